This is an optimization exercise on Yosys and OpenROAD, whose aim is small area and a short achievable clock period, not a production implementation.
Where RTL was checked, it was by simulation tests only, not by an equivalence proof against the original.
Order is by start time. A run may have started before the one above it ended, and the first run may already hold edits.
Some runs may be left out. An edit can pass the tests and still lose a function that they never use.
Only the layout flow was run in runs 5, 6, 8, 14, 20, 22, 25, 27 and 30; the RTL was not checked for function there.
The clock cells of runs 10 to 15, 18 to 26 and 28 to 30 come from the design's own scripts or RTL, not from TritonCTS.
No driver is modelled on the clock port, so clock power and skew are understated where the tree is cut down; a real chip needs a root buffer or a tree.
Power figures rest on the tool's default switching activity, not on a simulated workload.

--- flow/run.sh ---
#!/bin/bash
# synth_recipe.tcl (not shown) runs the flow's synth.tcl, then flattens the netlist and writes it again
# the make line also repeats each setting of config.mk as NAME=value (left out here)
make -C /OpenROAD-flow-scripts/flow DESIGN_CONFIG=/design/flow/config.mk WORK_HOME=/design/flow/orfs CLKGATE_MAP_FILE= SYNTH_SCRIPT=/design/flow/synth_recipe.tcl finish
--- flow/config.mk ---
export PLATFORM = sky130hd
export DESIGN_NAME = alu_top
export DESIGN_NICKNAME = alu_top
export VERILOG_FILES = /design/flow/design.v
export SDC_FILE = /design/flow/constraint.sdc
export NUM_CORES = 4
export LEC_CHECK = 0
export CAP_MARGIN = 20
export CORE_MARGIN = 2
export CORE_UTILIZATION = 40
export SLEW_MARGIN = 20
--- flow/constraint.sdc ---
create_clock -name core_clock -period 10.0 [get_ports {clk}]
set_input_delay 2.0000 -clock core_clock [delete_from_list [all_inputs] [get_ports {clk}]]
set_output_delay 2.0000 -clock core_clock [all_outputs]
set_load 0.01 [all_outputs]
--- flow/design.v ---
module alu_top (
    input             clk,
    input      [3:0]  control,
    input             CI,
    input      [31:0] DATA_A,
    input      [31:0] DATA_B,
    output reg [31:0] OUT,
    output reg        CO,
    output reg        OVF,
    output reg        N,
    output reg        Z
);
reg  [3:0]  control_q;
reg         CI_q;
reg  [31:0] A_q, B_q;
wire [31:0] out_w;
wire        co_w, ovf_w, n_w, z_w;
always @(posedge clk) begin
    control_q <= control;
    CI_q      <= CI;
    A_q       <= DATA_A;
    B_q       <= DATA_B;
end
ALU #(.WIDTH(32)) alu (
    .control(control_q), .CI(CI_q), .DATA_A(A_q), .DATA_B(B_q),
    .OUT(out_w), .CO(co_w), .OVF(ovf_w), .N(n_w), .Z(z_w)
);
always @(posedge clk) begin
    OUT <= out_w;
    CO  <= co_w;
    OVF <= ovf_w;
    N   <= n_w;
    Z   <= z_w;
end
endmodule

module ALU #(parameter WIDTH=8)
    (
	  input [3:0] control,
	  input CI,
	  input [WIDTH-1:0] DATA_A,
	  input [WIDTH-1:0] DATA_B,
      output reg [WIDTH-1:0] OUT,
	  output reg CO,
	  output reg OVF,
	  output N, Z
    );
parameter AND=4'b0000,
		  EXOR=4'b0001,
		  SubtractionAB=4'b0010,
		  SubtractionBA=4'b0011,
		  Addition=4'b0100,
		  Addition_Carry=4'b0101,
		  SubtractionAB_Carry=4'b0110,
		  SubtractionBA_Carry=4'b0111,
		  ORR=4'b1100,
		  Move=4'b1101,
		  Bit_Clear=4'b1110,
		  Move_Not=4'b1111;
assign N = OUT[WIDTH-1];
assign Z = ~(|OUT);
always@(*) begin
	case(control)
		AND:begin
			OUT = DATA_A & DATA_B;
			CO = 1'b0;
			OVF = 1'b0;
		end
		EXOR:begin
			OUT = DATA_A ^ DATA_B;
			CO = 1'b0;
			OVF = 1'b0;
		end
		SubtractionAB:begin
			OUT = DATA_A - DATA_B;
			CO = ~N;  
			OVF = (DATA_A[WIDTH-1] & ~DATA_B[WIDTH-1] & ~OUT[WIDTH-1]) | (~DATA_A[WIDTH-1] & DATA_B[WIDTH-1] & OUT[WIDTH-1]);
		end
		SubtractionBA:begin
			OUT = DATA_B - DATA_A;
			CO = ~N;  
			OVF = (DATA_B[WIDTH-1] & ~DATA_A[WIDTH-1] & ~OUT[WIDTH-1]) | (~DATA_B[WIDTH-1] & DATA_A[WIDTH-1] & OUT[WIDTH-1]);
		end
		Addition:begin
			{CO,OUT} = DATA_A + DATA_B;
			OVF = (DATA_A[WIDTH-1] & DATA_B[WIDTH-1] & ~OUT[WIDTH-1]) | (~DATA_A[WIDTH-1] & ~DATA_B[WIDTH-1] & OUT[WIDTH-1]);
		end
		Addition_Carry:begin
			{CO,OUT} = DATA_A + DATA_B + CI;
			OVF = (DATA_A[WIDTH-1] & DATA_B[WIDTH-1] & ~OUT[WIDTH-1]) | (~DATA_A[WIDTH-1] & ~DATA_B[WIDTH-1] & OUT[WIDTH-1]);
		end
		SubtractionAB_Carry:begin
			OUT = DATA_A - DATA_B + CI - 1;
			CO = ~N;  
			OVF = (DATA_A[WIDTH-1] & ~DATA_B[WIDTH-1] & ~OUT[WIDTH-1]) | (~DATA_A[WIDTH-1] & DATA_B[WIDTH-1] & OUT[WIDTH-1]);
		end
		SubtractionBA_Carry:begin
			OUT = DATA_B - DATA_A + CI - 1;
			CO = ~N;  
			OVF = (DATA_B[WIDTH-1] & ~DATA_A[WIDTH-1] & ~OUT[WIDTH-1]) | (~DATA_B[WIDTH-1] & DATA_A[WIDTH-1] & OUT[WIDTH-1]);
		end
		ORR:begin
			OUT = DATA_A | DATA_B;
			CO = 1'b0;
			OVF = 1'b0;
		end
		Move:begin
			OUT = DATA_B;
			CO = 1'b0;
			OVF = 1'b0;
		end
		Bit_Clear:begin
			OUT = DATA_A ^ ~DATA_B;
			CO = 1'b0;
			OVF = 1'b0;
		end
		Move_Not:begin
			OUT = ~DATA_B;
			CO = 1'b0;
			OVF = 1'b0;
		end
		default:begin
		OUT = {WIDTH{1'b0}};
		CO = 1'b0;
		OVF = 1'b0;
		end
	endcase
end
endmodule	 
==> flow_metrics.env, run 1 <==
export IMPL_vias=16300
export IMPL_regToRegStartpoint="B_q[10]$_DFF_P_"
export IMPL_floorplan_die_area_mm2=0.0373
export IMPL_slowest_cell_on_crit_path="sky130_fd_sc_hd__a2111oi_2"
export IMPL_yosys_most_used_dff="sky130_fd_sc_hd__dfxtp_1"
export IMPL_root_buffer="sky130_fd_sc_hd__clkbuf_16"
export IMPL_outcome="no timing/DRC/antenna violations"
export IMPL_drt_first_pass_iters=6
export IMPL_period_minus_ws_final_ps=6330
export IMPL_cts_tree="yes"
export IMPL_critical_path_top_delay_family="compound AO/OA/AOI/OAI gates"
export IMPL_cts_path_max_buffers=2
export IMPL_detail_route_wirelength_um=66900
export IMPL_post_cts_repair_setup_buffers=0
export IMPL_hpwl_um=52600
export IMPL_seq_area_frac_synth=0.146
export IMPL_drc=0
export IMPL_post_cts_hold_buffer_count=0
export IMPL_initial_utilization=0.404
export IMPL_diodes=0
export IMPL_fin_ws_ps=3670
export IMPL_hold_path_startpoint="A_q[31]$_DFF_P_"
export IMPL_synthesis_warnings=2
export IMPL_wl_per_cell_um=27.2
export IMPL_class_of_the_tightest_hold_or_removal_check="reg -> reg"
export IMPL_slowest_delay_ps=840
export IMPL_leakage_dissipation_uw=0.00619
export IMPL_core_area_mm2=0.0354
export IMPL_vdd_ir_drop_worst_mv=0.121
export IMPL_critical_path_buf_inv_count=2
export IMPL_mostFrequentLayoutCell="sky130_fd_sc_hd__a21oi_1"
export IMPL_drtIter0Drc=2302
export IMPL_clock_latency_ps=400
export IMPL_number_of_enable_flip_flop_cells_after_synthesis=0
export IMPL_post_route_cell_area_mm2=0.0160
export IMPL_final_hold_violation_count=0
export IMPL_r2r_cells=15
export IMPL_cts_resized=0
export IMPL_period_share=0.633
export IMPL_slew_violations=0
export IMPL_endpoint_type_of_the_worst_setup_path="flop"
export IMPL_fp_dieW_um=193
export IMPL_worst_clock_skew_ps=14.5
export IMPL_critical_path_class="reg -> reg"
export IMPL_critical_path_max_fanout=17
export IMPL_yosys_cell_types_count=100
export IMPL_clock_sink_count=104
export IMPL_ff2ff_setup_slack_ps=3670
export IMPL_placed_cell_area_mm2=0.0157
export IMPL_post_synth_instance_area_mm2=0.0143
export IMPL_grt_setup_unrepaired="false"
export IMPL_normalized_max_slew_margin=0.283
export IMPL_timing_final_setup_violations=0
export IMPL_antenna_violating_nets_post_route=0
export IMPL_setup_tns_final_ps=0
export IMPL_ys_seq_elements=104
export IMPL_grt_antenna_before_repair=0
export IMPL_buffer_ports_inserted=105
export IMPL_grt_max_degree=41
export IMPL_drv_cap=0
export IMPL_globalRouteTotalUtil=0.354
export IMPL_worst_hold_path_num_cells=2
export IMPL_finalNetCount=2205
export IMPL_cts_buffers=9
export IMPL_asyncSetResetFlopFracSynth=0
export IMPL_syn_inst=1951
export IMPL_vias_per_cell=6.64
export IMPL_layout_cell_share_with_drive_strength_beyond_1=0.0536
export IMPL_power_per_cell_area_mw_per_mm2=118
export IMPL_std_cell_rows=69
export IMPL_htree_levels=3
export IMPL_fp_dieH_um=193
export IMPL_synth_avg_cell_area_um2=7.33
export IMPL_wire_length_of_the_first_global_routing_pass_um=97100
export IMPL_layout_cells_most_common_list="sky130_fd_sc_hd__a21oi_1 (154), sky130_fd_sc_hd__nand2_1 (148), sky130_fd_sc_hd__ha_1 (140), sky130_fd_sc_hd__o21ai_0 (121), sky130_fd_sc_hd__nor2_1 (114)"
export IMPL_syn2layout_area_growth_pct=12.2
export IMPL_rr_endpoint="Z$_DFF_P_"
export IMPL_cp_arrival_ps=6630
export IMPL_first_global_vias=14700
export IMPL_place_gp_congestion=1.07
export IMPL_worstPathCellList="inv_1 > ha_1 > inv_2 > a21oi_1 > o31ai_1 > a2111oi_2 > xnor2_1 > a221oi_1 > o211ai_1 > a31o_2 > a211o_1 > or4_1 > nor4_1 > nand4b_1 > nor4b_2"
export IMPL_critical_path_startpoint_type="flop"
export IMPL_critPathRequiredTime_ps=10310
export IMPL_worstHoldEndpoint="OVF$_DFF_P_"
export IMPL_timing_worst_slew_pin_value_ps=1060
export IMPL_achievable_frequency_mhz=158
export IMPL_globalRouteOverflowTotal=0
export IMPL_clkSlewWorstSetupHoldPaths_ps=80
export IMPL_postSynthNetCount=2164
export IMPL_dpl_ws_ps=3890
export IMPL_design_portCount=106
[metrics by stage]
stage	power (µW)	hold WS [ps]	cells	util
final	1890	741	2458	0.453
after global routing	1980	779	2458	0.453
after CTS	1860	750	2458	0.453
after detailed placement	1490	727	2442	0.445
after global placement	1490	710	2442	0.445
after floorplan	1130	590	1951	-
[state kept, by name, summed over array words and instances (netlist names), 4 cells and up]
register and cells:
control_q 4, A_q 32, OUT 31, B_q 32
[cells by family (layout without fill, tap and decap cells)]
family,count (synthesis),after routing,share of synthesized area
AO/OA/AOI/OAI,617,617,0.290
buffers and inverters,213,259,0.0587
adder cells (fa/ha/maj),143,143,0.127
multiplexers,13,13,0.00928
flip-flops,104,104,0.146
XOR/XNOR,169,169,0.105
AND/OR/NAND/NOR,692,692,0.264
[synth_stat cells (37+ instances only)]
master,instances,share of area
sky130_fd_sc_hd__dfxtp_1,104,0.15
sky130_fd_sc_hd__xnor2_1,105,0.064
sky130_fd_sc_hd__nor2_1,116,0.030
sky130_fd_sc_hd__clkbuf_1,67,0.018
sky130_fd_sc_hd__xor2_1,62,0.038
sky130_fd_sc_hd__nand3_1,49,0.017
sky130_fd_sc_hd__ha_1,140,0.12
sky130_fd_sc_hd__nand2_1,148,0.039
sky130_fd_sc_hd__nor4_1,53,0.023
sky130_fd_sc_hd__a21oi_1,154,0.054
sky130_fd_sc_hd__nand4_1,37,0.016
sky130_fd_sc_hd__inv_1,102,0.027
sky130_fd_sc_hd__nor3_1,72,0.025
sky130_fd_sc_hd__o21ai_0,121,0.042
[report_power, final]
part	switching, µW	leakage (µW)	internal [µW]
Clock	192	0.000135	173
Combinational	670	0.00518	366
Sequential	35.1	0.000875	454
[metal layers]
| layer | GRT usage | wire length, µm | up-vias | share of wire |
|---|---|---|---|---|
| met4 | 0.130 | 2430 | 0 | 0.036 |
| met5 | 0 | 0 | - | 0 |
| met3 | 0.0979 | 7710 | 123 | 0.12 |
| li1 | - | - | 7365 | - |
| met1 | 0.502 | 29700 | 7870 | 0.44 |
| met2 | 0.508 | 27100 | 957 | 0.40 |
[worst max path at each step]
stage,slack (ps),startpoint,endpoint,cells after the start
global placement,3880,B_q[5]$_DFF_P_,Z$_DFF_P_,15
CTS,3790,B_q[5]$_DFF_P_,Z$_DFF_P_,15
floorplan,5560,B_q[12]$_DFF_P_,Z$_DFF_P_,16
finish,3670,B_q[10]$_DFF_P_,Z$_DFF_P_,15
detailed placement,3890,B_q[5]$_DFF_P_,Z$_DFF_P_,15
global route,3470,B_q[5]$_DFF_P_,Z$_DFF_P_,15
[worst register-to-register path, cell delays in order (launching register included)]
cell and delay (ps):
sky130_fd_sc_hd__dfxtp_1 460, sky130_fd_sc_hd__inv_1 120, sky130_fd_sc_hd__ha_1 700, sky130_fd_sc_hd__inv_2 190, sky130_fd_sc_hd__a21oi_1 540, sky130_fd_sc_hd__o31ai_1 290, sky130_fd_sc_hd__a2111oi_2 840, sky130_fd_sc_hd__xnor2_1 460
sky130_fd_sc_hd__a221oi_1 690, sky130_fd_sc_hd__o211ai_1 220, sky130_fd_sc_hd__a31o_2 260, sky130_fd_sc_hd__a211o_1 270, sky130_fd_sc_hd__or4_1 550, sky130_fd_sc_hd__nor4_1 260, sky130_fd_sc_hd__nand4b_1 170, sky130_fd_sc_hd__nor4b_2 220
[cell type report]
class / instances / area, µm²
fill: 3657 / 19400
multi-input combinational: 1634 / 11400
sequential: 104 / 2080
timing repair buffer: 134 / 1270
tap: 461 / 577
inverter: 109 / 409
clock buffer: 10 / 229
clock inverter: 6 / 50.0
==> inputs of run 2 (changes only) <==
==> flow/design.v (replaced) <==
module alu_top (
    input             clk,
    input      [3:0]  control,
    input             CI,
    input      [31:0] DATA_A,
    input      [31:0] DATA_B,
    output reg [31:0] OUT,
    output reg        CO,
    output reg        OVF,
    output reg        N,
    output reg        Z
);
reg  [3:0]  control_q;
reg         CI_q;
reg  [31:0] A_q, B_q;
wire [31:0] out_w;
wire        co_w, ovf_w, n_w, z_w;
always @(posedge clk) begin
    control_q <= control;
    CI_q      <= CI;
    A_q       <= DATA_A;
    B_q       <= DATA_B;
end
ALU #(.WIDTH(32)) alu (
    .control(control_q), .CI(CI_q), .DATA_A(A_q), .DATA_B(B_q),
    .OUT(out_w), .CO(co_w), .OVF(ovf_w), .N(n_w), .Z(z_w)
);
always @(posedge clk) begin
    OUT <= out_w;
    CO  <= co_w;
    OVF <= ovf_w;
    N   <= n_w;
    Z   <= z_w;
end
endmodule

module ALU #(parameter WIDTH=8)
    (
	  input [3:0] control,
	  input CI,
	  input [WIDTH-1:0] DATA_A,
	  input [WIDTH-1:0] DATA_B,
      output [WIDTH-1:0] OUT,
	  output CO,
	  output OVF,
	  output N, Z
    );
wire c3 = control[3], c2 = control[2], c1 = control[1], c0 = control[0];
wire arith = ~c3 & (c2 | c1);
wire sub   = c1;                        
wire inv   = c1 & c0;                   
wire cin   = ~c2 | ((c1 | c0) & CI);    
wire k     = cin ^ inv;                 
wire [WIDTH-1:0] X = DATA_A;
wire [WIDTH-1:0] Y = DATA_B ^ {WIDTH{sub}};
wire [WIDTH:0] sum = {1'b0, X} + {1'b0, Y} + {{WIDTH{1'b0}}, k};
wire [WIDTH-1:0] S = sum[WIDTH-1:0];
wire c_out = sum[WIDTH];
wire c_msb = S[WIDTH-1] ^ X[WIDTH-1] ^ Y[WIDTH-1];    
reg [WIDTH-1:0] L;
always @(*) begin
	case ({c3, c1, c0})
		3'b000: L = DATA_A & DATA_B;
		3'b001: L = DATA_A ^ DATA_B;
		3'b100: L = DATA_A | DATA_B;
		3'b101: L = DATA_B;
		3'b110: L = DATA_A ^ ~DATA_B;
		3'b111: L = ~DATA_B;
		default: L = {WIDTH{1'b0}};
	endcase
end
wire lvalid = (c3 & c2) | (~c3 & ~c2 & ~c1);    
wire [WIDTH-1:0] LM = L & {WIDTH{lvalid}};
assign OUT = arith ? (S ^ {WIDTH{inv}}) : LM;
assign N = OUT[WIDTH-1];
wire [WIDTH-1:0] P = X ^ Y;
wire [WIDTH-1:0] T = inv ? (X & Y) : (X | Y);
wire [WIDTH-1:0] Tprev = {T[WIDTH-2:0], k};
wire [WIDTH-1:0] zbit_a = ~(P ^ Tprev ^ {WIDTH{inv}});
assign Z = arith ? &zbit_a : ~|LM;
wire addop = ~c3 & c2 & ~c1;                    
assign CO  = arith & (sub ? ~OUT[WIDTH-1] : c_out);
assign OVF = arith & (c_msb ^ c_out);
endmodule
==> flow_metrics.env, run 2 <==
export IMPL_postSynthNetCount=1120
export IMPL_vias=6818
export IMPL_mostFrequentLayoutCell="sky130_fd_sc_hd__clkdlybuf4s50_1"
export IMPL_wl_per_cell_um=15.6
export IMPL_diodes=0
export IMPL_critPathRequiredTime_ps=10230
export IMPL_drc=0
export IMPL_clock_sink_count=104
export IMPL_period_minus_ws_final_ps=4240
export IMPL_worstHoldEndpoint="OUT[27]$_DFF_P_"
export IMPL_netlist_top_cells_area="sky130_fd_sc_hd__dfxtp_1 (26%), sky130_fd_sc_hd__ha_1 (9.9%), sky130_fd_sc_hd__xor2_1 (9.9%)"
export IMPL_period_share=0.424
export IMPL_worstPathCellList="buf_4 > mux2i_1 > a211o_1 > fa_1 > fa_1 > a21oi_1 > o211a_1 > o31ai_4 > a31o_2 > a21bo_2 > a31oi_1 > o21ai_0 > xnor2_1 > o21ai_0"
export IMPL_slowest_delay_ps=620
export IMPL_cts_path_max_buffers=2
export IMPL_design_portCount=106
export IMPL_timing_final_setup_violations=0
export IMPL_critical_path_startpoint_type="flop"
export IMPL_grt_max_degree=88
export IMPL_synthXorXnorAreaFrac=0.190
export IMPL_globalRouteTotalUtil=0.199
export IMPL_antenna_violating_nets_post_route=0
export IMPL_fin_total_pwr_uw=1410
export IMPL_layout_cell_share_with_drive_strength_beyond_1=0.0427
export IMPL_fp_dieH_um=145
export IMPL_grt_antenna_before_repair=0
export IMPL_post_synth_mux_area_share=0.0391
export IMPL_std_cell_rows=51
export IMPL_finalNetCount=1183
export IMPL_buffer_ports_inserted=105
export IMPL_most_frequently_used_cell_type_in_the_post_synthesis_netlist="sky130_fd_sc_hd__dfxtp_1"
export IMPL_ys_seq_elements=104
export IMPL_num_fill_cells=1932
export IMPL_number_of_enable_flip_flop_cells_after_synthesis=0
export IMPL_layout_top_registers="A_q x32, B_q x32, OUT x31"
export IMPL_vdd_ir_drop_worst_mv=0.103
export IMPL_endpoint_type_of_the_worst_setup_path="flop"
export IMPL_clkSlewWorstSetupHoldPaths_ps=70
export IMPL_yosys_cell_types_count=68
export IMPL_yosys_area_share_adder=0.104
export IMPL_ff2ff_setup_slack_ps=5760
export IMPL_achievable_frequency_mhz=236
export IMPL_synth_avg_cell_area_um2=8.06
export IMPL_post_synth_instance_area_mm2=0.00794
export IMPL_critical_path_max_fanout=54
export IMPL_class_of_the_tightest_hold_or_removal_check="reg -> reg"
export IMPL_critical_path_buf_inv_count=1
export IMPL_cts_buffers=9
export IMPL_synthesis_warnings=2
export IMPL_critical_path_top_delay_family="compound AO/OA/AOI/OAI gates"
export IMPL_slowest_cell_on_crit_path="sky130_fd_sc_hd__buf_4"
export IMPL_post_cts_hold_buffer_count=0
export IMPL_r2r_cells=14
export IMPL_place_gp_congestion=0.889
export IMPL_worst_clock_skew_ps=7.94
export IMPL_vias_per_cell=5.17
export IMPL_hpwl_um=15400
export IMPL_leakage_dissipation_uw=0.00412
export IMPL_drtIter0Drc=379
export IMPL_normalized_max_slew_margin=0.405
export IMPL_timing_worst_slew_pin_value_ps=889
export IMPL_largest_family_of_logic_cells_by_synthesized_area="XOR/XNOR gates"
export IMPL_rr_endpoint="OUT[18]$_DFF_P_"
export IMPL_outcome="no timing/DRC/antenna violations"
export IMPL_grt_setup_unrepaired="false"
export IMPL_setup_tns_final_ps=0
export IMPL_post_cts_repair_setup_buffers=0
export IMPL_syn_inst=985
export IMPL_final_hold_violation_count=0
export IMPL_layout_cells_most_common_list="sky130_fd_sc_hd__clkdlybuf4s50_1 (105), sky130_fd_sc_hd__dfxtp_1 (102), sky130_fd_sc_hd__a21oi_1 (94), sky130_fd_sc_hd__xor2_1 (90), sky130_fd_sc_hd__nand2_1 (82)"
export IMPL_cts_resized=0
export IMPL_syn2layout_area_growth_pct=18.7
export IMPL_globalRouteOverflowTotal=0
export IMPL_yosys_most_used_dff="sky130_fd_sc_hd__dfxtp_1"
export IMPL_post_synth_most_frequent_cells="sky130_fd_sc_hd__dfxtp_1 (104), sky130_fd_sc_hd__a21oi_1 (94), sky130_fd_sc_hd__xor2_1 (90)"
export IMPL_synth_compound_area_frac=0.189
export IMPL_hold_path_startpoint="A_q[27]$_DFF_P_"
export IMPL_fp_dieW_um=145
export IMPL_initial_utilization=0.408
export IMPL_basic_gate_share_of_the_synthesized_area_counting_and_or_nand_and_nor_cells=0.143
export IMPL_drv_cap=0
export IMPL_slew_violations=0
export IMPL_wire_length_of_the_first_global_routing_pass_um=32700
export IMPL_cp_arrival_ps=4470
export IMPL_drt_first_pass_iters=5
export IMPL_core_area_mm2=0.0195
export IMPL_yosys_area_top_type="sky130_fd_sc_hd__dfxtp_1"
export IMPL_worst_hold_path_num_cells=3
export IMPL_seq_area_frac_synth=0.262
export IMPL_placed_cells_incl_taps=1302
export IMPL_htree_levels=3
export IMPL_floorplan_die_area_mm2=0.0210
export IMPL_detail_route_wirelength_um=20600
export IMPL_critical_path_class="reg -> reg"
export IMPL_layout_core_utilization=0.484
export IMPL_clock_latency_ps=360
export IMPL_power_per_cell_area_mw_per_mm2=150
export IMPL_asyncSetResetFlopFracSynth=0
export IMPL_cts_tree="yes"
export IMPL_root_buffer="sky130_fd_sc_hd__clkbuf_16"
export IMPL_final_cells=1318
export IMPL_regToRegStartpoint="control_q[1]$_DFF_P_"
export IMPL_first_global_vias=6284
export IMPL_yosysTopAreaCellShare=0.262
[run 2: cell types whose count changed in the layout (fill, tap and decap cells not counted), sizes merged, moves of 28 or more]
cell	change
xor2	+28
nor4	-51
nand4	-28
o21ai	-73
nor3	-60
nand3	-39
a221oi	-28
ha	-77
nand2	-65
a21oi	-60
nor2	-36
inv	-35
o211ai	-30
o31ai	-30
[run 2: logic make-up (layout without fill, tap and decap cells)]
kind of cell | Yosys count | count (layout)
XOR/XNOR | 171 | 171
adder cells (fa/ha/maj) | 65 | 65
AND/OR/NAND/NOR | 244 | 244
multiplexers | 31 | 31
flip-flops | 104 | 104
AO/OA/AOI/OAI | 239 | 239
buffers and inverters | 131 | 199
[run 2: where the power goes]
group / switching (µW) / internal, µW / leakage, µW
clock: 164 / 228 / 0.000159
sequential: 31.8 / 459 / 0.000875
combinational: 276 / 251 / 0.00309
total: 472 / 938 / 0.00412
[run 2: final cells by class]
cell class,instances,area (µm²),area share
Multi-Input combinational cell,750,5300,0.563
Sequential cell,104,2080,0.221
Timing Repair Buffer,113,1110,0.118
Tap cell,265,332,0.0352
Inverter,70,263,0.0279
Clock buffer,10,239,0.0254
Clock inverter,6,90.1,0.00957
[run 2: worst min-delay path: stages, from the launching register on]
cell	delay [ps]
sky130_fd_sc_hd__dfxtp_1	350
sky130_fd_sc_hd__o32ai_1	130
sky130_fd_sc_hd__a211oi_1	80
sky130_fd_sc_hd__o21ai_1	70
[run 2: how the worst max path moves through the flow]
stage	depth (start not counted)	slack, ps	end	start
finish	14	5760	OUT[18]$_DFF_P_	control_q[1]$_DFF_P_
detailed placement	14	5770	OUT[18]$_DFF_P_	control_q[1]$_DFF_P_
global placement	14	5820	OUT[18]$_DFF_P_	control_q[1]$_DFF_P_
global route	14	5520	OUT[18]$_DFF_P_	control_q[1]$_DFF_P_
CTS	14	5760	OUT[18]$_DFF_P_	control_q[1]$_DFF_P_
floorplan	16	5800	OUT[18]$_DFF_P_	control_q[1]$_DFF_P_
[run 2: per-layer routing]
| layer | wire length [µm] | vias up | global-route usage |
|---|---|---|---|
| met3 | 1110 | 32 | 0.0359 |
| li1 | - | 3451 | - |
| met5 | 0 | - | 0 |
| met2 | 9400 | 208 | 0.322 |
| met1 | 9570 | 3127 | 0.267 |
| met4 | 486 | 0 | 0.0700 |
[run 2: metrics by stage]
| stage | hold slack, ps | cell area [µm²] | worst slack (ps) |
|---|---|---|---|
| floorplan | 571 | 7940 | 5800 |
| global placement | 656 | 9090 | 5820 |
| detailed placement | 635 | 9090 | 5770 |
| CTS | 657 | 9420 | 5760 |
| global route | 697 | 9420 | 5520 |
| finish | 658 | 9420 | 5760 |
==> inputs of run 3 (changes only) <==
--- a/flow/config.mk
+++ b/flow/config.mk
@@ -5,6 +5,7 @@
 export SDC_FILE = /design/flow/constraint.sdc
 export NUM_CORES = 4
 export LEC_CHECK = 0
+export ABC_CLOCK_PERIOD_IN_PS = 2000
 export CAP_MARGIN = 20
 export CORE_MARGIN = 2
 export CORE_UTILIZATION = 40
==> flow_metrics.env, run 3 <==
export IMPL_grt_setup_unrepaired="false"
export IMPL_worst_clock_skew_ps=7.94
export IMPL_ys_seq_elements=104
export IMPL_vias=6818
export IMPL_yosys_cell_types_count=68
export IMPL_yosys_most_used_dff="sky130_fd_sc_hd__dfxtp_1"
export IMPL_grt_antenna_before_repair=0
export IMPL_yosys_area_top_type="sky130_fd_sc_hd__dfxtp_1"
export IMPL_cp_arrival_ps=4470
export IMPL_antenna_violating_nets_post_route=0
export IMPL_fp_dieH_um=145
export IMPL_timing_final_setup_violations=0
export IMPL_critical_path_class="reg -> reg"
export IMPL_number_of_enable_flip_flop_cells_after_synthesis=0
export IMPL_synth_avg_cell_area_um2=8.06
export IMPL_leakage_dissipation_uw=0.00412
export IMPL_class_of_the_tightest_hold_or_removal_check="reg -> reg"
export IMPL_period_minus_ws_final_ps=4240
export IMPL_drc=0
export IMPL_root_buffer="sky130_fd_sc_hd__clkbuf_16"
export IMPL_seq_area_frac_synth=0.262
export IMPL_first_global_vias=6284
export IMPL_place_gp_congestion=0.889
export IMPL_achievable_frequency_mhz=236
export IMPL_slew_violations=0
export IMPL_core_area_mm2=0.0195
export IMPL_wl_per_cell_um=15.6
export IMPL_layout_cells_most_common_list="sky130_fd_sc_hd__clkdlybuf4s50_1 (105), sky130_fd_sc_hd__dfxtp_1 (102), sky130_fd_sc_hd__a21oi_1 (94), sky130_fd_sc_hd__xor2_1 (90), sky130_fd_sc_hd__nand2_1 (82)"
export IMPL_vdd_ir_drop_worst_mv=0.103
export IMPL_cts_tree="yes"
export IMPL_power_per_cell_area_mw_per_mm2=150
export IMPL_syn2layout_area_growth_pct=18.7
export IMPL_globalRouteOverflowTotal=0
export IMPL_drv_cap=0
export IMPL_diodes=0
export IMPL_design_portCount=106
export IMPL_layout_core_utilization=0.484
export IMPL_asyncSetResetFlopFracSynth=0
export IMPL_postSynthNetCount=1120
export IMPL_detail_route_wirelength_um=20600
export IMPL_critPathRequiredTime_ps=10230
export IMPL_wire_length_of_the_first_global_routing_pass_um=32700
export IMPL_drt_first_pass_iters=5
export IMPL_initial_utilization=0.408
export IMPL_timing_worst_slew_pin_value_ps=889
export IMPL_grt_max_degree=88
export IMPL_most_frequently_used_cell_type_in_the_post_synthesis_netlist="sky130_fd_sc_hd__dfxtp_1"
export IMPL_clock_latency_ps=360
export IMPL_mostFrequentLayoutCell="sky130_fd_sc_hd__clkdlybuf4s50_1"
export IMPL_cts_buffers=9
export IMPL_placed_cells_incl_taps=1302
export IMPL_final_hold_violation_count=0
export IMPL_syn_inst=985
export IMPL_synthesis_warnings=2
export IMPL_cts_resized=0
export IMPL_fin_total_pwr_uw=1410
export IMPL_endpoint_type_of_the_worst_setup_path="flop"
export IMPL_post_cts_hold_buffer_count=0
export IMPL_floorplan_die_area_mm2=0.0210
export IMPL_std_cell_rows=51
export IMPL_drtIter0Drc=379
export IMPL_period_share=0.424
export IMPL_layout_cell_share_with_drive_strength_beyond_1=0.0427
export IMPL_htree_levels=3
export IMPL_clock_sink_count=104
export IMPL_post_synth_most_frequent_cells="sky130_fd_sc_hd__dfxtp_1 (104), sky130_fd_sc_hd__a21oi_1 (94), sky130_fd_sc_hd__xor2_1 (90)"
export IMPL_globalRouteTotalUtil=0.199
export IMPL_layout_top_registers="A_q x32, B_q x32, OUT x31"
export IMPL_setup_tns_final_ps=0
export IMPL_outcome="no timing/DRC/antenna violations"
export IMPL_finalNetCount=1183
export IMPL_worstPathCellList="buf_4 > mux2i_1 > a211o_1 > fa_1 > fa_1 > a21oi_1 > o211a_1 > o31ai_4 > a31o_2 > a21bo_2 > a31oi_1 > o21ai_0 > xnor2_1 > o21ai_0"
export IMPL_yosysTopAreaCellShare=0.262
export IMPL_vias_per_cell=5.17
export IMPL_fp_dieW_um=145
export IMPL_buffer_ports_inserted=105
export IMPL_cts_path_max_buffers=2
export IMPL_critical_path_max_fanout=54
export IMPL_critical_path_startpoint_type="flop"
export IMPL_slowest_cell_on_crit_path="sky130_fd_sc_hd__buf_4"
export IMPL_normalized_max_slew_margin=0.405
export IMPL_hpwl_um=15400
export IMPL_final_cells=1318
export IMPL_post_synth_instance_area_mm2=0.00794
export IMPL_post_cts_repair_setup_buffers=0
export IMPL_slowest_delay_ps=620
export IMPL_netlist_top_cells_area="sky130_fd_sc_hd__dfxtp_1 (26%), sky130_fd_sc_hd__ha_1 (9.9%), sky130_fd_sc_hd__xor2_1 (9.9%)"
export IMPL_clkSlewWorstSetupHoldPaths_ps=70
run 3: cell counts after synthesis:
Identical to the previous run, type by type.
run 3: layout make-up:
class                      count  area (µm²)
fill                        1932       10000
multi-input combinational    750        5300
clock buffer                  10         239
clock inverter                 6        90.1
inverter                      70         263
sequential                   104        2080
timing repair buffer         113        1110
tap                          265         332
run 3: worst max-delay path, delay by kind of cell, from the launching register on:
| family | cells | cell delay (ps) |
|---|---|---|
| xor gates and xnor gates | 1 | 150 |
| muxes | 1 | 160 |
| DFF | 1 | 310 |
| AOI/OAI and AO/OA | 9 | 1920 |
| buffers and inverters | 1 | 620 |
| adders and majority gates | 2 | 890 |
run 3: path summary, 6_finish.rpt:
check | end | startpoint | slack (ps) | cells past startpoint
hold / removal | OUT[27]$_DFF_P_ | A_q[27]$_DFF_P_ | 660 | 3
hold reg to reg | OUT[27]$_DFF_P_ | A_q[27]$_DFF_P_ | 660 | 3
setup reg to reg | OUT[18]$_DFF_P_ | control_q[1]$_DFF_P_ | 5760 | 14
setup / recovery | OUT[18]$_DFF_P_ | control_q[1]$_DFF_P_ | 5760 | 14
run 3: per-layer routing:
metal	track usage	part of all wire	vias up
li1	-	-	3451
met1	0.267	0.47	3127
met2	0.322	0.46	208
met3	0.0359	0.054	32
met4	0.0700	0.024	0
met5	0	0	-
run 3: cell families after synthesis:
group                      synth area share
DFF                                   0.262
and+or+nand+nor                       0.143
muxes                                0.0391
buffers and inverters                0.0716
xor gates and xnor gates              0.190
AOI/OAI and AO/OA                     0.189
adders and majority gates             0.104
run 3: power by group:
| group | switching (µW) | internal [µW] |
|---|---|---|
| combinational | 276 | 251 |
| clock | 164 | 228 |
| sequential | 31.8 | 459 |
run 3: metrics by stage:
stage	cell area (µm²)	hold WS (ps)	setup WS, ps
2_1_floorplan	7940	571	5800
4_1_cts	9420	657	5760
6_report	9420	658	5760
3_5_place_dp	9090	635	5770
3_3_place_gp	9090	656	5820
5_1_grt	9420	697	5520
==> inputs of run 4 (changes only) <==
==> flow/design.v (replaced) <==
module alu_top (
    input             clk,
    input      [3:0]  control,
    input             CI,
    input      [31:0] DATA_A,
    input      [31:0] DATA_B,
    output reg [31:0] OUT,
    output reg        CO,
    output reg        OVF,
    output reg        N,
    output reg        Z
);
reg  [3:0]  control_q;
reg         CI_q;
reg  [31:0] A_q, B_q;
wire [31:0] out_w;
wire        co_w, ovf_w, n_w, z_w;
always @(posedge clk) begin
    control_q <= control;
    CI_q      <= CI;
    A_q       <= DATA_A;
    B_q       <= DATA_B;
end
ALU #(.WIDTH(32)) alu (
    .control(control_q), .CI(CI_q), .DATA_A(A_q), .DATA_B(B_q),
    .OUT(out_w), .CO(co_w), .OVF(ovf_w), .N(n_w), .Z(z_w)
);
always @(posedge clk) begin
    OUT <= out_w;
    CO  <= co_w;
    OVF <= ovf_w;
    N   <= n_w;
    Z   <= z_w;
end
endmodule

module ALU #(parameter WIDTH=8)
    (
	  input [3:0] control,
	  input CI,
	  input [WIDTH-1:0] DATA_A,
	  input [WIDTH-1:0] DATA_B,
      output [WIDTH-1:0] OUT,
	  output CO,
	  output OVF,
	  output N, Z
    );
generate if (WIDTH == 32) begin : g_fast
wire c3 = control[3], c2 = control[2], c1 = control[1], c0 = control[0];
wire arith = ~c3 & (c2 | c1);                
wire sub   = c1;                             
wire inv   = arith & c1 & c0;                
wire cin   = ~c2 | ((c1 | c0) & CI);
wire k     = arith & (cin ^ inv);            
wire addop = ~c3 & c2 & ~c1;                 
wire subop = arith & c1;
wire [WIDTH-1:0] a = DATA_A;
wire [WIDTH-1:0] y = DATA_B ^ {WIDTH{sub}};
wire [WIDTH-1:0] p = a ^ y;
wire [WIDTH-1:0] g = a & y & {WIDTH{arith}};
wire [WIDTH-1:0] t = a | y;
wire l_and = ~c3 & ~c2 & ~c1 & ~c0;
wire l_xor = (~c3 & ~c2 & ~c1 & c0) | (c3 & c2 & c1 & ~c0);    
wire l_orr = c3 & c2 & ~c1 & ~c0;
wire l_mov = c3 & c2 & c0;                                      
wire [WIDTH-1:0] q = ({WIDTH{arith}} & (p ^ {WIDTH{inv}}))
                   | ({WIDTH{l_and}} & (a & y))
                   | ({WIDTH{l_xor}} & p)
                   | ({WIDTH{l_orr}} & t)
                   | ({WIDTH{l_mov}} & y);
wire [31:0] G0 = {g[30:0], k};
wire [31:0] P0 = {p[30:0], 1'b0};
wire G1_1 = G0[1] | (P0[1] & G0[0]);
wire G1_3 = G0[3] | (P0[3] & G0[2]);
wire P1_3 = P0[3] & P0[2];
wire G1_5 = G0[5] | (P0[5] & G0[4]);
wire P1_5 = P0[5] & P0[4];
wire G1_7 = G0[7] | (P0[7] & G0[6]);
wire P1_7 = P0[7] & P0[6];
wire G1_9 = G0[9] | (P0[9] & G0[8]);
wire P1_9 = P0[9] & P0[8];
wire G1_11 = G0[11] | (P0[11] & G0[10]);
wire P1_11 = P0[11] & P0[10];
wire G1_13 = G0[13] | (P0[13] & G0[12]);
wire P1_13 = P0[13] & P0[12];
wire G1_15 = G0[15] | (P0[15] & G0[14]);
wire P1_15 = P0[15] & P0[14];
wire G1_17 = G0[17] | (P0[17] & G0[16]);
wire P1_17 = P0[17] & P0[16];
wire G1_19 = G0[19] | (P0[19] & G0[18]);
wire P1_19 = P0[19] & P0[18];
wire G1_21 = G0[21] | (P0[21] & G0[20]);
wire P1_21 = P0[21] & P0[20];
wire G1_23 = G0[23] | (P0[23] & G0[22]);
wire P1_23 = P0[23] & P0[22];
wire G1_25 = G0[25] | (P0[25] & G0[24]);
wire P1_25 = P0[25] & P0[24];
wire G1_27 = G0[27] | (P0[27] & G0[26]);
wire P1_27 = P0[27] & P0[26];
wire G1_29 = G0[29] | (P0[29] & G0[28]);
wire P1_29 = P0[29] & P0[28];
wire G1_31 = G0[31] | (P0[31] & G0[30]);
wire P1_31 = P0[31] & P0[30];
wire G2_3 = G1_3 | (P1_3 & G1_1);
wire G2_7 = G1_7 | (P1_7 & G1_5);
wire P2_7 = P1_7 & P1_5;
wire G2_11 = G1_11 | (P1_11 & G1_9);
wire P2_11 = P1_11 & P1_9;
wire G2_15 = G1_15 | (P1_15 & G1_13);
wire P2_15 = P1_15 & P1_13;
wire G2_19 = G1_19 | (P1_19 & G1_17);
wire P2_19 = P1_19 & P1_17;
wire G2_23 = G1_23 | (P1_23 & G1_21);
wire P2_23 = P1_23 & P1_21;
wire G2_27 = G1_27 | (P1_27 & G1_25);
wire P2_27 = P1_27 & P1_25;
wire G2_31 = G1_31 | (P1_31 & G1_29);
wire P2_31 = P1_31 & P1_29;
wire G3_7 = G2_7 | (P2_7 & G2_3);
wire G3_15 = G2_15 | (P2_15 & G2_11);
wire P3_15 = P2_15 & P2_11;
wire G3_23 = G2_23 | (P2_23 & G2_19);
wire P3_23 = P2_23 & P2_19;
wire G3_31 = G2_31 | (P2_31 & G2_27);
wire P3_31 = P2_31 & P2_27;
wire G4_15 = G3_15 | (P3_15 & G3_7);
wire G4_31 = G3_31 | (P3_31 & G3_23);
wire P4_31 = P3_31 & P3_23;
wire G5_31 = G4_31 | (P4_31 & G4_15);
wire G6_23 = G3_23 | (P3_23 & G4_15);
wire G7_11 = G2_11 | (P2_11 & G3_7);
wire G7_19 = G2_19 | (P2_19 & G4_15);
wire G7_27 = G2_27 | (P2_27 & G6_23);
wire G8_5 = G1_5 | (P1_5 & G2_3);
wire G8_9 = G1_9 | (P1_9 & G3_7);
wire G8_13 = G1_13 | (P1_13 & G7_11);
wire G8_17 = G1_17 | (P1_17 & G4_15);
wire G8_21 = G1_21 | (P1_21 & G7_19);
wire G8_25 = G1_25 | (P1_25 & G6_23);
wire G8_29 = G1_29 | (P1_29 & G7_27);
wire G9_2 = G0[2] | (P0[2] & G1_1);
wire G9_4 = G0[4] | (P0[4] & G2_3);
wire G9_6 = G0[6] | (P0[6] & G8_5);
wire G9_8 = G0[8] | (P0[8] & G3_7);
wire G9_10 = G0[10] | (P0[10] & G8_9);
wire G9_12 = G0[12] | (P0[12] & G7_11);
wire G9_14 = G0[14] | (P0[14] & G8_13);
wire G9_16 = G0[16] | (P0[16] & G4_15);
wire G9_18 = G0[18] | (P0[18] & G8_17);
wire G9_20 = G0[20] | (P0[20] & G7_19);
wire G9_22 = G0[22] | (P0[22] & G8_21);
wire G9_24 = G0[24] | (P0[24] & G6_23);
wire G9_26 = G0[26] | (P0[26] & G8_25);
wire G9_28 = G0[28] | (P0[28] & G7_27);
wire G9_30 = G0[30] | (P0[30] & G8_29);
wire [31:0] c;   
assign c[0] = G0[0];
assign c[1] = G1_1;
assign c[2] = G9_2;
assign c[3] = G2_3;
assign c[4] = G9_4;
assign c[5] = G8_5;
assign c[6] = G9_6;
assign c[7] = G3_7;
assign c[8] = G9_8;
assign c[9] = G8_9;
assign c[10] = G9_10;
assign c[11] = G7_11;
assign c[12] = G9_12;
assign c[13] = G8_13;
assign c[14] = G9_14;
assign c[15] = G4_15;
assign c[16] = G9_16;
assign c[17] = G8_17;
assign c[18] = G9_18;
assign c[19] = G7_19;
assign c[20] = G9_20;
assign c[21] = G8_21;
assign c[22] = G9_22;
assign c[23] = G6_23;
assign c[24] = G9_24;
assign c[25] = G8_25;
assign c[26] = G9_26;
assign c[27] = G7_27;
assign c[28] = G9_28;
assign c[29] = G8_29;
assign c[30] = G9_30;
assign c[31] = G5_31;
assign OUT = q ^ c;
assign N = OUT[WIDTH-1];
wire [WIDTH-1:0] tq = inv ? g : (t & {WIDTH{arith}});
wire [WIDTH-1:0] pc = {tq[WIDTH-2:0], k};
assign Z = ~|(q ^ pc);
wire c32 = g[WIDTH-1] | (p[WIDTH-1] & c[WIDTH-1]);
assign CO  = (addop & c32) | (subop & ~OUT[WIDTH-1]);
assign OVF = arith & (c[WIDTH-1] ^ c32);
end else begin : g_generic
reg [WIDTH-1:0] R; reg RC, RV;
always @(*) begin
	RC = 1'b0; RV = 1'b0;
	case (control)
		4'b0000: R = DATA_A & DATA_B;
		4'b0001: R = DATA_A ^ DATA_B;
		4'b0010: R = DATA_A - DATA_B;
		4'b0011: R = DATA_B - DATA_A;
		4'b0100: {RC, R} = DATA_A + DATA_B;
		4'b0101: {RC, R} = DATA_A + DATA_B + CI;
		4'b0110: R = DATA_A - DATA_B + CI - 1;
		4'b0111: R = DATA_B - DATA_A + CI - 1;
		4'b1100: R = DATA_A | DATA_B;
		4'b1101: R = DATA_B;
		4'b1110: R = DATA_A ^ ~DATA_B;
		4'b1111: R = ~DATA_B;
		default: R = {WIDTH{1'b0}};
	endcase
	case (control)
		4'b0010, 4'b0110: begin RC = ~R[WIDTH-1]; RV = (DATA_A[WIDTH-1] & ~DATA_B[WIDTH-1] & ~R[WIDTH-1]) | (~DATA_A[WIDTH-1] & DATA_B[WIDTH-1] & R[WIDTH-1]); end
		4'b0011, 4'b0111: begin RC = ~R[WIDTH-1]; RV = (DATA_B[WIDTH-1] & ~DATA_A[WIDTH-1] & ~R[WIDTH-1]) | (~DATA_B[WIDTH-1] & DATA_A[WIDTH-1] & R[WIDTH-1]); end
		4'b0100, 4'b0101: RV = (DATA_A[WIDTH-1] & DATA_B[WIDTH-1] & ~R[WIDTH-1]) | (~DATA_A[WIDTH-1] & ~DATA_B[WIDTH-1] & R[WIDTH-1]);
		default: ;
	endcase
end
assign OUT = R; assign CO = RC; assign OVF = RV;
assign N = R[WIDTH-1];
assign Z = ~|R;
end endgenerate
endmodule
--- a/flow/config.mk
+++ b/flow/config.mk
@@ -5,7 +5,7 @@
 export SDC_FILE = /design/flow/constraint.sdc
 export NUM_CORES = 4
 export LEC_CHECK = 0
-export ABC_CLOCK_PERIOD_IN_PS = 2000
+export ABC_AREA = 1
 export CAP_MARGIN = 20
 export CORE_MARGIN = 2
 export CORE_UTILIZATION = 40
==> flow_metrics.env, run 4 <==
export IMPL_outcome="no timing/DRC/antenna violations"
export IMPL_placed_cells_incl_taps=1048
export IMPL_drtIter0Drc=314
export IMPL_cts_tree="yes"
export IMPL_post_synth_instance_area_mm2=0.00618
export IMPL_floorplan_die_area_mm2=0.0165
export IMPL_grt_max_degree=39
export IMPL_r2r_cells=11
export IMPL_most_frequently_used_cell_type_in_the_post_synthesis_netlist="sky130_fd_sc_hd__inv_1"
export IMPL_root_buffer="sky130_fd_sc_hd__clkbuf_16"
export IMPL_post_cts_repair_setup_buffers=0
export IMPL_layout_cells_most_common_list="sky130_fd_sc_hd__inv_1 (137), sky130_fd_sc_hd__clkdlybuf4s50_1 (105), sky130_fd_sc_hd__dfxtp_1 (103), sky130_fd_sc_hd__nand2_1 (102), sky130_fd_sc_hd__ha_1 (64)"
export IMPL_layout_core_utilization=0.505
export IMPL_final_hold_violation_count=0
export IMPL_critical_path_max_fanout=38
export IMPL_critical_path_class="reg -> reg"
export IMPL_mostFrequentLayoutCell="sky130_fd_sc_hd__inv_1"
export IMPL_cts_buffers=9
export IMPL_hpwl_um=11400
export IMPL_endpoint_type_of_the_worst_setup_path="flop"
export IMPL_finalNetCount=1005
export IMPL_htree_levels=3
export IMPL_critical_path_startpoint_type="flop"
export IMPL_first_global_vias=5045
export IMPL_fin_total_pwr_uw=1240
export IMPL_yosys_most_used_dff="sky130_fd_sc_hd__dfxtp_1"
export IMPL_syn_inst=781
export IMPL_post_synth_most_frequent_cells="sky130_fd_sc_hd__inv_1 (137), sky130_fd_sc_hd__dfxtp_1 (104), sky130_fd_sc_hd__nand2_1 (102)"
export IMPL_yosys_cell_types_count=40
export IMPL_worstPathCellList="buf_4 > nand3_2 > inv_1 > buf_4 > nor2_2 > inv_1 > o22ai_1 > xor2_1 > nor4_1 > nand3b_1 > nor2_1"
export IMPL_vias=5192
export IMPL_clock_sink_count=104
export IMPL_ys_seq_elements=104
export IMPL_setup_tns_final_ps=0
export IMPL_drt_first_pass_iters=5
export IMPL_period_minus_ws_final_ps=4220
export IMPL_layout_top_registers="A_q x32, B_q x32, OUT x31"
export IMPL_wl_per_cell_um=14.6
export IMPL_yosysTopAreaCellShare=0.337
export IMPL_critical_path_depth=11
export IMPL_antenna_violating_nets_post_route=0
export IMPL_synth_avg_cell_area_um2=7.91
export IMPL_normalized_max_slew_margin=0.316
export IMPL_slew_violations=0
export IMPL_class_of_the_tightest_hold_or_removal_check="reg -> reg"
export IMPL_globalRouteOverflowTotal=0
export IMPL_clock_latency_ps=360
export IMPL_drc=0
export IMPL_layout_cell_share_with_drive_strength_beyond_1=0.0514
export IMPL_netlist_top_cells_area="sky130_fd_sc_hd__dfxtp_1 (34%), sky130_fd_sc_hd__ha_1 (13%), sky130_fd_sc_hd__inv_1 (8.3%)"
export IMPL_period_share=0.422
export IMPL_critPathRequiredTime_ps=10300
export IMPL_drv_cap=0
export IMPL_core_area_mm2=0.0151
export IMPL_cts_resized=0
export IMPL_diodes=0
export IMPL_initial_utilization=0.408
export IMPL_yosys_area_top_type="sky130_fd_sc_hd__dfxtp_1"
export IMPL_timing_worst_slew_pin_value_ps=1030
export IMPL_place_gp_congestion=0.896
export IMPL_asyncSetResetFlopFracSynth=0
export IMPL_std_cell_rows=45
export IMPL_syn2layout_area_growth_pct=23.7
export IMPL_placed_cell_area_mm2=0.00734
export IMPL_slowest_delay_ps=760
export IMPL_synthesis_warnings=1
export IMPL_timing_final_setup_violations=0
export IMPL_wire_length_of_the_first_global_routing_pass_um=25000
export IMPL_postSynthNetCount=915
export IMPL_fp_dieW_um=128
export IMPL_globalRouteTotalUtil=0.193
export IMPL_vias_per_cell=4.88
export IMPL_fp_dieH_um=128
export IMPL_post_route_cell_area_mm2=0.00764
export IMPL_grt_antenna_before_repair=0
export IMPL_worst_clock_skew_ps=7.68
export IMPL_grt_setup_unrepaired="false"
export IMPL_critical_path_buf_inv_count=4
export IMPL_num_fill_cells=1496
export IMPL_cts_path_max_buffers=2
export IMPL_power_per_cell_area_mw_per_mm2=162
export IMPL_number_of_enable_flip_flop_cells_after_synthesis=0
export IMPL_achievable_frequency_mhz=237
export IMPL_slowest_cell_on_crit_path="sky130_fd_sc_hd__inv_1"
export IMPL_final_cells=1064
export IMPL_detail_route_wirelength_um=15600
export IMPL_design_portCount=106
export IMPL_cp_arrival_ps=4530
export IMPL_clkSlewWorstSetupHoldPaths_ps=70
export IMPL_buffer_ports_inserted=105
export IMPL_critical_path_top_delay_family="buffers and inverters"
export IMPL_worst_hold_path_num_cells=4
export IMPL_vdd_ir_drop_worst_mv=0.0858
export IMPL_leakage_dissipation_uw=0.00352
export IMPL_seq_area_frac_synth=0.337
export IMPL_post_cts_hold_buffer_count=0
## run 4: worst min-delay path, cell delays in order, from the launching register on
cell and delay, ps:
sky130_fd_sc_hd__dfxtp_1 370, sky130_fd_sc_hd__nand2_1 90, sky130_fd_sc_hd__nor2_1 40, sky130_fd_sc_hd__nand2_1 50, sky130_fd_sc_hd__nand2_1 40
## run 4: cell families after synthesis
group	Yosys count	synth area share
compound gates	178	0.170
simple gates	182	0.135
fa+ha+maj	64	0.130
flops	104	0.337
buf+inv	169	0.110
xor+xnor	84	0.119
## run 4: path summary, 6_finish.rpt
| kind | slack (ps) | to | startpoint |
|---|---|---|---|
| worst max-delay path | 5780 | Z$_DFF_P_ | control_q[1]$_DFF_P_ |
| worst max register to register | 5780 | Z$_DFF_P_ | control_q[1]$_DFF_P_ |
| worst min register to register | 650 | CO$_DFF_P_ | control_q[2]$_DFF_P_ |
| worst min-delay path | 650 | CO$_DFF_P_ | control_q[2]$_DFF_P_ |
## run 4: per-layer routing
metal,vias up,global-route usage,routed length [µm]
met2,144,0.328,7250
met1,2308,0.251,7270
met5,-,0,0
met3,14,0.0371,830
li1,2726,-,-
met4,0,0.0569,237
## run 4: final cells by class
cell class	instances	area, µm²	share of cell area
multi-input cells	508	3420	0.447
repair buffers	109	1080	0.141
inverters	139	522	0.0683
flip-flops and latches	104	2080	0.273
well taps	188	235	0.0308
clock buffers	9	225	0.0295
clock inverters	7	77.6	0.0101
## run 4: through the flow
stage	hold WS [ps]	setup WS, ps
3_5_place_dp	628	5770
5_1_grt	698	5230
4_1_cts	647	5750
3_3_place_gp	646	5910
6_report	646	5780
2_1_floorplan	575	7230
## run 4: power by group
| part | total [µW] | switching, µW | internal [µW] | leakage (µW) |
|---|---|---|---|---|
| combinational | 396 | 212 | 184 | 0.00250 |
| sequential | 484 | 17.8 | 466 | 0.000876 |
| clock | 358 | 161 | 197 | 0.000147 |
| total | 1240 | 391 | 847 | 0.00352 |
==> inputs of run 5 (changes only) <==
--- a/flow/design.v
+++ b/flow/design.v
@@ -101,90 +101,136 @@
 wire P1_29 = P0[29] & P0[28];
 wire G1_31 = G0[31] | (P0[31] & G0[30]);
 wire P1_31 = P0[31] & P0[30];
+wire G2_2 = G0[2] | (P0[2] & G1_1);
 wire G2_3 = G1_3 | (P1_3 & G1_1);
+wire G2_6 = G0[6] | (P0[6] & G1_5);
+wire P2_6 = P0[6] & P1_5;
 wire G2_7 = G1_7 | (P1_7 & G1_5);
 wire P2_7 = P1_7 & P1_5;
+wire G2_10 = G0[10] | (P0[10] & G1_9);
+wire P2_10 = P0[10] & P1_9;
 wire G2_11 = G1_11 | (P1_11 & G1_9);
 wire P2_11 = P1_11 & P1_9;
+wire G2_14 = G0[14] | (P0[14] & G1_13);
+wire P2_14 = P0[14] & P1_13;
 wire G2_15 = G1_15 | (P1_15 & G1_13);
 wire P2_15 = P1_15 & P1_13;
+wire G2_18 = G0[18] | (P0[18] & G1_17);
+wire P2_18 = P0[18] & P1_17;
 wire G2_19 = G1_19 | (P1_19 & G1_17);
 wire P2_19 = P1_19 & P1_17;
+wire G2_22 = G0[22] | (P0[22] & G1_21);
+wire P2_22 = P0[22] & P1_21;
 wire G2_23 = G1_23 | (P1_23 & G1_21);
 wire P2_23 = P1_23 & P1_21;
+wire G2_26 = G0[26] | (P0[26] & G1_25);
+wire P2_26 = P0[26] & P1_25;
 wire G2_27 = G1_27 | (P1_27 & G1_25);
 wire P2_27 = P1_27 & P1_25;
+wire G2_30 = G0[30] | (P0[30] & G1_29);
+wire P2_30 = P0[30] & P1_29;
 wire G2_31 = G1_31 | (P1_31 & G1_29);
 wire P2_31 = P1_31 & P1_29;
+wire G3_4 = G0[4] | (P0[4] & G2_3);
+wire G3_5 = G1_5 | (P1_5 & G2_3);
+wire G3_6 = G2_6 | (P2_6 & G2_3);
 wire G3_7 = G2_7 | (P2_7 & G2_3);
+wire G3_12 = G0[12] | (P0[12] & G2_11);
+wire P3_12 = P0[12] & P2_11;
+wire G3_13 = G1_13 | (P1_13 & G2_11);
+wire P3_13 = P1_13 & P2_11;
+wire G3_14 = G2_14 | (P2_14 & G2_11);
+wire P3_14 = P2_14 & P2_11;
 wire G3_15 = G2_15 | (P2_15 & G2_11);
 wire P3_15 = P2_15 & P2_11;
+wire G3_20 = G0[20] | (P0[20] & G2_19);
+wire P3_20 = P0[20] & P2_19;
+wire G3_21 = G1_21 | (P1_21 & G2_19);
+wire P3_21 = P1_21 & P2_19;
+wire G3_22 = G2_22 | (P2_22 & G2_19);
+wire P3_22 = P2_22 & P2_19;
 wire G3_23 = G2_23 | (P2_23 & G2_19);
 wire P3_23 = P2_23 & P2_19;
+wire G3_28 = G0[28] | (P0[28] & G2_27);
+wire P3_28 = P0[28] & P2_27;
+wire G3_29 = G1_29 | (P1_29 & G2_27);
+wire P3_29 = P1_29 & P2_27;
+wire G3_30 = G2_30 | (P2_30 & G2_27);
+wire P3_30 = P2_30 & P2_27;
 wire G3_31 = G2_31 | (P2_31 & G2_27);
 wire P3_31 = P2_31 & P2_27;
+wire G4_8 = G0[8] | (P0[8] & G3_7);
+wire G4_9 = G1_9 | (P1_9 & G3_7);
+wire G4_10 = G2_10 | (P2_10 & G3_7);
+wire G4_11 = G2_11 | (P2_11 & G3_7);
+wire G4_12 = G3_12 | (P3_12 & G3_7);
+wire G4_13 = G3_13 | (P3_13 & G3_7);
+wire G4_14 = G3_14 | (P3_14 & G3_7);
 wire G4_15 = G3_15 | (P3_15 & G3_7);
+wire G4_24 = G0[24] | (P0[24] & G3_23);
+wire P4_24 = P0[24] & P3_23;
+wire G4_25 = G1_25 | (P1_25 & G3_23);
+wire P4_25 = P1_25 & P3_23;
+wire G4_26 = G2_26 | (P2_26 & G3_23);
+wire P4_26 = P2_26 & P3_23;
+wire G4_27 = G2_27 | (P2_27 & G3_23);
+wire P4_27 = P2_27 & P3_23;
+wire G4_28 = G3_28 | (P3_28 & G3_23);
+wire P4_28 = P3_28 & P3_23;
+wire G4_29 = G3_29 | (P3_29 & G3_23);
+wire P4_29 = P3_29 & P3_23;
+wire G4_30 = G3_30 | (P3_30 & G3_23);
+wire P4_30 = P3_30 & P3_23;
 wire G4_31 = G3_31 | (P3_31 & G3_23);
 wire P4_31 = P3_31 & P3_23;
+wire G5_16 = G0[16] | (P0[16] & G4_15);
+wire G5_17 = G1_17 | (P1_17 & G4_15);
+wire G5_18 = G2_18 | (P2_18 & G4_15);
+wire G5_19 = G2_19 | (P2_19 & G4_15);
+wire G5_20 = G3_20 | (P3_20 & G4_15);
+wire G5_21 = G3_21 | (P3_21 & G4_15);
+wire G5_22 = G3_22 | (P3_22 & G4_15);
+wire G5_23 = G3_23 | (P3_23 & G4_15);
+wire G5_24 = G4_24 | (P4_24 & G4_15);
+wire G5_25 = G4_25 | (P4_25 & G4_15);
+wire G5_26 = G4_26 | (P4_26 & G4_15);
+wire G5_27 = G4_27 | (P4_27 & G4_15);
+wire G5_28 = G4_28 | (P4_28 & G4_15);
+wire G5_29 = G4_29 | (P4_29 & G4_15);
+wire G5_30 = G4_30 | (P4_30 & G4_15);
 wire G5_31 = G4_31 | (P4_31 & G4_15);
-wire G6_23 = G3_23 | (P3_23 & G4_15);
-wire G7_11 = G2_11 | (P2_11 & G3_7);
-wire G7_19 = G2_19 | (P2_19 & G4_15);
-wire G7_27 = G2_27 | (P2_27 & G6_23);
-wire G8_5 = G1_5 | (P1_5 & G2_3);
-wire G8_9 = G1_9 | (P1_9 & G3_7);
-wire G8_13 = G1_13 | (P1_13 & G7_11);
-wire G8_17 = G1_17 | (P1_17 & G4_15);
-wire G8_21 = G1_21 | (P1_21 & G7_19);
-wire G8_25 = G1_25 | (P1_25 & G6_23);
-wire G8_29 = G1_29 | (P1_29 & G7_27);
-wire G9_2 = G0[2] | (P0[2] & G1_1);
-wire G9_4 = G0[4] | (P0[4] & G2_3);
-wire G9_6 = G0[6] | (P0[6] & G8_5);
-wire G9_8 = G0[8] | (P0[8] & G3_7);
-wire G9_10 = G0[10] | (P0[10] & G8_9);
-wire G9_12 = G0[12] | (P0[12] & G7_11);
-wire G9_14 = G0[14] | (P0[14] & G8_13);
-wire G9_16 = G0[16] | (P0[16] & G4_15);
-wire G9_18 = G0[18] | (P0[18] & G8_17);
-wire G9_20 = G0[20] | (P0[20] & G7_19);
-wire G9_22 = G0[22] | (P0[22] & G8_21);
-wire G9_24 = G0[24] | (P0[24] & G6_23);
-wire G9_26 = G0[26] | (P0[26] & G8_25);
-wire G9_28 = G0[28] | (P0[28] & G7_27);
-wire G9_30 = G0[30] | (P0[30] & G8_29);
 wire [31:0] c;   
 assign c[0] = G0[0];
 assign c[1] = G1_1;
-assign c[2] = G9_2;
+assign c[2] = G2_2;
 assign c[3] = G2_3;
-assign c[4] = G9_4;
-assign c[5] = G8_5;
-assign c[6] = G9_6;
+assign c[4] = G3_4;
+assign c[5] = G3_5;
+assign c[6] = G3_6;
 assign c[7] = G3_7;
-assign c[8] = G9_8;
-assign c[9] = G8_9;
-assign c[10] = G9_10;
-assign c[11] = G7_11;
-assign c[12] = G9_12;
-assign c[13] = G8_13;
-assign c[14] = G9_14;
+assign c[8] = G4_8;
+assign c[9] = G4_9;
+assign c[10] = G4_10;
+assign c[11] = G4_11;
+assign c[12] = G4_12;
+assign c[13] = G4_13;
+assign c[14] = G4_14;
 assign c[15] = G4_15;
-assign c[16] = G9_16;
-assign c[17] = G8_17;
-assign c[18] = G9_18;
-assign c[19] = G7_19;
-assign c[20] = G9_20;
-assign c[21] = G8_21;
-assign c[22] = G9_22;
-assign c[23] = G6_23;
-assign c[24] = G9_24;
-assign c[25] = G8_25;
-assign c[26] = G9_26;
-assign c[27] = G7_27;
-assign c[28] = G9_28;
-assign c[29] = G8_29;
-assign c[30] = G9_30;
+assign c[16] = G5_16;
+assign c[17] = G5_17;
+assign c[18] = G5_18;
+assign c[19] = G5_19;
+assign c[20] = G5_20;
+assign c[21] = G5_21;
+assign c[22] = G5_22;
+assign c[23] = G5_23;
+assign c[24] = G5_24;
+assign c[25] = G5_25;
+assign c[26] = G5_26;
+assign c[27] = G5_27;
+assign c[28] = G5_28;
+assign c[29] = G5_29;
+assign c[30] = G5_30;
 assign c[31] = G5_31;
 assign OUT = q ^ c;
 assign N = OUT[WIDTH-1];
==> flow_metrics.env, run 5 <==
export IMPL_post_cts_hold_buffer_count=0
export IMPL_detail_route_wirelength_um=16100
export IMPL_globalRouteOverflowTotal=0
export IMPL_root_buffer="sky130_fd_sc_hd__clkbuf_16"
export IMPL_achievable_frequency_mhz=248
export IMPL_r2r_cells=18
export IMPL_globalRouteTotalUtil=0.188
export IMPL_yosys_area_top_type="sky130_fd_sc_hd__dfxtp_1"
export IMPL_number_of_enable_flip_flop_cells_after_synthesis=0
export IMPL_hpwl_um=11000
export IMPL_clkSlewWorstSetupHoldPaths_ps=80
export IMPL_ff2ff_setup_slack_ps=5960
export IMPL_post_cts_repair_setup_buffers=0
export IMPL_diodes=0
export IMPL_period_share=0.404
export IMPL_fp_dieH_um=132
export IMPL_fp_dieW_um=132
export IMPL_outcome="no timing/DRC/antenna violations"
export IMPL_initial_utilization=0.411
export IMPL_yosysTopAreaCellShare=0.318
export IMPL_vias_per_cell=4.73
export IMPL_vias=5529
export IMPL_drc=0
export IMPL_cts_tree="yes"
export IMPL_grt_antenna_before_repair=0
export IMPL_syn2layout_area_growth_pct=21.5
export IMPL_buffer_ports_inserted=105
export IMPL_finalNetCount=1083
export IMPL_drtIter0Drc=297
export IMPL_placed_cells_incl_taps=1154
export IMPL_post_synth_most_frequent_cells="sky130_fd_sc_hd__nand2_1 (165), sky130_fd_sc_hd__inv_1 (133), sky130_fd_sc_hd__dfxtp_1 (104)"
export IMPL_std_cell_rows=46
export IMPL_postSynthNetCount=996
export IMPL_worst_clock_skew_ps=11.2
export IMPL_post_synth_instance_area_mm2=0.00655
export IMPL_final_hold_violation_count=0
export IMPL_netlist_top_cells_area="sky130_fd_sc_hd__dfxtp_1 (32%), sky130_fd_sc_hd__ha_1 (12%), sky130_fd_sc_hd__xor2_1 (11%)"
export IMPL_synth_avg_cell_area_um2=7.60
export IMPL_period_minus_ws_final_ps=4040
export IMPL_critPathRequiredTime_ps=10260
export IMPL_endpoint_type_of_the_worst_setup_path="flop"
export IMPL_htree_levels=3
export IMPL_power_per_cell_area_mw_per_mm2=155
export IMPL_asyncSetResetFlopFracSynth=0
export IMPL_capture_point_of_the_critical_path="OUT[27]$_DFF_P_"
export IMPL_class_of_the_tightest_hold_or_removal_check="reg -> reg"
export IMPL_synthesis_warnings=1
export IMPL_most_frequently_used_cell_type_in_the_post_synthesis_netlist="sky130_fd_sc_hd__nand2_1"
export IMPL_floorplan_die_area_mm2=0.0174
export IMPL_fin_ws_ps=5960
export IMPL_wl_per_cell_um=13.7
export IMPL_mostFrequentLayoutCell="sky130_fd_sc_hd__nand2_1"
export IMPL_rr_endpoint="OUT[27]$_DFF_P_"
export IMPL_clock_latency_ps=360
export IMPL_layout_cell_share_with_drive_strength_beyond_1=0.0629
export IMPL_antenna_violating_nets_post_route=0
export IMPL_drv_cap=0
export IMPL_critical_path_max_fanout=47
export IMPL_timing_final_setup_violations=0
export IMPL_cp_arrival_ps=4300
export IMPL_vdd_ir_drop_worst_mv=0.121
export IMPL_design_portCount=106
export IMPL_grt_setup_unrepaired="false"
export IMPL_final_cells=1170
export IMPL_yosys_cell_types_count=41
export IMPL_ys_seq_elements=104
export IMPL_cts_buffers=9
export IMPL_cts_path_max_buffers=2
export IMPL_critical_path_startpoint_type="flop"
export IMPL_layout_cells_most_common_list="sky130_fd_sc_hd__nand2_1 (165), sky130_fd_sc_hd__inv_1 (133), sky130_fd_sc_hd__clkdlybuf4s50_1 (105), sky130_fd_sc_hd__dfxtp_1 (103), sky130_fd_sc_hd__xor2_1 (79)"
export IMPL_dpl_ws_ps=5950
export IMPL_regToRegStartpoint="control_q[1]$_DFF_P_"
export IMPL_leakage_dissipation_uw=0.00385
export IMPL_grt_max_degree=48
export IMPL_num_fill_cells=1576
export IMPL_layout_core_utilization=0.499
export IMPL_place_gp_congestion=0.853
export IMPL_normalized_max_slew_margin=0.297
export IMPL_seq_area_frac_synth=0.318
export IMPL_first_global_vias=5487
export IMPL_timing_worst_slew_pin_value_ps=1050
export IMPL_layout_top_registers="A_q x32, B_q x32, OUT x31"
export IMPL_drt_first_pass_iters=5
export IMPL_yosys_most_used_dff="sky130_fd_sc_hd__dfxtp_1"
export IMPL_fin_total_pwr_uw=1230
export IMPL_clock_sink_count=104
export IMPL_critical_path_class="reg -> reg"
export IMPL_cts_resized=0
export IMPL_syn_inst=862
export IMPL_launch_point_of_the_critical_path="control_q[1]$_DFF_P_"
export IMPL_core_area_mm2=0.0159
export IMPL_wire_length_of_the_first_global_routing_pass_um=26600
export IMPL_setup_tns_final_ps=0
export IMPL_slew_violations=0
==> run 5: worst max-delay path: stages, from the launching register on <==
cell and delay (ps):
sky130_fd_sc_hd__dfxtp_2 310, sky130_fd_sc_hd__buf_4 530, sky130_fd_sc_hd__nand3_2 670, sky130_fd_sc_hd__inv_2 900, sky130_fd_sc_hd__nand2_1 160, sky130_fd_sc_hd__nand4_1 130, sky130_fd_sc_hd__nand2_2 80, sky130_fd_sc_hd__nand2_1 70
sky130_fd_sc_hd__nand2_2 80, sky130_fd_sc_hd__nand2_2 90, sky130_fd_sc_hd__nand2_4 70, sky130_fd_sc_hd__nand2_2 70, sky130_fd_sc_hd__nand2_2 200, sky130_fd_sc_hd__nand2_1 120, sky130_fd_sc_hd__nand2_1 150, sky130_fd_sc_hd__nand2_1 120
sky130_fd_sc_hd__nand2_1 60, sky130_fd_sc_hd__nand2_1 50, sky130_fd_sc_hd__nand2_1 40
==> run 5: final cells by class <==
| class | instances | area (µm²) | share of cell area |
|---|---|---|---|
| clock buffers | 9 | 225 | 0.0283 |
| clock inverters | 7 | 60.1 | 0.00755 |
| inverters | 139 | 522 | 0.0656 |
| well taps | 216 | 270 | 0.0340 |
| repair buffers | 106 | 1060 | 0.133 |
| flip-flops and latches | 104 | 2080 | 0.262 |
| multi-input cells | 589 | 3740 | 0.470 |
==> run 5: per-stage QoR <==
step	cell area, µm²	hold slack (ps)
after global routing	7960	676
final	7960	613
after detailed placement	7670	599
after CTS	7960	611
after global placement	7670	606
after floorplan	6550	552
==> run 5: worst min-delay path by stage <==
stage,from,end,slack (ps),cells past startpoint
2_1_floorplan,control_q[2]$_DFF_P_,CO$_DFF_P_,550,4
3_5_place_dp,control_q[2]$_DFF_P_,CO$_DFF_P_,600,4
5_1_grt,control_q[2]$_DFF_P_,CO$_DFF_P_,680,4
4_1_cts,control_q[2]$_DFF_P_,CO$_DFF_P_,610,4
3_3_place_gp,control_q[2]$_DFF_P_,CO$_DFF_P_,610,4
6_report,control_q[2]$_DFF_P_,CO$_DFF_P_,610,4
==> run 5: logic make-up after synthesis <==
logic type                 synth area share
AOI/OAI and AO/OA                     0.152
xor gates and xnor gates              0.116
adders and majority gates             0.122
buffers and inverters                 0.113
DFF                                   0.318
and+or+nand+nor                       0.179
==> run 5: metal layers <==
layer  vias up  wire length [µm]  GRT usage
met4         0               241     0.0634
met5         -                 0          0
met3        19               770     0.0392
met1      2446              7530      0.234
met2       146              7510      0.324
li1       2918                 -          -
==> run 5: report_power, final <==
group          internal, µW  switching (µW)
Sequential              466            22.3
Clock                   175             171
Combinational           184             216
==> inputs of run 6 (changes only) <==
==> flow/flow/run.sh (new file) <==
#!/bin/bash
# Standard ORFS layout, with small fast port buffers and timing repair aimed
# below the clock period (the design is built and signed off at the design's period).
set -euo pipefail
bash standard.sh \
  "BUFFER_PORTS_ARGS=-buffer_cell sky130_fd_sc_hd__buf_1" \
  "SETUP_SLACK_MARGIN=7" \
  finish > make_finish.log 2>&1
==> flow/standard.sh (new file) <==
#!/bin/bash
# synth_recipe.tcl (not shown) runs the flow's synth.tcl, then flattens the netlist and writes it again
# the make line also repeats each setting of config.mk as NAME=value (left out here)
make -C /OpenROAD-flow-scripts/flow DESIGN_CONFIG=/design/flow/config.mk WORK_HOME=/design/flow/orfs CLKGATE_MAP_FILE= SYNTH_SCRIPT=/design/flow/synth_recipe.tcl "${@:-finish}"
removed: flow/run.sh
==> flow_metrics.env, run 6 <==
export IMPL_vdd_ir_drop_worst_mv=0.106
export IMPL_critical_path_top_delay_family="flip-flops"
export IMPL_synthesis_warnings=1
export IMPL_drtIter0Drc=371
export IMPL_seq_area_frac_synth=0.318
export IMPL_ff2ff_setup_slack_ps=7160
export IMPL_root_buffer="sky130_fd_sc_hd__clkbuf_16"
export IMPL_grtUsageMet3=0.0400
export IMPL_area_sequential_mm2=0.00208
export IMPL_wire_length_of_the_first_global_routing_pass_um=27000
export IMPL_r2r_cells=15
export IMPL_setup_tns_final_ps=0
export IMPL_wl_per_cell_um=14.7
export IMPL_yosysTopAreaCellShare=0.318
export IMPL_yosys_most_used_dff="sky130_fd_sc_hd__dfxtp_1"
export IMPL_rr_endpoint="CO$_DFF_P_"
export IMPL_cts_tree="yes"
export IMPL_cp_arrival_ps=900
export IMPL_first_global_vias=5569
export IMPL_drv_cap=0
export IMPL_hpwl_um=11100
export IMPL_yosys_cell_types_count=41
export IMPL_most_frequently_used_cell_type_in_the_post_synthesis_netlist="sky130_fd_sc_hd__nand2_1"
export IMPL_slew_violations=0
export IMPL_layout_cell_share_with_drive_strength_beyond_1=0.0888
export IMPL_grt_max_degree=48
export IMPL_std_cell_rows=46
export IMPL_cts_path_max_buffers=2
export IMPL_drt_first_pass_iters=6
export IMPL_worstPathCellList="buf_1"
export IMPL_diodes=0
export IMPL_finalNetCount=1098
export IMPL_hold_ws_ps=634
export IMPL_syn2layout_area_growth_pct=16.5
export IMPL_grt_antenna_before_repair=0
export IMPL_period_share=0.290
export IMPL_design_portCount=106
export IMPL_fp_dieW_um=132
export IMPL_class_of_the_tightest_hold_or_removal_check="reg -> reg"
export IMPL_critical_path_class="reg -> out"
export IMPL_vias=5675
export IMPL_htree_levels=3
export IMPL_antenna_violating_nets_post_route=0
export IMPL_clock_sink_count=104
export IMPL_critical_path_startpoint_type="flop"
export IMPL_normalized_max_slew_margin=0.368
export IMPL_multi_input_comb_area_mm2=0.00387
export IMPL_launch_point_of_the_critical_path="OUT[30]$_DFF_P_"
export IMPL_yosys_area_top_type="sky130_fd_sc_hd__dfxtp_1"
export IMPL_slowest_cell_on_crit_path="sky130_fd_sc_hd__dfxtp_1"
export IMPL_period_minus_ws_final_ps=2900
export IMPL_ys_seq_elements=104
export IMPL_number_of_enable_flip_flop_cells_after_synthesis=0
export IMPL_grt_busiest_layer="met2"
export IMPL_layout_cells_most_common_list="sky130_fd_sc_hd__nand2_1 (165), sky130_fd_sc_hd__inv_1 (133), sky130_fd_sc_hd__buf_1 (105), sky130_fd_sc_hd__dfxtp_1 (103), sky130_fd_sc_hd__xor2_1 (72)"
export IMPL_post_cts_hold_buffer_count=0
export IMPL_achievable_frequency_mhz=344
export IMPL_clock_latency_ps=370
export IMPL_fin_ws_ps=7100
export IMPL_grt_setup_unrepaired="true"
export IMPL_post_synth_instance_area_mm2=0.00655
export IMPL_globalRouteOverflowTotal=0
export IMPL_netlist_top_cells_area="sky130_fd_sc_hd__dfxtp_1 (32%), sky130_fd_sc_hd__ha_1 (12%), sky130_fd_sc_hd__xor2_1 (11%)"
export IMPL_critPathRequiredTime_ps=8000
export IMPL_power_per_cell_area_mw_per_mm2=162
export IMPL_place_gp_congestion=0.879
export IMPL_dpl_ws_ps=6010
export IMPL_layout_top_registers="A_q x32, B_q x32, OUT x31"
export IMPL_fp_dieH_um=132
export IMPL_post_synth_most_frequent_cells="sky130_fd_sc_hd__nand2_1 (165), sky130_fd_sc_hd__inv_1 (133), sky130_fd_sc_hd__dfxtp_1 (104)"
export IMPL_critical_path_buf_inv_count=1
export IMPL_worst_clock_skew_ps=11.8
export IMPL_cts_buffers=9
export IMPL_asyncSetResetFlopFracSynth=0
export IMPL_floorplan_die_area_mm2=0.0174
export IMPL_synth_avg_cell_area_um2=7.60
export IMPL_globalRouteTotalUtil=0.193
export IMPL_postSynthNetCount=996
export IMPL_critical_path_depth=1
export IMPL_core_area_mm2=0.0159
export IMPL_post_route_cell_area_mm2=0.00763
export IMPL_final_hold_violation_count=0
export IMPL_clkSlewWorstSetupHoldPaths_ps=70
export IMPL_num_fill_cells=1630
export IMPL_timing_worst_slew_pin_value_ps=946
export IMPL_syn_inst=862
export IMPL_timing_final_setup_violations=0
export IMPL_grt_util_met1=0.246
export IMPL_slowest_delay_ps=370
export IMPL_buffer_ports_inserted=105
export IMPL_initial_utilization=0.411
export IMPL_critical_path_max_fanout=1
export IMPL_endpoint_type_of_the_worst_setup_path="output port"
export IMPL_groute_layer_met2_usage=0.327
export IMPL_capture_point_of_the_critical_path="OUT[30]"
export IMPL_detail_route_wirelength_um=17400
export IMPL_regToRegStartpoint="control_q[1]$_DFF_P_"
export IMPL_mostFrequentLayoutCell="sky130_fd_sc_hd__nand2_1"
export IMPL_drc=0
export IMPL_placed_cell_area_mm2=0.00701
export IMPL_vias_per_cell=4.79
export IMPL_outcome="no timing/DRC/antenna violations"
export IMPL_leakage_dissipation_uw=0.00368
[run 6: changes by cell type in the layout (fill, tap and decap cells not counted), moves of 4 or more]
cell and change:
sky130_fd_sc_hd__buf_1 +105, sky130_fd_sc_hd__inv_6 -4, sky130_fd_sc_hd__buf_4 +8, sky130_fd_sc_hd__xor2_2 +6, sky130_fd_sc_hd__clkdlybuf4s50_1 -105, sky130_fd_sc_hd__xor2_1 -7
[run 6: how the worst min path moves through the flow]
stage | startpoint | endpoint | slack (ps) | cells past startpoint
detailed placement | control_q[2]$_DFF_P_ | CO$_DFF_P_ | 620 | 4
floorplan | control_q[2]$_DFF_P_ | CO$_DFF_P_ | 550 | 4
global placement | control_q[2]$_DFF_P_ | CO$_DFF_P_ | 610 | 4
finish | control_q[2]$_DFF_P_ | CO$_DFF_P_ | 630 | 4
CTS | control_q[2]$_DFF_P_ | CO$_DFF_P_ | 630 | 4
global route | control_q[2]$_DFF_P_ | CO$_DFF_P_ | 690 | 4
[run 6: area by class of cell]
class | instances | area share
clock buffer | 9 | 0.0295
timing repair buffer | 117 | 0.0697
tap | 216 | 0.0354
multi-input combinational | 593 | 0.508
sequential | 104 | 0.273
inverter | 139 | 0.0704
clock inverter | 7 | 0.0136
[run 6: layer usage]
layer	wire, µm	up-vias
met5	0	-
met4	301	0
met3	878	21
met2	8200	158
met1	8060	2559
li1	-	2937
[run 6: where the power goes]
group	internal, µW	switching (µW)	total, µW
sequential	466	24.2	490
combinational	131	226	357
clock	222	166	388
total	819	417	1240
[run 6: timing repair]
action | 4_1_cts | 5_1_grt
pin swaps | 2 | 4
cloned | 2 | 4
setup endpoints to repair | 35 | 12
gates resized for setup | 9 | 16
setup buffers | 3 | 6
[run 6: logic make-up (layout without fill, tap and decap cells)]
group / after synthesis / count (layout) / share of synthesized area
compound gates: 162 / 163 / 0.152
buf+inv: 169 / 272 / 0.113
flops: 104 / 104 / 0.318
xor+xnor: 87 / 87 / 0.116
fa+ha+maj: 64 / 64 / 0.122
simple gates: 276 / 279 / 0.179
[run 6: metrics by stage]
stage,instances,power (µW),util
after detailed placement,1154,833,0.440
final,1185,1240,0.478
after floorplan,862,742,-
after CTS,1175,1230,0.465
after global routing,1185,1310,0.478
after global placement,1154,834,0.440
==> inputs of run 7 (changes only) <==
==> flow/design.v: back to that of run 4 <==
==> flow/flow/run.sh (replaced) <==
#!/bin/bash
# ORFS layout through standard.sh, with three changes: the logic is mapped by
# this flow's own ABC script (flow/abc.script; the registers come out as in the standard
# synthesis), the ports get small fast buffers, and timing repair aims below the clock
# period (the design is still built and signed off at the design's period).
set -euo pipefail
here=$(pwd)
export MY_ABC_SCRIPT=$here/flow/abc.script
bash standard.sh \
  "SYNTH_SCRIPT=$here/flow/synth.tcl" \
  "ADDER_MAP_FILE=" \
  "BUFFER_PORTS_ARGS=-buffer_cell sky130_fd_sc_hd__buf_1" \
  "SETUP_SLACK_MARGIN=7" \
  finish > make_finish.log 2>&1
==> flow/flow/abc.script (new file) <==
strash; &get -n; &deepsyn -T 30; &put; dch; map -a; topo
==> flow/flow/synth.tcl (new file) <==
proc synth {args} { yosys synth -nofsm -noshare {*}$args }
# Map the logic with this flow's own ABC script instead of ORFS's.
proc abc {args} {
  set i [lsearch -exact $args -script]
  if {$i >= 0} { lset args [expr {$i + 1}] $::env(MY_ABC_SCRIPT) }
  yosys abc {*}$args
}
source $::env(SCRIPTS_DIR)/synth.tcl
# left out here: clear keep_hierarchy, flatten, clean up, hide names made inside functions, write 1_2_yosys.v
--- a/flow/config.mk
+++ b/flow/config.mk
@@ -5,7 +5,6 @@
 export SDC_FILE = /design/flow/constraint.sdc
 export NUM_CORES = 4
 export LEC_CHECK = 0
-export ABC_AREA = 1
 export CAP_MARGIN = 20
 export CORE_MARGIN = 2
 export CORE_UTILIZATION = 40
==> flow_metrics.env, run 7 <==
export IMPL_outcome="no timing/DRC/antenna violations"
export IMPL_setup_tns_final_ps=0
export IMPL_clkSlewWorstSetupHoldPaths_ps=80
export IMPL_hpwl_um=9660
export IMPL_leakage_dissipation_uw=0.00308
export IMPL_globalRouteTotalUtil=0.288
export IMPL_placed_cells_incl_taps=846
export IMPL_timing_worst_slew_pin_value_ps=1040
export IMPL_syn2layout_area_growth_pct=61.6
export IMPL_slowest_delay_ps=360
export IMPL_fp_dieH_um=111
export IMPL_design_portCount=106
export IMPL_met3_wirelength_um=1780
export IMPL_period_share=0.722
export IMPL_cts_tree="yes"
export IMPL_period_minus_ws_final_ps=7220
export IMPL_fin_ws_ps=2780
export IMPL_mostFrequentLayoutCell="sky130_fd_sc_hd__buf_4"
export IMPL_critical_path_buf_inv_count=41
export IMPL_vdd_ir_drop_worst_mv=0.125
export IMPL_floorplan_die_area_mm2=0.0124
export IMPL_clock_sink_count=104
export IMPL_netlist_top_cells_area="sky130_fd_sc_hd__dfxtp_1 (45%), sky130_fd_sc_hd__o21ai_0 (11%), sky130_fd_sc_hd__nand2_1 (8.4%)"
export IMPL_fp_dieW_um=111
export IMPL_std_cell_rows=39
export IMPL_worst_clock_skew_ps=10.2
export IMPL_wire_length_of_the_first_global_routing_pass_um=27500
export IMPL_route_top_layer_used="met4"
export IMPL_critical_path_max_fanout=4
export IMPL_place_gp_congestion=0.908
export IMPL_slew_violations=0
export IMPL_final_cells=1033
export IMPL_layout_top_registers="A_q x32, B_q x32, OUT x31"
export IMPL_class_of_the_tightest_hold_or_removal_check="reg -> reg"
export IMPL_endpoint_type_of_the_worst_setup_path="flop"
export IMPL_asyncSetResetFlopFracSynth=0
export IMPL_seq_area_frac_synth=0.453
export IMPL_normalized_max_slew_margin=0.287
export IMPL_yosys_area_top_type="sky130_fd_sc_hd__dfxtp_1"
export IMPL_ys_seq_elements=104
export IMPL_critical_path_startpoint_type="flop"
export IMPL_achievable_frequency_mhz=139
export IMPL_timing_final_setup_violations=0
export IMPL_routedLengthMet1_um=6910
export IMPL_vias=5657
export IMPL_layout_core_utilization=0.656
export IMPL_final_hold_violation_count=0
export IMPL_finalNetCount=955
export IMPL_htree_levels=3
export IMPL_root_buffer="sky130_fd_sc_hd__clkbuf_16"
export IMPL_drt_first_pass_iters=6
export IMPL_vias_per_cell=5.48
export IMPL_yosys_cell_types_count=31
export IMPL_synthesis_warnings=1
export IMPL_core_area_mm2=0.0113
export IMPL_initial_utilization=0.406
export IMPL_buffer_ports_inserted=105
export IMPL_critPathRequiredTime_ps=10220
export IMPL_power_per_cell_area_mw_per_mm2=169
export IMPL_cp_arrival_ps=7430
export IMPL_antenna_violating_nets_post_route=0
export IMPL_synth_avg_cell_area_um2=7.75
export IMPL_yosys_most_used_dff="sky130_fd_sc_hd__dfxtp_1"
export IMPL_dpl_ws_ps=1880
export IMPL_dr_wl_met2_um=8840
export IMPL_detail_route_wirelength_um=18900
export IMPL_clock_latency_ps=370
export IMPL_grt_setup_unrepaired="true"
export IMPL_drtIter0Drc=655
export IMPL_number_of_enable_flip_flop_cells_after_synthesis=0
export IMPL_most_frequently_used_cell_type_in_the_post_synthesis_netlist="sky130_fd_sc_hd__dfxtp_1"
export IMPL_critical_path_top_delay_family="buffers and inverters"
export IMPL_cts_buffers=9
export IMPL_post_synth_most_frequent_cells="sky130_fd_sc_hd__dfxtp_1 (104), sky130_fd_sc_hd__nand2_1 (103), sky130_fd_sc_hd__o21ai_0 (101)"
export IMPL_grt_antenna_before_repair=0
export IMPL_layout_cells_most_common_list="sky130_fd_sc_hd__buf_4 (122), sky130_fd_sc_hd__buf_1 (105), sky130_fd_sc_hd__dfxtp_1 (101), sky130_fd_sc_hd__nand2_1 (99), sky130_fd_sc_hd__o21ai_0 (83)"
export IMPL_syn_inst=593
export IMPL_globalRouteOverflowTotal=0
export IMPL_first_global_vias=5433
export IMPL_drc=0
export IMPL_critPathMostFrequentCell="sky130_fd_sc_hd__buf_4"
export IMPL_postSynthNetCount=663
export IMPL_post_synth_instance_area_mm2=0.00459
export IMPL_layout_cell_share_with_drive_strength_beyond_1=0.299
export IMPL_slowest_cell_on_crit_path="sky130_fd_sc_hd__dfxtp_2"
export IMPL_wl_per_cell_um=18.3
export IMPL_diodes=0
export IMPL_hold_ws_ps=599
export IMPL_yosysTopAreaCellShare=0.453
export IMPL_critical_path_class="reg -> reg"
export IMPL_cts_path_max_buffers=2
export IMPL_drv_cap=0
export IMPL_grt_max_degree=31
-- run 7: changes by cell type in the layout (fill, tap and decap cells not counted), moves of 49 or more --
| cell | delta |
|---|---|
| sky130_fd_sc_hd__buf_4 | +113 |
| sky130_fd_sc_hd__nand2_1 | -66 |
| sky130_fd_sc_hd__o21ai_0 | +54 |
| sky130_fd_sc_hd__ha_1 | -64 |
| sky130_fd_sc_hd__clkinv_1 | +49 |
| sky130_fd_sc_hd__inv_1 | -133 |
| sky130_fd_sc_hd__buf_6 | +52 |
-- run 7: path summary, 6_finish.rpt --
check                       start             end  slack, ps  depth (start not counted)
max          control_q[2]$_DFF_P_  OUT[9]$_DFF_P_       2780                         58
min                B_q[3]$_DFF_P_  OUT[3]$_DFF_P_        600                          2
max reg2reg  control_q[2]$_DFF_P_  OUT[9]$_DFF_P_       2780                         58
min reg2reg        B_q[3]$_DFF_P_  OUT[3]$_DFF_P_        600                          2
-- run 7: area by class of cell --
| type | instances | area [µm²] |
|---|---|---|
| clock inverter | 7 | 103 |
| fill | 908 | 3900 |
| inverter | 57 | 236 |
| clock buffer | 9 | 225 |
| multi-input combinational | 431 | 2640 |
| timing repair inverter | 1 | 5.00 |
| timing repair buffer | 281 | 1950 |
| tap | 143 | 179 |
| sequential | 104 | 2090 |
-- run 7: what timing repair did --
action | CTS | global route
endpoints found under the setup margin | 29 | 29
endpoints found under the hold margin | 0 | 0
setup buffers | 148 | 21
hold buffers | 0 | 0
gates resized for setup | 72 | 42
pin swaps | 39 | 33
gates cloned | 2 | 0
-- run 7: power by group --
part / total, µW / leakage, µW / internal [µW] / switching, µW
Clock: 382 / 0.000150 / 222 / 161
Combinational: 383 / 0.00205 / 180 / 203
Sequential: 486 / 0.000877 / 459 / 26.5
Total: 1250 / 0.00308 / 861 / 390
-- run 7: worst register-to-register path, delay by kind of cell, from the launching register on --
family / cells / cell delay, ps
fa+ha+maj: 3 / 670
flops: 1 / 360
compound gates: 7 / 570
xor+xnor: 1 / 150
buf+inv: 41 / 4680
simple gates: 6 / 650
-- run 7: cell families after synthesis --
family / Yosys count / share of synthesized area
AO/OA/AOI/OAI: 181 / 0.223
buffers and inverters: 58 / 0.0482
XOR/XNOR: 52 / 0.0991
AND/OR/NAND/NOR: 194 / 0.167
adder cells (fa/ha/maj): 4 / 0.00871
flip-flops: 104 / 0.453
-- run 7: stage by stage --
step                power [µW]  cell area (µm²)
finish                    1250             7420
global route              1300             7420
CTS                       1200             7080
detailed placement         712             5290
global placement           710             5290
floorplan                  634             4680
-- run 7: metal layers --
metal | global-route usage | vias up
met1 | 0.314 | 2546
met5 | 0 | -
met2 | 0.471 | 400
li1 | - | 2584
met3 | 0.0875 | 127
met4 | 0.212 | 0
==> inputs of run 8 (changes only) <==
==> flow/design.v: back to that of run 5 <==
==> flow_metrics.env, run 8 <==
export IMPL_outcome="no timing/DRC/antenna violations"
export IMPL_cts_buffers=9
export IMPL_initial_utilization=0.405
export IMPL_slew_violations=0
export IMPL_number_of_enable_flip_flop_cells_after_synthesis=0
export IMPL_cell_internal_pwr_uw=824
export IMPL_drv_cap=0
export IMPL_hpwl_um=10700
export IMPL_layout_cell_share_with_drive_strength_beyond_1=0.267
export IMPL_vias=5662
export IMPL_endpoint_type_of_the_worst_setup_path="flop"
export IMPL_period_share=0.669
export IMPL_most_frequently_used_cell_type_in_the_post_synthesis_netlist="sky130_fd_sc_hd__dfxtp_1"
export IMPL_fp_dieW_um=114
export IMPL_post_synth_instance_area_mm2=0.00483
export IMPL_cts_tree="yes"
export IMPL_ys_seq_elements=104
export IMPL_r2r_cells=55
export IMPL_place_gp_congestion=0.955
export IMPL_yosys_most_used_dff="sky130_fd_sc_hd__dfxtp_1"
export IMPL_yosys_cell_types_count=35
export IMPL_diodes=0
export IMPL_finalNetCount=963
export IMPL_mostFrequentLayoutCell="sky130_fd_sc_hd__buf_1"
export IMPL_achievable_frequency_mhz=149
export IMPL_postSynthNetCount=711
export IMPL_power_sequential_fraction=0.404
export IMPL_grt_setup_unrepaired="true"
export IMPL_wire_length_of_the_first_global_routing_pass_um=26600
export IMPL_drt_first_pass_iters=5
export IMPL_yosysTopAreaCellShare=0.431
export IMPL_normalized_max_slew_margin=0.365
export IMPL_first_global_vias=5153
export IMPL_rr_endpoint="OUT[8]$_DFF_P_"
export IMPL_slowest_delay_ps=370
export IMPL_globalRouteOverflowTotal=0
export IMPL_seq_area_frac_synth=0.431
export IMPL_root_buffer="sky130_fd_sc_hd__clkbuf_16"
export IMPL_synthesis_warnings=1
export IMPL_grt_max_degree=31
export IMPL_timing_final_setup_violations=0
export IMPL_floorplan_die_area_mm2=0.0130
export IMPL_post_synth_most_frequent_cells="sky130_fd_sc_hd__dfxtp_1 (104), sky130_fd_sc_hd__nand2_1 (98), sky130_fd_sc_hd__o21ai_0 (91)"
export IMPL_grt_antenna_before_repair=0
export IMPL_drc=0
export IMPL_worst_clock_skew_ps=9.65
export IMPL_ff2ff_setup_slack_ps=3310
export IMPL_std_cell_rows=40
export IMPL_critPathRequiredTime_ps=10290
export IMPL_yosys_area_top_type="sky130_fd_sc_hd__dfxtp_1"
export IMPL_globalRouteTotalUtil=0.268
export IMPL_design_portCount=106
export IMPL_power_frac_clock=0.290
export IMPL_final_hold_violation_count=0
export IMPL_power_per_cell_area_mw_per_mm2=165
export IMPL_class_of_the_tightest_hold_or_removal_check="reg -> reg"
export IMPL_asyncSetResetFlopFracSynth=0
export IMPL_clock_sink_count=104
export IMPL_synth_avg_cell_area_um2=7.53
export IMPL_clkSlewWorstSetupHoldPaths_ps=70
export IMPL_vias_per_cell=5.42
export IMPL_timing_worst_slew_pin_value_ps=951
export IMPL_switching_pwr_uw=380
export IMPL_period_minus_ws_final_ps=6690
export IMPL_buffer_ports_inserted=105
export IMPL_clock_latency_ps=360
export IMPL_placed_cells_incl_taps=895
export IMPL_cp_arrival_ps=6980
export IMPL_power_switching_fraction=0.316
export IMPL_critical_path_max_fanout=3
export IMPL_critical_path_class="reg -> reg"
export IMPL_slowest_cell_on_crit_path="sky130_fd_sc_hd__dfxtp_2"
export IMPL_worstHoldEndpoint="OVF$_DFF_P_"
export IMPL_drtIter0Drc=484
export IMPL_core_area_mm2=0.0119
export IMPL_setup_tns_final_ps=0
export IMPL_launch_point_of_the_critical_path="control_q[2]$_DFF_P_"
export IMPL_layout_top_registers="A_q x32, B_q x32, OUT x31"
export IMPL_netlist_top_cells_area="sky130_fd_sc_hd__dfxtp_1 (43%), sky130_fd_sc_hd__o21ai_0 (9.4%), sky130_fd_sc_hd__nand2_1 (7.6%)"
export IMPL_antenna_violating_nets_post_route=0
export IMPL_leakage_dissipation_uw=0.00295
export IMPL_regToRegStartpoint="control_q[2]$_DFF_P_"
export IMPL_detail_route_wirelength_um=18000
export IMPL_combPwrFrac=0.306
export IMPL_syn_inst=641
export IMPL_vdd_ir_drop_worst_mv=0.116
export IMPL_syn2layout_area_growth_pct=51.1
export IMPL_layout_cells_most_common_list="sky130_fd_sc_hd__buf_1 (105), sky130_fd_sc_hd__dfxtp_1 (100), sky130_fd_sc_hd__buf_4 (97), sky130_fd_sc_hd__nand2_1 (95), sky130_fd_sc_hd__o21ai_0 (76)"
export IMPL_worst_hold_path_num_cells=2
export IMPL_post_cts_hold_buffer_count=0
export IMPL_critical_path_startpoint_type="flop"
export IMPL_hold_path_startpoint="A_q[31]$_DFF_P_"
export IMPL_critPathMostFrequentCell="sky130_fd_sc_hd__buf_4"
export IMPL_cts_path_max_buffers=2
export IMPL_fp_dieH_um=114
export IMPL_htree_levels=3
export IMPL_wl_per_cell_um=17.2
export IMPL_final_cells=1045
-- run 8: kinds of logic after synthesis --
| family | after synthesis | synth area share |
|---|---|---|
| adders and majority gates | 3 | 0.00622 |
| xor gates and xnor gates | 51 | 0.0925 |
| buffers and inverters | 73 | 0.0575 |
| muxes | 1 | 0.00207 |
| AOI/OAI and AO/OA | 182 | 0.220 |
| DFF | 104 | 0.431 |
| and+or+nand+nor | 227 | 0.191 |
-- run 8: how the worst max path moves through the flow --
stage                      to  slack, ps
5_1_grt             Z$_DFF_P_       3090
4_1_cts             Z$_DFF_P_       3650
6_report       OUT[8]$_DFF_P_       3310
3_5_place_dp        Z$_DFF_P_       2600
2_1_floorplan       Z$_DFF_P_       3580
3_3_place_gp        Z$_DFF_P_       2820
-- run 8: area by class of cell --
class | count | area, µm²
clock inverter | 6 | 67.6
multi-input combinational | 465 | 2870
sequential | 104 | 2090
fill | 1057 | 4610
tap | 147 | 184
timing repair buffer | 241 | 1570
inverter | 72 | 289
clock buffer | 10 | 229
-- run 8: layer usage --
| metal | GRT usage | part of all wire |
|---|---|---|
| met2 | 0.449 | 0.47 |
| met5 | 0 | 0 |
| met4 | 0.146 | 0.053 |
| met1 | 0.315 | 0.40 |
| met3 | 0.0685 | 0.080 |
-- run 8: power groups by stage --
stage	Sequential, µW	Combinational (µW)	Clock [µW]
after global placement	495	234	0
after detailed placement	495	234	0
after global routing	491	393	373
final	486	369	349
after CTS	485	309	355
after floorplan	506	140	0
-- run 8: critical path, delay by kind of cell (launching register included) --
kind | cells | cell delay [ps]
AND/OR/NAND/NOR | 9 | 920
flip-flops | 1 | 370
AO/OA/AOI/OAI | 7 | 810
XOR/XNOR | 1 | 150
buffers and inverters | 38 | 4360
-- run 8: stage by stage --
stage	power (µW)	hold slack (ps)	area, µm²	setup WS, ps	utilization
after global placement	728	510	5530	2820	0.464
after detailed placement	729	511	5530	2600	0.464
after CTS	1150	528	6810	3650	0.571
after floorplan	647	468	4930	3580	-
after global routing	1260	536	7300	3090	0.613
final	1200	517	7300	3310	0.613
-- run 8: repair_timing --
item                                    CTS  global route
pin swaps                                34            44
gates cloned                              1             0
hold endpoints to repair                  0             0
endpoints found under the setup margin   32            29
gates resized for setup                  34            77
setup buffers                           108            25
==> inputs of run 9 (changes only) <==
==> flow/design.v: back to that of run 4 <==
==> flow/flow/run.sh (replaced) <==
#!/bin/bash
# Standard ORFS layout, with small fast port buffers and timing repair aimed
# below the clock period (the design is built and signed off at the design's period).
set -euo pipefail
bash standard.sh \
  "BUFFER_PORTS_ARGS=-buffer_cell sky130_fd_sc_hd__buf_1" \
  "SETUP_SLACK_MARGIN=7" \
  finish > make_finish.log 2>&1
--- a/flow/config.mk
+++ b/flow/config.mk
@@ -5,6 +5,7 @@
 export SDC_FILE = /design/flow/constraint.sdc
 export NUM_CORES = 4
 export LEC_CHECK = 0
+export ABC_AREA = 1
 export CAP_MARGIN = 20
 export CORE_MARGIN = 2
 export CORE_UTILIZATION = 40
removed: flow/flow/abc.script
removed: flow/flow/synth.tcl
==> flow_metrics.env, run 9 <==
export IMPL_outcome="no timing/DRC/antenna violations"
export IMPL_hold_path_startpoint="control_q[2]$_DFF_P_"
export IMPL_synthesis_warnings=1
export IMPL_worstHoldEndpoint="CO$_DFF_P_"
export IMPL_ys_seq_elements=104
export IMPL_combPwrFrac=0.301
export IMPL_cts_buffers=9
export IMPL_syn2layout_area_growth_pct=17.9
export IMPL_drv_cap=0
export IMPL_num_fill_cells=1547
export IMPL_normalized_max_slew_margin=0.541
export IMPL_grt_max_degree=33
export IMPL_layout_cell_share_with_drive_strength_beyond_1=0.0909
export IMPL_globalRouteTotalUtil=0.207
export IMPL_layout_core_utilization=0.481
export IMPL_regToRegStartpoint="control_q[0]$_DFF_P_"
export IMPL_detail_route_wirelength_um=17100
export IMPL_placed_cells_incl_taps=1047
export IMPL_fp_dieW_um=128
export IMPL_critPathRequiredTime_ps=8000
export IMPL_slew_violations=0
export IMPL_globalRouteOverflowTotal=0
export IMPL_class_of_the_tightest_hold_or_removal_check="reg -> reg"
export IMPL_cell_internal_pwr_uw=774
export IMPL_worstPathCellList="buf_1"
export IMPL_power_switching_fraction=0.341
export IMPL_buffer_ports_inserted=105
export IMPL_design_portCount=106
export IMPL_rr_endpoint="Z$_DFF_P_"
export IMPL_drt_first_pass_iters=5
export IMPL_mostFrequentLayoutCell="sky130_fd_sc_hd__inv_1"
export IMPL_achievable_frequency_mhz=345
export IMPL_final_cells=1079
export IMPL_timing_final_setup_violations=0
export IMPL_grt_antenna_before_repair=0
export IMPL_htree_levels=3
export IMPL_critical_path_top_delay_family="flip-flops"
export IMPL_area_sequential_mm2=0.00209
export IMPL_post_cts_hold_buffer_count=0
export IMPL_diodes=0
export IMPL_power_per_cell_area_mw_per_mm2=161
export IMPL_number_of_enable_flip_flop_cells_after_synthesis=0
export IMPL_endpoint_type_of_the_worst_setup_path="output port"
export IMPL_period_minus_ws_final_ps=2890
export IMPL_root_buffer="sky130_fd_sc_hd__clkbuf_16"
export IMPL_finalNetCount=1020
export IMPL_critical_path_class="reg -> out"
export IMPL_wire_length_of_the_first_global_routing_pass_um=26500
export IMPL_switching_pwr_uw=400
export IMPL_post_synth_instance_area_mm2=0.00618
export IMPL_hpwl_um=11200
export IMPL_asyncSetResetFlopFracSynth=0
export IMPL_ff2ff_setup_slack_ps=7110
export IMPL_syn_inst=781
export IMPL_seq_area_frac_synth=0.337
export IMPL_slowest_cell_on_crit_path="sky130_fd_sc_hd__dfxtp_1"
export IMPL_cts_tree="yes"
export IMPL_post_synth_most_frequent_cells="sky130_fd_sc_hd__inv_1 (137), sky130_fd_sc_hd__dfxtp_1 (104), sky130_fd_sc_hd__nand2_1 (102)"
export IMPL_multi_input_comb_area_mm2=0.00356
export IMPL_synth_avg_cell_area_um2=7.91
export IMPL_yosys_most_used_dff="sky130_fd_sc_hd__dfxtp_1"
export IMPL_grt_setup_unrepaired="false"
export IMPL_netlist_top_cells_area="sky130_fd_sc_hd__dfxtp_1 (34%), sky130_fd_sc_hd__ha_1 (13%), sky130_fd_sc_hd__inv_1 (8.3%)"
export IMPL_antenna_violating_nets_post_route=0
export IMPL_r2r_cells=10
export IMPL_setup_tns_final_ps=0
export IMPL_power_sequential_fraction=0.415
export IMPL_fp_dieH_um=128
export IMPL_wl_per_cell_um=15.8
export IMPL_floorplan_die_area_mm2=0.0165
export IMPL_critical_path_startpoint_type="flop"
export IMPL_critical_path_buf_inv_count=1
export IMPL_postSynthNetCount=915
export IMPL_yosysTopAreaCellShare=0.337
export IMPL_timing_worst_slew_pin_value_ps=687
export IMPL_vias=5524
export IMPL_leakage_dissipation_uw=0.00332
export IMPL_worst_hold_path_num_cells=4
export IMPL_vias_per_cell=5.12
export IMPL_layout_top_registers="A_q x32, B_q x32, OUT x31"
export IMPL_drc=0
export IMPL_most_frequently_used_cell_type_in_the_post_synthesis_netlist="sky130_fd_sc_hd__inv_1"
export IMPL_vdd_ir_drop_worst_mv=0.122
export IMPL_core_area_mm2=0.0151
export IMPL_slowest_delay_ps=370
export IMPL_worst_clock_skew_ps=11.6
export IMPL_cts_path_max_buffers=2
export IMPL_layout_cells_most_common_list="sky130_fd_sc_hd__inv_1 (131), sky130_fd_sc_hd__buf_1 (105), sky130_fd_sc_hd__dfxtp_1 (102), sky130_fd_sc_hd__nand2_1 (101), sky130_fd_sc_hd__ha_1 (63)"
export IMPL_clkSlewWorstSetupHoldPaths_ps=70
export IMPL_std_cell_rows=45
export IMPL_power_frac_clock=0.285
export IMPL_first_global_vias=5208
export IMPL_initial_utilization=0.408
export IMPL_period_share=0.289
export IMPL_cp_arrival_ps=890
export IMPL_critical_path_max_fanout=1
export IMPL_yosys_cell_types_count=40
export IMPL_place_gp_congestion=0.864
export IMPL_clock_sink_count=104
export IMPL_clock_latency_ps=360
export IMPL_yosys_area_top_type="sky130_fd_sc_hd__dfxtp_1"
export IMPL_drtIter0Drc=585
export IMPL_final_hold_violation_count=0
## run 9: what timing repair did
action / CTS / global route
endpoints found under the hold margin: 0 / 0
cloned: 5 / 2
setup buffers: 3 / 6
endpoints found under the setup margin: 35 / 11
gates resized for setup: 15 / 21
pin swaps: 3 / 4
## run 9: power groups by stage
| stage | combinational [µW] | sequential, µW | clock, µW |
|---|---|---|---|
| 6_report | 353 | 487 | 334 |
| 5_1_grt | 391 | 492 | 360 |
| 4_1_cts | 340 | 488 | 343 |
| 3_5_place_dp | 329 | 496 | 0 |
| 3_3_place_gp | 329 | 495 | 0 |
| 2_1_floorplan | 216 | 511 | 0 |
## run 9: worst max-delay path by stage
stage / startpoint / endpoint / slack [ps] / cells after the start
floorplan: control_q[1]$_DFF_P_ / OUT[30]$_DFF_P_ / 7230 / 23
global placement: control_q[1]$_DFF_P_ / CO$_DFF_P_ / 6260 / 23
detailed placement: control_q[1]$_DFF_P_ / OUT[30]$_DFF_P_ / 6150 / 23
CTS: control_q[1]$_DFF_P_ / CO$_DFF_P_ / 6980 / 23
global route: control_q[1]$_DFF_P_ / CO$_DFF_P_ / 6990 / 23
finish: Z$_DFF_P_ / Z / 7110 / 1
## run 9: kinds of logic after synthesis
group / Yosys count / synth area share
AND/OR/NAND/NOR: 182 / 0.135
AO/OA/AOI/OAI: 178 / 0.170
buffers and inverters: 169 / 0.110
flip-flops: 104 / 0.337
XOR/XNOR: 84 / 0.119
adder cells (fa/ha/maj): 64 / 0.130
## run 9: layout make-up
class	count	area share
clock buffer	10	0.0328
timing repair inverter	2	0.00206
inverter	139	0.0726
clock inverter	6	0.00618
sequential	104	0.286
multi-input combinational	511	0.489
tap	188	0.0323
timing repair buffer	119	0.0788
## run 9: through the flow
step | setup slack [ps] | hold WS, ps | total power, µW | cell area [µm²]
after global placement | 6260 | 632 | 824 | 6680
after CTS | 6980 | 652 | 1170 | 7110
after global routing | 6990 | 688 | 1240 | 7290
final | 7110 | 644 | 1170 | 7290
after detailed placement | 6150 | 632 | 824 | 6680
after floorplan | 7230 | 575 | 727 | 6180
## run 9: metal layers
layer	GRT usage	routed length (µm)
met5	0	0
met4	0.0582	286
met3	0.0467	1300
met2	0.345	7980
met1	0.271	7520
==> inputs of run 10 (changes only) <==
==> flow/flow/run.sh (replaced) <==
#!/bin/bash
# Standard ORFS layout through standard.sh, with three changes: the ports get
# small fast buffers, the clock tree is one level of four clkbuf_16 (flow/cts_manual.tcl),
# and timing repair aims below the clock period (the design is still built and signed
# off at the design's period).
set -euo pipefail
here=$(pwd)
bash standard.sh \
  "BUFFER_PORTS_ARGS=-buffer_cell sky130_fd_sc_hd__buf_1" \
  "PRE_CTS_TCL=$here/flow/cts_manual.tcl" \
  "SETUP_SLACK_MARGIN=7" \
  finish > make_finish.log 2>&1
==> flow/flow/cts_manual.tcl (new file) <==
# Read by ORFS's CTS step (PRE_CTS_TCL). Replaces clock_tree_synthesis with a one-level
# clock tree: the clock port drives four clkbuf_16, each of which drives the registers of
# one quadrant of the placement (split at the median x, then at the median y). Every
# register sees the same single buffer stage, so the tree adds no deliberate skew.
proc clock_tree_synthesis { args } {
  set block [ord::get_db_block]
  set master [[ord::get_db] findMaster sky130_fd_sc_hd__clkbuf_16]
  set clknet [[$block findBTerm clk] getNet]
  set sinks {}
  foreach it [$clknet getITerms] {
    set bb [[$it getInst] getBBox]
    lappend sinks [list $it [expr {([$bb xMin] + [$bb xMax]) / 2}] [expr {([$bb yMin] + [$bb yMax]) / 2}]]
  }
  set sorted [lsort -integer -index 1 $sinks]
  set half [expr {[llength $sorted] / 2}]
  set groups {}
  foreach col [list [lrange $sorted 0 [expr {$half - 1}]] [lrange $sorted $half end]] {
    set col [lsort -integer -index 2 $col]
    set h [expr {[llength $col] / 2}]
    lappend groups [lrange $col 0 [expr {$h - 1}]] [lrange $col $h end]
  }
  set g 0
  foreach grp $groups {
    set inst [odb::dbInst_create $block $master clkbuf_q$g]
    set net [odb::dbNet_create $block clknet_q$g]
    $net setSigType CLOCK
    [$inst findITerm A] connect $clknet
    [$inst findITerm X] connect $net
    set sx 0
    set sy 0
    foreach s $grp {
      set it [lindex $s 0]
      $it disconnect
      $it connect $net
      set sx [expr {$sx + [lindex $s 1]}]
      set sy [expr {$sy + [lindex $s 2]}]
    }
    set m [llength $grp]
    $inst setLocation [expr {$sx / $m}] [expr {$sy / $m}]
    $inst setPlacementStatus PLACED
    incr g
  }
  puts "cts_manual: clock port drives $g clkbuf_16, [llength $sinks] registers"
  set_propagated_clock [all_clocks]
}
==> flow_metrics.env, run 10 <==
export IMPL_fp_dieH_um=128
export IMPL_netlist_top_cells_area="sky130_fd_sc_hd__dfxtp_1 (34%), sky130_fd_sc_hd__ha_1 (13%), sky130_fd_sc_hd__inv_1 (8.3%)"
export IMPL_class_of_the_tightest_hold_or_removal_check="reg -> reg"
export IMPL_synth_avg_cell_area_um2=7.91
export IMPL_slew_violations=0
export IMPL_globalRouteOverflowTotal=0
export IMPL_seq_area_frac_synth=0.337
export IMPL_asyncSetResetFlopFracSynth=0
export IMPL_buffer_ports_inserted=105
export IMPL_drtIter0Drc=457
export IMPL_drt_first_pass_iters=6
export IMPL_ys_seq_elements=104
export IMPL_initial_utilization=0.408
export IMPL_final_hold_violation_count=0
export IMPL_setup_tns_final_ps=0
export IMPL_globalRouteTotalUtil=0.198
export IMPL_leakage_dissipation_uw=0.00329
export IMPL_regToRegStartpoint="control_q[0]$_DFF_P_"
export IMPL_place_gp_congestion=0.864
export IMPL_critical_path_max_fanout=14
export IMPL_diodes=0
export IMPL_critical_path_class="reg -> reg"
export IMPL_power_per_cell_area_mw_per_mm2=141
export IMPL_number_of_enable_flip_flop_cells_after_synthesis=0
export IMPL_hold_path_startpoint="control_q[2]$_DFF_P_"
export IMPL_launch_point_of_the_critical_path="control_q[0]$_DFF_P_"
export IMPL_mostFrequentLayoutCell="sky130_fd_sc_hd__inv_1"
export IMPL_r2r_cells=9
export IMPL_ff2ff_setup_slack_ps=7180
export IMPL_clkSlewWorstSetupHoldPaths_ps=100
export IMPL_timing_worst_slew_pin_value_ps=717
export IMPL_endpoint_type_of_the_worst_setup_path="flop"
export IMPL_normalized_max_slew_margin=0.521
export IMPL_post_route_cell_area_mm2=0.00719
export IMPL_period_share=0.282
export IMPL_outcome="no timing/DRC/antenna violations"
export IMPL_postSynthNetCount=915
export IMPL_floorplan_die_area_mm2=0.0165
export IMPL_rr_endpoint="Z$_DFF_P_"
export IMPL_worst_clock_skew_ps=7.78
export IMPL_vias_per_cell=5.07
export IMPL_detail_route_wirelength_um=16800
export IMPL_critPathRequiredTime_ps=10100
export IMPL_grt_max_degree=33
export IMPL_drv_cap=0
export IMPL_worstHoldEndpoint="CO$_DFF_P_"
export IMPL_clock_latency_ps=160
export IMPL_layout_top_registers="A_q x32, B_q x32, OUT x31"
export IMPL_yosys_cell_types_count=40
export IMPL_fp_dieW_um=128
export IMPL_std_cell_rows=45
export IMPL_first_global_vias=5231
export IMPL_yosys_most_used_dff="sky130_fd_sc_hd__dfxtp_1"
export IMPL_vias=5471
export IMPL_synthesis_warnings=1
export IMPL_antenna_violating_nets_post_route=0
export IMPL_achievable_frequency_mhz=355
export IMPL_yosys_area_top_type="sky130_fd_sc_hd__dfxtp_1"
export IMPL_yosysTopAreaCellShare=0.337
export IMPL_syn2layout_area_growth_pct=16.3
export IMPL_post_synth_most_frequent_cells="sky130_fd_sc_hd__inv_1 (137), sky130_fd_sc_hd__dfxtp_1 (104), sky130_fd_sc_hd__nand2_1 (102)"
export IMPL_vdd_ir_drop_worst_mv=0.109
export IMPL_finalNetCount=1027
export IMPL_design_portCount=106
export IMPL_timing_final_setup_violations=0
export IMPL_cp_arrival_ps=2920
export IMPL_placed_cell_area_mm2=0.00668
export IMPL_post_synth_instance_area_mm2=0.00618
export IMPL_layout_cells_most_common_list="sky130_fd_sc_hd__inv_1 (133), sky130_fd_sc_hd__buf_1 (105), sky130_fd_sc_hd__dfxtp_1 (102), sky130_fd_sc_hd__nand2_1 (101), sky130_fd_sc_hd__ha_1 (63)"
export IMPL_critical_path_startpoint_type="flop"
export IMPL_wl_per_cell_um=15.6
export IMPL_layout_cell_share_with_drive_strength_beyond_1=0.0887
export IMPL_hpwl_um=11200
export IMPL_period_minus_ws_final_ps=2820
export IMPL_drc=0
export IMPL_worst_hold_path_num_cells=4
export IMPL_grt_setup_unrepaired="false"
export IMPL_wire_length_of_the_first_global_routing_pass_um=26500
export IMPL_most_frequently_used_cell_type_in_the_post_synthesis_netlist="sky130_fd_sc_hd__inv_1"
export IMPL_core_area_mm2=0.0151
export IMPL_syn_inst=781
export IMPL_grt_antenna_before_repair=0
-- run 10: area by class of cell --
class	count	area [µm²]
inverters	139	536
plain buffers	4	100
repair buffers	131	656
fillers	1551	7960
multi-input cells	511	3560
well taps	188	235
flip-flops and latches	104	2090
repair inverters	2	15.0
-- run 10: kinds of logic (layout without fill, tap and decap cells) --
group / Yosys count / after routing / synth area share
and+or+nand+nor: 182 / 185 / 0.135
adders and majority gates: 64 / 64 / 0.130
AOI/OAI and AO/OA: 178 / 178 / 0.170
DFF: 104 / 104 / 0.337
xor gates and xnor gates: 84 / 84 / 0.119
buffers and inverters: 169 / 276 / 0.110
-- run 10: worst max path at each step --
stage / end / depth (start not counted)
global placement: CO$_DFF_P_ / 23
detailed placement: OUT[30]$_DFF_P_ / 23
CTS: OUT[30]$_DFF_P_ / 23
global route: OUT[30]$_DFF_P_ / 23
finish: Z$_DFF_P_ / 9
floorplan: OUT[30]$_DFF_P_ / 23
-- run 10: critical path: stages, from the launching register on --
cell and delay [ps]:
sky130_fd_sc_hd__dfxtp_1 530, sky130_fd_sc_hd__inv_1 250, sky130_fd_sc_hd__nand3_4 310, sky130_fd_sc_hd__clkinvlp_4 370
sky130_fd_sc_hd__a21oi_1 250, sky130_fd_sc_hd__o211ai_1 180, sky130_fd_sc_hd__xor2_1 180, sky130_fd_sc_hd__nor4_1 450
sky130_fd_sc_hd__nand3b_1 130, sky130_fd_sc_hd__nor2_1 100
-- run 10: routing by layer --
metal  track usage  share of wire
met4        0.0388          0.022
met1         0.273           0.45
met2         0.342           0.46
met3        0.0138          0.065
met5             0              0
-- run 10: timing repair --
| action | CTS | global route |
|---|---|---|
| gates resized for setup | 15 | 20 |
| endpoints found under the setup margin | 35 | 14 |
| buffers inserted | 8 | 14 |
| cloned | 5 | 1 |
| hold buffers | 0 | 0 |
| pin swaps | 3 | 5 |
-- run 10: stage by stage --
| stage | setup WS [ps] | power (µW) | hold slack, ps | utilization | instances |
|---|---|---|---|---|---|
| after CTS | 7010 | 1010 | 658 | 0.460 | 1064 |
| after global routing | 6990 | 1080 | 699 | 0.475 | 1079 |
| after detailed placement | 6150 | 824 | 632 | 0.441 | 1047 |
| after floorplan | 7230 | 727 | 575 | - | 781 |
| after global placement | 6260 | 824 | 632 | 0.441 | 1047 |
| final | 7180 | 1010 | 654 | 0.475 | 1079 |
-- run 10: report_power, final --
group	internal [µW]	switching (µW)	total (µW)
logic	134	221	355
clock network	73.6	99.7	173
registers	466	20.2	486
total	673	341	1010
==> inputs of run 11 (changes only) <==
--- a/flow/design.v
+++ b/flow/design.v
@@ -59,15 +59,13 @@
 wire [WIDTH-1:0] p = a ^ y;
 wire [WIDTH-1:0] g = a & y & {WIDTH{arith}};
 wire [WIDTH-1:0] t = a | y;
-wire l_and = ~c3 & ~c2 & ~c1 & ~c0;
-wire l_xor = (~c3 & ~c2 & ~c1 & c0) | (c3 & c2 & c1 & ~c0);    
-wire l_orr = c3 & c2 & ~c1 & ~c0;
-wire l_mov = c3 & c2 & c0;                                      
-wire [WIDTH-1:0] q = ({WIDTH{arith}} & (p ^ {WIDTH{inv}}))
-                   | ({WIDTH{l_and}} & (a & y))
-                   | ({WIDTH{l_xor}} & p)
-                   | ({WIDTH{l_orr}} & t)
-                   | ({WIDTH{l_mov}} & y);
+wire addlike = arith & ~c1;                           
+wire m11 = (~c3 & ~c2 & ~c1 & ~c0) | (arith & c1 & ~c0) | (c3 & c2 & ~(c1 & c0));   
+wire m00 = (arith & c1 & ~c0) | (c3 & c2 & c1);                         
+wire m10 = (~c3 & ~c2 & ~c1 & c0) | addlike | inv | (c3 & c2 & ~c1 & ~c0) | (c3 & c2 & c1 & c0);  
+wire m01 = (~c3 & ~c2 & ~c1 & c0) | addlike | inv | (c3 & c2 & ~c1);    
+wire [WIDTH-1:0] q = (a & DATA_B & {WIDTH{m11}}) | (a & ~DATA_B & {WIDTH{m10}})
+                   | (~a & DATA_B & {WIDTH{m01}}) | (~a & ~DATA_B & {WIDTH{m00}});
 wire [31:0] G0 = {g[30:0], k};
 wire [31:0] P0 = {p[30:0], 1'b0};
 wire G1_1 = G0[1] | (P0[1] & G0[0]);
==> flow/flow/run.sh (replaced) <==
#!/bin/bash
# ORFS layout through standard.sh, with these changes:
# - the ports get small fast buffers (buf_1);
# - the clock tree is one level of four clkbuf_16 (flow/cts_manual.tcl);
# - timing repair aims below the clock period (SETUP_SLACK_MARGIN); the design is still
#   built and signed off at the design's period;
# - if flow/abc.script exists, synthesis maps the logic with it instead of ORFS's ABC
#   script (flow/synth.tcl is synth_recipe.tcl with that one change; registers are as in
#   the standard synthesis).
set -euo pipefail
here=$(pwd)
export MY_ABC_SCRIPT=$here/flow/abc.script
bash standard.sh \
  "SYNTH_SCRIPT=$here/flow/synth.tcl" \
  "ADDER_MAP_FILE=" \
  "BUFFER_PORTS_ARGS=-buffer_cell sky130_fd_sc_hd__buf_1" \
  "PRE_CTS_TCL=$here/flow/cts_manual.tcl" \
  "SETUP_SLACK_MARGIN=7.3" \
  finish > make_finish.log 2>&1
==> flow/flow/abc.script (new file) <==
strash; dch -f; map -B 0.5; topo; stime -c; buffer -c; upsize -c; dnsize -c
==> flow/flow/synth.tcl (new file) <==
proc synth {args} { yosys synth -nofsm -noshare {*}$args }
# Map the logic with this flow's own ABC script instead of ORFS's.
proc abc {args} {
  set i [lsearch -exact $args -script]
  if {$i >= 0} { lset args [expr {$i + 1}] $::env(MY_ABC_SCRIPT) }
  yosys abc {*}$args
}
source $::env(SCRIPTS_DIR)/synth.tcl
# left out here: clear keep_hierarchy, flatten, clean up, hide names made inside functions, write 1_2_yosys.v
==> flow_metrics.env, run 11 <==
export IMPL_slew_violations=0
export IMPL_syn2layout_area_growth_pct=14.7
export IMPL_std_cell_rows=44
export IMPL_post_synth_instance_area_mm2=0.00595
export IMPL_endpoint_type_of_the_worst_setup_path="output port"
export IMPL_critical_path_top_delay_family="flip-flops"
export IMPL_worstPathCellList="buf_1"
export IMPL_asyncSetResetFlopFracSynth=0
export IMPL_place_gp_congestion=0.841
export IMPL_hold_ws_ps=620
export IMPL_syn_inst=786
export IMPL_outcome="no timing/DRC/antenna violations"
export IMPL_power_per_cell_area_mw_per_mm2=140
export IMPL_yosysTopAreaCellShare=0.350
export IMPL_netlist_top_cells_area="sky130_fd_sc_hd__dfxtp_1 (35%), sky130_fd_sc_hd__nand2_1 (11%), sky130_fd_sc_hd__xor2_1 (7.7%)"
export IMPL_drt_first_pass_iters=5
export IMPL_layout_core_utilization=0.470
export IMPL_number_of_enable_flip_flop_cells_after_synthesis=0
export IMPL_timing_worst_slew_pin_value_ps=775
export IMPL_ys_seq_elements=104
export IMPL_clock_latency_ps=160
export IMPL_layout_cells_most_common_list="sky130_fd_sc_hd__nand2_1 (174), sky130_fd_sc_hd__buf_1 (105), sky130_fd_sc_hd__dfxtp_1 (102), sky130_fd_sc_hd__a21oi_1 (68), sky130_fd_sc_hd__nor2_1 (62)"
export IMPL_design_portCount=106
export IMPL_leakage_dissipation_uw=0.00304
export IMPL_grt_max_degree=41
export IMPL_fp_dieW_um=126
export IMPL_diodes=0
export IMPL_layout_cell_share_with_drive_strength_beyond_1=0.123
export IMPL_drv_cap=0
export IMPL_worst_clock_skew_ps=6.49
export IMPL_finalNetCount=964
export IMPL_drc=0
export IMPL_normalized_max_slew_margin=0.483
export IMPL_seq_area_frac_synth=0.350
export IMPL_buffer_ports_inserted=105
export IMPL_synthesis_warnings=1
export IMPL_critical_path_buf_inv_count=1
export IMPL_grt_antenna_before_repair=0
export IMPL_post_synth_most_frequent_cells="sky130_fd_sc_hd__nand2_1 (176), sky130_fd_sc_hd__dfxtp_1 (104), sky130_fd_sc_hd__a21oi_1 (68)"
export IMPL_class_of_the_tightest_hold_or_removal_check="reg -> reg"
export IMPL_grt_setup_unrepaired="true"
export IMPL_postSynthNetCount=856
export IMPL_core_area_mm2=0.0145
export IMPL_achievable_frequency_mhz=376
export IMPL_period_share=0.266
export IMPL_floorplan_die_area_mm2=0.0159
export IMPL_vdd_ir_drop_worst_mv=0.0699
export IMPL_hpwl_um=10300
export IMPL_yosys_cell_types_count=53
export IMPL_antenna_violating_nets_post_route=0
export IMPL_globalRouteTotalUtil=0.182
export IMPL_critical_path_startpoint_type="flop"
export IMPL_timing_final_setup_violations=0
export IMPL_vias=5378
export IMPL_slowest_delay_ps=350
export IMPL_wire_length_of_the_first_global_routing_pass_um=24100
export IMPL_setup_tns_final_ps=0
export IMPL_drtIter0Drc=283
export IMPL_critical_path_class="reg -> out"
export IMPL_critPathRequiredTime_ps=8000
export IMPL_most_frequently_used_cell_type_in_the_post_synthesis_netlist="sky130_fd_sc_hd__nand2_1"
export IMPL_mostFrequentLayoutCell="sky130_fd_sc_hd__nand2_1"
export IMPL_post_cts_hold_buffer_count=0
export IMPL_critical_path_max_fanout=1
export IMPL_first_global_vias=4846
export IMPL_wl_per_cell_um=14.6
export IMPL_slowest_cell_on_crit_path="sky130_fd_sc_hd__dfxtp_1"
export IMPL_yosys_most_used_dff="sky130_fd_sc_hd__dfxtp_1"
export IMPL_vias_per_cell=5.00
export IMPL_layout_top_registers="A_q x32, B_q x32, OUT x31"
export IMPL_cp_arrival_ps=660
export IMPL_fin_total_pwr_uw=956
export IMPL_clkSlewWorstSetupHoldPaths_ps=90
export IMPL_initial_utilization=0.410
export IMPL_detail_route_wirelength_um=15700
export IMPL_final_hold_violation_count=0
export IMPL_yosys_area_top_type="sky130_fd_sc_hd__dfxtp_1"
export IMPL_synth_avg_cell_area_um2=7.57
export IMPL_globalRouteOverflowTotal=0
export IMPL_period_minus_ws_final_ps=2660
export IMPL_fp_dieH_um=126
[run 11: changes by cell type after synthesis, sizes merged, moves of 9 or more]
cell,change
nand2,+80
inv,-75
ha,-64
nor2,+36
o22ai,-36
nand3,+35
a21oi,+24
xnor2,-16
o221ai,-12
xor2,+12
mux2i,+9
[run 11: cell families (layout without fill, tap and decap cells)]
group,after synthesis,in the layout,share of synthesized area
AND/OR/NAND/NOR,344,345,0.266
buffers and inverters,91,195,0.0782
flip-flops,104,104,0.350
XOR/XNOR,80,80,0.120
multiplexers,9,9,0.0164
AO/OA/AOI/OAI,158,159,0.170
[run 11: what timing repair did]
item	in CTS	in global routing
buffers inserted	1	11
cloned	3	5
pin swaps	2	2
setup endpoints to repair	35	18
resized for setup	19	19
[run 11: final timing paths]
path / startpoint / endpoint / slack, ps / cells after the start
setup / recovery: Z$_DFF_P_ / Z / 7340 / 1
hold / removal: A_q[31]$_DFF_P_ / OVF$_DFF_P_ / 620 / 3
hold reg to reg: A_q[31]$_DFF_P_ / OVF$_DFF_P_ / 620 / 3
setup reg to reg: control_q[1]$_DFF_P_ / OUT[26]$_DFF_P_ / 7410 / 17
[run 11: power breakdown]
group	total, µW	switching (µW)	internal (µW)
combinational	301	188	113
clock	169	95.8	73.4
sequential	486	25.8	460
[run 11: metrics by stage]
| step | cells | instance area [µm²] | setup WS, ps |
|---|---|---|---|
| after global placement | 1052 | 6380 | 5970 |
| after floorplan | 786 | 5950 | 7510 |
| after global routing | 1076 | 6820 | 7280 |
| after detailed placement | 1052 | 6380 | 5960 |
| after CTS | 1060 | 6610 | 7290 |
| final | 1076 | 6820 | 7340 |
[run 11: layout make-up]
cell class,count,area [µm²]
Timing Repair Buffer,121,573
Fill cell,1511,7710
Sequential cell,104,2090
Timing Repair inverter,4,35.0
Tap cell,184,230
Inverter,66,298
Multi-Input combinational cell,593,3500
Buffer,4,100
[run 11: per-layer routing]
layer | track usage | routed length, µm
met1 | 0.248 | 7140
met2 | 0.330 | 7480
met3 | 0.0127 | 899
met4 | 0.0110 | 166
met5 | 0 | 0
==> inputs of run 12 (changes only) <==
==> flow/flow/abc.script (replaced) <==
strash; dch -f; map -D 2200 -B 0.9; topo; stime -c; buffer -c; upsize -c -D 2200; dnsize -c -D 2200
==> flow_metrics.env, run 12 <==
export IMPL_outcome="no timing/DRC/antenna violations"
export IMPL_critical_path_buf_inv_count=1
export IMPL_yosys_area_top_type="sky130_fd_sc_hd__dfxtp_1"
export IMPL_switching_pwr_uw=295
export IMPL_core_area_mm2=0.0138
export IMPL_slew_violations=0
export IMPL_power_switching_fraction=0.315
export IMPL_cp_arrival_ps=680
export IMPL_worstPathCellList="buf_2"
export IMPL_power_frac_clock=0.188
export IMPL_clock_latency_ps=160
export IMPL_critical_path_top_delay_family="flip-flops"
export IMPL_drtIter0Drc=311
export IMPL_hpwl_um=10100
export IMPL_critical_path_depth=1
export IMPL_critical_path_class="reg -> out"
export IMPL_combPwrFrac=0.296
export IMPL_layout_cells_most_common_list="sky130_fd_sc_hd__nand2_1 (212), sky130_fd_sc_hd__dfxtp_1 (101), sky130_fd_sc_hd__buf_1 (98), sky130_fd_sc_hd__inv_1 (66), sky130_fd_sc_hd__xor2_1 (60)"
export IMPL_post_synth_most_frequent_cells="sky130_fd_sc_hd__nand2_1 (231), sky130_fd_sc_hd__dfxtp_1 (104), sky130_fd_sc_hd__inv_1 (72)"
export IMPL_drv_cap=0
export IMPL_final_hold_violation_count=0
export IMPL_fin_ws_ps=7320
export IMPL_launch_point_of_the_critical_path="Z$_DFF_P_"
export IMPL_timing_worst_slew_pin_value_ps=420
export IMPL_class_of_the_tightest_hold_or_removal_check="reg -> reg"
export IMPL_yosysTopAreaCellShare=0.370
export IMPL_critical_path_startpoint_type="flop"
export IMPL_wl_per_cell_um=13.4
export IMPL_timing_final_setup_violations=0
export IMPL_post_cts_hold_buffer_count=0
export IMPL_normalized_max_slew_margin=0.720
export IMPL_yosys_cell_types_count=35
export IMPL_synth_avg_cell_area_um2=6.96
export IMPL_synthesis_warnings=1
export IMPL_fp_dieH_um=123
export IMPL_initial_utilization=0.407
export IMPL_r2r_cells=13
export IMPL_regToRegStartpoint="control_q[1]$_DFF_P_"
export IMPL_num_fill_cells=1386
export IMPL_globalRouteTotalUtil=0.189
export IMPL_vias=5287
export IMPL_grt_setup_unrepaired="true"
export IMPL_placed_cell_area_mm2=0.00617
export IMPL_capture_point_of_the_critical_path="Z"
export IMPL_most_frequently_used_cell_type_in_the_post_synthesis_netlist="sky130_fd_sc_hd__nand2_1"
export IMPL_setup_tns_final_ps=0
export IMPL_power_per_cell_area_mw_per_mm2=140
export IMPL_slowest_delay_ps=370
export IMPL_critical_path_max_fanout=1
export IMPL_worst_hold_path_num_cells=3
export IMPL_finalNetCount=987
export IMPL_wire_length_of_the_first_global_routing_pass_um=23200
export IMPL_mostFrequentLayoutCell="sky130_fd_sc_hd__nand2_1"
export IMPL_slowest_cell_on_crit_path="sky130_fd_sc_hd__dfxtp_1"
export IMPL_layout_top_registers="A_q x32, B_q x32, OUT x31"
export IMPL_period_minus_ws_final_ps=2680
export IMPL_diodes=0
export IMPL_clkSlewWorstSetupHoldPaths_ps=100
export IMPL_endpoint_type_of_the_worst_setup_path="output port"
export IMPL_leakage_dissipation_uw=0.00309
export IMPL_grt_antenna_before_repair=0
export IMPL_worst_clock_skew_ps=7.83
export IMPL_seq_area_frac_synth=0.370
export IMPL_netlist_top_cells_area="sky130_fd_sc_hd__dfxtp_1 (37%), sky130_fd_sc_hd__nand2_1 (15%), sky130_fd_sc_hd__xor2_1 (9.3%)"
export IMPL_fin_total_pwr_uw=939
export IMPL_layout_cell_share_with_drive_strength_beyond_1=0.114
export IMPL_buffer_ports_inserted=105
export IMPL_period_share=0.268
export IMPL_layout_core_utilization=0.486
export IMPL_antenna_violating_nets_post_route=0
export IMPL_design_portCount=106
export IMPL_rr_endpoint="Z$_DFF_P_"
export IMPL_detail_route_wirelength_um=14700
export IMPL_hold_path_startpoint="A_q[31]$_DFF_P_"
export IMPL_post_synth_instance_area_mm2=0.00562
export IMPL_syn_inst=808
export IMPL_globalRouteOverflowTotal=0
export IMPL_yosys_most_used_dff="sky130_fd_sc_hd__dfxtp_1"
export IMPL_vdd_ir_drop_worst_mv=0.0834
export IMPL_drt_first_pass_iters=5
export IMPL_syn2layout_area_growth_pct=19.5
export IMPL_vias_per_cell=4.83
export IMPL_number_of_enable_flip_flop_cells_after_synthesis=0
export IMPL_ys_seq_elements=104
export IMPL_grt_max_degree=39
export IMPL_critPathRequiredTime_ps=8000
export IMPL_drc=0
export IMPL_postSynthNetCount=878
export IMPL_post_route_cell_area_mm2=0.00672
export IMPL_dpl_ws_ps=6350
export IMPL_power_sequential_fraction=0.516
export IMPL_fp_dieW_um=123
export IMPL_achievable_frequency_mhz=373
export IMPL_asyncSetResetFlopFracSynth=0
export IMPL_place_gp_congestion=0.821
export IMPL_first_global_vias=4855
export IMPL_cell_internal_pwr_uw=643
export IMPL_std_cell_rows=43
export IMPL_floorplan_die_area_mm2=0.0150
export IMPL_ff2ff_setup_slack_ps=7410
-- run 12: cell types whose count changed in the layout (fill, tap and decap cells not counted), sizes merged, moves of 5 or more --
cell and change:
mux2 +6, nand3 +8, clkbuf +5, a211oi +5
o21ai +7, nor4 -7, xor2 +7, xnor2 -5
nand2 +38, a21oi -38, mux2i -8
-- run 12: cell families after synthesis --
| family | count (synthesis) | share of synthesized area |
|---|---|---|
| flops | 104 | 0.370 |
| xor+xnor | 82 | 0.128 |
| buf+inv | 101 | 0.0716 |
| compound gates | 135 | 0.139 |
| mux | 7 | 0.0138 |
| simple gates | 379 | 0.277 |
-- run 12: how the worst min path moves through the flow --
stage / end / slack, ps
after floorplan: OVF$_DFF_P_ / 550
after global placement: OVF$_DFF_P_ / 630
after detailed placement: OVF$_DFF_P_ / 620
after CTS: OVF$_DFF_P_ / 650
after global routing: OVF$_DFF_P_ / 700
final: OVF$_DFF_P_ / 640
-- run 12: worst reg2reg max path: stages (launching register included) --
cell and delay, ps:
sky130_fd_sc_hd__dfxtp_4 360, sky130_fd_sc_hd__buf_4 150, sky130_fd_sc_hd__bufbuf_16 310, sky130_fd_sc_hd__nor2_1 100, sky130_fd_sc_hd__nor2_1 50, sky130_fd_sc_hd__o21ai_1 200
sky130_fd_sc_hd__buf_6 270, sky130_fd_sc_hd__a211oi_1 110, sky130_fd_sc_hd__a31oi_1 280, sky130_fd_sc_hd__xor2_1 210, sky130_fd_sc_hd__nand4_1 130, sky130_fd_sc_hd__nor2_1 140
sky130_fd_sc_hd__nand2_1 100, sky130_fd_sc_hd__nor2_1 110
-- run 12: repair_timing --
| item | in CTS | in global routing |
|---|---|---|
| setup buffers | 7 | 7 |
| pin swaps | 4 | 9 |
| cloned | 4 | 1 |
| gates resized for setup | 18 | 58 |
| endpoints found under the setup margin | 32 | 20 |
-- run 12: routing by layer --
metal / up-vias / part of all wire / track usage / wire [µm]
met1: 2337 / 0.47 / 0.265 / 6940
li1: 2819 / - / - / -
met4: 0 / 0.014 / 0.0259 / 207
met5: - / 0 / 0 / 0
met3: 12 / 0.047 / 0.0130 / 685
met2: 119 / 0.47 / 0.328 / 6850
-- run 12: cell type report --
cell class | count | area [µm²] | share of cell area
plain buffers | 4 | 100 | 0.0149
inverters | 73 | 290 | 0.0432
multi-input cells | 603 | 3310 | 0.492
flip-flops and latches | 104 | 2090 | 0.311
well taps | 180 | 225 | 0.0335
repair buffers | 129 | 703 | 0.105
repair inverters | 2 | 10.0 | 0.00149
-- run 12: power by group through the flow --
| stage | logic [µW] | registers, µW | clock network [µW] |
|---|---|---|---|
| global placement | 251 | 494 | 0 |
| CTS | 264 | 485 | 182 |
| global route | 311 | 491 | 200 |
| detailed placement | 251 | 494 | 0 |
| finish | 278 | 485 | 176 |
| floorplan | 167 | 503 | 0 |
-- run 12: per-stage QoR --
stage                     hold slack [ps]  instances
after floorplan                       550        808
after global placement                629       1072
after detailed placement              625       1072
after CTS                             646       1087
after global routing                  700       1095
final                                 642       1095
==> inputs of run 13 (changes only) <==
==> flow/flow/abc.script (replaced) <==
strash; dch -f; map -D 3000 -B 0.9; topo; stime -c; buffer -c; upsize -c -D 3000; dnsize -c -D 3000
==> flow_metrics.env, run 13 <==
export IMPL_class_of_the_tightest_hold_or_removal_check="reg -> reg"
export IMPL_normalized_max_slew_margin=0.739
export IMPL_layout_cell_share_with_drive_strength_beyond_1=0.0971
export IMPL_cell_internal_pwr_uw=641
export IMPL_final_hold_violation_count=0
export IMPL_outcome="no timing/DRC/antenna violations"
export IMPL_clock_latency_ps=160
export IMPL_detail_route_wirelength_um=14900
export IMPL_drt_first_pass_iters=5
export IMPL_setup_tns_final_ps=0
export IMPL_combPwrFrac=0.295
export IMPL_leakage_dissipation_uw=0.00308
export IMPL_postSynthNetCount=878
export IMPL_core_area_mm2=0.0138
export IMPL_layout_top_registers="A_q x32, B_q x32, OUT x31"
export IMPL_hpwl_um=10300
export IMPL_fp_dieW_um=122
export IMPL_synth_avg_cell_area_um2=6.93
export IMPL_globalRouteOverflowTotal=0
export IMPL_vias=5341
export IMPL_post_cts_hold_buffer_count=0
export IMPL_achievable_frequency_mhz=376
export IMPL_yosys_area_top_type="sky130_fd_sc_hd__dfxtp_1"
export IMPL_critical_path_top_delay_family="flip-flops"
export IMPL_timing_final_setup_violations=0
export IMPL_post_synth_instance_area_mm2=0.00560
export IMPL_seq_area_frac_synth=0.372
export IMPL_slowest_delay_ps=350
export IMPL_critical_path_startpoint_type="flop"
export IMPL_fp_dieH_um=122
export IMPL_globalRouteTotalUtil=0.189
export IMPL_layout_cells_most_common_list="sky130_fd_sc_hd__nand2_1 (214), sky130_fd_sc_hd__dfxtp_1 (101), sky130_fd_sc_hd__buf_1 (100), sky130_fd_sc_hd__inv_1 (69), sky130_fd_sc_hd__nor2_1 (63)"
export IMPL_yosys_most_used_dff="sky130_fd_sc_hd__dfxtp_1"
export IMPL_yosysTopAreaCellShare=0.372
export IMPL_period_share=0.266
export IMPL_period_minus_ws_final_ps=2660
export IMPL_std_cell_rows=43
export IMPL_diodes=0
export IMPL_switching_pwr_uw=292
export IMPL_asyncSetResetFlopFracSynth=0
export IMPL_num_fill_cells=1467
export IMPL_floorplan_die_area_mm2=0.0150
export IMPL_hold_path_startpoint="A_q[31]$_DFF_P_"
export IMPL_syn2layout_area_growth_pct=19.2
export IMPL_yosys_cell_types_count=33
export IMPL_grt_max_degree=47
export IMPL_power_per_cell_area_mw_per_mm2=140
export IMPL_regToRegStartpoint="control_q[1]$_DFF_P_"
export IMPL_number_of_enable_flip_flop_cells_after_synthesis=0
export IMPL_vdd_ir_drop_worst_mv=0.0728
export IMPL_cp_arrival_ps=660
export IMPL_mostFrequentLayoutCell="sky130_fd_sc_hd__nand2_1"
export IMPL_critical_path_max_fanout=1
export IMPL_antenna_violating_nets_post_route=0
export IMPL_critical_path_buf_inv_count=1
export IMPL_timing_worst_slew_pin_value_ps=390
export IMPL_slew_violations=0
export IMPL_grt_setup_unrepaired="false"
export IMPL_worstPathCellList="buf_1"
export IMPL_place_gp_congestion=0.822
export IMPL_most_frequently_used_cell_type_in_the_post_synthesis_netlist="sky130_fd_sc_hd__nand2_1"
export IMPL_drtIter0Drc=334
export IMPL_first_global_vias=4797
export IMPL_clkSlewWorstSetupHoldPaths_ps=100
export IMPL_finalNetCount=989
export IMPL_power_switching_fraction=0.313
export IMPL_slowest_cell_on_crit_path="sky130_fd_sc_hd__dfxtp_1"
export IMPL_buffer_ports_inserted=105
export IMPL_endpoint_type_of_the_worst_setup_path="output port"
export IMPL_power_sequential_fraction=0.519
export IMPL_drv_cap=0
export IMPL_wire_length_of_the_first_global_routing_pass_um=23200
export IMPL_drc=0
export IMPL_syn_inst=808
export IMPL_wl_per_cell_um=13.5
export IMPL_synthesis_warnings=1
export IMPL_critical_path_class="reg -> out"
export IMPL_post_synth_most_frequent_cells="sky130_fd_sc_hd__nand2_1 (231), sky130_fd_sc_hd__dfxtp_1 (104), sky130_fd_sc_hd__inv_1 (72)"
export IMPL_netlist_top_cells_area="sky130_fd_sc_hd__dfxtp_1 (37%), sky130_fd_sc_hd__nand2_1 (15%), sky130_fd_sc_hd__xor2_1 (9.4%)"
export IMPL_design_portCount=106
export IMPL_initial_utilization=0.406
export IMPL_launch_point_of_the_critical_path="OUT[26]$_DFF_P_"
export IMPL_worst_clock_skew_ps=10.0
export IMPL_critPathRequiredTime_ps=8000
export IMPL_power_frac_clock=0.186
export IMPL_ys_seq_elements=104
export IMPL_grt_antenna_before_repair=0
export IMPL_layout_core_utilization=0.484
export IMPL_vias_per_cell=4.87
-- run 13: changes by cell type after synthesis --
cell	previous run	this run
sky130_fd_sc_hd__clkbuf_1	14	25
sky130_fd_sc_hd__buf_2	7	0
sky130_fd_sc_hd__buf_4	4	1
sky130_fd_sc_hd__buf_1	3	2
sky130_fd_sc_hd__nor2_1	64	65
sky130_fd_sc_hd__nor2_2	1	0
sky130_fd_sc_hd__o21ai_1	0	1
sky130_fd_sc_hd__o21ai_2	1	0
-- run 13: power by group through the flow --
stage                     logic (µW)  registers, µW  clock network [µW]
final                            275            484                 173
after global routing             308            489                 195
after CTS                        262            484                 179
after detailed placement         251            493                   0
after global placement           251            494                   0
after floorplan                  166            503                   0
-- run 13: final cells by class --
type	instances	area, µm²	area share
plain buffers	4	100	0.0150
repair buffers	132	706	0.106
repair inverters	1	6.26	0.000938
flip-flops and latches	104	2090	0.313
multi-input cells	603	3250	0.488
inverters	73	290	0.0435
well taps	180	225	0.0338
-- run 13: per-layer routing --
| metal | part of all wire | track usage | wire [µm] |
|---|---|---|---|
| met1 | 0.47 | 0.264 | 7040 |
| met2 | 0.45 | 0.324 | 6760 |
| met3 | 0.048 | 0.00883 | 710 |
| met4 | 0.023 | 0.0431 | 348 |
| met5 | 0 | 0 | 0 |
-- run 13: worst paths after layout --
kind	to	depth (start not counted)	slack [ps]
setup / recovery	OUT[26]	1	7340
hold / removal	OVF$_DFF_P_	3	620
setup reg to reg	Z$_DFF_P_	13	7510
hold reg to reg	OVF$_DFF_P_	3	620
-- run 13: what timing repair did --
action / CTS / global route
cloned: 2 / 1
setup buffers: 7 / 11
pin swaps: 1 / 6
setup endpoints to repair: 33 / 21
resized for setup: 24 / 34
-- run 13: kinds of logic (layout without fill, tap and decap cells) --
kind of cell / after synthesis / in the layout / synth area share
compound gates: 135 / 135 / 0.139
xor+xnor: 82 / 82 / 0.128
buf+inv: 101 / 210 / 0.0684
flops: 104 / 104 / 0.372
mux: 7 / 7 / 0.0139
simple gates: 379 / 379 / 0.278
-- run 13: tightest hold or removal path: stages (launching register included) --
cell and delay, ps:
sky130_fd_sc_hd__dfxtp_1 370, sky130_fd_sc_hd__nor2_1 70, sky130_fd_sc_hd__nor2_1 90, sky130_fd_sc_hd__nor2_1 50
-- run 13: stage by stage --
stage / instance area [µm²] / hold slack, ps / cells / setup WS (ps) / total power (µW)
after floorplan: 5600 / 550 / 808 / 7370 / 668
after global placement: 6160 / 614 / 1072 / 6310 / 745
after detailed placement: 6160 / 608 / 1072 / 6150 / 744
after CTS: 6470 / 627 / 1085 / 7310 / 925
after global routing: 6670 / 702 / 1097 / 7280 / 993
final: 6670 / 623 / 1097 / 7340 / 932
==> inputs of run 14 (changes only) <==
--- a/flow/design.v
+++ b/flow/design.v
@@ -186,7 +186,7 @@
 assign c[31] = G5_31;
 assign OUT = q ^ c;
 assign N = OUT[WIDTH-1];
-wire [WIDTH-1:0] tq = inv ? g : (t & {WIDTH{arith}});
+wire [WIDTH-1:0] tq = ((a & y) | ({WIDTH{~inv}} & (a | y))) & {WIDTH{arith}};
 wire [WIDTH-1:0] pc = {tq[WIDTH-2:0], k};
 assign Z = ~|(q ^ pc);
 wire c32 = g[WIDTH-1] | (p[WIDTH-1] & c[WIDTH-1]);
==> flow/flow/abc.script (replaced) <==
strash; dch -f; map -D 2200 -B 0.9; topo; stime -c; buffer -c; upsize -c -D 2200; dnsize -c -D 2200
==> flow_metrics.env, run 14 <==
export IMPL_outcome="no timing/DRC/antenna violations"
export IMPL_first_global_vias=5039
export IMPL_buffer_ports_inserted=105
export IMPL_detail_route_wirelength_um=15400
export IMPL_fin_total_pwr_uw=940
export IMPL_endpoint_type_of_the_worst_setup_path="output port"
export IMPL_critical_path_buf_inv_count=1
export IMPL_place_gp_congestion=0.841
export IMPL_design_portCount=106
export IMPL_power_per_cell_area_mw_per_mm2=139
export IMPL_slowest_delay_ps=350
export IMPL_critPathRequiredTime_ps=8000
export IMPL_ff2ff_setup_slack_ps=7470
export IMPL_layout_cells_most_common_list="sky130_fd_sc_hd__nand2_1 (217), sky130_fd_sc_hd__buf_1 (104), sky130_fd_sc_hd__dfxtp_1 (100), sky130_fd_sc_hd__inv_1 (82), sky130_fd_sc_hd__o21ai_0 (64)"
export IMPL_hpwl_um=10700
export IMPL_critical_path_top_delay_family="flip-flops"
export IMPL_diodes=0
export IMPL_post_synth_most_frequent_cells="sky130_fd_sc_hd__nand2_1 (235), sky130_fd_sc_hd__dfxtp_1 (104), sky130_fd_sc_hd__inv_1 (84)"
export IMPL_syn2layout_area_growth_pct=19.8
export IMPL_worstPathCellList="buf_1"
export IMPL_fp_dieW_um=123
export IMPL_ys_seq_elements=104
export IMPL_class_of_the_tightest_hold_or_removal_check="reg -> reg"
export IMPL_globalRouteOverflowTotal=0
export IMPL_most_frequently_used_cell_type_in_the_post_synthesis_netlist="sky130_fd_sc_hd__nand2_1"
export IMPL_yosysTopAreaCellShare=0.370
export IMPL_worstHoldEndpoint="CO$_DFF_P_"
export IMPL_asyncSetResetFlopFracSynth=0
export IMPL_critical_path_startpoint_type="flop"
export IMPL_globalRouteTotalUtil=0.201
export IMPL_initial_utilization=0.407
export IMPL_grt_setup_unrepaired="true"
export IMPL_worst_hold_path_num_cells=3
export IMPL_drv_cap=0
export IMPL_fp_dieH_um=123
export IMPL_post_synth_instance_area_mm2=0.00563
export IMPL_drc=0
export IMPL_core_area_mm2=0.0138
export IMPL_period_share=0.266
export IMPL_leakage_dissipation_uw=0.00306
export IMPL_mostFrequentLayoutCell="sky130_fd_sc_hd__nand2_1"
export IMPL_slew_violations=0
export IMPL_layout_cell_share_with_drive_strength_beyond_1=0.0860
export IMPL_antenna_violating_nets_post_route=0
export IMPL_grt_antenna_before_repair=0
export IMPL_vias=5474
export IMPL_yosys_cell_types_count=30
export IMPL_hold_ws_ps=651
export IMPL_synthesis_warnings=1
export IMPL_drtIter0Drc=318
export IMPL_worst_clock_skew_ps=11.7
export IMPL_wl_per_cell_um=13.8
export IMPL_timing_worst_slew_pin_value_ps=503
export IMPL_yosys_area_top_type="sky130_fd_sc_hd__dfxtp_1"
export IMPL_number_of_enable_flip_flop_cells_after_synthesis=0
export IMPL_final_cells=1122
export IMPL_normalized_max_slew_margin=0.662
export IMPL_vias_per_cell=4.88
export IMPL_std_cell_rows=43
export IMPL_cp_arrival_ps=660
export IMPL_clock_latency_ps=160
export IMPL_final_hold_violation_count=0
export IMPL_yosys_most_used_dff="sky130_fd_sc_hd__dfxtp_1"
export IMPL_regToRegStartpoint="control_q[3]$_DFF_P_"
export IMPL_setup_tns_final_ps=0
export IMPL_floorplan_die_area_mm2=0.0150
export IMPL_fin_ws_ps=7340
export IMPL_clkSlewWorstSetupHoldPaths_ps=100
export IMPL_hold_path_startpoint="control_q[3]$_DFF_P_"
export IMPL_layout_top_registers="A_q x32, B_q x32, OUT x31"
export IMPL_wire_length_of_the_first_global_routing_pass_um=24400
export IMPL_slowest_cell_on_crit_path="sky130_fd_sc_hd__dfxtp_1"
export IMPL_finalNetCount=1014
export IMPL_rr_endpoint="Z$_DFF_P_"
export IMPL_placed_cells_incl_taps=1093
export IMPL_seq_area_frac_synth=0.370
export IMPL_postSynthNetCount=897
export IMPL_grt_max_degree=47
export IMPL_achievable_frequency_mhz=376
export IMPL_drt_first_pass_iters=7
export IMPL_vdd_ir_drop_worst_mv=0.0818
export IMPL_r2r_cells=13
export IMPL_period_minus_ws_final_ps=2660
export IMPL_timing_final_setup_violations=0
export IMPL_netlist_top_cells_area="sky130_fd_sc_hd__dfxtp_1 (37%), sky130_fd_sc_hd__nand2_1 (16%), sky130_fd_sc_hd__xnor2_1 (7.3%)"
export IMPL_critical_path_max_fanout=1
export IMPL_syn_inst=827
export IMPL_critical_path_class="reg -> out"
export IMPL_synth_avg_cell_area_um2=6.81
export IMPL_dpl_ws_ps=6310
-- run 14: cell types whose count changed in the layout (fill, tap and decap cells not counted), sizes merged, moves of 10 or more --
| cell | delta |
|---|---|
| xor2 | -29 |
| xnor2 | +25 |
| a21oi | +21 |
| o21ai | +18 |
| inv | +12 |
| nor2 | -12 |
| o211ai | +10 |
-- run 14: timing repair --
action	4_1_cts	5_1_grt
hold buffers	0	0
gates cloned	4	0
resized for setup	24	42
pin swaps	2	13
setup buffers	4	17
endpoints found under the setup margin	36	17
-- run 14: worst max-delay path by stage --
stage,end,slack (ps),depth (start not counted),startpoint
after floorplan,OUT[31],7510,1,N$_DFF_P_
after global placement,Z$_DFF_P_,6380,13,control_q[1]$_DFF_P_
after detailed placement,Z$_DFF_P_,6310,13,control_q[1]$_DFF_P_
after CTS,OUT[30]$_DFF_P_,7300,23,control_q[1]$_DFF_P_
after global routing,OUT[30]$_DFF_P_,7260,23,control_q[1]$_DFF_P_
final,OUT[18],7340,1,OUT[18]$_DFF_P_
-- run 14: area by class of cell --
cell class                 count  area (µm²)
inverter                      85         327
timing repair inverter         1        7.51
fill                        1423        7080
multi-input combinational    612        3280
timing repair buffer         136         723
tap                          180         225
sequential                   104        2090
buffer                         4         100
-- run 14: kinds of logic after synthesis --
logic type / synth area share
xor gates and xnor gates: 0.121
DFF: 0.370
buffers and inverters: 0.0775
AOI/OAI and AO/OA: 0.164
and+or+nand+nor: 0.267
-- run 14: power breakdown --
| group | internal (µW) | switching [µW] |
|---|---|---|
| sequential | 459 | 24.3 |
| clock | 73.6 | 99.2 |
| combinational | 111 | 173 |
-- run 14: metrics by stage --
| step | util | area (µm²) |
|---|---|---|
| 5_1_grt | 0.488 | 6750 |
| 3_3_place_gp | 0.447 | 6190 |
| 4_1_cts | 0.468 | 6470 |
| 6_report | 0.488 | 6750 |
| 2_1_floorplan | - | 5630 |
| 3_5_place_dp | 0.447 | 6190 |
-- run 14: worst register-to-register path: cells and delay by family (launching register included) --
kind	cells	cell delay, ps
buf+inv	2	500
xor+xnor	1	170
simple gates	7	860
flops	1	370
compound gates	3	580
-- run 14: per-layer routing --
layer | share of wire | global-route usage
met1 | 0.47 | 0.276
met2 | 0.45 | 0.342
met3 | 0.053 | 0.0163
met4 | 0.027 | 0.0481
met5 | 0 | 0
==> inputs of run 15 (changes only) <==
--- a/flow/design.v
+++ b/flow/design.v
@@ -186,7 +186,7 @@
 assign c[31] = G5_31;
 assign OUT = q ^ c;
 assign N = OUT[WIDTH-1];
-wire [WIDTH-1:0] tq = ((a & y) | ({WIDTH{~inv}} & (a | y))) & {WIDTH{arith}};
+wire [WIDTH-1:0] tq = inv ? g : (t & {WIDTH{arith}});
 wire [WIDTH-1:0] pc = {tq[WIDTH-2:0], k};
 assign Z = ~|(q ^ pc);
 wire c32 = g[WIDTH-1] | (p[WIDTH-1] & c[WIDTH-1]);
==> flow/flow/abc.script (replaced) <==
strash; dch -f; map -D 3000 -B 0.9; topo; stime -c; buffer -c; upsize -c -D 3000; dnsize -c -D 3000
--- a/flow/config.mk
+++ b/flow/config.mk
@@ -8,5 +8,6 @@
 export ABC_AREA = 1
 export CAP_MARGIN = 20
 export CORE_MARGIN = 2
-export CORE_UTILIZATION = 40
+export CORE_UTILIZATION = 65
+export PLACE_DENSITY = 0.75
 export SLEW_MARGIN = 20
==> flow_metrics.env, run 15 <==
export IMPL_post_synth_instance_area_mm2=0.00560
export IMPL_outcome="no timing/DRC/antenna violations"
export IMPL_class_of_the_tightest_hold_or_removal_check="reg -> reg"
export IMPL_syn_inst=808
export IMPL_critical_path_class="reg -> out"
export IMPL_critical_path_buf_inv_count=1
export IMPL_cp_arrival_ps=670
export IMPL_drc=0
export IMPL_synthesis_warnings=1
export IMPL_slew_violations=0
export IMPL_layout_cell_share_with_drive_strength_beyond_1=0.0940
export IMPL_critical_path_top_delay_family="flip-flops"
export IMPL_wl_per_cell_um=14.9
export IMPL_yosys_area_top_type="sky130_fd_sc_hd__dfxtp_1"
export IMPL_hold_ws_ps=647
export IMPL_power_per_cell_area_mw_per_mm2=144
export IMPL_synthXorXnorAreaFrac=0.128
export IMPL_vias=5714
export IMPL_ys_seq_elements=104
export IMPL_synth_avg_cell_area_um2=6.93
export IMPL_critical_path_startpoint_type="flop"
export IMPL_synth_compound_area_frac=0.139
export IMPL_yosysTopAreaCellShare=0.372
export IMPL_timing_final_setup_violations=0
export IMPL_critical_path_max_fanout=1
export IMPL_layout_core_utilization=0.782
export IMPL_buffer_ports_inserted=105
export IMPL_fp_dieH_um=96.8
export IMPL_critPathRequiredTime_ps=8000
export IMPL_post_synth_mux_area_share=0.0139
export IMPL_placed_cells_incl_taps=995
export IMPL_core_area_mm2=0.00830
export IMPL_clock_latency_ps=170
export IMPL_timing_worst_slew_pin_value_ps=781
export IMPL_worst_clock_skew_ps=13.4
export IMPL_post_synth_most_frequent_cells="sky130_fd_sc_hd__nand2_1 (231), sky130_fd_sc_hd__dfxtp_1 (104), sky130_fd_sc_hd__inv_1 (72)"
export IMPL_final_hold_violation_count=0
export IMPL_design_portCount=106
export IMPL_period_minus_ws_final_ps=2670
export IMPL_basic_gate_share_of_the_synthesized_area_counting_and_or_nand_and_nor_cells=0.278
export IMPL_first_global_vias=5157
export IMPL_final_cells=1020
export IMPL_yosys_area_share_adder=0
export IMPL_place_gp_congestion=0.913
export IMPL_grt_max_degree=39
export IMPL_yosys_most_used_dff="sky130_fd_sc_hd__dfxtp_1"
export IMPL_diodes=0
export IMPL_worstPathCellList="buf_1"
export IMPL_setup_tns_final_ps=0
export IMPL_num_fill_cells=663
export IMPL_initial_utilization=0.675
export IMPL_mostFrequentLayoutCell="sky130_fd_sc_hd__nand2_1"
export IMPL_normalized_max_slew_margin=0.479
export IMPL_globalRouteTotalUtil=0.300
export IMPL_leakage_dissipation_uw=0.00303
export IMPL_grt_setup_unrepaired="true"
export IMPL_vdd_ir_drop_worst_mv=0.109
export IMPL_drt_first_pass_iters=5
export IMPL_syn2layout_area_growth_pct=16.0
export IMPL_layout_cells_most_common_list="sky130_fd_sc_hd__nand2_1 (213), sky130_fd_sc_hd__buf_1 (103), sky130_fd_sc_hd__dfxtp_1 (102), sky130_fd_sc_hd__inv_1 (68), sky130_fd_sc_hd__xor2_1 (60)"
export IMPL_asyncSetResetFlopFracSynth=0
export IMPL_clkSlewWorstSetupHoldPaths_ps=100
export IMPL_netlist_top_cells_area="sky130_fd_sc_hd__dfxtp_1 (37%), sky130_fd_sc_hd__nand2_1 (15%), sky130_fd_sc_hd__xor2_1 (9.4%)"
export IMPL_slowest_cell_on_crit_path="sky130_fd_sc_hd__dfxtp_1"
export IMPL_number_of_enable_flip_flop_cells_after_synthesis=0
export IMPL_seq_area_frac_synth=0.372
export IMPL_std_cell_rows=33
export IMPL_most_frequently_used_cell_type_in_the_post_synthesis_netlist="sky130_fd_sc_hd__nand2_1"
export IMPL_grt_antenna_before_repair=0
export IMPL_wire_length_of_the_first_global_routing_pass_um=24000
export IMPL_slowest_delay_ps=350
export IMPL_layout_top_registers="A_q x32, B_q x32, OUT x31"
export IMPL_detail_route_wirelength_um=15200
export IMPL_postSynthNetCount=878
export IMPL_endpoint_type_of_the_worst_setup_path="output port"
export IMPL_largest_family_of_logic_cells_by_synthesized_area="simple AND/OR/NAND/NOR gates"
export IMPL_drtIter0Drc=357
export IMPL_finalNetCount=987
export IMPL_globalRouteOverflowTotal=0
export IMPL_vias_per_cell=5.60
export IMPL_antenna_violating_nets_post_route=0
export IMPL_fp_dieW_um=96.8
export IMPL_achievable_frequency_mhz=374
export IMPL_hpwl_um=9880
export IMPL_drv_cap=0
export IMPL_yosys_cell_types_count=33
export IMPL_period_share=0.267
export IMPL_floorplan_die_area_mm2=0.00937
==> run 15: cell count changes after synthesis, moves of 8 or more <==
cell / previous run / this run
sky130_fd_sc_hd__xor2_1: 31 / 60
sky130_fd_sc_hd__xnor2_1: 47 / 22
sky130_fd_sc_hd__nor2_1: 53 / 65
sky130_fd_sc_hd__inv_1: 84 / 72
sky130_fd_sc_hd__a22oi_1: 2 / 10
sky130_fd_sc_hd__o211ai_1: 19 / 9
sky130_fd_sc_hd__clkbuf_1: 17 / 25
sky130_fd_sc_hd__a21oi_1: 58 / 37
sky130_fd_sc_hd__a31oi_1: 1 / 9
sky130_fd_sc_hd__o21ai_0: 67 / 51
==> run 15: per-layer routing <==
metal	wire, µm	GRT usage	up-vias
met5	0	0	-
li1	-	-	2816
met3	1270	0.0181	61
met4	548	0.0834	0
met1	6100	0.403	2542
met2	7280	0.522	295
==> run 15: cell families after synthesis <==
family	after synthesis
compound gates	135
mux	7
flops	104
buf+inv	101
simple gates	379
xor+xnor	82
==> run 15: final cells by class <==
type	instances	area [µm²]	area share
Sequential cell	104	2090	0.321
Timing Repair inverter	1	5.00	0.000771
Tap cell	105	131	0.0202
Multi-Input combinational cell	605	3250	0.500
Buffer	4	100	0.0154
Inverter	73	283	0.0435
Timing Repair Buffer	128	639	0.0985
==> run 15: path summary, 6_finish.rpt <==
path,startpoint,to,slack (ps),depth (start not counted)
max,OUT[10]$_DFF_P_,OUT[10],7330,1
min,A_q[31]$_DFF_P_,OVF$_DFF_P_,650,3
max reg2reg,control_q[1]$_DFF_P_,OUT[30]$_DFF_P_,7380,22
min reg2reg,A_q[31]$_DFF_P_,OVF$_DFF_P_,650,3
==> run 15: tightest hold or removal path, stage by stage, from the launching register on <==
cell and delay, ps:
sky130_fd_sc_hd__dfxtp_1 370, sky130_fd_sc_hd__nor2_1 80, sky130_fd_sc_hd__nor2_1 100, sky130_fd_sc_hd__nor2_1 50
==> run 15: stage by stage <==
| step | instance area, µm² | power, µW | worst slack, ps |
|---|---|---|---|
| 6_report | 6490 | 938 | 7330 |
| 2_1_floorplan | 5600 | 668 | 7370 |
| 3_5_place_dp | 6060 | 742 | 5660 |
| 4_1_cts | 6320 | 923 | 7300 |
| 3_3_place_gp | 6060 | 734 | 5900 |
| 5_1_grt | 6490 | 986 | 7180 |
==> run 15: what timing repair did <==
item / in CTS / in global routing
pin swaps: 2 / 8
cloned: 3 / 2
endpoints found under the setup margin: 35 / 14
hold buffers: 0 / 0
resized for setup: 20 / 27
setup buffers: 5 / 11
==> run 15: report_power, final <==
part	internal, µW	total, µW	switching, µW
Sequential	459	484	24.9
Combinational	105	277	171
Clock	73.8	177	103
==> inputs of run 16 (changes only) <==
==> flow/flow/abc.script (replaced) <==
strash; dch -f; map -D 2200 -B 0.9; topo; stime -c; buffer -c; upsize -c -D 2200; dnsize -c -D 2200
--- a/flow/config.mk
+++ b/flow/config.mk
@@ -8,6 +8,6 @@
 export ABC_AREA = 1
 export CAP_MARGIN = 20
 export CORE_MARGIN = 2
-export CORE_UTILIZATION = 65
-export PLACE_DENSITY = 0.75
+export CORE_UTILIZATION = 80
+export PLACE_DENSITY = 0.85
 export SLEW_MARGIN = 20
==> flow_metrics.env, run 16 <==
export IMPL_number_of_enable_flip_flop_cells_after_synthesis=0
export IMPL_yosys_cell_types_count=35
export IMPL_post_synth_instance_area_mm2=0.00562
export IMPL_fp_dieW_um=87.8
export IMPL_dpl_ws_ps=6200
export IMPL_std_cell_rows=30
export IMPL_worst_endpoint_pin_kind="register data pin"
export IMPL_fp_dieH_um=87.8
export IMPL_yosysTopAreaCellShare=0.370
export IMPL_buffer_ports_inserted=105
export IMPL_most_frequently_used_cell_type_in_the_post_synthesis_netlist="sky130_fd_sc_hd__nand2_1"
export IMPL_hpwl_um=11300
export IMPL_synthesis_warnings=1
export IMPL_error="[ERROR DPL-0038] Utilization greater than 100%, impossible to legalize"
export IMPL_postSynthNetCount=878
export IMPL_yosys_area_top_type="sky130_fd_sc_hd__dfxtp_1"
export IMPL_place_gp_congestion=0.920
export IMPL_worst_endpoint="OUT[30]$_DFF_P_/D"
export IMPL_failed_stage="global routing (5_1_grt)"
export IMPL_outcome="aborted with a tool error"
export IMPL_yosys_most_used_dff="sky130_fd_sc_hd__dfxtp_1"
export IMPL_netlist_top_cells_area="sky130_fd_sc_hd__dfxtp_1 (37%), sky130_fd_sc_hd__nand2_1 (15%), sky130_fd_sc_hd__xor2_1 (9.3%)"
export IMPL_placed_cells_incl_taps=986
export IMPL_syn_inst=808
export IMPL_ys_seq_elements=104
export IMPL_synth_avg_cell_area_um2=6.96
export IMPL_design_portCount=106
export IMPL_grt_max_degree=31
export IMPL_asyncSetResetFlopFracSynth=0
export IMPL_seq_area_frac_synth=0.370
export IMPL_initial_utilization=0.828
export IMPL_post_synth_most_frequent_cells="sky130_fd_sc_hd__nand2_1 (231), sky130_fd_sc_hd__dfxtp_1 (104), sky130_fd_sc_hd__inv_1 (72)"
## run 16: power by group through the flow
stage	Combinational, µW	Sequential [µW]	Clock [µW]
after detailed placement	254	493	0
after floorplan	167	503	0
after global placement	240	489	0
after CTS	275	485	174
## run 16: cell families after synthesis
| kind of cell | Yosys count | synth area share |
|---|---|---|
| and+or+nand+nor | 379 | 0.277 |
| buffers and inverters | 101 | 0.0716 |
| AOI/OAI and AO/OA | 135 | 0.139 |
| xor gates and xnor gates | 82 | 0.128 |
| muxes | 7 | 0.0138 |
| DFF | 104 | 0.370 |
## run 16: how the worst min path moves through the flow
stage,cells after the start,end
after floorplan,3,OVF$_DFF_P_
after global placement,3,OVF$_DFF_P_
after detailed placement,3,OVF$_DFF_P_
after CTS,3,OVF$_DFF_P_
## run 16: what timing repair did
action	CTS
resized for setup	24
gates cloned	4
pin swaps	3
buffers inserted	6
hold buffers	0
setup endpoints to repair	33
## run 16: through the flow
stage          utilization  area [µm²]  total power, µW  hold WS (ps)
2_1_floorplan            -        5620              669           550
3_3_place_gp         0.890        6050              730           581
3_5_place_dp         0.890        6050              746           622
4_1_cts              0.938        6370              934           658
==> inputs of run 17 (changes only) <==
==> flow/flow/abc.script (replaced) <==
strash; dch -f; map -D 3000 -B 0.9; topo; stime -c; buffer -c; upsize -c -D 3000; dnsize -c -D 3000
==> flow_metrics.env, run 17 <==
export IMPL_outcome="aborted with a tool error"
export IMPL_failed_stage="global routing (5_1_grt)"
export IMPL_error="[ERROR GRT-0232] Routing congestion too high. Check the congestion heatmap in the GUI."
export IMPL_synth_avg_cell_area_um2=6.93
export IMPL_number_of_enable_flip_flop_cells_after_synthesis=0
export IMPL_yosysTopAreaCellShare=0.372
export IMPL_grt_max_degree=38
export IMPL_fp_dieH_um=87.7
export IMPL_syn_inst=808
export IMPL_fp_dieW_um=87.7
export IMPL_most_frequently_used_cell_type_in_the_post_synthesis_netlist="sky130_fd_sc_hd__nand2_1"
export IMPL_post_synth_most_frequent_cells="sky130_fd_sc_hd__nand2_1 (231), sky130_fd_sc_hd__dfxtp_1 (104), sky130_fd_sc_hd__inv_1 (72)"
export IMPL_postSynthNetCount=878
export IMPL_initial_utilization=0.824
export IMPL_yosys_cell_types_count=33
export IMPL_hpwl_um=11200
export IMPL_design_portCount=106
export IMPL_globalRouteTotalUtil=0.977
export IMPL_place_gp_congestion=0.909
export IMPL_buffer_ports_inserted=105
export IMPL_post_synth_instance_area_mm2=0.00560
export IMPL_netlist_top_cells_area="sky130_fd_sc_hd__dfxtp_1 (37%), sky130_fd_sc_hd__nand2_1 (15%), sky130_fd_sc_hd__xor2_1 (9.4%)"
export IMPL_worst_endpoint="Z$_DFF_P_/D"
export IMPL_globalRouteOverflowTotal=614
export IMPL_asyncSetResetFlopFracSynth=0
export IMPL_ys_seq_elements=104
export IMPL_synthesis_warnings=1
export IMPL_seq_area_frac_synth=0.372
export IMPL_yosys_most_used_dff="sky130_fd_sc_hd__dfxtp_1"
export IMPL_yosys_area_top_type="sky130_fd_sc_hd__dfxtp_1"
export IMPL_worst_endpoint_pin_kind="register data pin"
export IMPL_std_cell_rows=30
export IMPL_post_cts_hold_buffer_count=0
[run 17: repair_timing]
item,CTS
gates cloned,1
pin swaps,1
setup buffers,11
gates resized for setup,15
setup endpoints to repair,35
[run 17: cells by family after synthesis]
family | share of synthesized area
xor+xnor | 0.128
simple gates | 0.278
compound gates | 0.139
buf+inv | 0.0684
flops | 0.372
mux | 0.0139
[run 17: power by group through the flow]
stage,Combinational (µW),Sequential [µW],Clock (µW)
floorplan,166,503,0
global placement,235,494,0
detailed placement,250,497,0
CTS,265,485,173
[run 17: metal layers]
layer / global-route usage / GRT overflow
met3: 0.655 / 6
met2: 1.32 / 470
met1: 0.881 / 8
met5: 0.279 / 2
met4: 1.14 / 128
[run 17: metrics by stage]
step	std cells	power [µW]	util	worst slack (ps)	cell area [µm²]
CTS	1001	923	0.924	7300	6280
global placement	985	728	0.889	5710	6040
floorplan	808	668	-	7370	5600
detailed placement	985	747	0.889	5440	6040
[run 17: worst max-delay path by stage]
stage,slack (ps),depth (start not counted),endpoint,from
floorplan,7370,15,Z$_DFF_P_,control_q[1]$_DFF_P_
global placement,5710,23,OUT[30]$_DFF_P_,control_q[1]$_DFF_P_
detailed placement,5440,23,OUT[30]$_DFF_P_,control_q[1]$_DFF_P_
CTS,7300,24,OUT[30]$_DFF_P_,control_q[1]$_DFF_P_
==> inputs of run 18 (changes only) <==
--- a/flow/config.mk
+++ b/flow/config.mk
@@ -8,6 +8,6 @@
 export ABC_AREA = 1
 export CAP_MARGIN = 20
 export CORE_MARGIN = 2
-export CORE_UTILIZATION = 80
-export PLACE_DENSITY = 0.85
+export CORE_UTILIZATION = 72
+export PLACE_DENSITY = 0.8
 export SLEW_MARGIN = 20
==> flow_metrics.env, run 18 <==
export IMPL_hold_ws_ps=646
export IMPL_period_share=0.267
export IMPL_std_cell_rows=32
export IMPL_critical_path_class="reg -> out"
export IMPL_r2r_cells=13
export IMPL_slowest_cell_on_crit_path="sky130_fd_sc_hd__dfxtp_1"
export IMPL_slowest_delay_ps=340
export IMPL_drtIter0Drc=346
export IMPL_post_synth_instance_area_mm2=0.00560
export IMPL_rr_endpoint="Z$_DFF_P_"
export IMPL_vias=5929
export IMPL_syn2layout_area_growth_pct=18.6
export IMPL_diodes=0
export IMPL_antenna_violating_nets_post_route=0
export IMPL_timing_final_setup_violations=0
export IMPL_layout_cell_share_with_drive_strength_beyond_1=0.116
export IMPL_outcome="no timing/DRC/antenna violations"
export IMPL_yosys_area_top_type="sky130_fd_sc_hd__dfxtp_1"
export IMPL_cp_arrival_ps=670
export IMPL_achievable_frequency_mhz=374
export IMPL_hpwl_um=10300
export IMPL_place_gp_congestion=0.865
export IMPL_yosys_most_used_dff="sky130_fd_sc_hd__dfxtp_1"
export IMPL_wire_length_of_the_first_global_routing_pass_um=24400
export IMPL_final_hold_violation_count=0
export IMPL_layout_top_registers="A_q x32, B_q x32, OUT x31"
export IMPL_power_per_cell_area_mw_per_mm2=144
export IMPL_grt_max_degree=39
export IMPL_globalRouteTotalUtil=0.348
export IMPL_clkSlewWorstSetupHoldPaths_ps=100
export IMPL_yosysTopAreaCellShare=0.372
export IMPL_design_portCount=106
export IMPL_initial_utilization=0.732
export IMPL_synth_avg_cell_area_um2=6.93
export IMPL_critical_path_startpoint_type="flop"
export IMPL_buffer_ports_inserted=105
export IMPL_vias_per_cell=5.81
export IMPL_ys_seq_elements=104
export IMPL_endpoint_type_of_the_worst_setup_path="output port"
export IMPL_setup_tns_final_ps=0
export IMPL_clock_latency_ps=160
export IMPL_grt_setup_unrepaired="false"
export IMPL_finalNetCount=991
export IMPL_seq_area_frac_synth=0.372
export IMPL_critical_path_buf_inv_count=1
export IMPL_drv_cap=0
export IMPL_yosys_cell_types_count=33
export IMPL_timing_worst_slew_pin_value_ps=476
export IMPL_worstPathCellList="buf_1"
export IMPL_most_frequently_used_cell_type_in_the_post_synthesis_netlist="sky130_fd_sc_hd__nand2_1"
export IMPL_syn_inst=808
export IMPL_regToRegStartpoint="control_q[1]$_DFF_P_"
export IMPL_class_of_the_tightest_hold_or_removal_check="reg -> reg"
export IMPL_postSynthNetCount=878
export IMPL_worstHoldEndpoint="CO$_DFF_P_"
export IMPL_synthesis_warnings=1
export IMPL_period_minus_ws_final_ps=2670
export IMPL_floorplan_die_area_mm2=0.00850
export IMPL_mostFrequentLayoutCell="sky130_fd_sc_hd__nand2_1"
export IMPL_detail_route_wirelength_um=16500
export IMPL_worst_clock_skew_ps=11.7
export IMPL_ff2ff_setup_slack_ps=7370
export IMPL_slew_violations=0
export IMPL_netlist_top_cells_area="sky130_fd_sc_hd__dfxtp_1 (37%), sky130_fd_sc_hd__nand2_1 (15%), sky130_fd_sc_hd__xor2_1 (9.4%)"
export IMPL_first_global_vias=5560
export IMPL_critical_path_max_fanout=1
export IMPL_hold_path_startpoint="control_q[3]$_DFF_P_"
export IMPL_leakage_dissipation_uw=0.00308
export IMPL_critical_path_top_delay_family="flip-flops"
export IMPL_globalRouteOverflowTotal=0
export IMPL_fp_dieH_um=92.2
export IMPL_post_cts_hold_buffer_count=0
export IMPL_critPathRequiredTime_ps=8000
export IMPL_normalized_max_slew_margin=0.681
export IMPL_worst_hold_path_num_cells=3
export IMPL_drc=0
export IMPL_asyncSetResetFlopFracSynth=0
export IMPL_fp_dieW_um=92.2
export IMPL_vdd_ir_drop_worst_mv=0.171
export IMPL_layout_cells_most_common_list="sky130_fd_sc_hd__nand2_1 (204), sky130_fd_sc_hd__dfxtp_1 (102), sky130_fd_sc_hd__buf_1 (101), sky130_fd_sc_hd__inv_1 (67), sky130_fd_sc_hd__xor2_1 (60)"
export IMPL_number_of_enable_flip_flop_cells_after_synthesis=0
export IMPL_wl_per_cell_um=16.1
export IMPL_post_synth_most_frequent_cells="sky130_fd_sc_hd__nand2_1 (231), sky130_fd_sc_hd__dfxtp_1 (104), sky130_fd_sc_hd__inv_1 (72)"
export IMPL_core_area_mm2=0.00765
export IMPL_grt_antenna_before_repair=0
export IMPL_drt_first_pass_iters=7
run 18: per-stage QoR:
| stage | instances | instance area, µm² | utilization | worst slack [ps] | power [µW] |
|---|---|---|---|---|---|
| after floorplan | 808 | 5600 | - | 7370 | 668 |
| after global placement | 993 | 6060 | 0.792 | 5870 | 731 |
| after detailed placement | 995 | 6080 | 0.795 | 6490 | 743 |
| after CTS | 1010 | 6360 | 0.832 | 7300 | 922 |
| after global routing | 1021 | 6640 | 0.868 | 7210 | 995 |
| final | 1021 | 6640 | 0.868 | 7330 | 954 |
run 18: kinds of logic (layout without fill, tap and decap cells):
| family | count (synthesis) | after routing | share of synthesized area |
|---|---|---|---|
| muxes | 7 | 7 | 0.0139 |
| DFF | 104 | 104 | 0.372 |
| buffers and inverters | 101 | 212 | 0.0684 |
| AOI/OAI and AO/OA | 135 | 135 | 0.139 |
| xor gates and xnor gates | 82 | 82 | 0.128 |
| and+or+nand+nor | 379 | 379 | 0.278 |
run 18: layer usage:
| layer | GRT usage | routed length [µm] | up-vias |
|---|---|---|---|
| met2 | 0.631 | 8210 | 357 |
| met1 | 0.413 | 6000 | 2648 |
| met3 | 0.0296 | 1430 | 89 |
| li1 | - | - | 2835 |
| met5 | 0 | 0 | - |
| met4 | 0.170 | 815 | 0 |
run 18: power breakdown:
part           internal (µW)  total, µW  switching [µW]
registers                459        485            26.2
logic                    111        292             181
clock network           73.7        176             103
total                    644        954             310
run 18: final cells by class:
class | count | area (µm²)
Multi-Input combinational cell | 603 | 3300
Sequential cell | 104 | 2090
Fill cell | 433 | 1010
Timing Repair Buffer | 133 | 716
Inverter | 73 | 289
Tap cell | 102 | 128
Buffer | 4 | 100
Timing Repair inverter | 2 | 12.5
run 18: repair_timing:
item | CTS | global route
hold endpoints to repair | 0 | 0
endpoints found under the setup margin | 31 | 19
pin swaps | 1 | 18
resized for setup | 16 | 61
buffers inserted | 8 | 9
gates cloned | 3 | 2
run 18: how the worst max path moves through the flow:
stage,to,cells after the start,slack [ps],from
after floorplan,Z$_DFF_P_,15,7370,control_q[1]$_DFF_P_
after global placement,OUT[30]$_DFF_P_,24,5870,control_q[1]$_DFF_P_
after detailed placement,Z$_DFF_P_,14,6490,control_q[1]$_DFF_P_
after CTS,Z$_DFF_P_,12,7300,control_q[3]$_DFF_P_
after global routing,CO$_DFF_P_,22,7210,control_q[1]$_DFF_P_
final,OUT[6],1,7330,OUT[6]$_DFF_P_
run 18: worst reg2reg max path: cells and delay by family, from the launching register on:
| kind | cells | cell delay (ps) |
|---|---|---|
| buf+inv | 3 | 520 |
| flops | 1 | 420 |
| compound gates | 3 | 700 |
| xor+xnor | 1 | 230 |
| simple gates | 6 | 680 |
==> inputs of run 19 (changes only) <==
==> flow/flow/abc.script (replaced) <==
strash; dch -f; map -D 2200 -B 0.9; topo; stime -c; buffer -c; upsize -c -D 2200; dnsize -c -D 2200
==> flow_metrics.env, run 19 <==
export IMPL_ff2ff_setup_slack_ps=7410
export IMPL_clock_latency_ps=160
export IMPL_grt_max_degree=39
export IMPL_seq_area_frac_synth=0.370
export IMPL_period_share=0.267
export IMPL_largest_family_of_logic_cells_by_synthesized_area="simple AND/OR/NAND/NOR gates"
export IMPL_drt_first_pass_iters=5
export IMPL_core_area_mm2=0.00765
export IMPL_first_global_vias=5635
export IMPL_fp_dieW_um=92.4
export IMPL_final_cells=1010
export IMPL_initial_utilization=0.735
export IMPL_slowest_cell_on_crit_path="sky130_fd_sc_hd__dfxtp_1"
export IMPL_yosys_most_used_dff="sky130_fd_sc_hd__dfxtp_1"
export IMPL_std_cell_rows=32
export IMPL_post_cts_hold_buffer_count=0
export IMPL_buffer_ports_inserted=105
export IMPL_rr_endpoint="CO$_DFF_P_"
export IMPL_place_gp_congestion=0.889
export IMPL_final_hold_violation_count=0
export IMPL_normalized_max_slew_margin=0.523
export IMPL_slowest_delay_ps=360
export IMPL_finalNetCount=980
export IMPL_syn_inst=808
export IMPL_synth_avg_cell_area_um2=6.96
export IMPL_grt_setup_unrepaired="true"
export IMPL_hold_ws_ps=620
export IMPL_vias=5846
export IMPL_regToRegStartpoint="control_q[1]$_DFF_P_"
export IMPL_floorplan_die_area_mm2=0.00853
export IMPL_critical_path_max_fanout=1
export IMPL_yosys_area_share_adder=0
export IMPL_asyncSetResetFlopFracSynth=0
export IMPL_wire_length_of_the_first_global_routing_pass_um=24700
export IMPL_critical_path_top_delay_family="flip-flops"
export IMPL_synthXorXnorAreaFrac=0.128
export IMPL_yosys_area_top_type="sky130_fd_sc_hd__dfxtp_1"
export IMPL_vias_per_cell=5.79
export IMPL_hold_path_startpoint="A_q[31]$_DFF_P_"
export IMPL_yosys_cell_types_count=35
export IMPL_setup_tns_final_ps=0
export IMPL_layout_cells_most_common_list="sky130_fd_sc_hd__nand2_1 (216), sky130_fd_sc_hd__buf_1 (105), sky130_fd_sc_hd__dfxtp_1 (101), sky130_fd_sc_hd__inv_1 (67), sky130_fd_sc_hd__nor2_1 (61)"
export IMPL_power_per_cell_area_mw_per_mm2=146
export IMPL_diodes=0
export IMPL_timing_worst_slew_pin_value_ps=714
export IMPL_postSynthNetCount=878
export IMPL_critical_path_class="reg -> out"
export IMPL_r2r_cells=15
export IMPL_fp_dieH_um=92.4
export IMPL_leakage_dissipation_uw=0.00296
export IMPL_period_minus_ws_final_ps=2670
export IMPL_achievable_frequency_mhz=375
export IMPL_clkSlewWorstSetupHoldPaths_ps=100
export IMPL_wl_per_cell_um=15.4
export IMPL_most_frequently_used_cell_type_in_the_post_synthesis_netlist="sky130_fd_sc_hd__nand2_1"
export IMPL_globalRouteOverflowTotal=0
export IMPL_syn2layout_area_growth_pct=13.5
export IMPL_post_synth_mux_area_share=0.0138
export IMPL_hpwl_um=10500
export IMPL_worst_hold_path_num_cells=3
export IMPL_outcome="no timing/DRC/antenna violations"
export IMPL_layout_top_registers="A_q x32, B_q x32, OUT x31"
export IMPL_critical_path_startpoint_type="flop"
export IMPL_drv_cap=0
export IMPL_mostFrequentLayoutCell="sky130_fd_sc_hd__nand2_1"
export IMPL_synth_compound_area_frac=0.139
export IMPL_globalRouteTotalUtil=0.349
export IMPL_netlist_top_cells_area="sky130_fd_sc_hd__dfxtp_1 (37%), sky130_fd_sc_hd__nand2_1 (15%), sky130_fd_sc_hd__xor2_1 (9.3%)"
export IMPL_timing_final_setup_violations=0
export IMPL_antenna_violating_nets_post_route=0
export IMPL_synthesis_warnings=1
export IMPL_worstPathCellList="buf_1"
export IMPL_placed_cells_incl_taps=992
export IMPL_worstHoldEndpoint="OVF$_DFF_P_"
export IMPL_layout_cell_share_with_drive_strength_beyond_1=0.0826
export IMPL_drtIter0Drc=369
export IMPL_worst_clock_skew_ps=10.5
export IMPL_ys_seq_elements=104
export IMPL_design_portCount=106
export IMPL_basic_gate_share_of_the_synthesized_area_counting_and_or_nand_and_nor_cells=0.277
export IMPL_detail_route_wirelength_um=15600
export IMPL_endpoint_type_of_the_worst_setup_path="output port"
export IMPL_launch_point_of_the_critical_path="OUT[10]$_DFF_P_"
export IMPL_critPathRequiredTime_ps=8000
export IMPL_post_synth_instance_area_mm2=0.00562
export IMPL_number_of_enable_flip_flop_cells_after_synthesis=0
export IMPL_class_of_the_tightest_hold_or_removal_check="reg -> reg"
export IMPL_post_synth_most_frequent_cells="sky130_fd_sc_hd__nand2_1 (231), sky130_fd_sc_hd__dfxtp_1 (104), sky130_fd_sc_hd__inv_1 (72)"
export IMPL_cp_arrival_ps=670
export IMPL_drc=0
export IMPL_critical_path_buf_inv_count=1
export IMPL_vdd_ir_drop_worst_mv=0.129
export IMPL_slew_violations=0
export IMPL_grt_antenna_before_repair=0
export IMPL_yosysTopAreaCellShare=0.370
-- run 19: changes by cell type in the layout (fill, tap and decap cells not counted), sizes merged --
cell,delta
clkinv,-2
inv,+2
clkbuf,-5
nor2,+1
buf,-3
bufbuf,-2
clkinvlp,-2
-- run 19: cell type report --
class                   instances  area, µm²
plain buffers                   4        100
fillers                       504       1260
inverters                      73        285
multi-input cells             604       3230
flip-flops and latches        104       2090
well taps                     102        128
repair buffers                123        553
-- run 19: what timing repair did --
item,CTS,global route
cloned,1,0
pin swaps,1,4
gates resized for setup,13,30
setup buffers,8,5
endpoints found under the setup margin,35,11
hold endpoints to repair,0,0
-- run 19: worst max path at each step --
| stage | to | slack, ps | cells past startpoint |
|---|---|---|---|
| floorplan | OUT[31] | 7510 | 1 |
| global placement | OUT[30]$_DFF_P_ | 5600 | 23 |
| detailed placement | OUT[30]$_DFF_P_ | 5500 | 23 |
| CTS | Z$_DFF_P_ | 7300 | 12 |
| global route | OUT[30]$_DFF_P_ | 7210 | 17 |
| finish | OUT[10] | 7330 | 1 |
-- run 19: metrics by stage --
stage | setup slack, ps | utilization | area (µm²) | total power, µW
6_report | 7330 | 0.835 | 6380 | 933
5_1_grt | 7210 | 0.835 | 6380 | 978
4_1_cts | 7300 | 0.819 | 6270 | 917
3_5_place_dp | 5500 | 0.792 | 6060 | 744
3_3_place_gp | 5600 | 0.792 | 6060 | 732
2_1_floorplan | 7510 | - | 5620 | 669
-- run 19: logic make-up (layout without fill, tap and decap cells) --
logic type      count (synthesis)  after routing
compound gates                135            135
xor+xnor                       82             82
buf+inv                       101            200
flops                         104            104
mux                             7              7
simple gates                  379            380
-- run 19: report_power, final --
| group | total, µW | internal, µW | switching [µW] | leakage (µW) |
|---|---|---|---|---|
| Sequential | 486 | 459 | 26.9 | 0.000877 |
| Clock | 173 | 73.6 | 99.6 | 0.0000493 |
| Combinational | 274 | 101 | 173 | 0.00203 |
| Total | 933 | 633 | 300 | 0.00296 |
-- run 19: per-layer routing --
metal  global-route usage  routed length [µm]
met4                0.129                 583
met2                0.650                7720
met5                    0                   0
met3               0.0391                1480
met1                0.409                5770
==> inputs of run 20 (changes only) <==
--- a/flow/design.v
+++ b/flow/design.v
@@ -186,7 +186,7 @@
 assign c[31] = G5_31;
 assign OUT = q ^ c;
 assign N = OUT[WIDTH-1];
-wire [WIDTH-1:0] tq = inv ? g : (t & {WIDTH{arith}});
+wire [WIDTH-1:0] tq = ((a & y) | ({WIDTH{~inv}} & (a | y))) & {WIDTH{arith}};
 wire [WIDTH-1:0] pc = {tq[WIDTH-2:0], k};
 assign Z = ~|(q ^ pc);
 wire c32 = g[WIDTH-1] | (p[WIDTH-1] & c[WIDTH-1]);
==> flow_metrics.env, run 20 <==
export IMPL_initial_utilization=0.736
export IMPL_fp_dieH_um=92.4
export IMPL_period_share=0.267
export IMPL_endpoint_type_of_the_worst_setup_path="output port"
export IMPL_post_synth_most_frequent_cells="sky130_fd_sc_hd__nand2_1 (235), sky130_fd_sc_hd__dfxtp_1 (104), sky130_fd_sc_hd__inv_1 (84)"
export IMPL_drc=0
export IMPL_yosys_most_used_dff="sky130_fd_sc_hd__dfxtp_1"
export IMPL_critical_path_top_delay_family="flip-flops"
export IMPL_diodes=0
export IMPL_wire_length_of_the_first_global_routing_pass_um=24500
export IMPL_class_of_the_tightest_hold_or_removal_check="reg -> reg"
export IMPL_grt_max_degree=27
export IMPL_place_gp_congestion=0.900
export IMPL_critical_path_buf_inv_count=1
export IMPL_post_synth_instance_area_mm2=0.00563
export IMPL_grt_antenna_before_repair=0
export IMPL_most_frequently_used_cell_type_in_the_post_synthesis_netlist="sky130_fd_sc_hd__nand2_1"
export IMPL_synth_avg_cell_area_um2=6.81
export IMPL_slowest_delay_ps=370
export IMPL_antenna_violating_nets_post_route=0
export IMPL_final_hold_violation_count=0
export IMPL_fin_total_pwr_uw=947
export IMPL_detail_route_wirelength_um=15900
export IMPL_number_of_enable_flip_flop_cells_after_synthesis=0
export IMPL_grt_setup_unrepaired="true"
export IMPL_ys_seq_elements=104
export IMPL_synthesis_warnings=1
export IMPL_yosys_area_top_type="sky130_fd_sc_hd__dfxtp_1"
export IMPL_layout_cell_share_with_drive_strength_beyond_1=0.0924
export IMPL_std_cell_rows=32
export IMPL_layout_cells_most_common_list="sky130_fd_sc_hd__nand2_1 (214), sky130_fd_sc_hd__buf_1 (104), sky130_fd_sc_hd__dfxtp_1 (101), sky130_fd_sc_hd__inv_1 (80), sky130_fd_sc_hd__o21ai_0 (58)"
export IMPL_globalRouteTotalUtil=0.345
export IMPL_globalRouteOverflowTotal=0
export IMPL_timing_final_setup_violations=0
export IMPL_syn2layout_area_growth_pct=18.2
export IMPL_seq_area_frac_synth=0.370
export IMPL_cp_arrival_ps=670
export IMPL_fin_ws_ps=7330
export IMPL_slew_violations=0
export IMPL_core_area_mm2=0.00765
export IMPL_achievable_frequency_mhz=374
export IMPL_post_cts_hold_buffer_count=0
export IMPL_critPathRequiredTime_ps=8000
export IMPL_first_global_vias=5523
export IMPL_yosysTopAreaCellShare=0.370
export IMPL_period_minus_ws_final_ps=2670
export IMPL_fp_dieW_um=92.4
export IMPL_buffer_ports_inserted=105
export IMPL_vias_per_cell=5.87
export IMPL_dpl_ws_ps=6390
export IMPL_drtIter0Drc=466
export IMPL_vias=6127
export IMPL_design_portCount=106
export IMPL_asyncSetResetFlopFracSynth=0
export IMPL_wl_per_cell_um=15.3
export IMPL_critical_path_class="reg -> out"
export IMPL_netlist_top_cells_area="sky130_fd_sc_hd__dfxtp_1 (37%), sky130_fd_sc_hd__nand2_1 (16%), sky130_fd_sc_hd__xnor2_1 (7.3%)"
export IMPL_drt_first_pass_iters=6
export IMPL_clock_latency_ps=160
export IMPL_timing_worst_slew_pin_value_ps=511
export IMPL_clkSlewWorstSetupHoldPaths_ps=100
export IMPL_outcome="no timing/DRC/antenna violations"
export IMPL_critical_path_startpoint_type="flop"
export IMPL_layout_top_registers="A_q x32, B_q x32, OUT x31"
export IMPL_syn_inst=827
export IMPL_mostFrequentLayoutCell="sky130_fd_sc_hd__nand2_1"
export IMPL_worstPathCellList="clkbuf_2"
export IMPL_slowest_cell_on_crit_path="sky130_fd_sc_hd__dfxtp_1"
export IMPL_setup_tns_final_ps=0
export IMPL_power_per_cell_area_mw_per_mm2=142
export IMPL_worst_clock_skew_ps=9.99
export IMPL_vdd_ir_drop_worst_mv=0.132
export IMPL_finalNetCount=1014
export IMPL_yosys_cell_types_count=30
export IMPL_leakage_dissipation_uw=0.00305
export IMPL_floorplan_die_area_mm2=0.00855
export IMPL_postSynthNetCount=897
export IMPL_hpwl_um=10300
export IMPL_normalized_max_slew_margin=0.656
export IMPL_critical_path_max_fanout=1
export IMPL_hold_ws_ps=667
export IMPL_layout_core_utilization=0.870
export IMPL_drv_cap=0
run 20: cell types whose count changed after synthesis, moves of 5 or more:
| cell | change |
|---|---|
| sky130_fd_sc_hd__mux2_2 | -6 |
| sky130_fd_sc_hd__a21oi_1 | +21 |
| sky130_fd_sc_hd__a22oi_1 | -8 |
| sky130_fd_sc_hd__o211ai_1 | +10 |
| sky130_fd_sc_hd__nor4_1 | +5 |
| sky130_fd_sc_hd__nor2_1 | -11 |
| sky130_fd_sc_hd__or2_2 | -7 |
| sky130_fd_sc_hd__xnor2_1 | +25 |
| sky130_fd_sc_hd__o21ai_0 | +16 |
| sky130_fd_sc_hd__a211oi_1 | -7 |
| sky130_fd_sc_hd__xor2_1 | -29 |
| sky130_fd_sc_hd__inv_1 | +12 |
| sky130_fd_sc_hd__a31oi_1 | -8 |
run 20: path summary, 6_finish.rpt:
check,from,end,slack [ps],cells past startpoint
max,Z$_DFF_P_,Z,7330,1
max reg2reg,control_q[1]$_DFF_P_,CO$_DFF_P_,7370,16
min,B_q[22]$_DFF_P_,OUT[22]$_DFF_P_,670,2
min reg2reg,B_q[22]$_DFF_P_,OUT[22]$_DFF_P_,670,2
run 20: cell type report:
class	instances	area, µm²
flip-flops and latches	104	2090
repair buffers	134	699
plain buffers	4	100
multi-input cells	612	3290
fillers	440	992
inverters	85	332
repair inverters	3	17.5
well taps	102	128
run 20: timing repair:
action / 4_1_cts / 5_1_grt
setup buffers: 3 / 15
cloned: 6 / 0
gates resized for setup: 28 / 48
pin swaps: 1 / 13
hold endpoints to repair: 0 / 0
setup endpoints to repair: 34 / 11
run 20: stage by stage:
step | cells | cell area [µm²]
2_1_floorplan | 827 | 5630
3_3_place_gp | 1016 | 6100
3_5_place_dp | 1016 | 6100
4_1_cts | 1029 | 6400
5_1_grt | 1044 | 6660
6_report | 1044 | 6660
run 20: cell families after synthesis:
kind of cell	after synthesis	synth area share
compound gates	166	0.164
xor+xnor	78	0.121
buf+inv	111	0.0775
flops	104	0.370
simple gates	368	0.267
run 20: report_power, final:
| part | switching, µW | internal (µW) |
|---|---|---|
| sequential | 24.6 | 459 |
| clock | 98.9 | 73.6 |
| combinational | 181 | 111 |
| total | 304 | 643 |
run 20: routing by layer:
| layer | share of wire | wire (µm) | vias to the layer above | track usage |
|---|---|---|---|---|
| li1 | - | - | 2910 | - |
| met1 | 0.36 | 5780 | 2690 | 0.403 |
| met2 | 0.48 | 7690 | 416 | 0.636 |
| met3 | 0.10 | 1610 | 111 | 0.0325 |
| met4 | 0.054 | 856 | 0 | 0.154 |
| met5 | 0 | 0 | - | 0 |
==> inputs of run 21 (changes only) <==
--- a/flow/design.v
+++ b/flow/design.v
@@ -186,7 +186,7 @@
 assign c[31] = G5_31;
 assign OUT = q ^ c;
 assign N = OUT[WIDTH-1];
-wire [WIDTH-1:0] tq = ((a & y) | ({WIDTH{~inv}} & (a | y))) & {WIDTH{arith}};
+wire [WIDTH-1:0] tq = inv ? g : (t & {WIDTH{arith}});
 wire [WIDTH-1:0] pc = {tq[WIDTH-2:0], k};
 assign Z = ~|(q ^ pc);
 wire c32 = g[WIDTH-1] | (p[WIDTH-1] & c[WIDTH-1]);
==> flow/flow/abc.script (replaced) <==
strash; dch -f; map -D 2500 -B 0.9; topo; stime -c; buffer -c; upsize -c -D 2500; dnsize -c -D 2500
==> flow_metrics.env, run 21 <==
export IMPL_core_area_mm2=0.00765
export IMPL_setup_tns_final_ps=0
export IMPL_cp_arrival_ps=680
export IMPL_critical_path_class="reg -> out"
export IMPL_worst_clock_skew_ps=13.5
export IMPL_seq_area_frac_synth=0.372
export IMPL_post_synth_most_frequent_cells="sky130_fd_sc_hd__nand2_1 (231), sky130_fd_sc_hd__dfxtp_1 (104), sky130_fd_sc_hd__inv_1 (72)"
export IMPL_worstPathCellList="buf_1"
export IMPL_vias=6025
export IMPL_initial_utilization=0.733
export IMPL_mostFrequentLayoutCell="sky130_fd_sc_hd__nand2_1"
export IMPL_postSynthNetCount=878
export IMPL_diodes=0
export IMPL_layout_core_utilization=0.868
export IMPL_switching_pwr_uw=311
export IMPL_clkSlewWorstSetupHoldPaths_ps=100
export IMPL_vdd_ir_drop_worst_mv=0.132
export IMPL_critical_path_top_delay_family="flip-flops"
export IMPL_normalized_max_slew_margin=0.508
export IMPL_power_sequential_fraction=0.508
export IMPL_drv_cap=0
export IMPL_design_portCount=106
export IMPL_floorplan_die_area_mm2=0.00850
export IMPL_synthesis_warnings=1
export IMPL_yosys_cell_types_count=34
export IMPL_power_switching_fraction=0.325
export IMPL_ys_seq_elements=104
export IMPL_first_global_vias=5440
export IMPL_globalRouteTotalUtil=0.340
export IMPL_finalNetCount=997
export IMPL_dpl_ws_ps=6100
export IMPL_achievable_frequency_mhz=374
export IMPL_number_of_enable_flip_flop_cells_after_synthesis=0
export IMPL_timing_final_setup_violations=0
export IMPL_leakage_dissipation_uw=0.00310
export IMPL_buffer_ports_inserted=105
export IMPL_power_frac_clock=0.189
export IMPL_post_cts_hold_buffer_count=0
export IMPL_netlist_top_cells_area="sky130_fd_sc_hd__dfxtp_1 (37%), sky130_fd_sc_hd__nand2_1 (15%), sky130_fd_sc_hd__xor2_1 (9.4%)"
export IMPL_wl_per_cell_um=16.1
export IMPL_drt_first_pass_iters=6
export IMPL_grt_max_degree=39
export IMPL_syn2layout_area_growth_pct=18.5
export IMPL_outcome="no timing/DRC/antenna violations"
export IMPL_cell_internal_pwr_uw=644
export IMPL_detail_route_wirelength_um=16500
export IMPL_drtIter0Drc=496
export IMPL_final_hold_violation_count=0
export IMPL_period_minus_ws_final_ps=2680
export IMPL_fp_dieW_um=92.2
export IMPL_class_of_the_tightest_hold_or_removal_check="reg -> reg"
export IMPL_final_cells=1027
export IMPL_critical_path_max_fanout=1
export IMPL_critical_path_startpoint_type="flop"
export IMPL_num_fill_cells=464
export IMPL_place_gp_congestion=0.858
export IMPL_yosys_most_used_dff="sky130_fd_sc_hd__dfxtp_1"
export IMPL_layout_cells_most_common_list="sky130_fd_sc_hd__nand2_1 (212), sky130_fd_sc_hd__buf_1 (102), sky130_fd_sc_hd__dfxtp_1 (101), sky130_fd_sc_hd__inv_1 (67)"
export IMPL_vias_per_cell=5.87
export IMPL_timing_worst_slew_pin_value_ps=737
export IMPL_fin_ws_ps=7320
export IMPL_yosysTopAreaCellShare=0.372
export IMPL_antenna_violating_nets_post_route=0
export IMPL_grt_antenna_before_repair=1
export IMPL_placed_cells_incl_taps=993
export IMPL_ff2ff_setup_slack_ps=7360
export IMPL_fp_dieH_um=92.2
export IMPL_power_per_cell_area_mw_per_mm2=144
export IMPL_wire_length_of_the_first_global_routing_pass_um=23900
export IMPL_critPathRequiredTime_ps=8000
export IMPL_grt_setup_unrepaired="true"
export IMPL_critical_path_buf_inv_count=1
export IMPL_slowest_cell_on_crit_path="sky130_fd_sc_hd__dfxtp_1"
export IMPL_clock_latency_ps=170
export IMPL_std_cell_rows=32
export IMPL_combPwrFrac=0.303
export IMPL_post_synth_instance_area_mm2=0.00560
export IMPL_layout_cell_share_with_drive_strength_beyond_1=0.110
export IMPL_endpoint_type_of_the_worst_setup_path="output port"
export IMPL_slowest_delay_ps=350
export IMPL_yosys_area_top_type="sky130_fd_sc_hd__dfxtp_1"
export IMPL_hpwl_um=10200
export IMPL_drc=0
export IMPL_asyncSetResetFlopFracSynth=0
export IMPL_slew_violations=0
export IMPL_globalRouteOverflowTotal=0
export IMPL_layout_top_registers="A_q x32, B_q x32, OUT x31"
export IMPL_most_frequently_used_cell_type_in_the_post_synthesis_netlist="sky130_fd_sc_hd__nand2_1"
export IMPL_synth_avg_cell_area_um2=6.93
export IMPL_syn_inst=808
export IMPL_period_share=0.268
==> run 21: cell types whose count changed in the layout (fill, tap and decap cells not counted), moves of 6 or more <==
cell / delta
sky130_fd_sc_hd__buf_4: +7
sky130_fd_sc_hd__a22oi_1: +8
sky130_fd_sc_hd__xor2_1: +30
sky130_fd_sc_hd__a211oi_1: +7
sky130_fd_sc_hd__nor2_1: +12
sky130_fd_sc_hd__xnor2_1: -25
sky130_fd_sc_hd__a31oi_1: +7
sky130_fd_sc_hd__o211ai_1: -10
sky130_fd_sc_hd__mux2_2: +6
sky130_fd_sc_hd__inv_1: -13
sky130_fd_sc_hd__o21ai_0: -11
sky130_fd_sc_hd__a21oi_1: -19
==> run 21: worst paths after layout <==
check | startpoint | to | depth (start not counted)
worst max-delay path | OUT[17]$_DFF_P_ | OUT[17] | 1
worst min-delay path | A_q[31]$_DFF_P_ | OVF$_DFF_P_ | 3
worst max register to register | control_q[1]$_DFF_P_ | Z$_DFF_P_ | 12
worst min register to register | A_q[31]$_DFF_P_ | OVF$_DFF_P_ | 3
==> run 21: power groups by stage <==
| stage | combinational (µW) | sequential [µW] | clock, µW |
|---|---|---|---|
| 5_1_grt | 314 | 489 | 192 |
| 2_1_floorplan | 166 | 503 | 0 |
| 4_1_cts | 264 | 484 | 178 |
| 3_3_place_gp | 241 | 491 | 0 |
| 6_report | 289 | 485 | 180 |
| 3_5_place_dp | 250 | 492 | 0 |
==> run 21: final cells by class <==
class / instances / area, µm² / share of cell area
timing repair buffer: 139 / 762 / 0.115
sequential: 104 / 2090 / 0.315
buffer: 4 / 100 / 0.0151
inverter: 73 / 290 / 0.0437
tap: 102 / 128 / 0.0192
timing repair inverter: 1 / 5.00 / 0.000754
multi-input combinational: 604 / 3270 / 0.492
==> run 21: stage by stage <==
step	total power [µW]	area [µm²]	hold WS, ps
4_1_cts	925	6380	615
3_5_place_dp	742	6060	598
5_1_grt	996	6640	675
2_1_floorplan	668	5600	550
6_report	954	6640	628
3_3_place_gp	731	6060	592
==> run 21: what timing repair did <==
action,CTS,global route
pin swaps,3,9
cloned,3,2
setup endpoints to repair,33,18
resized for setup,20,36
buffers inserted,12,13
==> run 21: cells by family after synthesis <==
group / after synthesis / synth area share
compound gates: 135 / 0.139
xor+xnor: 82 / 0.128
buf+inv: 101 / 0.0692
flops: 104 / 0.372
mux: 7 / 0.0138
simple gates: 379 / 0.278
==> run 21: layer usage <==
metal	GRT usage	vias to the layer above	wire length (µm)
met3	0.0345	98	1600
met2	0.642	387	7860
li1	-	2845	-
met1	0.387	2693	6050
met4	0.142	2	1010
met5	0	-	13
==> inputs of run 22 (changes only) <==
--- a/flow/design.v
+++ b/flow/design.v
@@ -99,90 +99,136 @@
 wire P1_29 = P0[29] & P0[28];
 wire G1_31 = G0[31] | (P0[31] & G0[30]);
 wire P1_31 = P0[31] & P0[30];
+wire G2_2 = G0[2] | (P0[2] & G1_1);
 wire G2_3 = G1_3 | (P1_3 & G1_1);
+wire G2_6 = G0[6] | (P0[6] & G1_5);
+wire P2_6 = P0[6] & P1_5;
 wire G2_7 = G1_7 | (P1_7 & G1_5);
 wire P2_7 = P1_7 & P1_5;
+wire G2_10 = G0[10] | (P0[10] & G1_9);
+wire P2_10 = P0[10] & P1_9;
 wire G2_11 = G1_11 | (P1_11 & G1_9);
 wire P2_11 = P1_11 & P1_9;
+wire G2_14 = G0[14] | (P0[14] & G1_13);
+wire P2_14 = P0[14] & P1_13;
 wire G2_15 = G1_15 | (P1_15 & G1_13);
 wire P2_15 = P1_15 & P1_13;
+wire G2_18 = G0[18] | (P0[18] & G1_17);
+wire P2_18 = P0[18] & P1_17;
 wire G2_19 = G1_19 | (P1_19 & G1_17);
 wire P2_19 = P1_19 & P1_17;
+wire G2_22 = G0[22] | (P0[22] & G1_21);
+wire P2_22 = P0[22] & P1_21;
 wire G2_23 = G1_23 | (P1_23 & G1_21);
 wire P2_23 = P1_23 & P1_21;
+wire G2_26 = G0[26] | (P0[26] & G1_25);
+wire P2_26 = P0[26] & P1_25;
 wire G2_27 = G1_27 | (P1_27 & G1_25);
 wire P2_27 = P1_27 & P1_25;
+wire G2_30 = G0[30] | (P0[30] & G1_29);
+wire P2_30 = P0[30] & P1_29;
 wire G2_31 = G1_31 | (P1_31 & G1_29);
 wire P2_31 = P1_31 & P1_29;
+wire G3_4 = G0[4] | (P0[4] & G2_3);
+wire G3_5 = G1_5 | (P1_5 & G2_3);
+wire G3_6 = G2_6 | (P2_6 & G2_3);
 wire G3_7 = G2_7 | (P2_7 & G2_3);
+wire G3_12 = G0[12] | (P0[12] & G2_11);
+wire P3_12 = P0[12] & P2_11;
+wire G3_13 = G1_13 | (P1_13 & G2_11);
+wire P3_13 = P1_13 & P2_11;
+wire G3_14 = G2_14 | (P2_14 & G2_11);
+wire P3_14 = P2_14 & P2_11;
 wire G3_15 = G2_15 | (P2_15 & G2_11);
 wire P3_15 = P2_15 & P2_11;
+wire G3_20 = G0[20] | (P0[20] & G2_19);
+wire P3_20 = P0[20] & P2_19;
+wire G3_21 = G1_21 | (P1_21 & G2_19);
+wire P3_21 = P1_21 & P2_19;
+wire G3_22 = G2_22 | (P2_22 & G2_19);
+wire P3_22 = P2_22 & P2_19;
 wire G3_23 = G2_23 | (P2_23 & G2_19);
 wire P3_23 = P2_23 & P2_19;
+wire G3_28 = G0[28] | (P0[28] & G2_27);
+wire P3_28 = P0[28] & P2_27;
+wire G3_29 = G1_29 | (P1_29 & G2_27);
+wire P3_29 = P1_29 & P2_27;
+wire G3_30 = G2_30 | (P2_30 & G2_27);
+wire P3_30 = P2_30 & P2_27;
 wire G3_31 = G2_31 | (P2_31 & G2_27);
 wire P3_31 = P2_31 & P2_27;
+wire G4_8 = G0[8] | (P0[8] & G3_7);
+wire G4_9 = G1_9 | (P1_9 & G3_7);
+wire G4_10 = G2_10 | (P2_10 & G3_7);
+wire G4_11 = G2_11 | (P2_11 & G3_7);
+wire G4_12 = G3_12 | (P3_12 & G3_7);
+wire G4_13 = G3_13 | (P3_13 & G3_7);
+wire G4_14 = G3_14 | (P3_14 & G3_7);
 wire G4_15 = G3_15 | (P3_15 & G3_7);
+wire G4_24 = G0[24] | (P0[24] & G3_23);
+wire P4_24 = P0[24] & P3_23;
+wire G4_25 = G1_25 | (P1_25 & G3_23);
+wire P4_25 = P1_25 & P3_23;
+wire G4_26 = G2_26 | (P2_26 & G3_23);
+wire P4_26 = P2_26 & P3_23;
+wire G4_27 = G2_27 | (P2_27 & G3_23);
+wire P4_27 = P2_27 & P3_23;
+wire G4_28 = G3_28 | (P3_28 & G3_23);
+wire P4_28 = P3_28 & P3_23;
+wire G4_29 = G3_29 | (P3_29 & G3_23);
+wire P4_29 = P3_29 & P3_23;
+wire G4_30 = G3_30 | (P3_30 & G3_23);
+wire P4_30 = P3_30 & P3_23;
 wire G4_31 = G3_31 | (P3_31 & G3_23);
 wire P4_31 = P3_31 & P3_23;
+wire G5_16 = G0[16] | (P0[16] & G4_15);
+wire G5_17 = G1_17 | (P1_17 & G4_15);
+wire G5_18 = G2_18 | (P2_18 & G4_15);
+wire G5_19 = G2_19 | (P2_19 & G4_15);
+wire G5_20 = G3_20 | (P3_20 & G4_15);
+wire G5_21 = G3_21 | (P3_21 & G4_15);
+wire G5_22 = G3_22 | (P3_22 & G4_15);
+wire G5_23 = G3_23 | (P3_23 & G4_15);
+wire G5_24 = G4_24 | (P4_24 & G4_15);
+wire G5_25 = G4_25 | (P4_25 & G4_15);
+wire G5_26 = G4_26 | (P4_26 & G4_15);
+wire G5_27 = G4_27 | (P4_27 & G4_15);
+wire G5_28 = G4_28 | (P4_28 & G4_15);
+wire G5_29 = G4_29 | (P4_29 & G4_15);
+wire G5_30 = G4_30 | (P4_30 & G4_15);
 wire G5_31 = G4_31 | (P4_31 & G4_15);
-wire G6_23 = G3_23 | (P3_23 & G4_15);
-wire G7_11 = G2_11 | (P2_11 & G3_7);
-wire G7_19 = G2_19 | (P2_19 & G4_15);
-wire G7_27 = G2_27 | (P2_27 & G6_23);
-wire G8_5 = G1_5 | (P1_5 & G2_3);
-wire G8_9 = G1_9 | (P1_9 & G3_7);
-wire G8_13 = G1_13 | (P1_13 & G7_11);
-wire G8_17 = G1_17 | (P1_17 & G4_15);
-wire G8_21 = G1_21 | (P1_21 & G7_19);
-wire G8_25 = G1_25 | (P1_25 & G6_23);
-wire G8_29 = G1_29 | (P1_29 & G7_27);
-wire G9_2 = G0[2] | (P0[2] & G1_1);
-wire G9_4 = G0[4] | (P0[4] & G2_3);
-wire G9_6 = G0[6] | (P0[6] & G8_5);
-wire G9_8 = G0[8] | (P0[8] & G3_7);
-wire G9_10 = G0[10] | (P0[10] & G8_9);
-wire G9_12 = G0[12] | (P0[12] & G7_11);
-wire G9_14 = G0[14] | (P0[14] & G8_13);
-wire G9_16 = G0[16] | (P0[16] & G4_15);
-wire G9_18 = G0[18] | (P0[18] & G8_17);
-wire G9_20 = G0[20] | (P0[20] & G7_19);
-wire G9_22 = G0[22] | (P0[22] & G8_21);
-wire G9_24 = G0[24] | (P0[24] & G6_23);
-wire G9_26 = G0[26] | (P0[26] & G8_25);
-wire G9_28 = G0[28] | (P0[28] & G7_27);
-wire G9_30 = G0[30] | (P0[30] & G8_29);
 wire [31:0] c;   
 assign c[0] = G0[0];
 assign c[1] = G1_1;
-assign c[2] = G9_2;
+assign c[2] = G2_2;
 assign c[3] = G2_3;
-assign c[4] = G9_4;
-assign c[5] = G8_5;
-assign c[6] = G9_6;
+assign c[4] = G3_4;
+assign c[5] = G3_5;
+assign c[6] = G3_6;
 assign c[7] = G3_7;
-assign c[8] = G9_8;
-assign c[9] = G8_9;
-assign c[10] = G9_10;
-assign c[11] = G7_11;
-assign c[12] = G9_12;
-assign c[13] = G8_13;
-assign c[14] = G9_14;
+assign c[8] = G4_8;
+assign c[9] = G4_9;
+assign c[10] = G4_10;
+assign c[11] = G4_11;
+assign c[12] = G4_12;
+assign c[13] = G4_13;
+assign c[14] = G4_14;
 assign c[15] = G4_15;
-assign c[16] = G9_16;
-assign c[17] = G8_17;
-assign c[18] = G9_18;
-assign c[19] = G7_19;
-assign c[20] = G9_20;
-assign c[21] = G8_21;
-assign c[22] = G9_22;
-assign c[23] = G6_23;
-assign c[24] = G9_24;
-assign c[25] = G8_25;
-assign c[26] = G9_26;
-assign c[27] = G7_27;
-assign c[28] = G9_28;
-assign c[29] = G8_29;
-assign c[30] = G9_30;
+assign c[16] = G5_16;
+assign c[17] = G5_17;
+assign c[18] = G5_18;
+assign c[19] = G5_19;
+assign c[20] = G5_20;
+assign c[21] = G5_21;
+assign c[22] = G5_22;
+assign c[23] = G5_23;
+assign c[24] = G5_24;
+assign c[25] = G5_25;
+assign c[26] = G5_26;
+assign c[27] = G5_27;
+assign c[28] = G5_28;
+assign c[29] = G5_29;
+assign c[30] = G5_30;
 assign c[31] = G5_31;
 assign OUT = q ^ c;
 assign N = OUT[WIDTH-1];
==> flow/flow/abc.script (replaced) <==
strash; dch -f; map -D 2200 -B 0.9; topo; stime -c; buffer -c; upsize -c -D 2200; dnsize -c -D 2200
==> flow_metrics.env, run 22 <==
export IMPL_drt_first_pass_iters=7
export IMPL_layout_top_registers="A_q x32, B_q x32, OUT x31"
export IMPL_combPwrFrac=0.318
export IMPL_timing_worst_slew_pin_value_ps=461
export IMPL_netlist_top_cells_area="sky130_fd_sc_hd__dfxtp_1 (34%), sky130_fd_sc_hd__nand2_1 (22%), sky130_fd_sc_hd__nand3_1 (6.7%)"
export IMPL_placed_cell_area_mm2=0.00665
export IMPL_postSynthNetCount=1063
export IMPL_fp_dieH_um=96.8
export IMPL_normalized_max_slew_margin=0.692
export IMPL_leakage_dissipation_uw=0.00352
export IMPL_fp_dieW_um=96.8
export IMPL_outcome="no timing/DRC/antenna violations"
export IMPL_vias=6822
export IMPL_post_cts_hold_buffer_count=0
export IMPL_final_hold_violation_count=0
export IMPL_power_sequential_fraction=0.500
export IMPL_hpwl_um=10800
export IMPL_wire_length_of_the_first_global_routing_pass_um=26300
export IMPL_globalRouteTotalUtil=0.325
export IMPL_hold_ws_ps=636
export IMPL_power_frac_clock=0.182
export IMPL_post_synth_most_frequent_cells="sky130_fd_sc_hd__nand2_1 (361), sky130_fd_sc_hd__inv_1 (105), sky130_fd_sc_hd__dfxtp_1 (104)"
export IMPL_syn_inst=993
export IMPL_layout_cell_share_with_drive_strength_beyond_1=0.0638
export IMPL_slowest_delay_ps=420
export IMPL_syn2layout_area_growth_pct=13.9
export IMPL_worst_clock_skew_ps=9.37
export IMPL_timing_final_setup_violations=0
export IMPL_critical_path_class="reg -> reg"
export IMPL_period_share=0.271
export IMPL_clock_latency_ps=160
export IMPL_switching_pwr_uw=322
export IMPL_cp_arrival_ps=2820
export IMPL_fin_total_pwr_uw=962
export IMPL_endpoint_type_of_the_worst_setup_path="flop"
export IMPL_yosysTopAreaCellShare=0.336
export IMPL_drv_cap=0
export IMPL_globalRouteOverflowTotal=0
export IMPL_power_switching_fraction=0.335
export IMPL_critPathRequiredTime_ps=10110
export IMPL_grt_max_degree=42
export IMPL_layout_cells_most_common_list="sky130_fd_sc_hd__nand2_1 (351), sky130_fd_sc_hd__dfxtp_1 (103), sky130_fd_sc_hd__inv_1 (102), sky130_fd_sc_hd__buf_1 (100), sky130_fd_sc_hd__nand3_1 (83)"
export IMPL_critical_path_startpoint_type="flop"
export IMPL_drc=0
export IMPL_std_cell_rows=33
export IMPL_synthesis_warnings=1
export IMPL_achievable_frequency_mhz=369
export IMPL_vdd_ir_drop_worst_mv=0.146
export IMPL_grt_setup_unrepaired="true"
export IMPL_mostFrequentLayoutCell="sky130_fd_sc_hd__nand2_1"
export IMPL_antenna_violating_nets_post_route=0
export IMPL_clkSlewWorstSetupHoldPaths_ps=100
export IMPL_place_gp_congestion=0.982
export IMPL_yosys_area_top_type="sky130_fd_sc_hd__dfxtp_1"
export IMPL_ys_seq_elements=104
export IMPL_first_global_vias=5861
export IMPL_initial_utilization=0.747
export IMPL_post_synth_instance_area_mm2=0.00620
export IMPL_number_of_enable_flip_flop_cells_after_synthesis=0
export IMPL_core_area_mm2=0.00830
export IMPL_seq_area_frac_synth=0.336
export IMPL_slowest_cell_on_crit_path="sky130_fd_sc_hd__dfxtp_4"
export IMPL_synth_avg_cell_area_um2=6.24
export IMPL_asyncSetResetFlopFracSynth=0
export IMPL_finalNetCount=1169
export IMPL_floorplan_die_area_mm2=0.00937
export IMPL_grt_antenna_before_repair=0
export IMPL_layout_core_utilization=0.851
export IMPL_detail_route_wirelength_um=17200
export IMPL_design_portCount=106
export IMPL_cell_internal_pwr_uw=640
export IMPL_vias_per_cell=5.68
export IMPL_setup_tns_final_ps=0
export IMPL_power_per_cell_area_mw_per_mm2=136
export IMPL_slew_violations=0
export IMPL_worstPathCellList="buf_12 > clkinvlp_4 > nand2_1 > nand2_2 > buf_4 > inv_1 > nor2_1 > o21bai_1 > nand2_1 > xnor2_1 > nor2_1 > nand2_1 > nor2_1 > nand2_1 > nor2_1"
export IMPL_critical_path_max_fanout=19
export IMPL_post_route_cell_area_mm2=0.00707
export IMPL_yosys_most_used_dff="sky130_fd_sc_hd__dfxtp_1"
export IMPL_buffer_ports_inserted=105
export IMPL_class_of_the_tightest_hold_or_removal_check="reg -> reg"
export IMPL_drtIter0Drc=771
export IMPL_wl_per_cell_um=14.3
export IMPL_yosys_cell_types_count=28
export IMPL_most_frequently_used_cell_type_in_the_post_synthesis_netlist="sky130_fd_sc_hd__nand2_1"
export IMPL_diodes=0
export IMPL_period_minus_ws_final_ps=2710
==> run 22: cell types whose count changed after synthesis, moves of 10 or more <==
cell,previous run,this run
sky130_fd_sc_hd__nand2_1,231,361
sky130_fd_sc_hd__a22oi_1,10,0
sky130_fd_sc_hd__nand3_1,58,83
sky130_fd_sc_hd__a21oi_1,37,56
sky130_fd_sc_hd__inv_1,72,105
sky130_fd_sc_hd__xor2_1,60,35
==> run 22: worst max-delay path: cells and delay by family, from the launching register on <==
family | cells | cell delay [ps]
AND/OR/NAND/NOR | 9 | 1160
buffers and inverters | 4 | 750
flip-flops | 1 | 420
AO/OA/AOI/OAI | 1 | 160
XOR/XNOR | 1 | 150
==> run 22: power groups by stage <==
stage / clock network [µW] / logic [µW] / registers [µW]
3_3_place_gp: 0 / 269 / 488
6_report: 175 / 306 / 481
3_5_place_dp: 0 / 272 / 488
5_1_grt: 190 / 339 / 485
4_1_cts: 176 / 282 / 479
2_1_floorplan: 0 / 189 / 497
==> run 22: repair_timing <==
action,in CTS,in global routing
buffers inserted,6,9
resized for setup,20,26
setup endpoints to repair,34,27
pin swaps,0,2
cloned,2,3
==> run 22: cells by family (layout without fill, tap and decap cells) <==
kind of cell	count (synthesis)	in the layout	share of synthesized area
xor gates and xnor gates	57	57	0.0805
and+or+nand+nor	546	547	0.366
AOI/OAI and AO/OA	149	149	0.133
buffers and inverters	137	240	0.0847
DFF	104	104	0.336
==> run 22: layout make-up <==
cell class              instances  area [µm²]
multi-input cells             753        3680
flip-flops and latches        104        2090
fillers                       559        1230
repair buffers                128         639
inverters                     106         412
well taps                     105         131
plain buffers                   4         100
repair inverters                2        15.0
==> run 22: stage by stage <==
stage	cells	setup slack [ps]
final	1202	7290
after global routing	1202	7210
after CTS	1190	7290
after detailed placement	1178	6490
after global placement	1178	6580
after floorplan	993	7510
==> run 22: layer usage <==
metal | up-vias | share of wire | track usage
met1 | 2945 | 0.40 | 0.439
met3 | 89 | 0.11 | 0.0289
li1 | 3393 | - | -
met5 | - | 0 | 0
met4 | 0 | 0.040 | 0.0888
met2 | 395 | 0.45 | 0.559
==> run 22: path summary, 6_finish.rpt <==
kind	startpoint	end	slack (ps)	cells past startpoint
worst max-delay path	control_q[1]$_DFF_P_	Z$_DFF_P_	7290	15
worst min-delay path	B_q[29]$_DFF_P_	OUT[29]$_DFF_P_	640	3
worst max register to register	control_q[1]$_DFF_P_	Z$_DFF_P_	7290	15
worst min register to register	B_q[29]$_DFF_P_	OUT[29]$_DFF_P_	640	3
==> inputs of run 23 (changes only) <==
==> flow/design.v: back to that of run 11 <==
--- a/flow/flow/run.sh
+++ b/flow/flow/run.sh
@@ -15,5 +15,5 @@
   "ADDER_MAP_FILE=" \
   "BUFFER_PORTS_ARGS=-buffer_cell sky130_fd_sc_hd__buf_1" \
   "PRE_CTS_TCL=$here/flow/cts_manual.tcl" \
-  "SETUP_SLACK_MARGIN=7.3" \
+  "SETUP_SLACK_MARGIN=7.25" \
   finish > make_finish.log 2>&1
==> flow_metrics.env, run 23 <==
export IMPL_synthesis_warnings=1
export IMPL_cell_internal_pwr_uw=632
export IMPL_asyncSetResetFlopFracSynth=0
export IMPL_timing_final_setup_violations=0
export IMPL_finalNetCount=980
export IMPL_critical_path_depth=1
export IMPL_timing_worst_slew_pin_value_ps=712
export IMPL_drtIter0Drc=360
export IMPL_yosys_most_used_dff="sky130_fd_sc_hd__dfxtp_1"
export IMPL_hpwl_um=10500
export IMPL_final_hold_violation_count=0
export IMPL_globalRouteTotalUtil=0.349
export IMPL_grt_antenna_before_repair=0
export IMPL_worstPathCellList="buf_1"
export IMPL_initial_utilization=0.735
export IMPL_num_fill_cells=505
export IMPL_critPathRequiredTime_ps=8000
export IMPL_grt_busiest_layer="met2"
export IMPL_wl_per_cell_um=15.2
export IMPL_place_gp_congestion=0.889
export IMPL_buffer_ports_inserted=105
export IMPL_synthXorXnorAreaFrac=0.128
export IMPL_fin_total_pwr_uw=929
export IMPL_wire_length_of_the_first_global_routing_pass_um=24700
export IMPL_slew_violations=0
export IMPL_basic_gate_share_of_the_synthesized_area_counting_and_or_nand_and_nor_cells=0.277
export IMPL_period_minus_ws_final_ps=2680
export IMPL_fp_dieW_um=92.4
export IMPL_post_synth_instance_area_mm2=0.00562
export IMPL_critical_path_buf_inv_count=1
export IMPL_period_share=0.268
export IMPL_critical_path_startpoint_type="flop"
export IMPL_detail_route_wirelength_um=15400
export IMPL_synth_avg_cell_area_um2=6.96
export IMPL_design_portCount=106
export IMPL_leakage_dissipation_uw=0.00295
export IMPL_yosys_area_share_adder=0
export IMPL_fp_dieH_um=92.4
export IMPL_seq_area_frac_synth=0.370
export IMPL_drt_first_pass_iters=5
export IMPL_yosys_area_top_type="sky130_fd_sc_hd__dfxtp_1"
export IMPL_globalRouteOverflowTotal=0
export IMPL_clock_latency_ps=160
export IMPL_antenna_violating_nets_post_route=0
export IMPL_grtUsageMet3=0.0391
export IMPL_most_frequently_used_cell_type_in_the_post_synthesis_netlist="sky130_fd_sc_hd__nand2_1"
export IMPL_critical_path_max_fanout=1
export IMPL_critical_path_class="reg -> out"
export IMPL_endpoint_type_of_the_worst_setup_path="output port"
export IMPL_clkSlewWorstSetupHoldPaths_ps=100
export IMPL_layout_core_utilization=0.832
export IMPL_ys_seq_elements=104
export IMPL_worst_clock_skew_ps=9.74
export IMPL_post_route_cell_area_mm2=0.00636
export IMPL_floorplan_die_area_mm2=0.00853
export IMPL_combPwrFrac=0.291
export IMPL_std_cell_rows=32
export IMPL_setup_tns_final_ps=0
export IMPL_grt_util_met1=0.409
export IMPL_vdd_ir_drop_worst_mv=0.129
export IMPL_power_sequential_fraction=0.523
export IMPL_yosysTopAreaCellShare=0.370
export IMPL_diodes=0
export IMPL_switching_pwr_uw=297
export IMPL_synth_compound_area_frac=0.139
export IMPL_achievable_frequency_mhz=373
export IMPL_cp_arrival_ps=680
export IMPL_groute_layer_met2_usage=0.650
export IMPL_power_switching_fraction=0.319
export IMPL_placed_cell_area_mm2=0.00606
export IMPL_core_area_mm2=0.00765
export IMPL_slowest_delay_ps=340
export IMPL_slowest_cell_on_crit_path="sky130_fd_sc_hd__dfxtp_1"
export IMPL_worst_hold_path_num_cells=3
export IMPL_drv_cap=0
export IMPL_vias=5787
export IMPL_r2r_cells=16
export IMPL_yosys_cell_types_count=35
export IMPL_drc=0
export IMPL_grt_max_degree=39
export IMPL_postSynthNetCount=878
export IMPL_layout_top_registers="A_q x32, B_q x32, OUT x31"
export IMPL_normalized_max_slew_margin=0.525
export IMPL_number_of_enable_flip_flop_cells_after_synthesis=0
export IMPL_largest_family_of_logic_cells_by_synthesized_area="simple AND/OR/NAND/NOR gates"
export IMPL_power_per_cell_area_mw_per_mm2=146
export IMPL_grt_setup_unrepaired="false"
export IMPL_first_global_vias=5635
export IMPL_class_of_the_tightest_hold_or_removal_check="reg -> reg"
export IMPL_mostFrequentLayoutCell="sky130_fd_sc_hd__nand2_1"
export IMPL_critical_path_top_delay_family="flip-flops"
export IMPL_post_synth_mux_area_share=0.0138
export IMPL_netlist_top_cells_area="sky130_fd_sc_hd__dfxtp_1 (37%), sky130_fd_sc_hd__nand2_1 (15%), sky130_fd_sc_hd__xor2_1 (9.3%)"
export IMPL_outcome="no timing/DRC/antenna violations"
export IMPL_layout_cells_most_common_list="sky130_fd_sc_hd__nand2_1 (221), sky130_fd_sc_hd__buf_1 (105), sky130_fd_sc_hd__dfxtp_1 (101), sky130_fd_sc_hd__inv_1 (68), sky130_fd_sc_hd__nor2_1 (61)"
export IMPL_syn_inst=808
export IMPL_post_synth_most_frequent_cells="sky130_fd_sc_hd__nand2_1 (231), sky130_fd_sc_hd__dfxtp_1 (104), sky130_fd_sc_hd__inv_1 (72)"
export IMPL_syn2layout_area_growth_pct=13.1
export IMPL_layout_cell_share_with_drive_strength_beyond_1=0.0749
export IMPL_power_frac_clock=0.186
export IMPL_vias_per_cell=5.73
==> run 23: logic make-up (layout without fill, tap and decap cells) <==
group / Yosys count / in the layout
xor+xnor: 82 / 82
buf+inv: 101 / 200
simple gates: 379 / 380
flops: 104 / 104
mux: 7 / 7
compound gates: 135 / 135
==> run 23: timing repair <==
action | 4_1_cts | 5_1_grt
hold buffers | 0 | 0
pin swaps | 1 | 3
setup endpoints to repair | 35 | 12
gates resized for setup | 12 | 22
cloned | 1 | 0
buffers inserted | 8 | 5
==> run 23: area by class of cell <==
cell class	count	area (µm²)	area share
Multi-Input combinational cell	604	3210	0.504
Inverter	73	285	0.0449
Tap cell	102	128	0.0201
Sequential cell	104	2090	0.328
Timing Repair Buffer	123	553	0.0870
Buffer	4	100	0.0157
==> run 23: final timing paths <==
path / startpoint / endpoint / slack (ps)
worst max-delay path: OUT[30]$_DFF_P_ / OUT[30] / 7320
worst min-delay path: A_q[31]$_DFF_P_ / OVF$_DFF_P_ / 620
worst max register to register: control_q[1]$_DFF_P_ / CO$_DFF_P_ / 7390
worst min register to register: A_q[31]$_DFF_P_ / OVF$_DFF_P_ / 620
==> run 23: metrics by stage <==
| stage | cells | hold WS [ps] | setup slack, ps |
|---|---|---|---|
| after floorplan | 808 | 550 | 7510 |
| after global placement | 992 | 581 | 5600 |
| after detailed placement | 992 | 593 | 5500 |
| after CTS | 1005 | 608 | 7260 |
| after global routing | 1010 | 639 | 7190 |
| final | 1010 | 622 | 7320 |
==> run 23: power groups by stage <==
stage / Sequential (µW) / Clock, µW / Combinational, µW
floorplan: 503 / 0 / 167
global placement: 494 / 0 / 238
detailed placement: 497 / 0 / 247
CTS: 485 / 174 / 258
global route: 490 / 188 / 298
finish: 486 / 173 / 271
==> run 23: layer usage <==
| layer | share of wire | vias up |
|---|---|---|
| met1 | 0.37 | 2579 |
| met3 | 0.093 | 63 |
| met2 | 0.50 | 336 |
| li1 | - | 2809 |
| met4 | 0.033 | 0 |
| met5 | 0 | - |
==> inputs of run 24 (changes only) <==
--- a/flow/flow/run.sh
+++ b/flow/flow/run.sh
@@ -15,5 +15,5 @@
   "ADDER_MAP_FILE=" \
   "BUFFER_PORTS_ARGS=-buffer_cell sky130_fd_sc_hd__buf_1" \
   "PRE_CTS_TCL=$here/flow/cts_manual.tcl" \
-  "SETUP_SLACK_MARGIN=7.25" \
+  "SETUP_SLACK_MARGIN=7.3" \
   finish > make_finish.log 2>&1
==> flow/flow/abc.script (replaced) <==
strash; &get -n; &dch -f; &nf -D 2200; &put; topo; stime -c; buffer -c; upsize -c -D 2200; dnsize -c -D 2200
==> flow_metrics.env, run 24 <==
export IMPL_fp_dieW_um=90.4
export IMPL_yosys_most_used_dff="sky130_fd_sc_hd__dfxtp_1"
export IMPL_floorplan_die_area_mm2=0.00816
export IMPL_class_of_the_tightest_hold_or_removal_check="reg -> reg"
export IMPL_period_share=0.329
export IMPL_drt_first_pass_iters=6
export IMPL_post_route_cell_area_mm2=0.00682
export IMPL_first_global_vias=4991
export IMPL_r2r_cells=16
export IMPL_drtIter0Drc=904
export IMPL_most_frequently_used_cell_type_in_the_post_synthesis_netlist="sky130_fd_sc_hd__dfxtp_1"
export IMPL_timing_worst_slew_pin_value_ps=959
export IMPL_final_hold_violation_count=0
export IMPL_std_cell_rows=31
export IMPL_finalNetCount=717
export IMPL_normalized_max_slew_margin=0.359
export IMPL_syn_inst=512
export IMPL_ys_seq_elements=104
export IMPL_number_of_enable_flip_flop_cells_after_synthesis=0
export IMPL_netlist_top_cells_area="sky130_fd_sc_hd__dfxtp_1 (39%), sky130_fd_sc_hd__mux4_2 (13%), sky130_fd_sc_hd__xor2_1 (8.6%)"
export IMPL_yosys_area_top_type="sky130_fd_sc_hd__dfxtp_1"
export IMPL_drv_cap=0
export IMPL_postSynthNetCount=582
export IMPL_buffer_ports_inserted=105
export IMPL_critical_path_max_fanout=6
export IMPL_cp_arrival_ps=3370
export IMPL_yosysTopAreaCellShare=0.388
export IMPL_worst_clock_skew_ps=13.6
export IMPL_yosys_cell_types_count=54
export IMPL_vias_per_cell=7.22
export IMPL_grt_max_degree=49
export IMPL_place_gp_congestion=0.939
export IMPL_initial_utilization=0.740
export IMPL_power_per_cell_area_mw_per_mm2=157
export IMPL_vias=5372
export IMPL_wire_length_of_the_first_global_routing_pass_um=25600
export IMPL_globalRouteTotalUtil=0.395
export IMPL_ff2ff_setup_slack_ps=6710
export IMPL_launch_point_of_the_critical_path="control_q[1]$_DFF_P_"
export IMPL_synthesis_warnings=1
export IMPL_post_synth_most_frequent_cells="sky130_fd_sc_hd__dfxtp_1 (104), sky130_fd_sc_hd__nor2_1 (60), sky130_fd_sc_hd__xor2_1 (53)"
export IMPL_outcome="no timing/DRC/antenna violations"
export IMPL_post_cts_hold_buffer_count=0
export IMPL_clkSlewWorstSetupHoldPaths_ps=100
export IMPL_critPathRequiredTime_ps=10070
export IMPL_endpoint_type_of_the_worst_setup_path="flop"
export IMPL_setup_tns_final_ps=0
export IMPL_asyncSetResetFlopFracSynth=0
export IMPL_wl_per_cell_um=27.8
export IMPL_drc=0
export IMPL_critical_path_class="reg -> reg"
export IMPL_seq_area_frac_synth=0.388
export IMPL_grt_antenna_before_repair=0
export IMPL_layout_cell_share_with_drive_strength_beyond_1=0.268
export IMPL_achievable_frequency_mhz=304
export IMPL_vdd_ir_drop_worst_mv=0.185
export IMPL_leakage_dissipation_uw=0.00255
export IMPL_syn2layout_area_growth_pct=27.1
export IMPL_fp_dieH_um=90.4
export IMPL_worst_hold_path_num_cells=2
export IMPL_capture_point_of_the_critical_path="OUT[28]$_DFF_P_"
export IMPL_placed_cell_area_mm2=0.00584
export IMPL_core_area_mm2=0.00725
export IMPL_rr_endpoint="OUT[28]$_DFF_P_"
export IMPL_diodes=0
export IMPL_timing_final_setup_violations=0
export IMPL_layout_top_registers="A_q x32, B_q x32, OUT x31"
export IMPL_globalRouteOverflowTotal=0
export IMPL_detail_route_wirelength_um=20700
export IMPL_regToRegStartpoint="control_q[1]$_DFF_P_"
export IMPL_synth_avg_cell_area_um2=10.5
export IMPL_post_synth_instance_area_mm2=0.00537
export IMPL_slew_violations=0
export IMPL_hpwl_um=9770
export IMPL_clock_latency_ps=170
export IMPL_antenna_violating_nets_post_route=0
export IMPL_design_portCount=106
export IMPL_mostFrequentLayoutCell="sky130_fd_sc_hd__buf_1"
export IMPL_grt_setup_unrepaired="true"
export IMPL_layout_cells_most_common_list="sky130_fd_sc_hd__buf_1 (103), sky130_fd_sc_hd__dfxtp_1 (100), sky130_fd_sc_hd__nor2_1 (55), sky130_fd_sc_hd__xnor2_1 (47), sky130_fd_sc_hd__xor2_1 (44)"
export IMPL_critical_path_startpoint_type="flop"
export IMPL_period_minus_ws_final_ps=3290
-- run 24: how the worst min path moves through the flow --
stage	from	to	slack, ps
floorplan	A_q[31]$_DFF_P_	OVF$_DFF_P_	540
global placement	A_q[31]$_DFF_P_	OVF$_DFF_P_	560
detailed placement	A_q[31]$_DFF_P_	OVF$_DFF_P_	580
CTS	A_q[31]$_DFF_P_	OVF$_DFF_P_	600
global route	B_q[18]$_DFF_P_	OUT[18]$_DFF_P_	720
finish	A_q[31]$_DFF_P_	OVF$_DFF_P_	690
-- run 24: kinds of logic after synthesis --
logic type,count (synthesis),synth area share
simple gates,160,0.142
fa+ha+maj,1,0.00186
xor+xnor,110,0.189
buf+inv,26,0.0268
compound gates,78,0.117
mux,33,0.136
flops,104,0.388
-- run 24: worst max-delay path, stage by stage, from the launching register on --
cell and delay (ps):
sky130_fd_sc_hd__dfxtp_4 400, sky130_fd_sc_hd__buf_12 140, sky130_fd_sc_hd__buf_16 150, sky130_fd_sc_hd__buf_12 150
sky130_fd_sc_hd__buf_6 140, sky130_fd_sc_hd__xor2_4 190, sky130_fd_sc_hd__xor2_2 200, sky130_fd_sc_hd__nor3b_4 170
sky130_fd_sc_hd__a211o_1 330, sky130_fd_sc_hd__nand2_2 110, sky130_fd_sc_hd__o21a_1 220, sky130_fd_sc_hd__o31ai_4 120
sky130_fd_sc_hd__buf_4 160, sky130_fd_sc_hd__a21oi_4 180, sky130_fd_sc_hd__buf_4 170, sky130_fd_sc_hd__o22ai_1 110
sky130_fd_sc_hd__xnor2_1 270
-- run 24: cell type report --
cell class | instances | area (µm²)
inverter | 2 | 7.51
multi-input combinational | 382 | 3620
buffer | 4 | 100
sequential | 104 | 2090
fill | 201 | 429
timing repair buffer | 153 | 878
tap | 99 | 124
-- run 24: stage by stage --
| stage | total power (µW) | hold WS, ps | cells | util | setup slack [ps] |
|---|---|---|---|---|---|
| floorplan | 706 | 539 | 512 | - | 7110 |
| global placement | 777 | 559 | 698 | 0.805 | 6440 |
| detailed placement | 788 | 577 | 698 | 0.805 | 6260 |
| CTS | 987 | 600 | 729 | 0.888 | 6930 |
| global route | 1090 | 717 | 744 | 0.941 | 6670 |
| finish | 1070 | 694 | 744 | 0.941 | 6710 |
-- run 24: where the power goes --
| part | internal, µW | total (µW) | switching [µW] | leakage [µW] |
|---|---|---|---|---|
| combinational | 166 | 397 | 230 | 0.00163 |
| sequential | 463 | 495 | 32.5 | 0.000877 |
| clock | 73.8 | 178 | 104 | 0.0000493 |
| total | 703 | 1070 | 367 | 0.00255 |
-- run 24: repair_timing --
action                                 4_1_cts  5_1_grt
endpoints found under the hold margin        0        0
pin swaps                                   32       28
buffers inserted                            24       15
setup endpoints to repair                   28       24
resized for setup                           46       55
cloned                                       3        0
-- run 24: layer usage --
layer  up-vias  global-route usage  wire (µm)
met5         -                   0          0
met4         0               0.186       2230
met3       257              0.0576       3000
met2       670               0.714       9450
met1      2374               0.463       6030
li1       2071                   -          -
==> inputs of run 25 (changes only) <==
--- a/flow/design.v
+++ b/flow/design.v
@@ -186,7 +186,7 @@
 assign c[31] = G5_31;
 assign OUT = q ^ c;
 assign N = OUT[WIDTH-1];
-wire [WIDTH-1:0] tq = inv ? g : (t & {WIDTH{arith}});
+wire [WIDTH-1:0] tq = ((a & y) | ({WIDTH{~inv}} & (a | y))) & {WIDTH{arith}};
 wire [WIDTH-1:0] pc = {tq[WIDTH-2:0], k};
 assign Z = ~|(q ^ pc);
 wire c32 = g[WIDTH-1] | (p[WIDTH-1] & c[WIDTH-1]);
==> flow_metrics.env, run 25 <==
export IMPL_post_synth_most_frequent_cells="sky130_fd_sc_hd__dfxtp_1 (104), sky130_fd_sc_hd__nand2_1 (70), sky130_fd_sc_hd__xnor2_1 (53), sky130_fd_sc_hd__xor2_1 (53), sky130_fd_sc_hd__o21ai_0 (40)"
export IMPL_clock_latency_ps=160
export IMPL_outcome="no timing/DRC/antenna violations"
export IMPL_grt_max_degree=31
export IMPL_fp_dieW_um=89.7
export IMPL_routedLengthMet1_um=6000
export IMPL_netlist_top_cells_area="sky130_fd_sc_hd__dfxtp_1 (39%), sky130_fd_sc_hd__mux4_2 (14%), sky130_fd_sc_hd__xnor2_1 (8.8%)"
export IMPL_placed_cells_incl_taps=704
export IMPL_clkSlewWorstSetupHoldPaths_ps=100
export IMPL_multi_input_comb_area_mm2=0.00354
export IMPL_post_synth_instance_area_mm2=0.00529
export IMPL_critical_path_top_delay_family="simple AND/OR/NAND/NOR gates"
export IMPL_achievable_frequency_mhz=326
export IMPL_initial_utilization=0.737
export IMPL_drt_first_pass_iters=8
export IMPL_syn2layout_area_growth_pct=25.6
export IMPL_layout_cells_most_common_list="sky130_fd_sc_hd__buf_1 (103), sky130_fd_sc_hd__dfxtp_1 (100), sky130_fd_sc_hd__nand2_1 (62), sky130_fd_sc_hd__xnor2_1 (49), sky130_fd_sc_hd__xor2_1 (40)"
export IMPL_worstHoldEndpoint="OVF$_DFF_P_"
export IMPL_antenna_violating_nets_post_route=0
export IMPL_buffer_ports_inserted=105
export IMPL_class_of_the_tightest_hold_or_removal_check="reg -> reg"
export IMPL_vias_per_cell=6.96
export IMPL_vias=5194
export IMPL_power_frac_clock=0.171
export IMPL_critical_path_max_fanout=5
export IMPL_layout_cell_share_with_drive_strength_beyond_1=0.255
export IMPL_yosys_most_used_dff="sky130_fd_sc_hd__dfxtp_1"
export IMPL_power_per_cell_area_mw_per_mm2=156
export IMPL_regToRegStartpoint="control_q[1]$_DFF_P_"
export IMPL_drtIter0Drc=670
export IMPL_fp_dieH_um=89.7
export IMPL_dr_wl_met2_um=8510
export IMPL_place_gp_congestion=0.925
export IMPL_synth_avg_cell_area_um2=10.1
export IMPL_grt_setup_unrepaired="true"
export IMPL_power_switching_fraction=0.337
export IMPL_drv_cap=0
export IMPL_core_area_mm2=0.00718
export IMPL_postSynthNetCount=595
export IMPL_area_sequential_mm2=0.00209
export IMPL_cell_internal_pwr_uw=690
export IMPL_timing_final_setup_violations=0
export IMPL_yosys_area_top_type="sky130_fd_sc_hd__dfxtp_1"
export IMPL_slew_violations=0
export IMPL_yosys_cell_types_count=47
export IMPL_critPathMostFrequentCell="sky130_fd_sc_hd__nor4_2"
export IMPL_mostFrequentLayoutCell="sky130_fd_sc_hd__buf_1"
export IMPL_fin_total_pwr_uw=1040
export IMPL_met3_wirelength_um=2570
export IMPL_final_hold_violation_count=0
export IMPL_post_cts_hold_buffer_count=0
export IMPL_hpwl_um=8710
export IMPL_route_top_layer_used="met4"
export IMPL_period_minus_ws_final_ps=3070
export IMPL_endpoint_type_of_the_worst_setup_path="flop"
export IMPL_seq_area_frac_synth=0.393
export IMPL_layout_top_registers="A_q x32, B_q x32, OUT x31"
export IMPL_slowest_cell_on_crit_path="sky130_fd_sc_hd__mux4_2"
export IMPL_synthesis_warnings=1
export IMPL_first_global_vias=4440
export IMPL_combPwrFrac=0.353
export IMPL_diodes=0
export IMPL_power_sequential_fraction=0.476
export IMPL_wl_per_cell_um=25.2
export IMPL_worst_hold_path_num_cells=2
export IMPL_ys_seq_elements=104
export IMPL_wire_length_of_the_first_global_routing_pass_um=22300
export IMPL_number_of_enable_flip_flop_cells_after_synthesis=0
export IMPL_slowest_delay_ps=560
export IMPL_cp_arrival_ps=3140
export IMPL_yosysTopAreaCellShare=0.393
export IMPL_asyncSetResetFlopFracSynth=0
export IMPL_globalRouteTotalUtil=0.341
export IMPL_layout_core_utilization=0.926
export IMPL_period_share=0.307
export IMPL_grt_antenna_before_repair=0
export IMPL_critical_path_class="reg -> reg"
export IMPL_vdd_ir_drop_worst_mv=0.134
export IMPL_r2r_cells=10
export IMPL_finalNetCount=719
export IMPL_ff2ff_setup_slack_ps=6930
export IMPL_critPathRequiredTime_ps=10070
export IMPL_syn_inst=525
export IMPL_normalized_max_slew_margin=0.594
export IMPL_critical_path_buf_inv_count=1
export IMPL_hold_ws_ps=694
export IMPL_std_cell_rows=31
export IMPL_detail_route_wirelength_um=18800
export IMPL_worst_clock_skew_ps=10.6
export IMPL_rr_endpoint="Z$_DFF_P_"
export IMPL_switching_pwr_uw=350
export IMPL_final_cells=746
export IMPL_drc=0
export IMPL_floorplan_die_area_mm2=0.00805
export IMPL_setup_tns_final_ps=0
export IMPL_critical_path_startpoint_type="flop"
export IMPL_globalRouteOverflowTotal=0
export IMPL_worstPathCellList="clkbuf_16 > nand2b_4 > nand2_1 > nand2_2 > or2_4 > mux4_2 > xnor2_1 > nor4_2 > nand4_1 > nor4_2"
export IMPL_design_portCount=106
export IMPL_num_fill_cells=237
export IMPL_most_frequently_used_cell_type_in_the_post_synthesis_netlist="sky130_fd_sc_hd__dfxtp_1"
export IMPL_timing_worst_slew_pin_value_ps=609
export IMPL_leakage_dissipation_uw=0.00244
export IMPL_hold_path_startpoint="A_q[31]$_DFF_P_"
[run 25: power groups by stage]
stage               logic (µW)  clock network, µW  registers, µW
floorplan                  188                  0            510
global placement           265                  0            496
detailed placement         271                  0            497
CTS                        297                175            490
global route               380                189            499
finish                     367                178            496
[run 25: worst max-delay path by stage]
stage	cells past startpoint	startpoint	to	slack (ps)
detailed placement	13	control_q[1]$_DFF_P_	OUT[30]$_DFF_P_	6140
finish	10	control_q[1]$_DFF_P_	Z$_DFF_P_	6930
global placement	13	control_q[1]$_DFF_P_	OUT[30]$_DFF_P_	6240
global route	9	control_q[1]$_DFF_P_	Z$_DFF_P_	6980
floorplan	14	control_q[1]$_DFF_P_	Z$_DFF_P_	7260
CTS	11	control_q[1]$_DFF_P_	OUT[30]$_DFF_P_	7270
[run 25: worst min-delay path, cell delays in order (launching register included)]
cell	delay, ps
sky130_fd_sc_hd__dfxtp_1	360
sky130_fd_sc_hd__a21oi_1	190
sky130_fd_sc_hd__nor3_1	90
[run 25: logic make-up (layout without fill, tap and decap cells)]
group | Yosys count | after routing | synth area share
compound gates | 96 | 97 | 0.116
xor+xnor | 108 | 108 | 0.182
fa+ha+maj | 1 | 1 | 0.00189
buf+inv | 29 | 147 | 0.0341
flops | 104 | 104 | 0.393
mux | 32 | 32 | 0.136
simple gates | 155 | 158 | 0.136
[run 25: repair_timing]
| action | 4_1_cts | 5_1_grt |
|---|---|---|
| endpoints found under the setup margin | 34 | 20 |
| gates resized for setup | 47 | 59 |
| gates cloned | 3 | 5 |
| setup buffers | 10 | 20 |
| pin swaps | 17 | 30 |
| endpoints found under the hold margin | 0 | 0 |
[run 25: cell type report]
cell class / count / share of cell area
Timing Repair Buffer: 142 / 0.119
Sequential cell: 104 / 0.315
Buffer: 4 / 0.0151
Multi-Input combinational cell: 396 / 0.532
Inverter: 1 / 0.000565
Tap cell: 99 / 0.0186
[run 25: per-stage QoR]
step	area (µm²)	setup WS (ps)
2_1_floorplan	5300	7260
3_5_place_dp	5660	6140
6_report	6650	6930
4_1_cts	6110	7270
3_3_place_gp	5660	6240
5_1_grt	6650	6980
[run 25: routing by layer]
layer | GRT usage | vias to the layer above
li1 | - | 2082
met4 | 0.0744 | 0
met5 | 0 | -
met3 | 0.0310 | 183
met2 | 0.610 | 541
met1 | 0.456 | 2388
==> inputs of run 26 (changes only) <==
--- a/flow/design.v
+++ b/flow/design.v
@@ -186,7 +186,7 @@
 assign c[31] = G5_31;
 assign OUT = q ^ c;
 assign N = OUT[WIDTH-1];
-wire [WIDTH-1:0] tq = ((a & y) | ({WIDTH{~inv}} & (a | y))) & {WIDTH{arith}};
+wire [WIDTH-1:0] tq = inv ? g : (t & {WIDTH{arith}});
 wire [WIDTH-1:0] pc = {tq[WIDTH-2:0], k};
 assign Z = ~|(q ^ pc);
 wire c32 = g[WIDTH-1] | (p[WIDTH-1] & c[WIDTH-1]);
==> flow/flow/abc.script (replaced) <==
strash; dch -f; map -D 2200 -B 0.9; topo
==> flow_metrics.env, run 26 <==
export IMPL_outcome="no timing/DRC/antenna violations"
export IMPL_post_cts_hold_buffer_count=0
export IMPL_initial_utilization=0.751
export IMPL_yosys_area_top_type="sky130_fd_sc_hd__dfxtp_1"
export IMPL_critical_path_max_fanout=19
export IMPL_detail_route_wirelength_um=19000
export IMPL_period_minus_ws_final_ps=2740
export IMPL_globalRouteTotalUtil=0.387
export IMPL_multi_input_comb_area_mm2=0.00329
export IMPL_achievable_frequency_mhz=365
export IMPL_slew_violations=0
export IMPL_class_of_the_tightest_hold_or_removal_check="reg -> reg"
export IMPL_yosys_cell_types_count=29
export IMPL_postSynthNetCount=851
export IMPL_yosysTopAreaCellShare=0.378
export IMPL_layout_cell_share_with_drive_strength_beyond_1=0.100
export IMPL_fin_total_pwr_uw=964
export IMPL_slowest_delay_ps=370
export IMPL_ys_seq_elements=104
export IMPL_first_global_vias=5942
export IMPL_power_per_cell_area_mw_per_mm2=147
export IMPL_asyncSetResetFlopFracSynth=0
export IMPL_drv_cap=0
export IMPL_fp_dieH_um=91.4
export IMPL_cp_arrival_ps=2840
export IMPL_globalRouteOverflowTotal=0
export IMPL_vias=6381
export IMPL_diodes=0
export IMPL_critical_path_class="reg -> reg"
export IMPL_synth_avg_cell_area_um2=7.05
export IMPL_hpwl_um=10600
export IMPL_number_of_enable_flip_flop_cells_after_synthesis=0
export IMPL_post_synth_most_frequent_cells="sky130_fd_sc_hd__nand2_1 (231), sky130_fd_sc_hd__dfxtp_1 (104), sky130_fd_sc_hd__clkinv_1 (73)"
export IMPL_std_cell_rows=31
export IMPL_drt_first_pass_iters=6
export IMPL_vias_per_cell=6.27
export IMPL_netlist_top_cells_area="sky130_fd_sc_hd__dfxtp_1 (38%), sky130_fd_sc_hd__nand2_1 (16%), sky130_fd_sc_hd__xor2_1 (9.5%)"
export IMPL_post_synth_instance_area_mm2=0.00550
export IMPL_grt_max_degree=49
export IMPL_drtIter0Drc=724
export IMPL_critPathRequiredTime_ps=10100
export IMPL_layout_top_registers="A_q x32, B_q x32, OUT x31"
export IMPL_endpoint_type_of_the_worst_setup_path="flop"
export IMPL_mostFrequentLayoutCell="sky130_fd_sc_hd__nand2_1"
export IMPL_slowest_cell_on_crit_path="sky130_fd_sc_hd__dfxtp_4"
export IMPL_leakage_dissipation_uw=0.00281
export IMPL_yosys_most_used_dff="sky130_fd_sc_hd__dfxtp_1"
export IMPL_vdd_ir_drop_worst_mv=0.179
export IMPL_worstPathCellList="clkbuf_4 > buf_4 > nor2_1 > inv_2 > nand2_8 > buf_4 > a21oi_1 > o21ai_0 > o21ai_0 > xnor2_1 > nand3_1 > nor3_2 > nand3_1 > nor2_1"
export IMPL_finalNetCount=990
export IMPL_syn_inst=781
export IMPL_setup_tns_final_ps=0
export IMPL_syn2layout_area_growth_pct=19.6
export IMPL_final_hold_violation_count=0
export IMPL_most_frequently_used_cell_type_in_the_post_synthesis_netlist="sky130_fd_sc_hd__nand2_1"
export IMPL_fp_dieW_um=91.4
export IMPL_grt_setup_unrepaired="true"
export IMPL_clock_latency_ps=160
export IMPL_timing_final_setup_violations=0
export IMPL_place_gp_congestion=0.875
export IMPL_worst_clock_skew_ps=9.32
export IMPL_area_sequential_mm2=0.00209
export IMPL_period_share=0.274
export IMPL_grt_antenna_before_repair=0
export IMPL_design_portCount=106
export IMPL_floorplan_die_area_mm2=0.00836
export IMPL_antenna_violating_nets_post_route=0
export IMPL_num_fill_cells=359
export IMPL_seq_area_frac_synth=0.378
export IMPL_drc=0
export IMPL_buffer_ports_inserted=105
export IMPL_normalized_max_slew_margin=0.485
export IMPL_wire_length_of_the_first_global_routing_pass_um=26700
export IMPL_core_area_mm2=0.00733
export IMPL_synthesis_warnings=1
export IMPL_critical_path_startpoint_type="flop"
export IMPL_timing_worst_slew_pin_value_ps=771
export IMPL_layout_cells_most_common_list="sky130_fd_sc_hd__nand2_1 (215), sky130_fd_sc_hd__buf_1 (105), sky130_fd_sc_hd__dfxtp_1 (101), sky130_fd_sc_hd__clkinv_1 (67), sky130_fd_sc_hd__nor2_1 (63)"
export IMPL_wl_per_cell_um=18.6
export IMPL_clkSlewWorstSetupHoldPaths_ps=100
==> run 26: where the power goes <==
part	leakage, µW	internal (µW)	switching (µW)	total (µW)
registers	0.000877	459	27.1	486
logic	0.00188	108	194	301
clock network	0.0000493	73.7	103	177
total	0.00281	640	324	964
==> run 26: stage by stage <==
step	hold WS, ps	cells	util	area (µm²)	setup WS, ps
after detailed placement	593	987	0.831	6090	6480
final	668	1017	0.897	6580	7260
after floorplan	558	781	-	5560	7300
after global routing	711	1017	0.897	6580	7180
after global placement	595	987	0.831	6090	6560
after CTS	663	999	0.859	6300	7300
==> run 26: cell type report <==
type | instances | area share
buffer | 4 | 0.0152
inverter | 73 | 0.0458
multi-input combinational | 604 | 0.500
sequential | 104 | 0.318
tap | 99 | 0.0188
timing repair buffer | 130 | 0.0989
timing repair inverter | 3 | 0.00361
==> run 26: worst max-delay path, delay by kind of cell, from the launching register on <==
| kind | cells | cell delay, ps |
|---|---|---|
| XOR/XNOR | 1 | 200 |
| flip-flops | 1 | 370 |
| AO/OA/AOI/OAI | 3 | 400 |
| buffers and inverters | 4 | 730 |
| AND/OR/NAND/NOR | 6 | 980 |
==> run 26: worst paths after layout <==
kind / startpoint / endpoint / slack, ps / cells after the start
worst min register to register: A_q[28]$_DFF_P_ / OUT[28]$_DFF_P_ / 670 / 2
worst min-delay path: A_q[28]$_DFF_P_ / OUT[28]$_DFF_P_ / 670 / 2
worst max-delay path: control_q[1]$_DFF_P_ / Z$_DFF_P_ / 7260 / 14
worst max register to register: control_q[1]$_DFF_P_ / Z$_DFF_P_ / 7260 / 14
==> run 26: logic make-up (layout without fill, tap and decap cells) <==
kind of cell,after synthesis,count (layout),share of synthesized area
muxes,7,7,0.0141
and+or+nand+nor,379,380,0.284
buffers and inverters,74,210,0.0512
AOI/OAI and AO/OA,135,135,0.142
DFF,104,104,0.378
xor gates and xnor gates,82,82,0.131
==> run 26: timing repair <==
action / CTS / global route
resized for setup: 11 / 35
gates cloned: 2 / 3
pin swaps: 3 / 7
setup buffers: 6 / 15
setup endpoints to repair: 32 / 16
==> run 26: per-layer routing <==
layer / GRT usage / routed length [µm] / vias up
met5: 0 / 0 / -
li1: - / - / 2834
met2: 0.710 / 9050 / 549
met4: 0.210 / 1590 / 0
met3: 0.0581 / 2150 / 197
met1: 0.422 / 6160 / 2801
==> inputs of run 27 (changes only) <==
--- a/flow/design.v
+++ b/flow/design.v
@@ -188,7 +188,7 @@
 assign N = OUT[WIDTH-1];
 wire [WIDTH-1:0] tq = inv ? g : (t & {WIDTH{arith}});
 wire [WIDTH-1:0] pc = {tq[WIDTH-2:0], k};
-assign Z = ~|(q ^ pc);
+assign Z = ~|OUT;
 wire c32 = g[WIDTH-1] | (p[WIDTH-1] & c[WIDTH-1]);
 assign CO  = (addop & c32) | (subop & ~OUT[WIDTH-1]);
 assign OVF = arith & (c[WIDTH-1] ^ c32);
==> flow/flow/abc.script (replaced) <==
strash; dch -f; map -D 2200 -B 0.9; topo; stime -c; buffer -c; upsize -c -D 2200; dnsize -c -D 2200
==> flow_metrics.env, run 27 <==
export IMPL_syn_inst=853
export IMPL_yosys_most_used_dff="sky130_fd_sc_hd__dfxtp_1"
export IMPL_ys_seq_elements=104
export IMPL_yosys_cell_types_count=38
export IMPL_hpwl_um=10900
export IMPL_seq_area_frac_synth=0.379
export IMPL_design_portCount=106
export IMPL_number_of_enable_flip_flop_cells_after_synthesis=0
export IMPL_worst_endpoint="Z$_DFF_P_/D"
export IMPL_place_gp_congestion=0.886
export IMPL_buffer_ports_inserted=105
export IMPL_synth_avg_cell_area_um2=6.45
export IMPL_globalRouteTotalUtil=1.05
export IMPL_globalRouteOverflowTotal=961
export IMPL_std_cell_rows=31
export IMPL_outcome="aborted with a tool error"
export IMPL_postSynthNetCount=923
export IMPL_synthesis_warnings=1
export IMPL_netlist_top_cells_area="sky130_fd_sc_hd__dfxtp_1 (38%), sky130_fd_sc_hd__nand2_1 (21%), sky130_fd_sc_hd__inv_1 (8.3%)"
export IMPL_post_synth_instance_area_mm2=0.00550
export IMPL_most_frequently_used_cell_type_in_the_post_synthesis_netlist="sky130_fd_sc_hd__nand2_1"
export IMPL_fp_dieH_um=91.4
export IMPL_initial_utilization=0.750
export IMPL_error="[ERROR GRT-0232] Routing congestion too high. Check the congestion heatmap in the GUI."
export IMPL_asyncSetResetFlopFracSynth=0
export IMPL_failed_stage="global routing (5_1_grt)"
export IMPL_yosys_area_top_type="sky130_fd_sc_hd__dfxtp_1"
export IMPL_yosysTopAreaCellShare=0.379
export IMPL_grt_max_degree=27
export IMPL_post_synth_most_frequent_cells="sky130_fd_sc_hd__nand2_1 (306), sky130_fd_sc_hd__inv_1 (122), sky130_fd_sc_hd__dfxtp_1 (104)"
export IMPL_fp_dieW_um=91.4
export IMPL_worst_endpoint_pin_kind="register data pin"
-- run 27: changes by cell type after synthesis, moves of 10 or more --
cell                       delta
sky130_fd_sc_hd__o31ai_1     +10
sky130_fd_sc_hd__clkinv_1    -72
sky130_fd_sc_hd__inv_1      +122
sky130_fd_sc_hd__xor2_1      -48
sky130_fd_sc_hd__nor2_1      -22
sky130_fd_sc_hd__nand2_1     +75
sky130_fd_sc_hd__nand3_1     +15
sky130_fd_sc_hd__nand3b_1    +12
-- run 27: per-layer routing --
| metal | global-route usage | GRT overflow |
|---|---|---|
| met3 | 0.749 | 6 |
| met4 | 1.14 | 166 |
| met2 | 1.46 | 778 |
| met1 | 0.906 | 11 |
| met5 | 0.269 | 0 |
-- run 27: worst max path at each step --
stage | cells past startpoint | start | slack [ps] | endpoint
after CTS | 22 | control_q[1]$_DFF_P_ | 7260 | Z$_DFF_P_
after detailed placement | 20 | control_q[1]$_DFF_P_ | 6240 | Z$_DFF_P_
after global placement | 20 | control_q[1]$_DFF_P_ | 6400 | Z$_DFF_P_
after floorplan | 1 | N$_DFF_P_ | 7510 | OUT[31]
-- run 27: logic make-up after synthesis --
family,count (synthesis),share of synthesized area
flip-flops,104,0.379
AO/OA/AOI/OAI,121,0.124
adder cells (fa/ha/maj),1,0.00182
multiplexers,1,0.00182
buffers and inverters,145,0.107
XOR/XNOR,25,0.0398
AND/OR/NAND/NOR,456,0.347
-- run 27: power by group through the flow --
stage                     Combinational, µW  Clock, µW  Sequential (µW)
after CTS                               270        173              480
after detailed placement                234          0              488
after global placement                  223          0              487
after floorplan                         154          0              496
-- run 27: timing repair --
action                                  4_1_cts
pin swaps                                    26
hold buffers                                  0
setup buffers                                20
resized for setup                            82
endpoints found under the setup margin       33
cloned                                        6
-- run 27: stage by stage --
stage / setup slack [ps] / utilization / area, µm² / cells
global placement: 6400 / 0.808 / 5920 / 1040
CTS: 7260 / 0.899 / 6590 / 1070
detailed placement: 6240 / 0.808 / 5920 / 1040
floorplan: 7510 / - / 5500 / 853
==> inputs of run 28 (changes only) <==
--- a/flow/design.v
+++ b/flow/design.v
@@ -188,7 +188,7 @@
 assign N = OUT[WIDTH-1];
 wire [WIDTH-1:0] tq = inv ? g : (t & {WIDTH{arith}});
 wire [WIDTH-1:0] pc = {tq[WIDTH-2:0], k};
-assign Z = ~|OUT;
+assign Z = ~|(q ^ pc);
 wire c32 = g[WIDTH-1] | (p[WIDTH-1] & c[WIDTH-1]);
 assign CO  = (addop & c32) | (subop & ~OUT[WIDTH-1]);
 assign OVF = arith & (c[WIDTH-1] ^ c32);
--- a/flow/config.mk
+++ b/flow/config.mk
@@ -5,9 +5,8 @@
 export SDC_FILE = /design/flow/constraint.sdc
 export NUM_CORES = 4
 export LEC_CHECK = 0
-export ABC_AREA = 1
 export CAP_MARGIN = 20
 export CORE_MARGIN = 2
-export CORE_UTILIZATION = 72
+export CORE_UTILIZATION = 68
 export PLACE_DENSITY = 0.8
 export SLEW_MARGIN = 20
==> flow_metrics.env, run 28 <==
export IMPL_critical_path_startpoint_type="flop"
export IMPL_combPwrFrac=0.295
export IMPL_rr_endpoint="Z$_DFF_P_"
export IMPL_hpwl_um=9990
export IMPL_area_sequential_mm2=0.00209
export IMPL_core_area_mm2=0.00813
export IMPL_period_minus_ws_final_ps=2660
export IMPL_seq_area_frac_synth=0.370
export IMPL_r2r_cells=13
export IMPL_slew_violations=0
export IMPL_regToRegStartpoint="control_q[1]$_DFF_P_"
export IMPL_critical_path_buf_inv_count=1
export IMPL_layout_top_registers="A_q x32, B_q x32, OUT x31"
export IMPL_setup_tns_final_ps=0
export IMPL_ys_seq_elements=104
export IMPL_critical_path_max_fanout=1
export IMPL_fp_dieW_um=94.9
export IMPL_drc=0
export IMPL_fp_dieH_um=94.9
export IMPL_post_synth_instance_area_mm2=0.00562
export IMPL_dpl_ws_ps=6220
export IMPL_multi_input_comb_area_mm2=0.00324
export IMPL_launch_point_of_the_critical_path="OUT[10]$_DFF_P_"
export IMPL_post_route_cell_area_mm2=0.00654
export IMPL_syn_inst=808
export IMPL_initial_utilization=0.691
export IMPL_timing_worst_slew_pin_value_ps=440
export IMPL_grt_antenna_before_repair=0
export IMPL_std_cell_rows=33
export IMPL_number_of_enable_flip_flop_cells_after_synthesis=0
export IMPL_diodes=0
export IMPL_clkSlewWorstSetupHoldPaths_ps=100
export IMPL_final_hold_violation_count=0
export IMPL_worstPathCellList="buf_1"
export IMPL_drv_cap=0
export IMPL_antenna_violating_nets_post_route=0
export IMPL_wire_length_of_the_first_global_routing_pass_um=22800
export IMPL_placed_cell_area_mm2=0.00609
export IMPL_worstHoldEndpoint="OVF$_DFF_P_"
export IMPL_worst_clock_skew_ps=9.79
export IMPL_layout_cell_share_with_drive_strength_beyond_1=0.0899
export IMPL_switching_pwr_uw=295
export IMPL_cell_internal_pwr_uw=639
export IMPL_most_frequently_used_cell_type_in_the_post_synthesis_netlist="sky130_fd_sc_hd__nand2_1"
export IMPL_layout_cells_most_common_list="sky130_fd_sc_hd__nand2_1 (216), sky130_fd_sc_hd__buf_1 (102), sky130_fd_sc_hd__dfxtp_1 (101), sky130_fd_sc_hd__inv_1 (69), sky130_fd_sc_hd__nor2_1 (62)"
export IMPL_first_global_vias=5148
export IMPL_drt_first_pass_iters=5
export IMPL_endpoint_type_of_the_worst_setup_path="output port"
export IMPL_worst_hold_path_num_cells=3
export IMPL_design_portCount=106
export IMPL_period_share=0.266
export IMPL_fin_ws_ps=7340
export IMPL_globalRouteOverflowTotal=0
export IMPL_buffer_ports_inserted=105
export IMPL_netlist_top_cells_area="sky130_fd_sc_hd__dfxtp_1 (37%), sky130_fd_sc_hd__nand2_1 (15%), sky130_fd_sc_hd__xor2_1 (9.3%)"
export IMPL_ff2ff_setup_slack_ps=7460
export IMPL_asyncSetResetFlopFracSynth=0
export IMPL_globalRouteTotalUtil=0.315
export IMPL_class_of_the_tightest_hold_or_removal_check="reg -> reg"
export IMPL_vias_per_cell=5.61
export IMPL_mostFrequentLayoutCell="sky130_fd_sc_hd__nand2_1"
export IMPL_synthesis_warnings=1
export IMPL_wl_per_cell_um=14.8
export IMPL_vias=5705
export IMPL_post_synth_most_frequent_cells="sky130_fd_sc_hd__nand2_1 (231), sky130_fd_sc_hd__dfxtp_1 (104), sky130_fd_sc_hd__inv_1 (72)"
export IMPL_power_frac_clock=0.186
export IMPL_power_per_cell_area_mw_per_mm2=143
export IMPL_postSynthNetCount=878
export IMPL_grt_setup_unrepaired="true"
export IMPL_yosys_most_used_dff="sky130_fd_sc_hd__dfxtp_1"
export IMPL_floorplan_die_area_mm2=0.00901
export IMPL_cp_arrival_ps=660
export IMPL_critical_path_top_delay_family="flip-flops"
export IMPL_normalized_max_slew_margin=0.707
export IMPL_slowest_cell_on_crit_path="sky130_fd_sc_hd__dfxtp_1"
export IMPL_place_gp_congestion=0.859
export IMPL_vdd_ir_drop_worst_mv=0.115
export IMPL_yosysTopAreaCellShare=0.370
export IMPL_placed_cells_incl_taps=997
export IMPL_outcome="no timing/DRC/antenna violations"
export IMPL_leakage_dissipation_uw=0.00305
export IMPL_grt_max_degree=40
export IMPL_power_switching_fraction=0.316
export IMPL_timing_final_setup_violations=0
export IMPL_detail_route_wirelength_um=15000
export IMPL_yosys_area_top_type="sky130_fd_sc_hd__dfxtp_1"
export IMPL_clock_latency_ps=160
export IMPL_critical_path_class="reg -> out"
export IMPL_syn2layout_area_growth_pct=16.2
export IMPL_final_cells=1017
export IMPL_num_fill_cells=585
export IMPL_synth_avg_cell_area_um2=6.96
export IMPL_yosys_cell_types_count=35
export IMPL_finalNetCount=984
export IMPL_achievable_frequency_mhz=376
export IMPL_hold_path_startpoint="A_q[31]$_DFF_P_"
export IMPL_power_sequential_fraction=0.519
export IMPL_critPathRequiredTime_ps=8000
export IMPL_slowest_delay_ps=350
export IMPL_drtIter0Drc=303
## run 28: cell count changes after synthesis, moves of 7 or more
| cell | before | now |
|---|---|---|
| sky130_fd_sc_hd__a211oi_1 | 0 | 9 |
| sky130_fd_sc_hd__a22oi_1 | 1 | 10 |
| sky130_fd_sc_hd__a31oi_1 | 0 | 9 |
| sky130_fd_sc_hd__clkbuf_1 | 6 | 14 |
| sky130_fd_sc_hd__inv_1 | 122 | 72 |
| sky130_fd_sc_hd__nand2_1 | 306 | 231 |
| sky130_fd_sc_hd__nand3_1 | 73 | 58 |
| sky130_fd_sc_hd__nand3b_1 | 13 | 1 |
| sky130_fd_sc_hd__nor2_1 | 43 | 64 |
| sky130_fd_sc_hd__o21ai_0 | 58 | 51 |
| sky130_fd_sc_hd__o31ai_1 | 10 | 0 |
| sky130_fd_sc_hd__or2_2 | 4 | 12 |
| sky130_fd_sc_hd__xnor2_1 | 13 | 22 |
| sky130_fd_sc_hd__xor2_1 | 12 | 60 |
## run 28: power groups by stage
stage | registers (µW) | logic [µW] | clock network (µW)
after floorplan | 503 | 167 | 0
after global placement | 491 | 242 | 0
after detailed placement | 493 | 250 | 0
after CTS | 484 | 260 | 178
after global routing | 489 | 305 | 193
final | 485 | 276 | 174
## run 28: worst max-delay path by stage
stage | slack (ps) | cells after the start | endpoint
final | 7340 | 1 | OUT[10]
after global routing | 7230 | 13 | Z$_DFF_P_
after floorplan | 7510 | 1 | OUT[31]
after global placement | 5860 | 24 | OUT[30]$_DFF_P_
after detailed placement | 6220 | 25 | OUT[30]$_DFF_P_
after CTS | 7250 | 24 | OUT[30]$_DFF_P_
## run 28: kinds of logic after synthesis
group / after synthesis / share of synthesized area
XOR/XNOR: 82 / 0.128
AND/OR/NAND/NOR: 379 / 0.277
flip-flops: 104 / 0.370
multiplexers: 7 / 0.0138
buffers and inverters: 101 / 0.0716
AO/OA/AOI/OAI: 135 / 0.139
## run 28: what timing repair did
item | in CTS | in global routing
setup buffers | 6 | 6
cloned | 2 | 2
hold buffers | 0 | 0
pin swaps | 1 | 5
endpoints found under the setup margin | 33 | 18
resized for setup | 18 | 33
## run 28: through the flow
stage	total power, µW	util	hold WS, ps
final	935	0.804	620
after global routing	987	0.804	651
after floorplan	669	-	550
after global placement	733	0.745	591
after CTS	922	0.782	615
after detailed placement	743	0.749	594
## run 28: layer usage
layer,track usage,vias up,wire length (µm)
met4,0.103,0,392
met5,0,-,0
met2,0.584,288,7570
li1,-,2818,-
met3,0.0223,40,1260
met1,0.385,2559,5800
## run 28: final cells by class
| class | count | area share |
|---|---|---|
| plain buffers | 4 | 0.0153 |
| repair buffers | 127 | 0.105 |
| multi-input cells | 603 | 0.495 |
| inverters | 73 | 0.0438 |
| flip-flops and latches | 104 | 0.319 |
| repair inverters | 1 | 0.000766 |
| well taps | 105 | 0.0201 |
## run 28: tightest hold or removal path, stage by stage (launching register included)
cell and delay [ps]:
sky130_fd_sc_hd__dfxtp_1 370, sky130_fd_sc_hd__nor2_1 70, sky130_fd_sc_hd__nor2_1 100, sky130_fd_sc_hd__nor2_1 50
==> inputs of run 29 (changes only) <==
--- a/flow/config.mk
+++ b/flow/config.mk
@@ -7,6 +7,7 @@
 export LEC_CHECK = 0
 export CAP_MARGIN = 20
 export CORE_MARGIN = 2
-export CORE_UTILIZATION = 68
+export CORE_UTILIZATION = 72
+export GPL_TIMING_DRIVEN = 0
 export PLACE_DENSITY = 0.8
 export SLEW_MARGIN = 20
==> flow_metrics.env, run 29 <==
export IMPL_endpoint_type_of_the_worst_setup_path="output port"
export IMPL_drv_cap=0
export IMPL_ys_seq_elements=104
export IMPL_hold_path_startpoint="A_q[31]$_DFF_P_"
export IMPL_period_minus_ws_final_ps=2720
export IMPL_leakage_dissipation_uw=0.00308
export IMPL_slew_violations=0
export IMPL_grt_setup_unrepaired="true"
export IMPL_cp_arrival_ps=720
export IMPL_yosys_most_used_dff="sky130_fd_sc_hd__dfxtp_1"
export IMPL_vias_per_cell=6.06
export IMPL_core_area_mm2=0.00765
export IMPL_normalized_max_slew_margin=0.498
export IMPL_first_global_vias=5813
export IMPL_drt_first_pass_iters=6
export IMPL_globalRouteTotalUtil=0.379
export IMPL_drtIter0Drc=603
export IMPL_postSynthNetCount=878
export IMPL_drc=0
export IMPL_floorplan_die_area_mm2=0.00853
export IMPL_launch_point_of_the_critical_path="N$_DFF_P_"
export IMPL_vdd_ir_drop_worst_mv=0.131
export IMPL_power_per_cell_area_mw_per_mm2=144
export IMPL_worst_clock_skew_ps=10.4
export IMPL_slowest_delay_ps=350
export IMPL_grt_max_degree=27
export IMPL_mostFrequentLayoutCell="sky130_fd_sc_hd__nand2_1"
export IMPL_yosys_cell_types_count=35
export IMPL_yosys_area_top_type="sky130_fd_sc_hd__dfxtp_1"
export IMPL_setup_tns_final_ps=0
export IMPL_critPathRequiredTime_ps=8000
export IMPL_slowest_cell_on_crit_path="sky130_fd_sc_hd__dfxtp_2"
export IMPL_layout_top_registers="A_q x32, B_q x32, OUT x31"
export IMPL_wire_length_of_the_first_global_routing_pass_um=26100
export IMPL_critical_path_class="reg -> out"
export IMPL_achievable_frequency_mhz=367
export IMPL_globalRouteOverflowTotal=0
export IMPL_timing_final_setup_violations=0
export IMPL_layout_cells_most_common_list="sky130_fd_sc_hd__nand2_1 (214), sky130_fd_sc_hd__buf_1 (105), sky130_fd_sc_hd__dfxtp_1 (102), sky130_fd_sc_hd__inv_1 (69)"
export IMPL_place_gp_congestion=0.906
export IMPL_initial_utilization=0.735
export IMPL_hpwl_um=12000
export IMPL_asyncSetResetFlopFracSynth=0
export IMPL_most_frequently_used_cell_type_in_the_post_synthesis_netlist="sky130_fd_sc_hd__nand2_1"
export IMPL_clkSlewWorstSetupHoldPaths_ps=100
export IMPL_antenna_violating_nets_post_route=0
export IMPL_grt_antenna_before_repair=0
export IMPL_post_synth_instance_area_mm2=0.00562
export IMPL_final_hold_violation_count=0
export IMPL_worstPathCellList="buf_6 > buf_6"
export IMPL_syn2layout_area_growth_pct=18.3
export IMPL_period_share=0.272
export IMPL_netlist_top_cells_area="sky130_fd_sc_hd__dfxtp_1 (37%), sky130_fd_sc_hd__nand2_1 (15%), sky130_fd_sc_hd__xor2_1 (9.3%)"
export IMPL_finalNetCount=1001
export IMPL_vias=6250
export IMPL_std_cell_rows=32
export IMPL_regToRegStartpoint="control_q[1]$_DFF_P_"
export IMPL_seq_area_frac_synth=0.370
export IMPL_class_of_the_tightest_hold_or_removal_check="reg -> reg"
export IMPL_critical_path_startpoint_type="flop"
export IMPL_buffer_ports_inserted=105
export IMPL_critical_path_max_fanout=2
export IMPL_wl_per_cell_um=17.4
export IMPL_fp_dieH_um=92.4
export IMPL_post_synth_most_frequent_cells="sky130_fd_sc_hd__nand2_1 (231), sky130_fd_sc_hd__dfxtp_1 (104), sky130_fd_sc_hd__inv_1 (72)"
export IMPL_synthesis_warnings=1
export IMPL_yosysTopAreaCellShare=0.370
export IMPL_synth_avg_cell_area_um2=6.96
export IMPL_detail_route_wirelength_um=17900
export IMPL_number_of_enable_flip_flop_cells_after_synthesis=0
export IMPL_ff2ff_setup_slack_ps=7290
export IMPL_fin_total_pwr_uw=959
export IMPL_syn_inst=808
export IMPL_clock_latency_ps=160
export IMPL_timing_worst_slew_pin_value_ps=753
export IMPL_outcome="no timing/DRC/antenna violations"
export IMPL_design_portCount=106
export IMPL_critPathMostFrequentCell="sky130_fd_sc_hd__buf_6"
export IMPL_diodes=0
export IMPL_hold_ws_ps=647
export IMPL_layout_cell_share_with_drive_strength_beyond_1=0.116
export IMPL_fp_dieW_um=92.4
## run 29: what timing repair did
item                                    in CTS  in global routing
cloned                                       0                  0
endpoints found under the setup margin      23                 17
setup buffers                                7                  5
pin swaps                                    3                  8
resized for setup                           39                 73
hold buffers                                 0                  0
## run 29: cells by family (layout without fill, tap and decap cells)
family                 after synthesis  after routing  share of synthesized area
buffers and inverters              101            222                     0.0716
flip-flops                         104            104                      0.370
AND/OR/NAND/NOR                    379            379                      0.277
AO/OA/AOI/OAI                      135            135                      0.139
multiplexers                         7              7                     0.0138
XOR/XNOR                            82             82                      0.128
## run 29: stage by stage
stage          cells  utilization  worst slack [ps]  cell area [µm²]
3_5_place_dp    1015        0.804              6710             6150
5_1_grt         1031        0.870              7150             6650
2_1_floorplan    808            -              7510             5620
4_1_cts         1026        0.840              7280             6420
3_3_place_gp    1015        0.804              6770             6150
6_report        1031        0.870              7280             6650
## run 29: path summary, 6_finish.rpt
kind | endpoint | cells past startpoint
setup / recovery | OUT[31] | 2
hold / removal | OVF$_DFF_P_ | 3
setup reg to reg | Z$_DFF_P_ | 13
hold reg to reg | OVF$_DFF_P_ | 3
## run 29: critical path: cells and delay by family, from the launching register on
family / cells / cell delay [ps]
flip-flops: 1 / 350
buffers and inverters: 2 / 220
## run 29: power breakdown
group	internal, µW	switching (µW)	leakage, µW	total (µW)
Sequential	459	24.2	0.000877	483
Combinational	112	191	0.00216	303
Clock	73.5	98.7	0.0000493	172
Total	645	314	0.00308	959
## run 29: cell type report
class	instances	area [µm²]
timing repair buffer	117	492
tap	102	128
inverter	73	282
sequential	104	2080
fill	446	996
multi-input combinational	603	3340
buffer	32	322
## run 29: metal layers
layer | vias to the layer above | share of wire | global-route usage
li1 | 2849 | - | -
met1 | 2765 | 0.34 | 0.425
met2 | 490 | 0.46 | 0.678
met3 | 146 | 0.12 | 0.0659
met4 | 0 | 0.072 | 0.206
met5 | - | 0 | 0
==> inputs of run 30 (changes only) <==
--- a/flow/design.v
+++ b/flow/design.v
@@ -188,7 +188,7 @@
 assign N = OUT[WIDTH-1];
 wire [WIDTH-1:0] tq = inv ? g : (t & {WIDTH{arith}});
 wire [WIDTH-1:0] pc = {tq[WIDTH-2:0], k};
-assign Z = ~|(q ^ pc);
+assign Z = ~(|OUT[15:0]) & ~(|(q[WIDTH-1:16] ^ pc[WIDTH-1:16]));
 wire c32 = g[WIDTH-1] | (p[WIDTH-1] & c[WIDTH-1]);
 assign CO  = (addop & c32) | (subop & ~OUT[WIDTH-1]);
 assign OVF = arith & (c[WIDTH-1] ^ c32);
--- a/flow/config.mk
+++ b/flow/config.mk
@@ -8,6 +8,5 @@
 export CAP_MARGIN = 20
 export CORE_MARGIN = 2
 export CORE_UTILIZATION = 72
-export GPL_TIMING_DRIVEN = 0
 export PLACE_DENSITY = 0.8
 export SLEW_MARGIN = 20
==> flow_metrics.env, run 30 <==
export IMPL_outcome="no timing/DRC/antenna violations"
export IMPL_largest_family_of_logic_cells_by_synthesized_area="simple AND/OR/NAND/NOR gates"
export IMPL_endpoint_type_of_the_worst_setup_path="output port"
export IMPL_grt_max_degree=33
export IMPL_period_share=0.269
export IMPL_post_synth_most_frequent_cells="sky130_fd_sc_hd__nand2_1 (291), sky130_fd_sc_hd__dfxtp_1 (104), sky130_fd_sc_hd__inv_1 (94)"
export IMPL_hpwl_um=11100
export IMPL_synthXorXnorAreaFrac=0.105
export IMPL_yosys_most_used_dff="sky130_fd_sc_hd__dfxtp_1"
export IMPL_wl_per_cell_um=17.1
export IMPL_post_synth_mux_area_share=0
export IMPL_synthesis_warnings=1
export IMPL_ys_seq_elements=104
export IMPL_slew_violations=0
export IMPL_layout_cell_share_with_drive_strength_beyond_1=0.0839
export IMPL_std_cell_rows=31
export IMPL_finalNetCount=1026
export IMPL_synth_compound_area_frac=0.115
export IMPL_setup_tns_final_ps=0
export IMPL_yosys_area_top_type="sky130_fd_sc_hd__dfxtp_1"
export IMPL_detail_route_wirelength_um=18000
export IMPL_achievable_frequency_mhz=371
export IMPL_post_synth_instance_area_mm2=0.00553
export IMPL_floorplan_die_area_mm2=0.00839
export IMPL_normalized_max_slew_margin=0.702
export IMPL_leakage_dissipation_uw=0.00321
export IMPL_critPathRequiredTime_ps=8000
export IMPL_period_minus_ws_final_ps=2690
export IMPL_slowest_cell_on_crit_path="sky130_fd_sc_hd__dfxtp_1"
export IMPL_critical_path_buf_inv_count=1
export IMPL_multi_input_comb_area_mm2=0.00317
export IMPL_clkSlewWorstSetupHoldPaths_ps=100
export IMPL_class_of_the_tightest_hold_or_removal_check="reg -> reg"
export IMPL_vdd_ir_drop_worst_mv=0.146
export IMPL_postSynthNetCount=910
export IMPL_fin_ws_ps=7310
export IMPL_critical_path_class="reg -> out"
export IMPL_drv_cap=0
export IMPL_syn_inst=840
export IMPL_area_sequential_mm2=0.00209
export IMPL_drt_first_pass_iters=8
export IMPL_design_portCount=106
export IMPL_initial_utilization=0.754
export IMPL_buffer_ports_inserted=105
export IMPL_number_of_enable_flip_flop_cells_after_synthesis=0
export IMPL_grt_setup_unrepaired="true"
export IMPL_vias_per_cell=6.01
export IMPL_synth_avg_cell_area_um2=6.58
export IMPL_yosys_cell_types_count=27
export IMPL_seq_area_frac_synth=0.377
export IMPL_globalRouteTotalUtil=0.369
export IMPL_first_global_vias=5823
export IMPL_worstPathCellList="buf_1"
export IMPL_globalRouteOverflowTotal=0
export IMPL_vias=6326
export IMPL_basic_gate_share_of_the_synthesized_area_counting_and_or_nand_and_nor_cells=0.322
export IMPL_syn2layout_area_growth_pct=18.3
export IMPL_final_hold_violation_count=0
export IMPL_layout_top_registers="A_q x32, B_q x32, OUT x31"
export IMPL_mostFrequentLayoutCell="sky130_fd_sc_hd__nand2_1"
export IMPL_drtIter0Drc=625
export IMPL_clock_latency_ps=160
export IMPL_fp_dieW_um=91.6
export IMPL_slowest_delay_ps=350
export IMPL_post_cts_hold_buffer_count=0
export IMPL_yosys_area_share_adder=0
export IMPL_fp_dieH_um=91.6
export IMPL_asyncSetResetFlopFracSynth=0
export IMPL_core_area_mm2=0.00733
export IMPL_timing_final_setup_violations=0
export IMPL_critical_path_max_fanout=1
export IMPL_critical_path_top_delay_family="flip-flops"
export IMPL_diodes=0
export IMPL_cp_arrival_ps=690
export IMPL_power_per_cell_area_mw_per_mm2=147
export IMPL_grt_antenna_before_repair=0
export IMPL_most_frequently_used_cell_type_in_the_post_synthesis_netlist="sky130_fd_sc_hd__nand2_1"
export IMPL_netlist_top_cells_area="sky130_fd_sc_hd__dfxtp_1 (38%), sky130_fd_sc_hd__nand2_1 (20%), sky130_fd_sc_hd__nand3_1 (6.8%)"
export IMPL_worst_clock_skew_ps=12.1
export IMPL_wire_length_of_the_first_global_routing_pass_um=25700
export IMPL_yosysTopAreaCellShare=0.377
export IMPL_layout_cells_most_common_list="sky130_fd_sc_hd__nand2_1 (274), sky130_fd_sc_hd__buf_1 (105), sky130_fd_sc_hd__dfxtp_1 (102), sky130_fd_sc_hd__inv_1 (89), sky130_fd_sc_hd__nand3_1 (72)"
export IMPL_antenna_violating_nets_post_route=0
export IMPL_drc=0
export IMPL_critical_path_startpoint_type="flop"
export IMPL_timing_worst_slew_pin_value_ps=444
export IMPL_dpl_ws_ps=5900
export IMPL_place_gp_congestion=0.913
export IMPL_num_fill_cells=397
run 30: changes by cell type in the layout (fill, tap and decap cells not counted), sizes merged, moves of 17 or more:
| cell | change |
|---|---|
| xor2 | -24 |
| inv | +19 |
| nand2 | +62 |
| nand3 | +17 |
run 30: routing by layer:
| metal | up-vias | global-route usage | share of wire |
|---|---|---|---|
| met4 | 0 | 0.177 | 0.071 |
| met1 | 2760 | 0.434 | 0.34 |
| met2 | 545 | 0.670 | 0.47 |
| met3 | 156 | 0.0378 | 0.12 |
| li1 | 2865 | - | - |
| met5 | - | 0 | 0 |
run 30: what timing repair did:
item,4_1_cts,5_1_grt
endpoints found under the setup margin,35,11
resized for setup,23,39
cloned,2,3
setup buffers,5,12
pin swaps,1,14
run 30: cells by family (layout without fill, tap and decap cells):
kind of cell / count (synthesis) / count (layout)
DFF: 104 / 104
AOI/OAI and AO/OA: 115 / 115
buffers and inverters: 117 / 229
and+or+nand+nor: 438 / 440
xor gates and xnor gates: 66 / 66
run 30: through the flow:
| step | cells | total power (µW) | instance area (µm²) | hold WS, ps | util |
|---|---|---|---|---|---|
| 2_1_floorplan | 840 | 662 | 5530 | 548 | - |
| 3_3_place_gp | 1027 | 729 | 5990 | 618 | 0.817 |
| 3_5_place_dp | 1027 | 742 | 5990 | 624 | 0.817 |
| 4_1_cts | 1038 | 920 | 6260 | 665 | 0.854 |
| 5_1_grt | 1053 | 997 | 6540 | 699 | 0.892 |
| 6_report | 1053 | 961 | 6540 | 670 | 0.892 |
run 30: path summary, 6_finish.rpt:
path	from	to	slack (ps)	cells past startpoint
setup reg to reg	control_q[1]$_DFF_P_	OUT[30]$_DFF_P_	7340	18
setup / recovery	Z$_DFF_P_	Z	7310	1
hold / removal	control_q[3]$_DFF_P_	CO$_DFF_P_	670	3
hold reg to reg	control_q[3]$_DFF_P_	CO$_DFF_P_	670	3
run 30: area by class of cell:
| cell class | instances | area share |
|---|---|---|
| inverters | 96 | 0.0605 |
| well taps | 99 | 0.0189 |
| flip-flops and latches | 104 | 0.319 |
| repair buffers | 129 | 0.102 |
| plain buffers | 4 | 0.0153 |
| multi-input cells | 621 | 0.484 |
run 30: power by group:
part           leakage, µW  total (µW)  switching [µW]  internal, µW
clock            0.0000493         179             105          73.9
combinational      0.00228         298             192           105
sequential        0.000877         484            25.9           458

[static timing again, ports no longer ideal]
The results above use ideal ports. As a check the final layouts listed here were re-extracted and re-timed, cells and wires unchanged. Step 1, drivers: a clkbuf_16 drives clk and a buf_2 each remaining input, both assumed. Step 2 adds t to the input delays and takes it off the output delays; t is the mean of the earliest and latest rising clock arrival at the registers after step 1. Input paths then give back, and output paths get back, about the clock's delay inside the block. a / b / c = no drivers / after step 1 / after step 2; a / b = the first two.
run | shift t [ns] | setup slack, ns | hold slack, ns | worst slew at a driven data input, ns
run 1 | 0.446 | 3.674 / 3.674 / 3.674 | 0.741 / 0.741 / 0.741 | 0.04
run 2 | 0.407 | 5.757 / 5.757 / 5.757 | 0.658 / 0.658 / 0.658 | 0.05
run 3 | 0.407 | 5.757 / 5.757 / 5.757 | 0.658 / 0.658 / 0.658 | 0.05
run 4 | 0.400 | 5.777 / 5.777 / 5.777 | 0.646 / 0.646 / 0.646 | 0.04
run 5 | 0.397 | 5.961 / 5.961 / 5.961 | 0.613 / 0.613 / 0.613 | 0.05
run 6 | 0.406 | 7.095 / 7.052 / 7.155 | 0.634 / 0.634 / 0.634 | 0.04
run 7 | 0.402 | 2.785 / 2.785 / 2.785 | 0.599 / 0.599 / 0.599 | 0.04
run 8 | 0.396 | 3.310 / 3.310 / 3.310 | 0.517 / 0.517 / 0.517 | 0.04
run 9 | 0.399 | 7.106 / 7.064 / 7.107 | 0.644 / 0.644 / 0.644 | 0.03
run 10 | 0.249 | 7.183 / 7.183 / 7.183 | 0.654 / 0.654 / 0.654 | 0.03
run 11 | 0.246 | 7.339 / 7.247 / 7.409 | 0.620 / 0.620 / 0.620 | 0.04
run 12 | 0.250 | 7.320 / 7.228 / 7.411 | 0.642 / 0.642 / 0.642 | 0.04
run 13 | 0.246 | 7.340 / 7.253 / 7.499 | 0.623 / 0.623 / 0.623 | 0.04
run 14 | 0.249 | 7.344 / 7.249 / 7.469 | 0.651 / 0.651 / 0.651 | 0.04
run 15 | 0.243 | 7.329 / 7.245 / 7.381 | 0.647 / 0.647 / 0.647 | 0.03
run 18 | 0.242 | 7.328 / 7.243 / 7.373 | 0.646 / 0.646 / 0.646 | 0.04
run 19 | 0.240 | 7.330 / 7.245 / 7.415 | 0.620 / 0.620 / 0.620 | 0.03
run 20 | 0.243 | 7.326 / 7.238 / 7.366 | 0.667 / 0.667 / 0.667 | 0.04
run 21 | 0.246 | 7.324 / 7.237 / 7.359 | 0.628 / 0.628 / 0.628 | 0.05
run 22 | 0.243 | 7.288 / 7.220 / 7.288 | 0.636 / 0.637 / 0.637 | 0.04
run 23 | 0.236 | 7.320 / 7.238 / 7.391 | 0.622 / 0.622 / 0.622 | 0.03
run 24 | 0.252 | 6.707 / 6.707 / 6.707 | 0.694 / 0.694 / 0.694 | 0.05
run 25 | 0.243 | 6.931 / 6.931 / 6.931 | 0.694 / 0.694 / 0.694 | 0.05
run 26 | 0.248 | 7.263 / 7.239 / 7.263 | 0.668 / 0.668 / 0.668 | 0.05
run 28 | 0.241 | 7.337 / 7.251 / 7.456 | 0.620 / 0.620 / 0.620 | 0.03
run 29 | 0.245 | 7.279 / 7.189 / 7.286 | 0.647 / 0.647 / 0.647 | 0.05
run 30 | 0.249 | 7.306 / 7.216 / 7.341 | 0.670 / 0.670 / 0.670 | 0.05
After both steps setup and hold are still met in every run listed.
